From an optimization exercise on the open Yosys and OpenROAD flow, aimed at small area; shortcuts taken in it are not production practice. RTL that was checked went through simulation tests only; none was proved equivalent to the original. Runs are listed by start time; runs that overlapped did not see each other's results, and the first one shown may already differ from the original design. Some runs may be left out. An edit can pass the tests and still lose a function that they never use. The RTL of runs 4 to 6 and 20 was laid out without a check of its function. No driver is modelled on the clock port, so clocking that relies on it looks cheaper here than on a real chip. Power and IR drop assume default switching activity.

## flow/config.mk

```make
export PLATFORM = sky130hd
export DESIGN_NAME = digi_clock
export DESIGN_NICKNAME = digi_clock
export VERILOG_FILES = /design/flow/design.v
export SDC_FILE = /design/flow/constraint.sdc
export NUM_CORES = 4
export LEC_CHECK = 0
export CAP_MARGIN = 20
export CORE_MARGIN = 2
export CORE_UTILIZATION = 40
export SLEW_MARGIN = 20
```

## flow/constraint.sdc

```tcl
create_clock -name core_clock -period 10.0 [get_ports {clk}]
set_input_delay 2.0000 -clock core_clock [delete_from_list [all_inputs] [get_ports {clk}]]
set_output_delay 2.0000 -clock core_clock [all_outputs]
set_load 0.01 [all_outputs]
```

## flow/design.v

```verilog
`timescale 1ns / 1ps
module clk_gen(
  input  clk,
   input  rst,
   input  ce,
   output o_clk,
   output o_tick
 );
 parameter WIDTH = 3;
 parameter N     = 6;
 reg [WIDTH-1:0] cnt_p;
 reg             clk_p;
 assign o_clk  = clk_p;
 assign o_tick = ce & (cnt_p == (N-1));
 always@(posedge clk) begin
   if (rst)
     cnt_p <= 0;
   else if (ce) begin
     if (cnt_p == (N-1))
       cnt_p <= 0;
     else
       cnt_p <= cnt_p + 1;
   end
 end
 always@(posedge clk) begin
   if (rst) 
     clk_p <= 1;
   else if (ce) begin
     if (cnt_p < (N>>1))
       clk_p <= 1;
     else
       clk_p <= 0;    
   end
 end
 endmodule
module counter60 (
  input            clk,
  input            rst,
  input            ce,
  input            clr,
  input            load,
  input            en,
  input      [3:0] d0,
  input      [2:0] d1,
  output reg [3:0] q0,
  output reg [2:0] q1,
  output           co
);
assign co = q1[2] & q1[0] & q0[3] & q0[0];  
always@(posedge clk) begin
  if (rst) begin
    q0 <= 0;
    q1 <= 0;
  end
  else if (!ce) begin
    q0 <= q0;
    q1 <= q1;
  end
  else if (clr) begin
    q0 <= 0;
    q1 <= 0;
  end
  else if (load) begin
    q0 <= d0;
    q1 <= d1;
  end
  else if (en) begin
    if (q0 == 9) begin
      q0 <= 0;
      if (q1 == 5) 
        q1 <= 0;
      else
        q1 <= q1 + 1;
    end
    else 
      q0 <= q0 + 1;
  end 
  else begin
    q0 <= q0;
    q1 <= q1;
  end
end
endmodule
module counter24 (
  input            clk,
  input            rst,
  input            ce,
  input            clr,
  input            load,
  input            en,
  input      [3:0] d0,
  input      [1:0] d1,
  output reg [3:0] q0,
  output reg [1:0] q1,
  output           co
);
assign co = q0[1] & q0[0] & q1[1];  
always@(posedge clk) begin
  if (rst) begin
    q0 <= 0;
    q1 <= 0;
  end
  else if (!ce) begin
    q0 <= q0;
    q1 <= q1;
  end
  else if (clr) begin
    q0 <= 0;
    q1 <= 0;
  end
  else if (load) begin
    q0 <= d0;
    q1 <= d1;
  end
  else if (en) begin
    if (q0 == 9) begin
      q0 <= 0;
      q1 <= q1 + 1;
    end
    else if (q1 == 2 & q0 == 3) begin  
      q1 <= 0;
      q0 <= 0;
    end 
    else 
      q0 <= q0 + 1;
  end
  else begin
    q0 <= q0;
    q1 <= q1;
  end
end
endmodule
module clock (
  input        clk, 
  input        ce,  
  input        en,  
  input        clr, 
  input        load,
  input  [3:0] sd0, 
  input  [2:0] sd1, 
  input  [3:0] md0, 
  input  [2:0] md1, 
  input  [3:0] hd0, 
  input  [1:0] hd1,   
  output [3:0] sq0,
  output [2:0] sq1,
  output [3:0] mq0, 
  output [2:0] mq1, 
  output [3:0] hq0, 
  output [1:0] hq1, 
  output       co   
);
wire       w_clr;
wire [3:0] w_md0; 
wire [2:0] w_md1;
reg  [3:0] w_hd0;
reg  [1:0] w_hd1;
wire       w_sco;  
wire       w_mco;  
wire       w_hco;  
counter60 sec (
  .clk(clk),
  .rst(clr),
  .ce(ce),
  .load(load),
  .clr(w_clr),
  .en(en),
  .d0(sd0),
  .d1(sd1),
  .q0(sq0),
  .q1(sq1),
  .co(w_sco)
);
counter60 min (
  .clk(clk),
  .rst(clr),
  .ce(ce),
  .load(load),
  .clr(w_clr),
  .en(en & w_sco),
  .d0(w_md0),
  .d1(w_md1),
  .q0(mq0),
  .q1(mq1),
  .co(w_mco)
);
counter24 hour (
  .clk(clk),
  .rst(clr),
  .ce(ce),
  .load(load),
  .clr(w_clr),
  .en(en & w_mco & w_sco),
  .d0(w_hd0),
  .d1(w_hd1),
  .q0(hq0),
  .q1(hq1),
  .co(w_hco)
);
assign w_clr = co;
assign co    = w_hco & w_mco & w_sco;
assign w_md0 = (!load) ? 0 :
               (md0 < 10) ? md0 : 9;
assign w_md1 = (!load) ? 0 : 
               (md1 < 6)  ? md1 : 5;
always@(load or hd0 or hd1) begin
  if (!load) begin
    w_hd0 = 0;
    w_hd1 = 0;
  end
  else begin
    if (hd1 <= 1) begin  
      w_hd1 = hd1;
      if (hd0 < 10)
        w_hd0 = hd0;
      else
        w_hd0 = 9;
    end
    else begin  
      w_hd1 = 2;
      if (hd0 < 4)
        w_hd0 = hd0;
      else
        w_hd0 = 3;
    end
  end
end                        
endmodule
`timescale 1ns / 1ps
module SetTime(
    input clk,
    input ce,
    input en,
	input clr,
    input mp,
    input hp,
    output reg [3:0] mq0,
    output reg [2:0] mq1,
    output reg [3:0] hq0,
    output reg [1:0] hq1
    );
always@( posedge clk ) begin
  if (clr) begin
    mq0 <= 0;
    mq1 <= 0;
	hq0 <= 0;
    hq1 <= 0;
  end
  else if (ce & en) begin
    if ( mp ) begin
	  if (mq0 == 9) begin
        mq0 <= 0;
        if (mq1 == 5)
		  mq1 <= 0;
        else 
		  mq1 <= mq1 + 1;
      end
      else begin
        mq0 <= mq0 + 1;
	  end
	end
	else if ( hp ) begin
	  if (hq0 == 9) begin
        hq0 <= 0;
        hq1 <= hq1 + 1;
      end
      else if (hq1 == 2 & hq0 == 3) begin  
        hq1 <= 0;
        hq0 <= 0;
      end 
      else begin 
        hq0 <= hq0 + 1;
	  end
    end
  end
end
endmodule
`timescale 1ns / 1ps
module AlarmClock(
    input clk,
    input ce,
    input [3:0] sw_en,
    input clr,
    input mp,
    input hp,
	input [1:0] sw_ouput,
	output [3:0] mq0,
    output [2:0] mq1,
    output [3:0] hq0,
    output [1:0] hq1
    );
	wire [3:0] w_acmq0[0:3] ;
    wire [2:0] w_acmq1[0:3] ;
    wire [3:0] w_achq0[0:3] ;
    wire [1:0] w_achq1[0:3] ;
    wire [1:0] sw_ena ;
	assign sw_ena = ( sw_en == 4'b1000 ) ? 2'd3 :
                   	( sw_en == 4'b0100 ) ? 2'd2 :
	                ( sw_en == 4'b0010 ) ? 2'd1 : 2'd0 ;
	assign mq0 = ( sw_en != 4'b0000 ) ? w_acmq0[sw_ena] : w_acmq0[sw_ouput] ;
	assign mq1 = ( sw_en != 4'b0000 ) ? w_acmq1[sw_ena] : w_acmq1[sw_ouput] ;
	assign hq0 = ( sw_en != 4'b0000 ) ? w_achq0[sw_ena] : w_achq0[sw_ouput] ;
	assign hq1 = ( sw_en != 4'b0000 ) ? w_achq1[sw_ena] : w_achq1[sw_ouput] ;
SetTime ac0( 
    .clk( clk ),
    .ce( ce ),
    .en( sw_en[0] ),
	.clr( clr ),
    .mp( mp ),
    .hp( hp ),
    .mq0(w_acmq0[0]),
    .mq1(w_acmq1[0]),
    .hq0(w_achq0[0]),
    .hq1(w_achq1[0])
) ;
SetTime ac1( 
    .clk( clk ),
    .ce( ce ),
    .en( sw_en[1] ),
	.clr( clr ),
    .mp( mp ),
    .hp( hp ),
    .mq0(w_acmq0[1]),
    .mq1(w_acmq1[1]),
    .hq0(w_achq0[1]),
    .hq1(w_achq1[1])
) ;
SetTime ac2( 
    .clk( clk ),
    .ce( ce ),
    .en( sw_en[2] ),
	.clr( clr ),
    .mp( mp ),
    .hp( hp ),
    .mq0(w_acmq0[2]),
    .mq1(w_acmq1[2]),
    .hq0(w_achq0[2]),
    .hq1(w_achq1[2])
) ;
SetTime ac3( 
    .clk( clk ),
    .ce( ce ),
    .en( sw_en[3] ),
	.clr( clr ),
    .mp( mp ),
    .hp( hp ),
    .mq0(w_acmq0[3]),
    .mq1(w_acmq1[3]),
    .hq0(w_achq0[3]),
    .hq1(w_achq1[3])
) ;
endmodule
`timescale 1ns / 1ps
module disp( seg, an, sel, hex );
input	 [3:0]	hex;
input	 [3:0]	sel;	
output reg	[7:0] seg;
output [3:0] an;
assign	an = sel;
always @(*) begin
  case (hex)
       4'b0001 : seg = 8'b11111001;   	 
       4'b0010 : seg = 8'b10100100;   	 
       4'b0011 : seg = 8'b10110000;   	 
       4'b0100 : seg = 8'b10011001;   	 
       4'b0101 : seg = 8'b10010010;   	 
       4'b0110 : seg = 8'b10000010;   	 
       4'b0111 : seg = 8'b11111000;   	 
       4'b1000 : seg = 8'b10000000;   	 
       4'b1001 : seg = 8'b10010000;   	 
       4'b1010 : seg = 8'b10001000;   	 
       4'b1011 : seg = 8'b10000011;   	 
       4'b1100 : seg = 8'b11000110;  	 
       4'b1101 : seg = 8'b10100001;   	 
       4'b1110 : seg = 8'b10000110;   	 
       4'b1111 : seg = 8'b10001110;   	 
       default : seg = 8'b11000000;   	 
   endcase
end   
endmodule
`timescale 1ns / 1ps
module digi_clock ( clk, sw, btn, seg, Led, an );
input clk ;
input [7:0] sw ;
input [3:0] btn ;
output [4:1] Led ;
output [7:0]	seg;
output [3:0]	an;
reg [3:0]	disphex;
reg [3:0]	sel;
wire sw_mshm, sw_setTime, sw_ringmode, sw_ring ;
wire [3:0] sw_en ;
assign sw_setTime = sw[7] ;
assign sw_ringmode = sw[6] ;
assign sw_ring = sw[5] ;
assign sw_en = { sw[4], sw[3], sw[2], sw[1] } ;
assign sw_mshm = sw[0] ;
wire	rst, load, hp, mp ;
assign	rst = btn[3] ;
assign	load = btn[2] ;
assign	hp = btn[1] ;
assign	mp = btn[0] ;
wire [3:0] w_sq0;
wire [2:0] w_sq1;
wire [3:0] w_mq0;
wire [2:0] w_mq1;
wire [3:0] w_hq0;
wire [1:0] w_hq1;
wire	tick_01;
clk_gen	#(2,4) div_5M(
  .clk	(clk),
  .rst	(rst),
  .ce	(1'b1),
  .o_clk	(),
  .o_tick	(tick_01)
 );
wire	tick_10;
clk_gen	#(7,100) div_100(
  .clk	(clk),
  .rst	(rst),
  .ce	(tick_01),
  .o_clk	(),
  .o_tick	(tick_10)
 );
wire	clk_5;
clk_gen	#(1,2) div_2(
  .clk	(clk),
  .rst	(rst),
  .ce	(tick_10),
  .o_clk	(clk_5),
  .o_tick	()
 );
wire	tick_1;
clk_gen	#(10,1000) div_10(
  .clk	(clk),
  .rst	(rst),
  .ce	(tick_01),
  .o_clk	(),
  .o_tick	(tick_1)
 );
wire [3:0] w_setmq0;
wire [2:0] w_setmq1;
wire [3:0] w_sethq0;
wire [1:0] w_sethq1;
SetTime setT( 
    .clk( clk ),
    .ce( tick_10 ),
    .en( sw_setTime ),
	.clr( rst ),
    .mp( mp ),
    .hp( hp ),
    .mq0(w_setmq0),
    .mq1(w_setmq1),
    .hq0(w_sethq0),
    .hq1(w_sethq1)
) ;
clock c1 (
  .clk(clk),
  .ce(tick_1),
  .en(1'b1),      
  .clr(rst),     
  .load( sw_setTime & load ),    
  .sd0(4'd0),       
  .sd1(3'd0),       
  .md0(w_setmq0),    
  .md1(w_setmq1),    
  .hd0(w_sethq0),   
  .hd1(w_sethq1),  
  .sq0(w_sq0),      
  .sq1(w_sq1),      
  .mq0(w_mq0),      
  .mq1(w_mq1),      
  .hq0(w_hq0),      
  .hq1(w_hq1),       
  .co()
);
wire [1:0] w_sw_ouput;
wire [3:0] w_acmq0;
wire [2:0] w_acmq1;
wire [3:0] w_achq0;
wire [1:0] w_achq1;
AlarmClock ac ( 
    .clk( clk ),
    .ce( tick_10 ),
    .sw_en( sw_en ),
	.clr( rst ),
    .mp( mp ),
    .hp( hp ),
	.sw_ouput( w_sw_ouput ),
	.mq0(w_acmq0),
    .mq1(w_acmq1),
    .hq0(w_achq0),
    .hq1(w_achq1)
) ;
wire w_ringing, w_ringmode ;
assign w_ringmode = sw_ringmode ? clk_5 : 1'b1 ;
assign w_ringing = ( sw_en == 4'b0000 ) && ( sw_ring & w_ringmode ) && 
				   ( w_mq0 == w_acmq0 ) && ( w_mq1 == w_acmq1 ) && ( w_hq0 == w_achq0 ) && ( w_hq1 == w_achq1 ) ;
assign Led[1] = ( w_sw_ouput == 2'd0 ) && w_ringing ;
assign Led[2] = ( w_sw_ouput == 2'd1 ) && w_ringing ;
assign Led[3] = ( w_sw_ouput == 2'd2 ) && w_ringing ;
assign Led[4] = ( w_sw_ouput == 2'd3 ) && w_ringing ;
reg	[1:0]	cnt ;
assign w_sw_ouput = cnt ;
always @(posedge clk)
begin
if(rst) begin
	cnt <= 2'd0;
end
else if(tick_01) begin
	cnt <= cnt + 1'b1;
end
end
reg [3:0] tmphex0, tmphex1, tmphex2, tmphex3 ;
always @(*)
begin
    if ( sw_setTime ) begin
		tmphex0 = w_setmq0 ;
		tmphex1 = { 1'b0, w_setmq1 } ;
		tmphex2 = w_sethq0 ;
		tmphex3 = { 2'b00, w_sethq1 } ;
	end
    else if ( sw[4] | sw[3] | sw[2] | sw[1] ) begin
		tmphex0 = w_acmq0 ;
		tmphex1 = { 1'b0, w_acmq1 } ;
		tmphex2 = w_achq0 ;
		tmphex3 = { 2'b00, w_achq1 } ;
	end
	else begin
		tmphex0 = sw_mshm ? w_sq0 : w_mq0 ;
        tmphex1 = { 1'b0, ( sw_mshm ? w_sq1 : w_mq1 ) }  ;
        tmphex2 = sw_mshm ? w_mq0 : w_hq0 ;
        tmphex3 = sw_mshm ? { 1'b0, w_mq1 } : { 2'b00, w_hq1 } ;
	end
	case(cnt)
	2'd0: sel = 4'b1110;
	2'd1: sel = 4'b1101;
	2'd2: sel = 4'b1011;
	2'd3: sel = 4'b0111;
	default: sel = 4'b1110;
	endcase
	case(cnt)
	2'd0: disphex = tmphex0 ;
	2'd1: disphex = tmphex1 ;
	2'd2: disphex = tmphex2 ;
	default: disphex = tmphex3 ;
	endcase
end
disp seg_disp( .seg(seg), .an(an), .sel(sel), .hex(disphex));
endmodule
```

## flow/run.sh

```bash
#!/bin/bash
# synth_recipe.tcl (not shown) runs the flow's synth.tcl, then flattens the netlist and writes it again
# the make line also repeats each setting of config.mk as NAME=value (left out here)
make -C /OpenROAD-flow-scripts/flow DESIGN_CONFIG=/design/flow/config.mk WORK_HOME=/design/flow/orfs CLKGATE_MAP_FILE= SYNTH_SCRIPT=/design/flow/synth_recipe.tcl finish
```

==> results of run 1 <==
worst min-delay path by stage:
stage | from | to | cells after the start
after global routing | div_5M.cnt_p[0] | div_5M.cnt_p[0] | 1
after floorplan | div_5M.cnt_p[0] | div_5M.cnt_p[0] | 1
after detailed placement | div_5M.cnt_p[0] | div_5M.cnt_p[0] | 1
after global placement | div_5M.cnt_p[0] | div_5M.cnt_p[0] | 1
after CTS | div_5M.cnt_p[0] | div_5M.cnt_p[0] | 1
final | div_5M.cnt_p[0] | div_5M.cnt_p[0] | 1
cells in the final DEF, fill, tap and decap left out, drive strengths merged, types with 16 or more instances in the layout:
| cell | synthesis | layout |
|---|---|---|
| ha | 37 | 37 |
| o21ai | 44 | 44 |
| nor2 | 128 | 128 |
| inv | 44 | 49 |
| nor3b | 20 | 20 |
| nor2b | 26 | 26 |
| a21oi | 79 | 79 |
| nand4 | 16 | 16 |
| nor3 | 46 | 46 |
| a222oi | 20 | 20 |
| nand3 | 35 | 35 |
| mux2i | 26 | 26 |
| clkdlybuf4s50 | 0 | 26 |
| nand2 | 83 | 83 |
| xor2 | 20 | 20 |
| or3 | 19 | 19 |
| dfxtp | 108 | 108 |
| xnor2 | 19 | 19 |
| a211oi | 16 | 16 |
area by class of cell:
class / count / area, um^2
Multi-Input combinational cell: 766 / 4810
Tap cell: 229 / 287
Clock inverter: 7 / 83.8
Clock buffer: 9 / 225
Sequential cell: 108 / 2160
Timing Repair Buffer: 36 / 335
Fill cell: 1849 / 9960
Inverter: 44 / 165
state kept, by name (all words and copies together) (netlist names), 4 cells and up:
signal,count
div_10.cnt_p,10
ac.ac3.mq0,4
c1.min.q0,4
c1.hour.q0,4
ac.ac2.mq0,4
setT.hq0,4
div_100.cnt_p,7
ac.ac1.hq0,4
ac.ac3.hq0,4
ac.ac0.hq0,4
ac.ac2.hq0,4
ac.ac0.mq0,4
c1.sec.q0,4
ac.ac1.mq0,4
setT.mq0,4
cells by family after synthesis:
| kind of cell | Yosys count | share of synthesized area |
|---|---|---|
| DFF | 108 | 0.293 |
| other | 1 | 0.000508 |
| muxes | 30 | 0.0414 |
| AOI/OAI and AO/OA | 228 | 0.203 |
| buffers and inverters | 108 | 0.0570 |
| adders and majority gates | 37 | 0.0627 |
| xor gates and xnor gates | 39 | 0.0463 |
| and+or+nand+nor | 431 | 0.296 |
layer usage:
metal  vias to the layer above  track usage  part of all wire
met5                         -            0                 0
met4                         0       0.0605             0.019
met3                        33       0.0365             0.055
met2                       201        0.316              0.43
met1                      3279        0.301              0.49
li1                       3484            -                 -
report_power, final:
part | switching (W) | internal [W]
combinational | 0.0000519 | 0.0000282
clock | 0.000195 | 0.000181
sequential | 0.00000175 | 0.000432
metrics by stage:
stage | hold slack, ns | util | area, um^2 | setup WS [ns]
after global routing | 0.490 | 0.447 | 8070 | 1.45
final | 0.444 | 0.447 | 8070 | 1.69
after CTS | 0.444 | 0.447 | 8070 | 1.70
after floorplan | 0.404 | - | 7380 | 3.18
after detailed placement | 0.432 | 0.430 | 7760 | 1.71
after global placement | 0.420 | 0.430 | 7760 | 1.81
critical path, delay by kind of cell:
kind	cells	cell delay, ns
adder cells (fa/ha/maj)	1	0.23
AO/OA/AOI/OAI	3	0.98
buffers and inverters	4	1.34
multiplexers	1	0.32
AND/OR/NAND/NOR	4	1.42
==> summary.md, run 1 <==
| Metric | Value |
|---|---|
| Critical Path AT | `6.31 ns` |
| Cts bufs inserted | `9` |
| Synth Flop Type | `dfxtp_1` |
| Area fraction of the dominant cell type after synthesis | `0.293` |
| Sequential area share after synthesis | `0.293` |
| CORE AREA | `~18000 um^2` |
| Synth cell count leaders | `nor2_1 (128), dfxtp_1 (108), nand2_1 (83)` |
| Initial antenna violation count | `0` |
| Synth area leaders | `dfxtp_1 (29%), nor2_1 (6.5%), ha_1 (6.3%)` |
| Endpoint type of the worst setup path | `primary output` |
| Total Die Area | `between 15000 and 20000 um^2` |
| Max clock buf depth | `2` |
| Total Routing Usage GR | `0.208` |
| Final nets | `approximately 1000` |
| Worst r2r path cells | `8` |
| Crit-path cells | `clkdlybuf4s50_1 > buf_4 > or4b_4 > o21a_1 > a222oi_1 > a211oi_1 > or4_1 > nand2_1 > inv_1 > ha_1 > nor2b_1 > mux2_2 > clkdlybuf4s50_1` |
| Flop2flop setup slack | `7.12 ns` |
| Skew-Pair Late Insertion Delay | `0.37 ns` |
| IO Port Bufs | `27` |
| Worst-path clk slew | `0.08 ns` |
| Final setup viols | `0` |
| Register bit total from synthesis | `108` |
| Die span in x | `140 um` |
| DRC | `0` |
| EDFF count, synth | `0` |
| Post-CTS Hold Buffers | `0` |
| Slew headroom | `0.282` |
| Tcrit/Tclk final | `0.831` |
| Leak Pwr | `2.79 nW` |
| Synthesized area per cell | `7.51 um^2` |
| CTS Sinks | `108` |
| Hold Vio Cnt, Final | `0` |
| DP HPWL | `14500 um` |
| Yosys warning count | `11` |
| Iter 0 DRT Violations | `741` |
| Crit Path Class | `input port to primary output` |
| Unrepaired setup endpoints after global routing | `no` |
| Slowest cell on crit path | `a222oi_1` |
| Final slew viol count | `0` |
| Reg2reg end | `ac.ac3.hq0[3]` |
| Vias | `6997` |
| GP Congestion | `0.963` |
| ANT nets after route | `0` |
| Async SR Flop Fraction | `0` |
| Site Rows | `just under 50` |
| Final cell count without fillers | `1199` |
| IO Pins | `29` |
| Synthesis-to-finish area growth | `9.31%` |
| Mapped Cells | `between 900 and 1000` |
| # resized after CTS | `0` |
| Synth area leader | `dfxtp_1` |
| Netlist cell types | `64` |
| CP Capture Point | `seg[1]` |
| Cell repeated most along the worst path | `clkdlybuf4s50_1` |
| Worst Tran Pin Value | `1.07 ns` |
| # Post-CTS Setup Buffers | `0` |
| Crit-path max cell delay | `0.63 ns` |
| CTS tree | `done` |
| Crit path from | `sw[2]` |
| WL/cell | `between 15 and 20 um` |
| Pwr Total | `0.000889 W` |
| Type of the worst min-delay path | `flip-flop to flip-flop` |
| First-pass GRT wire length | `around 33000 um` |
| CTS root buf | `clkbuf_16` |
| Die Ht | `~140 um` |
| Total Wirelength | `20200 um` |
| VDD IR max | `0.0783 mV` |
| Final Critical Period | `8.31 ns` |
| Fmax | `120 MHz` |
| Status | `finished clean` |
| Vias in the first global route | `6183` |
| Diode count | `0` |
| RR Startpoint | `div_5M.cnt_p[0]` |
| Detail-routed via count per cell | `about 6` |
| Starting Density | `0.409` |
| Max-cap violations | `0` |
| Mapped Area | `~7400 um^2` |
| WP data required | `around 8 ns` |
| Remaining global-route overflow | `0` |
| Pwr Density | `around 110 nW/um^2` |
| Critical Path Start Type | `input port` |
| Cells after DPL | `1183` |
| Initial DRT Pass Iterations | `6` |
| Layout cell share with drive strength beyond 1 | `0.0474` |
| Count leader, synth | `nor2_1` |
| Setup_tns | `0 ns` |
| Largest net degree at the start of global routing | `96` |
| Post-synth net total | `1032` |
| Crit-path max FO | `35` |
| Clock skew | `about 0.011 ns` |
| H-tree Lvls | `3` |
==> run 2: changes to the inputs <==
==> flow/design.v (replaced) <==
`timescale 1ns / 1ps
module digi_clock ( clk, sw, btn, seg, Led, an );
input clk ;
input [7:0] sw ;
input [3:0] btn ;
output [4:1] Led ;
output [7:0] seg ;
output [3:0] an ;
wire rst  = btn[3] ;
wire load = btn[2] ;
wire hp   = btn[1] ;
wire mp   = btn[0] ;
reg [8:0] t ;
wire tick10 = t[8] & t[7] & t[3] & t[2] & t[1] & t[0] ;    
always @(posedge clk)
  if (rst | tick10) t <= 9'd0 ;
  else              t <= t + 9'd1 ;
wire [1:0] cnt = t[3:2] ;
reg [3:0] d ;
wire d_last = d[3] & d[0] ;             
wire tick1  = tick10 & d[3] & d[0] & ~d[1] ;
always @(posedge clk)
  if (rst)          d <= 4'b1011 ;
  else if (tick10)  d <= d_last ? {3'b000, d[1]} : d + 4'd1 ;
wire blink = d[0] ;
reg [5:0] rm [0:4] ;    
reg [4:0] rh [0:4] ;
wire [4:0] ren = {sw[4:1], sw[7]} ;
integer k ;
always @(posedge clk)
  for (k = 0; k < 5; k = k + 1)
    if (rst) begin
      rm[k] <= 6'd0 ;
      rh[k] <= 5'd0 ;
    end
    else if (tick10 & ren[k]) begin
      if (mp)
        rm[k] <= (rm[k][5] & rm[k][4] & rm[k][3] & rm[k][1] & rm[k][0]) ? 6'd0 : rm[k] + 6'd1 ;
      else if (hp)
        rh[k] <= (rh[k][4] & rh[k][2] & rh[k][1] & rh[k][0]) ? 5'd0 : rh[k] + 5'd1 ;
    end
reg [5:0] cs, cm ;
reg [4:0] ch ;
wire s59 = cs[5] & cs[4] & cs[3] & cs[1] & cs[0] ;
wire m59 = cm[5] & cm[4] & cm[3] & cm[1] & cm[0] ;
wire h23 = ch[4] & ch[2] & ch[1] & ch[0] ;
always @(posedge clk)
  if (rst | (tick1 & s59 & m59 & h23)) begin
    cs <= 6'd0 ; cm <= 6'd0 ; ch <= 5'd0 ;
  end
  else if (tick1) begin
    if (sw[7] & load) begin
      cs <= 6'd0 ; cm <= rm[0] ; ch <= rh[0] ;
    end
    else begin
      cs <= s59 ? 6'd0 : cs + 6'd1 ;
      if (s59) begin
        cm <= m59 ? 6'd0 : cm + 6'd1 ;
        if (m59) ch <= ch + 5'd1 ;
      end
    end
  end
wire any_en = |sw[4:1] ;
wire [1:0] a_sel = any_en ? ( sw[4:1] == 4'b1000 ? 2'd3 :
                              sw[4:1] == 4'b0100 ? 2'd2 :
                              sw[4:1] == 4'b0010 ? 2'd1 : 2'd0 ) : cnt ;
wire [5:0] am = rm[a_sel + 3'd1] ;
wire [4:0] ah = rh[a_sel + 3'd1] ;
wire ring = ~any_en & sw[5] & (blink | ~sw[6]) & (am == cm) & (ah == ch) ;
assign Led[1] = ring & (cnt == 2'd0) ;
assign Led[2] = ring & (cnt == 2'd1) ;
assign Led[3] = ring & (cnt == 2'd2) ;
assign Led[4] = ring & (cnt == 2'd3) ;
wire [5:0] lo = sw[7] ? rm[0] : any_en ? am : sw[0] ? cs : cm ;
wire [5:0] hi = sw[7] ? {1'b0, rh[0]} : any_en ? {1'b0, ah} : sw[0] ? cm : {1'b0, ch} ;
wire [5:0] v  = cnt[1] ? hi : lo ;
reg [3:0] hex ;
always @(*) begin
  if (cnt[0]) hex = v / 6'd10 ;
  else        hex = v % 6'd10 ;
end
assign an = ~(4'b0001 << cnt) ;
reg [6:0] sg ;
always @(*)
  case (hex)
    4'd1: sg = 7'b1111001 ;
    4'd2: sg = 7'b0100100 ;
    4'd3: sg = 7'b0110000 ;
    4'd4: sg = 7'b0011001 ;
    4'd5: sg = 7'b0010010 ;
    4'd6: sg = 7'b0000010 ;
    4'd7: sg = 7'b1111000 ;
    4'd8: sg = 7'b0000000 ;
    4'd9: sg = 7'b0010000 ;
    default: sg = 7'b1000000 ;
  endcase
assign seg = {1'b1, sg} ;
endmodule
--- a/flow/config.mk
+++ b/flow/config.mk
@@ -5,6 +5,7 @@
 export SDC_FILE = /design/flow/constraint.sdc
 export NUM_CORES = 4
 export LEC_CHECK = 0
+export ABC_AREA = 1
 export CAP_MARGIN = 20
 export CORE_MARGIN = 2
 export CORE_UTILIZATION = 40
==> run 2 against run 1 <==
Net effect:
- first-iteration DRC count decreased by 38%
- non-clock buffer count down 8
- via count decreased by 23%
- still clean on timing, DRC and antenna
- register-to-register slack worse by 1.0 ns
- die area decreased by 24%
- worst setup slack improved by 0.35 ns
- critical endpoint is now seg[3]
- final cell count is 15% lower
==> summary.md, run 2 <==
| Metric | Value |
|---|---|
| Final Critical Period | `7.97 ns` |
| Crit-path max cell delay | `0.52 ns` |
| Async SR Flop Fraction | `0` |
| Synth Flop Type | `dfxtp_1` |
| VDD IR max | `0.0907 mV` |
| IO Port Bufs | `27` |
| # Post-CTS Setup Buffers | `0` |
| Layout cell share with drive strength beyond 1 | `0.108` |
| Iter 0 DRT Violations | `458` |
| Final nets | `866` |
| Mapped Area | `about 5500 um^2` |
| Sw power | `0.000200 W` |
| Sequential area share after synthesis | `0.307` |
| Netlist cell types | `56` |
| Starting Density | `0.413` |
| Final slew viol count | `0` |
| Critical Path AT | `5.97 ns` |
| Register bit total from synthesis | `85` |
| Type of the worst min-delay path | `flip-flop to flip-flop` |
| Yosys warning count | `3` |
| Clk network pwr share | `0.466` |
| Area of the multi-input gates | `3280 um^2` |
| Fmax | `approximately 130 MHz` |
| Tcrit/Tclk final | `0.797` |
| CTS Sinks | `between 80 and 90` |
| Post-CTS Hold Buffers | `0` |
| Max-cap violations | `0` |
| Most common cell after layout, fill and taps aside | `nand2_1` |
| Synth area leader | `dfxtp_1` |
| Total Wirelength | `14800 um` |
| Dpl ws | `2.02 ns` |
| Status | `finished clean` |
| DRC | `0` |
| IO Pins | `29` |
| Reg with most FFs | `rm` |
| Setup_tns | `0 ns` |
| Critical Path Start Type | `input port` |
| Initial antenna violation count | `0` |
| Synthesized area per cell | `6.82 um^2` |
| ANT nets after route | `0` |
| CTS root buf | `clkbuf_16` |
| Pwr Density | `132 nW/um^2` |
| Site Rows | `42` |
| Cell repeated most along the worst path | `nand2_1` |
| Area fraction of the dominant cell type after synthesis | `0.307` |
| Skew-Pair Late Insertion Delay | `0.35 ns` |
| Endpoint type of the worst setup path | `primary output` |
| CTS tree | `done` |
| CORE AREA | `13400 um^2` |
| Unrepaired setup endpoints after global routing | `no` |
| Synth cell count leaders | `nand2_1 (139), inv_1 (103), a21oi_1 (86)` |
| Vias in the first global route | `a little over 5000` |
| Detail-routed via count per cell | `5.33` |
| # resized after CTS | `0` |
| Clock skew | `0.00671 ns` |
| Vias | `between 5000 and 6000` |
| Hold Vio Cnt, Final | `0` |
| GP Congestion | `around 0.96` |
| Max clock buf depth | `2` |
| Total Routing Usage GR | `0.212` |
| Combinational fraction of design power | `0.125` |
| Slew headroom | `0.480` |
| Final setup viols | `0` |
| EDFF count, synth | `0` |
| Die span in x | `122 um` |
| Diode count | `0` |
| Slowest cell on crit path | `clkdlybuf4s50_1` |
| Max reg flops | `30` |
| Leak Pwr | `2.44 nW` |
| Worst-path clk slew | `~0.060 ns` |
| Crit-path max FO | `12` |
| Pwr Total | `between 0.0008 and 0.0009 W` |
| Biggest regs | `rm x30, rh x25, t x9` |
| Post-synth net total | `843` |
| Remaining global-route overflow | `0` |
| Sw Share | `0.241` |
| # fillers | `~1400` |
| Largest net degree at the start of global routing | `35` |
| DP HPWL | `11600 um` |
| Final worst slack | `a little over 2 ns` |
| WP data required | `8.00 ns` |
| FF/Latch Area | `about 1700 um^2` |
| Sequential power share | `0.410` |
| First-pass GRT wire length | `24500 um` |
| WL/cell | `14.6 um` |
| Mapped Cells | `between 800 and 900` |
| Internal | `0.000632 W` |
| Synth area leaders | `dfxtp_1 (31%), nand2_1 (9.4%), a21oi_1 (7.8%)` |
| Die Ht | `122 um` |
| Total Die Area | `about 15000 um^2` |
| Count leader, synth | `nand2_1` |
| Worst Tran Pin Value | `~0.77 ns` |
| Most frequent cells in the layout | `nand2_1 (139), inv_1 (103), a21oi_1 (86), dfxtp_1 (85), nor2_1 (65)` |
| H-tree Lvls | `3` |
| Crit Path Class | `input port to primary output` |
| Synthesis-to-finish area growth | `14.1%` |
| Cts bufs inserted | `9` |
| Initial DRT Pass Iterations | `5` |
==> run 2: changes by cell type in the layout (fill, tap and decap cells not counted), sizes merged, moves of 19 or more <==
cell    previous run  this run
a222oi            20         0
inv               49       121
or3               19         0
ha                37        18
dfxtp            108        85
nand2             83       166
nor2b             26         0
o21ai             44        64
nor2             128        76
mux2i             26         0
==> run 2: power by group through the flow <==
stage                     registers (W)  clock network [W]  logic [W]
after global routing           0.000341           0.000413   0.000115
after floorplan                0.000348                  0  0.0000710
after detailed placement       0.000348                  0   0.000102
final                          0.000341           0.000388   0.000104
after global placement         0.000348                  0   0.000101
after CTS                      0.000341           0.000398   0.000103
==> run 2: kinds of logic (layout without fill, tap and decap cells) <==
| logic type | count (synthesis) | count (layout) | share of synthesized area |
|---|---|---|---|
| XOR/XNOR | 14 | 14 | 0.0221 |
| AO/OA/AOI/OAI | 201 | 201 | 0.209 |
| buffers and inverters | 139 | 167 | 0.101 |
| other | 1 | 1 | 0.000677 |
| AND/OR/NAND/NOR | 354 | 354 | 0.319 |
| adder cells (fa/ha/maj) | 18 | 18 | 0.0407 |
| flip-flops | 85 | 85 | 0.307 |
==> run 2: per-layer routing <==
metal  vias to the layer above  share of wire  track usage
met2                       147           0.44        0.342
met5                         -              0            0
met4                         0          0.023       0.0812
li1                       2781              -            -
met3                        28          0.055       0.0360
met1                      2459           0.48        0.283
==> run 2: critical path: cells and delay by family <==
family | cells | cell delay, ns
and+or+nand+nor | 19 | 1.66
AOI/OAI and AO/OA | 2 | 0.25
adders and majority gates | 2 | 0.49
buffers and inverters | 8 | 1.55
==> run 2: path summary, 6_finish.rpt <==
| kind | from | endpoint | slack [ns] | depth (start not counted) |
|---|---|---|---|---|
| max reg2reg | t[3] | ch[2] | 6.11 | 15 |
| max | sw[1] | seg[3] | 2.03 | 31 |
| min | t[0] | t[0] | 0.46 | 1 |
| min reg2reg | t[0] | t[0] | 0.46 | 1 |
==> run 2: final cells by class <==
class	count	area share
multi-input cells	588	0.519
flip-flops and latches	85	0.269
inverters	123	0.0743
repair buffers	28	0.0471
clock buffers	11	0.0384
well taps	176	0.0349
clock inverters	5	0.0170
==> run 2: stage by stage <==
stage	util	hold WS, ns	instance area, um^2	std cells
6_report	0.471	0.456	6320	1016
5_1_grt	0.471	0.493	6320	1016
4_1_cts	0.469	0.458	6290	1015
3_5_place_dp	0.443	0.447	5940	999
3_3_place_gp	0.443	0.427	5940	999
2_1_floorplan	-	0.418	5540	812
==> run 3: changes to the inputs <==
==> flow/design.v (replaced) <==
`timescale 1ns / 1ps
module digi_clock ( clk, sw, btn, seg, Led, an );
input clk ;
input [7:0] sw ;
input [3:0] btn ;
output [4:1] Led ;
output [7:0] seg ;
output [3:0] an ;
wire rst  = btn[3] ;
wire load = btn[2] ;
wire hp   = btn[1] ;
wire mp   = btn[0] ;
function fu ;
  input [3:0] q ;
  fu = (~q[0] & ~q[3]) | (q[1] & ~q[2]) | (q[2] & ~q[3]) ;
endfunction
function u9 ;
  input [3:0] q ;
  u9 = q[3] & ~q[2] & ~q[0] ;
endfunction
function t5 ;
  input [2:0] q ;
  t5 = q[2] & ~q[1] ;
endfunction
reg [1:0] ph ;
always @(posedge clk)
  if (rst) ph <= 2'b00 ;
  else     ph <= {ph[0], ~ph[1]} ;
wire tick01 = ph[1] & ~ph[0] ;
reg [1:0] cnt ;
always @(posedge clk)
  if (rst)         cnt <= 2'd0 ;
  else if (tick01) cnt <= cnt + 2'd1 ;
reg [4:0] q25 ;
wire e25 = tick01 & cnt[1] & cnt[0] ;
wire q25_last = q25[4] & ~q25[3] & ~q25[1] & ~q25[0] ;
always @(posedge clk)
  if (rst)      q25 <= 5'd0 ;
  else if (e25) q25 <= {q25[3:0], (q25[0] & q25[2] & q25[4]) | (~q25[2] & ~q25[4]) | (q25[2] & q25[3] & q25[4])} ;
wire tick10 = e25 & q25_last ;
reg [3:0] d10 ;
always @(posedge clk)
  if (rst)         d10 <= 4'b1110 ;
  else if (tick10) d10 <= {d10[2:0], (~d10[0] & ~d10[1] & d10[3]) | (~d10[0] & ~d10[2] & ~d10[3]) | (~d10[1] & ~d10[2] & ~d10[3])} ;
wire tick1 = tick10 & d10[0] & d10[1] ;
wire blink = (~d10[0] & d10[3]) | (d10[1] & ~d10[2]) ;
reg [3:0] rmu [0:4] ;
reg [2:0] rmt [0:4] ;
reg [3:0] rhu [0:4] ;
reg [1:0] rht [0:4] ;
wire [4:0] ren = {sw[4:1], sw[7]} ;
integer k ;
always @(posedge clk)
  for (k = 0; k < 5; k = k + 1) begin
    if (rst)
      rmu[k] <= 4'd0 ;
    else if (tick10 & ren[k] & mp)
      rmu[k] <= {rmu[k][2:0], fu(rmu[k])} ;
    if (rst)
      rmt[k] <= 3'd0 ;
    else if (tick10 & ren[k] & mp & u9(rmu[k]))
      rmt[k] <= {rmt[k][1:0], ~rmt[k][2]} ;
    if (rst | (tick10 & ren[k] & ~mp & hp & rht[k][1] & rhu[k][2])) begin
      rhu[k] <= 4'd0 ;
      rht[k] <= 2'd0 ;
    end
    else if (tick10 & ren[k] & ~mp & hp) begin
      rhu[k] <= {rhu[k][2:0], fu(rhu[k])} ;
      if (u9(rhu[k])) rht[k] <= {rht[k][0], 1'b1} ;
    end
  end
reg [3:0] su, mu, hu ;
reg [2:0] st, mt ;
reg [1:0] ht ;
wire c1 = u9(su) ;
wire c2 = c1 & t5(st) ;
wire c3 = c2 & u9(mu) ;
wire c4 = c3 & t5(mt) ;
wire c5 = c4 & u9(hu) ;
wire cz = rst | (tick1 & c4 & ht[1] & hu[2]) ;    
always @(posedge clk)
  if (cz) begin
    su <= 4'd0 ; st <= 3'd0 ; mu <= 4'd0 ; mt <= 3'd0 ; hu <= 4'd0 ; ht <= 2'd0 ;
  end
  else if (tick1) begin
    if (sw[7] & load) begin
      su <= 4'd0 ; st <= 3'd0 ;
      mu <= rmu[0] ; mt <= rmt[0] ; hu <= rhu[0] ; ht <= rht[0] ;
    end
    else begin
      su <= {su[2:0], fu(su)} ;
      if (c1) st <= {st[1:0], ~st[2]} ;
      if (c2) mu <= {mu[2:0], fu(mu)} ;
      if (c3) mt <= {mt[1:0], ~mt[2]} ;
      if (c4) hu <= {hu[2:0], fu(hu)} ;
      if (c5) ht <= {ht[0], 1'b1} ;
    end
  end
wire any_en = |sw[4:1] ;
wire [1:0] a_sel = any_en ? ( sw[4:1] == 4'b1000 ? 2'd3 :
                              sw[4:1] == 4'b0100 ? 2'd2 :
                              sw[4:1] == 4'b0010 ? 2'd1 : 2'd0 ) : cnt ;
wire [3:0] amu = rmu[a_sel + 3'd1] ;
wire [2:0] amt = rmt[a_sel + 3'd1] ;
wire [3:0] ahu = rhu[a_sel + 3'd1] ;
wire [1:0] aht = rht[a_sel + 3'd1] ;
wire ring = ~any_en & sw[5] & (blink | ~sw[6]) &
            (amu == mu) & (amt == mt) & (ahu == hu) & (aht == ht) ;
assign Led[1] = ring & (cnt == 2'd0) ;
assign Led[2] = ring & (cnt == 2'd1) ;
assign Led[3] = ring & (cnt == 2'd2) ;
assign Led[4] = ring & (cnt == 2'd3) ;
wire [3:0] lo_u = sw[7] ? rmu[0] : any_en ? amu : sw[0] ? su : mu ;
wire [2:0] lo_t = sw[7] ? rmt[0] : any_en ? amt : sw[0] ? st : mt ;
wire [3:0] hi_u = sw[7] ? rhu[0] : any_en ? ahu : sw[0] ? mu : hu ;
wire [2:0] hi_t = sw[7] ? {1'b0, rht[0]} : any_en ? {1'b0, aht} : sw[0] ? mt : {1'b0, ht} ;
wire [3:0] u = cnt[1] ? hi_u : lo_u ;
wire [2:0] t = cnt[1] ? hi_t : lo_t ;
wire [6:0] su_seg, st_seg ;
assign su_seg[0] = u[0] & ~u[2] ;
assign su_seg[1] = u[0] & u[1] & u[2] ;
assign su_seg[2] = ~u[0] & u[1] & ~u[2] ;
assign su_seg[3] = (~u[0] & u[1] & u[2]) | (u[0] & ~u[2]) ;
assign su_seg[4] = (~u[0] & u[1] & u[2]) | (u[0] & ~u[3]) | (~u[2] & u[3]) ;
assign su_seg[5] = u[0] ^ u[1] ;
assign su_seg[6] = (~u[0] & u[1] & u[2]) | (~u[1] & ~u[2] & ~u[3]) ;
assign st_seg[0] = t[0] ^ t[1] ;
assign st_seg[1] = ~t[1] & t[2] ;
assign st_seg[2] = t[1] & ~t[2] ;
assign st_seg[3] = t[0] ^ t[1] ;
assign st_seg[4] = (t[0] & ~t[1]) | t[2] ;
assign st_seg[5] = t[0] ;
assign st_seg[6] = ~t[1] & ~t[2] ;
assign seg = {1'b1, cnt[0] ? st_seg : su_seg} ;
assign an  = ~(4'b0001 << cnt) ;
endmodule
==> run 3 against run 2 <==
Net effect:
- still clean on timing, DRC and antenna
- maximum frequency is 13% higher
- critical path depth is 18 lower
- core utilization shrank 0.67 points
- non-clock buffer count stayed put
- clock-buffer cell count increased by 1
- first-iteration DRC count down 16%
- global-route usage grew 0.52 points
- final cell count up 0.98%
- critical path type unchanged
==> summary.md, run 3 <==
| Metric | Value |
|---|---|
| Total Wirelength | `15100 um` |
| Most crowded layer after global routing | `met2` |
| CORE AREA | `13300 um^2` |
| Synth Flop Type | `dfxtp_1` |
| Crit path from | `sw[4]` |
| IO Pins | `29` |
| Worst r2r path cells | `10` |
| Async SR Flop Fraction | `0` |
| IO Port Bufs | `27` |
| Leak Pwr | `2.27 nW` |
| Critical Path Start Type | `input port` |
| Initial antenna violation count | `0` |
| Final cell count without fillers | `just over 1000` |
| Largest net degree at the start of global routing | `39` |
| Clk network pwr share | `0.428` |
| FF/Latch Area | `~2000 um^2` |
| Mapped Cells | `830` |
| EDFF count, synth | `0` |
| Final nets | `roughly 870` |
| Worst-path clk slew | `0.07 ns` |
| Pwr Density | `130 nW/um^2` |
| DP HPWL | `11500 um` |
| Synthesized area per cell | `6.65 um^2` |
| Area fraction of the dominant cell type after synthesis | `0.355` |
| RR Startpoint | `cnt[0]` |
| Sw Share | `0.248` |
| Crit-path max FO | `19` |
| Mapped Area | `5520 um^2` |
| Slew headroom | `0.316` |
| Remaining global-route overflow | `0` |
| Status | `finished clean` |
| Register bit total from synthesis | `98` |
| # fillers | `approximately 1400` |
| Flop2flop setup slack | `7.14 ns` |
| Critical Path AT | `5.08 ns` |
| Grt met1 use | `0.275` |
| WP data required | `~8.0 ns` |
| Starting Density | `0.414` |
| Reg2reg end | `ht[1]` |
| Site Rows | `42` |
| Yosys warning count | `5` |
| WL/cell | `14.8 um` |
| Count leader, synth | `nand2_1` |
| Max clock buf depth | `2` |
| Initial DRT Pass Iterations | `7` |
| Crit Path Class | `input port to primary output` |
| Final slew viol count | `0` |
| # Post-CTS Setup Buffers | `0` |
| CTS tree | `done` |
| Most frequent cells in the layout | `nand2_1 (181), a21oi_1 (121), inv_1 (106), dfxtp_1 (98), nor2_1 (67)` |
| Synth cell count leaders | `nand2_1 (181), a21oi_1 (121), inv_1 (106)` |
| DRC | `0` |
| Type of the worst min-delay path | `flip-flop to flip-flop` |
| Die Ht | `121 um` |
| Sequential power share | `0.487` |
| Netlist cell types | `between 40 and 50` |
| Combinational fraction of design power | `0.084` |
| GR Util met3 | `0.0399` |
| Synth area leaders | `dfxtp_1 (36%), nand2_1 (12%), a21oi_1 (11%)` |
| CTS Sinks | `98` |
| Max-cap violations | `0` |
| Hold Vio Cnt, Final | `0` |
| Diode count | `0` |
| GP Congestion | `0.921` |
| M2 GR Usage | `0.367` |
| Area of the multi-input gates | `2990 um^2` |
| Cells after DPL | `1010` |
| Sequential area share after synthesis | `0.355` |
| Final Critical Period | `between 7 and 8 ns` |
| Die span in x | `121 um` |
| Endpoint type of the worst setup path | `primary output` |
| Biggest regs | `rhu x20, rmu x20, rmt x15` |
| Unrepaired setup endpoints after global routing | `no` |
| Setup_tns | `0 ns` |
| Total Die Area | `between 10000 and 15000 um^2` |
| CP Capture Point | `seg[3]` |
| Total Routing Usage GR | `0.217` |
| VDD IR max | `0.0844 mV` |
| Vias in the first global route | `5088` |
| Hold path cells | `1` |
| Final setup viols | `0` |
| Tcrit/Tclk final | `0.708` |
| Worst Tran Pin Value | `1.02 ns` |
| H-tree Lvls | `3` |
| Synthesis-to-finish area growth | `12.3%` |
| Post-synth net total | `850` |
| Fmax | `141 MHz` |
| WHS | `0.438 ns` |
| Post-CTS Hold Buffers | `0` |
| Vias | `around 5400` |
| CTS root buf | `clkbuf_16` |
| Internal | `about 0.0006 W` |
| Synth area leader | `dfxtp_1` |
| Skew-Pair Late Insertion Delay | `0.36 ns` |
| Sw power | `0.000200 W` |
| ANT nets after route | `0` |
| Iter 0 DRT Violations | `383` |
| Clock skew | `0.0127 ns` |
| First-pass GRT wire length | `24900 um` |
| Cts bufs inserted | `9` |
| Most common cell after layout, fill and taps aside | `nand2_1` |
| # resized after CTS | `0` |
| Layout cell share with drive strength beyond 1 | `0.0788` |
| Detail-routed via count per cell | `5.31` |
| Final core occ | `0.465` |
## run 3: critical path: stages
cell	delay (ns)
clkdlybuf4s50_1	0.59
nor2_4	0.09
nand2_2	0.19
clkinv_1	0.44
a21oi_1	0.25
o21ai_1	0.09
nand2_1	0.06
nand2_1	0.05
nand2_1	0.15
ha_1	0.24
or2_2	0.31
nand3_1	0.09
clkdlybuf4s50_1	0.54
## run 3: cell families after synthesis
family | synth area share
and+or+nand+nor | 0.267
AOI/OAI and AO/OA | 0.248
buffers and inverters | 0.103
DFF | 0.355
xor gates and xnor gates | 0.0111
adders and majority gates | 0.0159
other | 0.000679
## run 3: stage by stage
step | cell area [um^2] | setup slack, ns | power, W
after floorplan | 5520 | 4.17 | 0.000445
after global placement | 5910 | 2.98 | 0.000469
after detailed placement | 5910 | 2.92 | 0.000470
after CTS | 6200 | 2.93 | 0.000813
after global routing | 6200 | 2.64 | 0.000836
final | 6200 | 2.92 | 0.000807
## run 3: how the worst min path moves through the flow
| stage | slack (ns) | endpoint | startpoint |
|---|---|---|---|
| after floorplan | 0.41 | rmt[0][0] | rmt[0][2] |
| after global placement | 0.42 | rmt[0][0] | rmt[0][2] |
| after detailed placement | 0.43 | ph[0] | ph[1] |
| after CTS | 0.44 | rmt[0][0] | rmt[0][2] |
| after global routing | 0.48 | rmt[0][0] | rmt[0][2] |
| final | 0.44 | rmt[0][0] | rmt[0][2] |
## run 3: layout make-up
cell class	instances	area share
clock buffers	12	0.0430
clock inverters	4	0.00504
inverters	120	0.0730
multi-input cells	588	0.482
flip-flops and latches	98	0.316
well taps	176	0.0355
repair buffers	28	0.0448
## run 3: routing by layer
layer	wire, um	up-vias
met2	7200	148
met4	354	0
met5	0	-
met3	774	22
li1	-	2768
met1	6810	2511
## run 3: power groups by stage
stage,clock network (W),logic [W],registers [W]
2_1_floorplan,0,0.0000438,0.000401
3_3_place_gp,0,0.0000673,0.000402
3_5_place_dp,0,0.0000675,0.000402
4_1_cts,0.000352,0.0000682,0.000393
5_1_grt,0.000367,0.0000757,0.000393
6_report,0.000345,0.0000679,0.000393
==> run 4: changes to the inputs <==
==> flow/design.v (replaced) <==
`timescale 1ns / 1ps
module digi_clock ( clk, sw, btn, seg, Led, an );
input clk ;
input [7:0] sw ;
input [3:0] btn ;
output [4:1] Led ;
output [7:0] seg ;
output [3:0] an ;
wire rst  = btn[3] ;
wire load = btn[2] ;
wire hp   = btn[1] ;
wire mp   = btn[0] ;
reg [8:0] t ;
wire tick10 = t[8] & t[7] & t[3] & t[2] & t[1] & t[0] ;    
always @(posedge clk)
  if (rst | tick10) t <= 9'd0 ;
  else              t <= t + 9'd1 ;
wire [1:0] cnt = t[3:2] ;
reg [3:0] d ;
wire d_last = d[3] & d[0] ;             
wire tick1  = tick10 & d[3] & d[0] & ~d[1] ;
always @(posedge clk)
  if (rst)          d <= 4'b1011 ;
  else if (tick10)  d <= d_last ? {3'b000, d[1]} : d + 4'd1 ;
wire blink = d[0] ;
wire [4:0] ren = {sw[4:1], sw[7]} ;
wire em = tick10 & mp ;
wire eh = tick10 & ~mp & hp ;
wire [5:0] rm0, rm1, rm2, rm3, rm4 ;
wire [4:0] rh0, rh1, rh2, rh3, rh4 ;
hm_reg r0 (.clk(clk), .rst(rst), .em(em & ren[0]), .eh(eh & ren[0]), .m(rm0), .h(rh0)) ;
hm_reg r1 (.clk(clk), .rst(rst), .em(em & ren[1]), .eh(eh & ren[1]), .m(rm1), .h(rh1)) ;
hm_reg r2 (.clk(clk), .rst(rst), .em(em & ren[2]), .eh(eh & ren[2]), .m(rm2), .h(rh2)) ;
hm_reg r3 (.clk(clk), .rst(rst), .em(em & ren[3]), .eh(eh & ren[3]), .m(rm3), .h(rh3)) ;
hm_reg r4 (.clk(clk), .rst(rst), .em(em & ren[4]), .eh(eh & ren[4]), .m(rm4), .h(rh4)) ;
reg [5:0] cs, cm ;
reg [4:0] ch ;
wire s59 = cs[5] & cs[4] & cs[3] & cs[1] & cs[0] ;
wire m59 = cm[5] & cm[4] & cm[3] & cm[1] & cm[0] ;
wire h23 = ch[4] & ch[2] & ch[1] & ch[0] ;
wire ld  = sw[7] & load ;
wire cz  = rst | (tick1 & s59 & m59 & h23) ;
wire sz  = cz | (tick1 & (ld | s59)) ;
wire mz  = cz | (tick1 & ~ld & s59 & m59) ;
always @(posedge clk) begin
  if (sz)         cs <= 6'd0 ;
  else if (tick1) cs <= cs + 6'd1 ;
  if (mz)         cm <= 6'd0 ;
  else if (tick1 & ld) cm <= rm0 ;
  else if (tick1 & s59) cm <= cm + 6'd1 ;
  if (cz)         ch <= 5'd0 ;
  else if (tick1 & ld) ch <= rh0 ;
  else if (tick1 & s59 & m59) ch <= ch + 5'd1 ;
end
wire any_en = |sw[4:1] ;
wire [1:0] a_sel = any_en ? ( sw[4:1] == 4'b1000 ? 2'd3 :
                              sw[4:1] == 4'b0100 ? 2'd2 :
                              sw[4:1] == 4'b0010 ? 2'd1 : 2'd0 ) : cnt ;
reg [5:0] am ;
reg [4:0] ah ;
always @(*)
  case (a_sel)
    2'd0: begin am = rm1 ; ah = rh1 ; end
    2'd1: begin am = rm2 ; ah = rh2 ; end
    2'd2: begin am = rm3 ; ah = rh3 ; end
    default: begin am = rm4 ; ah = rh4 ; end
  endcase
wire ring = ~any_en & sw[5] & (blink | ~sw[6]) & (am == cm) & (ah == ch) ;
assign Led[1] = ring & (cnt == 2'd0) ;
assign Led[2] = ring & (cnt == 2'd1) ;
assign Led[3] = ring & (cnt == 2'd2) ;
assign Led[4] = ring & (cnt == 2'd3) ;
wire [5:0] lo = sw[7] ? rm0 : any_en ? am : sw[0] ? cs : cm ;
wire [5:0] hi = sw[7] ? {1'b0, rh0} : any_en ? {1'b0, ah} : sw[0] ? cm : {1'b0, ch} ;
wire [5:0] v  = cnt[1] ? hi : lo ;
reg [3:0] hex ;
always @(*) begin
  if (cnt[0]) hex = v / 6'd10 ;
  else        hex = v % 6'd10 ;
end
assign an = ~(4'b0001 << cnt) ;
reg [6:0] sg ;
always @(*)
  case (hex)
    4'd1: sg = 7'b1111001 ;
    4'd2: sg = 7'b0100100 ;
    4'd3: sg = 7'b0110000 ;
    4'd4: sg = 7'b0011001 ;
    4'd5: sg = 7'b0010010 ;
    4'd6: sg = 7'b0000010 ;
    4'd7: sg = 7'b1111000 ;
    4'd8: sg = 7'b0000000 ;
    4'd9: sg = 7'b0010000 ;
    default: sg = 7'b1000000 ;
  endcase
assign seg = {1'b1, sg} ;
endmodule
module hm_reg ( clk, rst, em, eh, m, h ) ;
input clk, rst, em, eh ;
output reg [5:0] m ;
output reg [4:0] h ;
wire mz = rst | (em & m[5] & m[4] & m[3] & m[1] & m[0]) ;    
wire hz = rst | (eh & h[4] & h[2] & h[1] & h[0]) ;           
always @(posedge clk) begin
  if (mz)      m <= 6'd0 ;
  else if (em) m <= m + 6'd1 ;
  if (hz)      h <= 5'd0 ;
  else if (eh) h <= h + 5'd1 ;
end
endmodule
==> flow/flow/run.sh (new file) <==
#!/bin/bash
# Layout flow: the standard ORFS flow (standard.sh), with these changes:
#  - synthesis maps the logic with an area-oriented ABC script
#    (flow/abc_area.script) in place of ORFS's delay-oriented one, and does
#    not map adders to half/full-adder cells (ADDER_MAP_FILE empty). The
#    registers are mapped by dfflibmap before ABC runs, exactly as in the
#    standard synthesis, so they keep their names and cells;
#  - the port buffers are the smallest buffer cell (buf_1).
# Everything else (floorplan, power grid, tap cells, placement, CTS,
# routing) is ORFS's unchanged. make's full output goes to flow_make.log in
# this folder; ORFS writes each tool's own log under orfs/logs/.
set -euo pipefail
here=$(pwd)
rm -rf "$here/scripts_abc"
cp -r "$FLOW_HOME/scripts" "$here/scripts_abc"
cp "$here/flow/abc_area.script" "$here/scripts_abc/abc_area.script"
bash standard.sh SCRIPTS_DIR="$here/scripts_abc" ABC_AREA=1 ADDER_MAP_FILE= \
  BUFFER_PORTS_ARGS="-buffer_cell sky130_fd_sc_hd__buf_1" finish > "$here/flow_make.log" 2>&1
==> flow/flow/abc_area.script (new file) <==
strash
&get -n
&st
&dch -f
&nf -a -R 1000 -F 4 -A 4 -C 32
&put
strash
&get -n
&st
&dch -f
&nf -a -R 1000 -F 4 -A 4 -C 32
&put
topo
==> flow/standard.sh (new file) <==
#!/bin/bash
# synth_recipe.tcl (not shown) runs the flow's synth.tcl, then flattens the netlist and writes it again
# the make line also repeats each setting of config.mk as NAME=value (left out here)
make -C /OpenROAD-flow-scripts/flow DESIGN_CONFIG=/design/flow/config.mk WORK_HOME=/design/flow/orfs CLKGATE_MAP_FILE= SYNTH_SCRIPT=/design/flow/synth_recipe.tcl "${@:-finish}"
--- a/flow/config.mk
+++ b/flow/config.mk
@@ -9,4 +9,5 @@
 export CAP_MARGIN = 20
 export CORE_MARGIN = 2
 export CORE_UTILIZATION = 40
+export CTS_BUF_LIST = sky130_fd_sc_hd__clkbuf_8
 export SLEW_MARGIN = 20
removed: flow/run.sh
==> run 4 against run 3 <==
Net effect:
- still clean on timing, DRC and antenna
- global-route usage shrank 2.1 points
- via count shrank 27%
- die area shrank 24%
- first-iteration DRC count shrank 21%
- clock skew shrank 0.0033 ns
- core utilization shrank 0.46 points
- non-clock buffer count grew 5
- sequential cell count shrank 13
- combinational power shrank 35%
- power shrank 21%
- sequential power shrank 13%
- critical endpoint unchanged
==> summary.md, run 4 <==
| Metric | Value |
|---|---|
| WHS | `0.474 ns` |
| Final core occ | `0.460` |
| Crit Path Class | `input port to primary output` |
| Register bit total from synthesis | `85` |
| Total Wirelength | `10700 um` |
| Most frequent cells in the layout | `dfxtp_1 (85), nor2_1 (75), a21oi_1 (62), nor3_1 (45), and3_1 (29)` |
| Worst hold path startpoint | `t[8]` |
| Diode count | `0` |
| Final Critical Period | `9.27 ns` |
| Post-synth net total | `517` |
| Reg with most FFs | `t` |
| Site Rows | `37` |
| Flop2flop setup slack | `5.57 ns` |
| Synth area leaders | `dfxtp_1 (41%), a21oi_1 (7.6%), nor2_1 (6.7%)` |
| Total Die Area | `11300 um^2` |
| IO Port Bufs | `27` |
| Fmax | `108 MHz` |
| CTS tree | `done` |
| Synth area leader | `dfxtp_1` |
| Hold Vio Cnt, Final | `0` |
| DRC | `0` |
| CTS Sinks | `85` |
| Initial antenna violation count | `0` |
| Synth cell count leaders | `dfxtp_1 (85), nor2_1 (75), a21oi_1 (63)` |
| Vias in the first global route | `3583` |
| Type of the worst min-delay path | `flip-flop to flip-flop` |
| Die Ht | `approximately 110 um` |
| Crit-path max FO | `14` |
| Largest net degree at the start of global routing | `47` |
| DP HPWL | `7850 um` |
| CORE AREA | `roughly 10000 um^2` |
| Final worst slack | `0.729 ns` |
| Skew-Pair Late Insertion Delay | `0.36 ns` |
| EDFF count, synth | `0` |
| Area fraction of the dominant cell type after synthesis | `0.408` |
| Synth Flop Type | `dfxtp_1` |
| Setup_tns | `0 ns` |
| Mapped Cells | `504` |
| Netlist cell types | `42` |
| Final nets | `560` |
| Vias | `3989` |
| Worst-case hold path end point | `t[8]` |
| Die span in x | `106 um` |
| Cts bufs inserted | `9` |
| Mapped Area | `4170 um^2` |
| Synthesized area per cell | `around 8.3 um^2` |
| Max-cap violations | `0` |
| IO Pins | `29` |
| Yosys warning count | `2` |
| # resized after CTS | `0` |
| Count leader, synth | `dfxtp_1` |
| Max clock buf depth | `2` |
| Reg2reg end | `cm[0]` |
| Final setup viols | `0` |
| First-pass GRT wire length | `approximately 18000 um` |
| Post-CTS Hold Buffers | `0` |
| Status | `finished clean` |
| Remaining global-route overflow | `0` |
| Cell repeated most along the worst path | `nor2_1` |
| Initial DRT Pass Iterations | `8` |
| Unrepaired setup endpoints after global routing | `no` |
| Endpoint type of the worst setup path | `primary output` |
| Crit-path max cell delay | `0.53 ns` |
| Worst-path clk slew | `0.09 ns` |
| Critical Path Start Type | `input port` |
| Critical Path AT | `7.27 ns` |
| Max reg flops | `9` |
| VDD IR max | `0.0541 mV` |
| WP data required | `8.00 ns` |
| Synthesis-to-finish area growth | `12.8%` |
| CTS root buf | `clkbuf_8` |
| Async SR Flop Fraction | `0` |
| Starting Density | `0.408` |
| Sequential area share after synthesis | `0.408` |
| Tcrit/Tclk final | `0.927` |
| # fillers | `1008` |
| Slew headroom | `0.290` |
| Most common cell after layout, fill and taps aside | `dfxtp_1` |
| # Post-CTS Setup Buffers | `0` |
| Iter 0 DRT Violations | `304` |
| H-tree Lvls | `3` |
| Layout cell share with drive strength beyond 1 | `0.0562` |
| Slowest cell on crit path | `or4_1` |
| ANT nets after route | `0` |
| Hold path cells | `2` |
| Leak Pwr | `1.76 nW` |
| RR Startpoint | `t[2]` |
| Worst Tran Pin Value | `between 1 and 1.5 ns` |
| Pwr Density | `roughly 140 nW/um^2` |
| Clock skew | `0.00940 ns` |
| Dpl ws | `about 0.6 ns` |
| Final slew viol count | `0` |
| Worst r2r path cells | `10` |
| Detail-routed via count per cell | `roughly 5.8` |
| GP Congestion | `0.981` |
| Total Routing Usage GR | `0.196` |
| WL/cell | `15.5 um` |
[run 4: cell count changes after synthesis, moves of 18 or more]
cell      delta
a222oi_1    +18
a21oi_1     -58
o21ai_0     -47
inv_1      -106
xnor2_1     +18
nand3_1     -19
o21ai_1     -23
and3_1      +29
clkbuf_1    -18
nand2_1    -158
nor3_1      +38
[run 4: layout make-up]
class,count,area [um^2],area share
Inverter,4,15.0,0.00319
Clock buffer,9,124,0.0263
Timing Repair Buffer,33,153,0.0324
Multi-Input combinational cell,414,2460,0.524
Tap cell,136,170,0.0361
Clock inverter,7,80.1,0.0170
Sequential cell,85,1700,0.361
[run 4: worst max-delay path: cells and delay by family]
family / cells / cell delay, ns
compound gates: 11 / 2.01
buf+inv: 4 / 0.63
simple gates: 12 / 2.46
xor+xnor: 1 / 0.16
[run 4: how the worst max path moves through the flow]
stage	start	endpoint	slack [ns]	depth (start not counted)
finish	sw[4]	seg[3]	0.73	28
CTS	sw[4]	seg[3]	0.58	29
detailed placement	sw[4]	seg[3]	0.61	29
global route	sw[2]	seg[3]	0.11	28
global placement	sw[4]	seg[3]	0.84	29
floorplan	sw[3]	seg[3]	0.84	25
[run 4: logic make-up (layout without fill, tap and decap cells)]
family	after synthesis	in the layout	synth area share
XOR/XNOR	22	22	0.0462
AO/OA/AOI/OAI	151	151	0.241
AND/OR/NAND/NOR	231	231	0.274
multiplexers	9	9	0.0246
buffers and inverters	5	53	0.00540
other	1	1	0.000898
flip-flops	85	85	0.408
[run 4: metrics by stage]
| stage | total power [W] | std cells | instance area [um^2] |
|---|---|---|---|
| floorplan | 0.000373 | 504 | 4170 |
| CTS | 0.000642 | 688 | 4700 |
| global placement | 0.000391 | 672 | 4490 |
| global route | 0.000662 | 688 | 4710 |
| detailed placement | 0.000392 | 672 | 4490 |
| finish | 0.000636 | 688 | 4710 |
[run 4: report_power, final]
group	switching [W]	internal (W)	leakage (nW)
Sequential	0.00000168	0.000339	0.685
Combinational	0.0000290	0.0000152	0.976
Clock	0.000132	0.000119	0.102
[run 4: routing by layer]
layer	GRT usage	vias up	wire, um
met3	0.0472	12	699
met4	0.0630	0	145
met1	0.268	1844	4990
li1	-	2000	-
met2	0.305	133	4860
met5	0	-	0
==> run 5: changes to the inputs <==
--- a/flow/config.mk
+++ b/flow/config.mk
@@ -8,6 +8,6 @@
 export ABC_AREA = 1
 export CAP_MARGIN = 20
 export CORE_MARGIN = 2
-export CORE_UTILIZATION = 40
+export CORE_UTILIZATION = 70
 export CTS_BUF_LIST = sky130_fd_sc_hd__clkbuf_8
 export SLEW_MARGIN = 20
==> run 5 against run 4 <==
Net effect:
- maximum frequency shrank 1.1%
- clock-buffer cell count is the same
- first-iteration DRC count grew 91%
- wire length grew 2.0%
- via count grew 4.4%
- worst setup slack lost 0.11 ns
- sequential cell count is the same
- non-clock buffer count shrank 2
==> summary.md, run 5 <==
| Metric | Value |
|---|---|
| Sequential area share after synthesis | `0.408` |
| Worst-path clk slew | `0.09 ns` |
| Unrepaired setup endpoints after global routing | `no` |
| Total Routing Usage GR | `0.338` |
| Final slew viol count | `0` |
| Clock skew | `roughly 0.012 ns` |
| Diode count | `0` |
| VDD IR max | `0.151 mV` |
| DP HPWL | `7850 um` |
| Post-CTS Hold Buffers | `0` |
| Layout cell share with drive strength beyond 1 | `0.0455` |
| Tcrit/Tclk final | `0.938` |
| Async SR Flop Fraction | `0` |
| Final core occ | `0.787` |
| Max-cap violations | `0` |
| Die span in x | `around 80 um` |
| Detail-routed via count per cell | `between 6 and 7` |
| Most common cell after layout, fill and taps aside | `dfxtp_1` |
| CTS Sinks | `85` |
| # Post-CTS Setup Buffers | `0` |
| Final nets | `558` |
| Leak Pwr | `1.75 nW` |
| Critical Path AT | `7.38 ns` |
| Synthesized area per cell | `8.28 um^2` |
| Cell repeated most along the worst path | `nor2_1` |
| IO Port Bufs | `27` |
| Synthesis-to-finish area growth | `10.4%` |
| Skew-Pair Late Insertion Delay | `roughly 0.37 ns` |
| Grt met1 use | `0.446` |
| Critical Path Start Type | `input port` |
| Vias | `~4200` |
| Cts bufs inserted | `9` |
| Max reg flops | `9` |
| IO Pins | `29` |
| GP Congestion | `0.960` |
| Area fraction of the dominant cell type after synthesis | `0.408` |
| Most crowded layer after global routing | `met2` |
| Hold Vio Cnt, Final | `0` |
| EDFF count, synth | `0` |
| Final setup viols | `0` |
| Die Ht | `81.2 um` |
| DRC | `0` |
| Vias in the first global route | `roughly 3600` |
| # resized after CTS | `0` |
| Synth area leaders | `dfxtp_1 (41%), a21oi_1 (7.6%), nor2_1 (6.7%)` |
| Slowest cell on crit path | `or4_4` |
| Reg with most FFs | `t` |
| Max clock buf depth | `2` |
| Status | `finished clean` |
| WL/cell | `17.4 um` |
| CTS tree | `done` |
| Crit Path Class | `input port to primary output` |
| Synth Flop Type | `dfxtp_1` |
| Synth cell count leaders | `dfxtp_1 (85), nor2_1 (75), a21oi_1 (63)` |
| Post-synth net total | `517` |
| Fmax | `approximately 110 MHz` |
| Remaining global-route overflow | `0` |
| Endpoint type of the worst setup path | `primary output` |
| Pwr Density | `138 nW/um^2` |
| Iter 0 DRT Violations | `582` |
| Register bit total from synthesis | `85` |
| Slew headroom | `0.287` |
| Initial DRT Pass Iterations | `6` |
| Synth area leader | `dfxtp_1` |
| Netlist cell types | `42` |
| CTS root buf | `clkbuf_8` |
| Site Rows | `28` |
| Largest net degree at the start of global routing | `47` |
| M2 GR Usage | `0.537` |
| Starting Density | `0.713` |
| Total Die Area | `around 6600 um^2` |
| Crit-path max FO | `14` |
| Yosys warning count | `2` |
| Most frequent cells in the layout | `dfxtp_1 (85), nor2_1 (74), a21oi_1 (63), nor3_1 (45), and3_1 (29)` |
| Type of the worst min-delay path | `flip-flop to flip-flop` |
| Count leader, synth | `dfxtp_1` |
| First-pass GRT wire length | `17100 um` |
| H-tree Lvls | `3` |
| Mapped Area | `4170 um^2` |
| Mapped Cells | `504` |
| Final cell count without fillers | `~630` |
| Final Critical Period | `about 9.4 ns` |
| Setup_tns | `0 ns` |
| Crit-path max cell delay | `0.68 ns` |
| GR Util met3 | `0.0822` |
| Initial antenna violation count | `0` |
| # fillers | `440` |
| CORE AREA | `5850 um^2` |
| WP data required | `8.00 ns` |
| WHS | `around 0.47 ns` |
| Worst Tran Pin Value | `1.04 ns` |
| Cells after DPL | `609` |
| Total Wirelength | `about 11000 um` |
| ANT nets after route | `0` |
==> run 5: cell counts after synthesis <==
Identical to the previous run, type by type.
==> run 5: per-stage QoR <==
stage | total power [W] | setup WS (ns) | cell area, um^2
after floorplan | 0.000373 | 0.838 | 4170
final | 0.000637 | 0.622 | 4610
after global routing | 0.000656 | 0.0642 | 4610
after global placement | 0.000389 | 0.769 | 4390
after detailed placement | 0.000391 | 0.418 | 4390
after CTS | 0.000639 | 0.392 | 4600
==> run 5: worst paths after layout <==
path         slack, ns  depth (start not counted)   from  endpoint
min               0.47                          1   t[0]      t[0]
max reg2reg       5.71                         10   t[2]     cm[1]
min reg2reg       0.47                          1   t[0]      t[0]
max               0.62                         28  sw[4]    seg[3]
==> run 5: worst max-delay path: cells and delay by family <==
family          cells  cell delay [ns]
xor+xnor            2             0.27
buf+inv             3             0.51
compound gates     10             2.15
simple gates       13             2.44
==> run 5: kinds of logic after synthesis <==
| kind of cell | synth area share |
|---|---|
| DFF | 0.408 |
| muxes | 0.0246 |
| and+or+nand+nor | 0.274 |
| xor gates and xnor gates | 0.0462 |
| other | 0.000898 |
| AOI/OAI and AO/OA | 0.241 |
| buffers and inverters | 0.00540 |
==> run 5: metal layers <==
| layer | up-vias | wire [um] |
|---|---|---|
| met4 | 0 | 219 |
| met3 | 23 | 876 |
| met1 | 1958 | 4760 |
| li1 | 1998 | - |
| met2 | 184 | 5050 |
| met5 | - | 0 |
==> run 5: cell type report <==
type / count / area, um^2 / area share
repair buffers: 31 / 133 / 0.0288
clock inverters: 7 / 78.8 / 0.0171
flip-flops and latches: 85 / 1700 / 0.369
multi-input cells: 414 / 2460 / 0.534
inverters: 4 / 15.0 / 0.00326
clock buffers: 9 / 124 / 0.0269
well taps: 75 / 93.8 / 0.0204
==> run 5: power by group <==
| part | switching (W) | total [W] | internal [W] |
|---|---|---|---|
| Combinational | 0.0000294 | 0.0000441 | 0.0000146 |
| Sequential | 0.00000160 | 0.000341 | 0.000339 |
| Clock | 0.000133 | 0.000252 | 0.000119 |
| Total | 0.000164 | 0.000637 | 0.000473 |
==> run 6: changes to the inputs <==
--- a/flow/config.mk
+++ b/flow/config.mk
@@ -8,6 +8,6 @@
 export ABC_AREA = 1
 export CAP_MARGIN = 20
 export CORE_MARGIN = 2
-export CORE_UTILIZATION = 70
-export CTS_BUF_LIST = sky130_fd_sc_hd__clkbuf_8
+export CORE_UTILIZATION = 60
+export CTS_BUF_LIST = sky130_fd_sc_hd__clkbuf_4 sky130_fd_sc_hd__clkbuf_8
 export SLEW_MARGIN = 20
==> run 6 against run 5 <==
Net effect:
- still clean
- combinational power about the same
- global-route usage down 5.5 points
- synthesized area did not move
- worst setup slack worse by 0.043 ns
- register-to-register slack improved by 0.06 ns
- clock skew down 0.0028 ns
- synthesized cell count unchanged
- sequential share of layout area shrank 0.42 points
- critical path type unchanged
- largest cell class unchanged
- largest power group unchanged
==> summary.md, run 6 <==
| Metric | Value |
|---|---|
| Largest net degree at the start of global routing | `47` |
| EDFF count, synth | `0` |
| Slew headroom | `0.285` |
| Mapped Area | `4170 um^2` |
| Max reg flops | `9` |
| Initial DRT Pass Iterations | `6` |
| Final Critical Period | `approximately 9.4 ns` |
| Total Wirelength | `10300 um` |
| Area fraction of the dominant cell type after synthesis | `0.408` |
| VDD IR max | `0.151 mV` |
| Tcrit/Tclk final | `0.942` |
| Synth cell count leaders | `dfxtp_1 (85), nor2_1 (75), a21oi_1 (63)` |
| Mapped Cells | `between 500 and 600` |
| IO Port Bufs | `27` |
| IO Pins | `29` |
| Fmax | `106 MHz` |
| Hold Vio Cnt, Final | `0` |
| Register bit total from synthesis | `85` |
| Critical Path AT | `~7.4 ns` |
| Crit Path Class | `input port to primary output` |
| FF/Latch Area | `1700 um^2` |
| Design area | `around 4700 um^2` |
| Critical Path Start Type | `input port` |
| Worst-path clk slew | `0.09 ns` |
| Type of the worst min-delay path | `flip-flop to flip-flop` |
| Iter 0 DRT Violations | `420` |
| Total Die Area | `7640 um^2` |
| Clock skew | `0.00890 ns` |
| Count leader, synth | `dfxtp_1` |
| Synthesized area per cell | `8.28 um^2` |
| Setup_tns | `0 ns` |
| Endpoint type of the worst setup path | `primary output` |
| CTS root buf | `clkbuf_8` |
| Skew-Pair Late Insertion Delay | `0.36 ns` |
| CTS tree | `done` |
| Diode count | `0` |
| Most frequent cells in the layout | `dfxtp_1 (85), nor2_1 (75), a21oi_1 (63), nor3_1 (45), and3_1 (29)` |
| Worst Tran Pin Value | `1.06 ns` |
| Synth area leader | `dfxtp_1` |
| Site Rows | `30` |
| DP HPWL | `7480 um` |
| Synthesis-to-finish area growth | `11.6%` |
| Layout cell share with drive strength beyond 1 | `0.0506` |
| Max clock buf depth | `2` |
| Die Ht | `87.4 um` |
| Vias in the first global route | `roughly 3500` |
| Area of the multi-input gates | `2460 um^2` |
| Pwr Density | `138 nW/um^2` |
| Unrepaired setup endpoints after global routing | `no` |
| Die span in x | `87.4 um` |
| Synth Flop Type | `dfxtp_1` |
| Final setup viols | `0` |
| Total Routing Usage GR | `0.283` |
| Detail-routed via count per cell | `6.37` |
| WL/cell | `between 15 and 20 um` |
| Synth area leaders | `dfxtp_1 (41%), a21oi_1 (7.6%), nor2_1 (6.7%)` |
| Most common cell after layout, fill and taps aside | `dfxtp_1` |
| First-pass GRT wire length | `16900 um` |
| Final slew viol count | `0` |
| DRC | `0` |
| Post-synth net total | `517` |
| # fillers | `589` |
| ANT nets after route | `0` |
| Starting Density | `0.618` |
| Leak Pwr | `1.77 nW` |
| Reg with most FFs | `t` |
| GP Congestion | `0.943` |
| Status | `finished clean` |
| Sequential area share after synthesis | `0.408` |
| Final core occ | `0.690` |
| WP data required | `8.00 ns` |
| Max-cap violations | `0` |
| DP Area | `4420 um^2` |
| Netlist cell types | `between 40 and 50` |
| CORE AREA | `between 6000 and 7000 um^2` |
| Crit-path max FO | `13` |
| Vias | `between 4000 and 5000` |
| Cts bufs inserted | `9` |
| Yosys warning count | `2` |
| Remaining global-route overflow | `0` |
| Async SR Flop Fraction | `0` |
| Final nets | `561` |
| CTS Sinks | `between 80 and 90` |
| Initial antenna violation count | `0` |
| H-tree Lvls | `3` |
run 6: cell types whose count changed in the layout (fill, tap and decap cells not counted), moves of 2 or more:
cell       delta
clkinv_4      +2
a2111oi_1     -2
buf_4         +2
clkbuf_8      +2
inv_6         -4
run 6: report_power, final:
| group | total, W | switching [W] | internal [W] |
|---|---|---|---|
| registers | 0.000341 | 0.00000157 | 0.000339 |
| logic | 0.0000439 | 0.0000287 | 0.0000152 |
| clock network | 0.000260 | 0.000128 | 0.000132 |
| total | 0.000645 | 0.000159 | 0.000486 |
run 6: final cells by class:
class                   count  area share
multi-input cells         414       0.529
repair buffers             34      0.0341
clock inverters             5      0.0145
inverters                   4     0.00322
well taps                  80      0.0215
clock buffers              11      0.0325
flip-flops and latches     85       0.365
run 6: worst max-delay path, stage by stage:
cell and delay, ns:
buf_1 0.19, or4_1 0.59, buf_4 0.20, nor2_1 0.10, a2111oi_0 0.08, buf_4 0.18, nor2_1 0.49, a222oi_1 0.19
a21oi_1 0.34, o21ai_0 0.13, a31oi_1 0.39, o21bai_1 0.15, xnor2_1 0.15, or2_0 0.21, a21oi_1 0.21, or2_0 0.17
o31ai_1 0.11, nor2_1 0.16, nor2_1 0.07, nor2b_1 0.23, xnor2_1 0.15, nor2_1 0.05, a21oi_1 0.25, a21oi_1 0.14
nor2b_1 0.19, nor2_1 0.10, buf_1 0.16
run 6: metal layers:
metal | wire (um) | GRT usage | vias to the layer above
met4 | 282 | 0.101 | 0
met3 | 640 | 0.0436 | 28
li1 | - | - | 2002
met5 | 0 | 0 | -
met1 | 4860 | 0.401 | 1862
met2 | 4540 | 0.436 | 141
run 6: what timing repair did:
action                     in CTS  in global routing
setup endpoints to repair       0                  6
resized for setup               0                  3
setup buffers                   0                  0
hold buffers                    0                  0
run 6: worst paths after layout:
path	from	end	slack, ns	cells past startpoint
min	t[8]	t[8]	0.47	2
max	sw[4]	seg[3]	0.58	27
min reg2reg	t[8]	t[8]	0.47	2
max reg2reg	t[2]	cm[0]	5.77	10
run 6: cells by family after synthesis:
family                    Yosys count  synth area share
DFF                                85             0.408
and+or+nand+nor                   231             0.274
xor gates and xnor gates           22            0.0462
AOI/OAI and AO/OA                 151             0.241
muxes                               9            0.0246
buffers and inverters               5           0.00540
other                               1          0.000898
run 6: metrics by stage:
stage               hold WS (ns)  setup slack (ns)  total power [W]  cells
floorplan                  0.432             0.838         0.000373    504
global placement           0.445             0.854         0.000390    616
detailed placement         0.454             0.555         0.000391    616
CTS                        0.475             0.543         0.000649    632
global route               0.520            0.0467         0.000668    633
finish                     0.470             0.579         0.000645    633
==> run 7: changes to the inputs <==
--- a/flow/design.v
+++ b/flow/design.v
@@ -53,26 +53,37 @@
   else if (tick1 & s59 & m59) ch <= ch + 5'd1 ;
 end
 wire any_en = |sw[4:1] ;
-wire [1:0] a_sel = any_en ? ( sw[4:1] == 4'b1000 ? 2'd3 :
-                              sw[4:1] == 4'b0100 ? 2'd2 :
-                              sw[4:1] == 4'b0010 ? 2'd1 : 2'd0 ) : cnt ;
-reg [5:0] am ;
-reg [4:0] ah ;
-always @(*)
-  case (a_sel)
-    2'd0: begin am = rm1 ; ah = rh1 ; end
-    2'd1: begin am = rm2 ; ah = rh2 ; end
-    2'd2: begin am = rm3 ; ah = rh3 ; end
-    default: begin am = rm4 ; ah = rh4 ; end
-  endcase
+wire c0 = ~cnt[1] & ~cnt[0] ;
+wire c1 = ~cnt[1] &  cnt[0] ;
+wire c2 =  cnt[1] & ~cnt[0] ;
+wire c3 =  cnt[1] &  cnt[0] ;
+wire e3 =  sw[4] & ~sw[3] & ~sw[2] & ~sw[1] ;
+wire e2 = ~sw[4] &  sw[3] & ~sw[2] & ~sw[1] ;
+wire e1 = ~sw[4] & ~sw[3] &  sw[2] & ~sw[1] ;
+wire k0 = any_en ? ~(e1 | e2 | e3) : c0 ;
+wire k1 = any_en ? e1 : c1 ;
+wire k2 = any_en ? e2 : c2 ;
+wire k3 = any_en ? e3 : c3 ;
+wire [5:0] am = ({6{k0}} & rm1) | ({6{k1}} & rm2) | ({6{k2}} & rm3) | ({6{k3}} & rm4) ;
+wire [4:0] ah = ({5{k0}} & rh1) | ({5{k1}} & rh2) | ({5{k2}} & rh3) | ({5{k3}} & rh4) ;
 wire ring = ~any_en & sw[5] & (blink | ~sw[6]) & (am == cm) & (ah == ch) ;
-assign Led[1] = ring & (cnt == 2'd0) ;
-assign Led[2] = ring & (cnt == 2'd1) ;
-assign Led[3] = ring & (cnt == 2'd2) ;
-assign Led[4] = ring & (cnt == 2'd3) ;
-wire [5:0] lo = sw[7] ? rm0 : any_en ? am : sw[0] ? cs : cm ;
-wire [5:0] hi = sw[7] ? {1'b0, rh0} : any_en ? {1'b0, ah} : sw[0] ? cm : {1'b0, ch} ;
-wire [5:0] v  = cnt[1] ? hi : lo ;
+assign Led[1] = ring & c0 ;
+assign Led[2] = ring & c1 ;
+assign Led[3] = ring & c2 ;
+assign Led[4] = ring & c3 ;
+wire dS = sw[7] ;
+wire dA = ~sw[7] & any_en ;
+wire dC = ~sw[7] & ~any_en ;
+wire dSm = dS & ~cnt[1] ;
+wire dSh = dS &  cnt[1] ;
+wire dAm = dA & ~cnt[1] ;
+wire dAh = dA &  cnt[1] ;
+wire dCs = dC &  sw[0] & ~cnt[1] ;
+wire dCm = dC & (sw[0] ~^ cnt[1]) ;
+wire dCh = dC & ~sw[0] &  cnt[1] ;
+wire [5:0] v = ({6{dSm}} & rm0) | ({6{dSh}} & {1'b0, rh0}) |
+               ({6{dAm}} & am)  | ({6{dAh}} & {1'b0, ah})  |
+               ({6{dCs}} & cs)  | ({6{dCm}} & cm) | ({6{dCh}} & {1'b0, ch}) ;
 reg [3:0] hex ;
 always @(*) begin
   if (cnt[0]) hex = v / 6'd10 ;
--- a/flow/config.mk
+++ b/flow/config.mk
@@ -8,6 +8,8 @@
 export ABC_AREA = 1
 export CAP_MARGIN = 20
 export CORE_MARGIN = 2
-export CORE_UTILIZATION = 60
-export CTS_BUF_LIST = sky130_fd_sc_hd__clkbuf_4 sky130_fd_sc_hd__clkbuf_8
+export CORE_UTILIZATION = 70
+export CTS_BUF_LIST = sky130_fd_sc_hd__clkbuf_16
+export CTS_CLUSTER_DIAMETER = 100
+export CTS_CLUSTER_SIZE = 30
 export SLEW_MARGIN = 20
==> run 7 against run 6 <==
Net effect:
- die area decreased by 16%
- maximum frequency increased by 5.0%
- worst hold slack about the same
- combinational power decreased by 43%
- power increased by 6.8%
- core utilization increased by 13 points
- synthesized cell count decreased by 2.2%
- clock-buffer cell count decreased by 2
- register-to-register slack improved by 0.09 ns
- worst setup slack improved by 0.45 ns
- critical path type unchanged
- critical endpoint is now seg[0]
- largest cell class unchanged
==> summary.md, run 7 <==
| Metric | Value |
|---|---|
| Total Die Area | `around 6500 um^2` |
| Type of the worst min-delay path | `flip-flop to flip-flop` |
| Synth area leaders | `dfxtp_1 (42%), nor2_1 (6.7%), a21oi_1 (5.6%)` |
| Reg with most FFs | `t` |
| Site Rows | `27` |
| Largest net degree at the start of global routing | `41` |
| Combinational fraction of design power | `0.036` |
| Detail-routed via count per cell | `6.90` |
| Critical Path AT | `6.97 ns` |
| Final slew viol count | `0` |
| Crit Path Class | `input port to primary output` |
| Sequential power share | `0.495` |
| Tcrit/Tclk final | `0.897` |
| WL/cell | `around 18 um` |
| Crit-path max FO | `11` |
| Final setup viols | `0` |
| Iter 0 DRT Violations | `~430` |
| Vias in the first global route | `~3700` |
| # fillers | `338` |
| Most common cell after layout, fill and taps aside | `dfxtp_1` |
| Mapped Cells | `between 400 and 500` |
| Hold Vio Cnt, Final | `0` |
| Critical Path Start Type | `input port` |
| Internal | `0.000520 W` |
| Most frequent cells in the layout | `dfxtp_1 (85), nor2_1 (73), a21oi_1 (46), nor3_1 (41), nand2_1 (28)` |
| Register bit total from synthesis | `85` |
| GP Congestion | `0.904` |
| Mapped Area | `4080 um^2` |
| Leak Pwr | `approximately 1.6 nW` |
| Area fraction of the dominant cell type after synthesis | `0.417` |
| Max reg flops | `9` |
| Largest family of logic cells by synthesized area | `simple AND/OR/NAND/NOR gates` |
| Clock skew | `0.00731 ns` |
| XOR/XNOR share of the synthesized area | `0.0494` |
| EDFF count, synth | `0` |
| Sw power | `roughly 0.00017 W` |
| Total Routing Usage GR | `0.349` |
| WHS | `roughly 0.47 ns` |
| Max clock buf depth | `2` |
| WP data required | `roughly 8.0 ns` |
| Max-cap violations | `0` |
| Synthesis-to-finish area growth | `12.6%` |
| Clk network pwr share | `0.469` |
| Endpoint type of the worst setup path | `primary output` |
| Synthesized-area fraction occupied by adder cells | `0` |
| DP HPWL | `7640 um` |
| Initial antenna violation count | `0` |
| CTS root buf | `clkbuf_16` |
| CTS Sinks | `85` |
| Remaining global-route overflow | `0` |
| Yosys warning count | `2` |
| Synth area leader | `dfxtp_1` |
| Post-CTS Hold Buffers | `0` |
| Count leader, synth | `dfxtp_1` |
| Die span in x | `between 80 and 90 um` |
| Final nets | `roughly 550` |
| Netlist cell types | `just over 40` |
| H-tree Lvls | `3` |
| Synthesized area per cell | `between 8 and 9 um^2` |
| Pwr Density | `approximately 150 nW/um^2` |
| CTS tree | `done` |
| Post-synth net total | `506` |
| Setup_tns | `0 ns` |
| # Post-CTS Setup Buffers | `0` |
| Synth cell count leaders | `dfxtp_1 (85), nor2_1 (73), a21oi_1 (46)` |
| Sequential area share after synthesis | `0.417` |
| Skew-Pair Late Insertion Delay | `0.34 ns` |
| ANT nets after route | `0` |
| Layout cell share with drive strength beyond 1 | `0.0408` |
| Starting Density | `0.732` |
| Fmax | `111 MHz` |
| CORE AREA | `5570 um^2` |
| Die Ht | `80.3 um` |
| Vias | `4216` |
| Initial DRT Pass Iterations | `6` |
| Synth Flop Type | `dfxtp_1` |
| Diode count | `0` |
| Async SR Flop Fraction | `0` |
| DRC | `0` |
| VDD IR max | `0.149 mV` |
| Synth Area in Simple Gates | `0.277` |
| Slew headroom | `0.406` |
| Total Wirelength | `around 11000 um` |
| Status | `finished clean` |
| Worst Tran Pin Value | `0.887 ns` |
| Cts bufs inserted | `9` |
| Final Critical Period | `8.97 ns` |
| # resized after CTS | `0` |
| Sw Share | `0.245` |
| Post-synthesis mux area share | `0.00245` |
| Worst-path clk slew | `~0.070 ns` |
| IO Port Bufs | `27` |
| First-pass GRT wire length | `17500 um` |
| Unrepaired setup endpoints after global routing | `no` |
| Compound-cell area share of the yosys netlist | `0.246` |
| IO Pins | `29` |
-- run 7: changes by cell type in the layout (fill, tap and decap cells not counted), moves of 5 or more --
| cell | change |
|---|---|
| mux2i_1 | -7 |
| o21ai_0 | +5 |
| a22oi_1 | +6 |
| nand2_1 | +5 |
| and4_1 | +5 |
| a21oi_1 | -17 |
| clkbuf_8 | -11 |
| a31oi_1 | +8 |
| a21boi_0 | +6 |
| clkbuf_16 | +9 |
| nor2b_1 | -5 |
| o21bai_1 | -6 |
-- run 7: critical path, stage by stage --
cell and delay [ns]:
buf_1 0.20, nor4_1 0.38, buf_4 0.23, a21boi_1 0.25, a222oi_1 0.44, a21boi_0 0.40
o2111ai_1 0.14, nor2_1 0.21, a21oi_1 0.16, xnor2_1 0.18, nor2_1 0.15, clkinv_1 0.10
a21o_1 0.23, xnor2_1 0.23, nand2_1 0.13, a21boi_0 0.37, nor3_1 0.11, o22ai_1 0.15
mux2i_1 0.17, and2_0 0.21, a211o_1 0.25, nor2_1 0.11, buf_1 0.17
-- run 7: through the flow --
stage,std cells,cell area [um^2],setup WS (ns),total power (W),utilization
6_report,611,4590,1.03,0.000689,0.824
4_1_cts,611,4590,0.932,0.000687,0.824
3_5_place_dp,595,4300,0.983,0.000373,0.771
3_3_place_gp,595,4300,1.25,0.000372,0.771
2_1_floorplan,493,4080,1.41,0.000360,-
5_1_grt,611,4590,0.590,0.000703,0.824
-- run 7: path summary, 6_finish.rpt --
| path | from | to | slack (ns) | depth (start not counted) |
|---|---|---|---|---|
| worst max-delay path | sw[1] | seg[0] | 1.03 | 23 |
| worst min-delay path | t[0] | t[0] | 0.47 | 1 |
| worst min register to register | t[0] | t[0] | 0.47 | 1 |
| worst max register to register | t[2] | cm[0] | 5.86 | 11 |
-- run 7: kinds of logic (layout without fill, tap and decap cells) --
kind of cell,after synthesis,count (layout)
AOI/OAI and AO/OA,149,149
xor gates and xnor gates,23,23
buffers and inverters,6,52
DFF,85,85
muxes,1,1
other,1,1
and+or+nand+nor,228,228
-- run 7: layout make-up --
class | count | area, um^2 | area share
clock buffers | 9 | 225 | 0.0490
inverters | 5 | 18.8 | 0.00409
multi-input cells | 402 | 2360 | 0.513
repair buffers | 31 | 133 | 0.0289
well taps | 72 | 90.1 | 0.0196
clock inverters | 7 | 66.3 | 0.0144
flip-flops and latches | 85 | 1700 | 0.371
-- run 7: power groups by stage --
| stage | clock, W | combinational [W] | sequential, W |
|---|---|---|---|
| 2_1_floorplan | 0 | 0.0000117 | 0.000348 |
| 3_3_place_gp | 0 | 0.0000236 | 0.000348 |
| 3_5_place_dp | 0 | 0.0000241 | 0.000348 |
| 4_1_cts | 0.000322 | 0.0000244 | 0.000341 |
| 5_1_grt | 0.000335 | 0.0000271 | 0.000341 |
| 6_report | 0.000323 | 0.0000250 | 0.000341 |
-- run 7: layer usage --
metal	GRT usage	part of all wire
met5	0	0
met4	0.124	0.028
met3	0.0708	0.083
met2	0.606	0.48
met1	0.429	0.41
==> run 8: changes to the inputs <==
--- a/flow/config.mk
+++ b/flow/config.mk
@@ -8,8 +8,7 @@
 export ABC_AREA = 1
 export CAP_MARGIN = 20
 export CORE_MARGIN = 2
-export CORE_UTILIZATION = 70
-export CTS_BUF_LIST = sky130_fd_sc_hd__clkbuf_16
-export CTS_CLUSTER_DIAMETER = 100
-export CTS_CLUSTER_SIZE = 30
+export CORE_UTILIZATION = 80
+export CTS_BUF_LIST = sky130_fd_sc_hd__clkbuf_8
+export CTS_CLUSTER_SIZE = 20
 export SLEW_MARGIN = 20
==> run 8 against run 7 <==
Net effect:
- the run now fails in global placement
- synthesized cell count unchanged
- synthesized area unchanged
==> summary.md, run 8 <==
| Metric | Value |
|---|---|
| EDFF count, synth | `0` |
| Mapped Area | `4080 um^2` |
| Die Ht | `75.4 um` |
| Starting Density | `0.846` |
| Stop stage | `global placement` |
| IO Port Bufs | `27` |
| Netlist cell types | `41` |
| Synth area leader | `dfxtp_1` |
| IO Pins | `29` |
| Yosys warning count | `2` |
| Status | `did not finish` |
| Site Rows | `25` |
| Count leader, synth | `dfxtp_1` |
| Area fraction of the dominant cell type after synthesis | `0.417` |
| Async SR Flop Fraction | `0` |
| Synth area leaders | `dfxtp_1 (42%), nor2_1 (6.7%), a21oi_1 (5.6%)` |
| Sequential area share after synthesis | `0.417` |
| Post-synth net total | `506` |
| Mapped Cells | `approximately 490` |
| Synthesized area per cell | `between 8 and 9 um^2` |
| Synth cell count leaders | `dfxtp_1 (85), nor2_1 (73), a21oi_1 (46)` |
| First Err | `[ERROR GPL-0301] Utilization 101.201 % exceeds 100%.` |
| Synth Flop Type | `dfxtp_1` |
| Die span in x | `75.4 um` |
| Register bit total from synthesis | `85` |
run 8: cells by family after synthesis:
group                  synth area share
buffers and inverters           0.00644
AND/OR/NAND/NOR                   0.277
XOR/XNOR                         0.0494
other                          0.000920
flip-flops                        0.417
AO/OA/AOI/OAI                     0.246
multiplexers                    0.00245
==> run 9: changes to the inputs <==
==> flow/flow/run.sh (replaced) <==
#!/bin/bash
# Layout flow: the standard ORFS flow (standard.sh), with these changes:
#  - synthesis maps the logic with an area-oriented ABC script
#    (flow/abc_area.script) in place of ORFS's delay-oriented one, and does
#    not map adders to half/full-adder cells (ADDER_MAP_FILE empty). The
#    registers are mapped by dfflibmap before ABC runs, exactly as in the
#    standard synthesis, so they keep their names and cells;
#  - the port buffers are the smallest buffer cell (buf_1);
#  - clock tree synthesis uses the arguments in flow/cts_args (no dummy
#    loads; buffers as listed there).
# Everything else (floorplan, power grid, tap cells, placement, routing) is
# ORFS's unchanged. make's full output goes to flow_make.log in this folder;
# ORFS writes each tool's own log under orfs/logs/.
set -euo pipefail
here=$(pwd)
rm -rf "$here/scripts_abc"
cp -r "$FLOW_HOME/scripts" "$here/scripts_abc"
cp "$here/flow/abc_area.script" "$here/scripts_abc/abc_area.script"
cts_args=$(cat "$here/flow/cts_args")
bash standard.sh SCRIPTS_DIR="$here/scripts_abc" ABC_AREA=1 ADDER_MAP_FILE= \
  BUFFER_PORTS_ARGS="-buffer_cell sky130_fd_sc_hd__buf_1" \
  CTS_ARGS="$cts_args" finish > "$here/flow_make.log" 2>&1
==> flow/flow/cts_args (new file) <==
-sink_clustering_enable -repair_clock_nets -buf_list sky130_fd_sc_hd__clkbuf_8 -dont_use_dummy_load -sink_clustering_size 25 -sink_clustering_max_diameter 80
--- a/flow/config.mk
+++ b/flow/config.mk
@@ -8,7 +8,6 @@
 export ABC_AREA = 1
 export CAP_MARGIN = 20
 export CORE_MARGIN = 2
-export CORE_UTILIZATION = 80
-export CTS_BUF_LIST = sky130_fd_sc_hd__clkbuf_8
-export CTS_CLUSTER_SIZE = 20
+export CORE_UTILIZATION = 70
+export GPL_TIMING_DRIVEN = 0
 export SLEW_MARGIN = 20
==> run 9 against run 8 <==
Net effect:
- synthesized area did not move
- now clean on timing, DRC and antenna
- synthesized cell count did not move
==> summary.md, run 9 <==
| Metric | Value |
|---|---|
| Status | `finished clean` |
| CORE AREA | `roughly 5600 um^2` |
| Count leader, synth | `dfxtp_1` |
| Largest net degree at the start of global routing | `41` |
| ANT nets after route | `0` |
| Vias | `4210` |
| Critical Path Start Type | `input port` |
| GP Congestion | `0.951` |
| Sw power | `0.000128 W` |
| Max reg flops | `9` |
| Bufs and invs on worst path | `3` |
| Synthesized area per cell | `8.27 um^2` |
| Total Wirelength | `11100 um` |
| Initial antenna violation count | `0` |
| IO Port Bufs | `27` |
| Crit-path max FO | `11` |
| Slowest cell on crit path | `nor4_4` |
| Combinational fraction of design power | `0.046` |
| Final setup viols | `0` |
| Tcrit/Tclk final | `0.946` |
| Cts bufs inserted | `9` |
| IO Pins | `29` |
| Synth Flop Type | `dfxtp_1` |
| CTS tree | `done` |
| Crit-path cells | `buf_1 > nor4_4 > a21boi_1 > a222oi_1 > a21boi_0 > o21ai_0 > a31oi_1 > a21oi_1 > xnor2_1 > nor2_1 > clkinv_1 > a21o_1 > xnor2_1 > nand2_1 > a21boi_0 > xnor2_1 > o21ai_0 > a21oi_1 > or2_0 > nor2_1 > buf_1` |
| Setup_tns | `0 ns` |
| Post-synth net total | `506` |
| Most crowded layer after global routing | `met2` |
| Netlist cell types | `41` |
| Internal | `0.000426 W` |
| Reg with most FFs | `t` |
| Skew-Pair Late Insertion Delay | `0.36 ns` |
| Remaining global-route overflow | `0` |
| Endpoint type of the worst setup path | `primary output` |
| Critical Path AT | `7.46 ns` |
| Die Ht | `80.3 um` |
| Final core occ | `0.795` |
| H-tree Lvls | `3` |
| Post-CTS Hold Buffers | `0` |
| EDFF count, synth | `0` |
| Cell repeated most along the worst path | `xnor2_1` |
| Type of the worst min-delay path | `flip-flop to flip-flop` |
| CTS Sinks | `85` |
| Total Routing Usage GR | `0.360` |
| Synth cell count leaders | `dfxtp_1 (85), nor2_1 (73), a21oi_1 (46)` |
| Starting Density | `0.732` |
| WHS | `0.470 ns` |
| Initial DRT Pass Iterations | `6` |
| VDD IR max | `0.111 mV` |
| Mapped Cells | `493` |
| Final Critical Period | `9.46 ns` |
| Worst Tran Pin Value | `approximately 0.8 ns` |
| Register bit total from synthesis | `85` |
| DRC | `0` |
| First-pass GRT wire length | `18000 um` |
| Max clock buf depth | `2` |
| Slew headroom | `0.452` |
| Clock skew | `0.0156 ns` |
| Most frequent cells in the layout | `dfxtp_1 (85), nor2_1 (73), a21oi_1 (46), nor3_1 (41), nand2_1 (28)` |
| Mapped Area | `roughly 4000 um^2` |
| M2 GR Usage | `0.598` |
| Fmax | `106 MHz` |
| GR Util met3 | `0.0584` |
| Pwr Density | `125 nW/um^2` |
| Dpl ws | `0.187 ns` |
| Final nets | `546` |
| Hold path cells | `1` |
| Area fraction of the dominant cell type after synthesis | `0.417` |
| Worst r2r path cells | `11` |
| Sequential power share | `0.615` |
| Layout cell share with drive strength beyond 1 | `0.0301` |
| Flop2flop setup slack | `between 5 and 6 ns` |
| Synth area leaders | `dfxtp_1 (42%), nor2_1 (6.7%), a21oi_1 (5.6%)` |
| Crit-path max cell delay | `roughly 0.67 ns` |
| Die span in x | `between 80 and 90 um` |
| Final worst slack | `approximately 0.54 ns` |
| Sw Share | `0.230` |
| Total Die Area | `6450 um^2` |
| Site Rows | `27` |
| RR Startpoint | `t[2]` |
| Synth area leader | `dfxtp_1` |
| Iter 0 DRT Violations | `654` |
| CTS root buf | `clkbuf_8` |
| Worst-case hold path end point | `t[0]` |
| WP data required | `8.00 ns` |
| Grt met1 use | `0.461` |
| Worst-path clk slew | `approximately 0.08 ns` |
| Async SR Flop Fraction | `0` |
| Unrepaired setup endpoints after global routing | `no` |
| Final slew viol count | `0` |
| Sequential area share after synthesis | `0.417` |
| Reg2reg end | `ch[0]` |
| Yosys warning count | `2` |
| Pwr Total | `0.000554 W` |
| Diode count | `0` |
| Clk network pwr share | `0.339` |
| Vias in the first global route | `3851` |
| Worst hold path startpoint | `t[0]` |
| Leak Pwr | `between 1.5 and 2 nW` |
| WL/cell | `18.4 um` |
| Detail-routed via count per cell | `6.98` |
| Hold Vio Cnt, Final | `0` |
| DP HPWL | `just under 8000 um` |
| Max-cap violations | `0` |
| Crit Path Class | `input port to primary output` |
| Most common cell after layout, fill and taps aside | `dfxtp_1` |
| Synthesis-to-finish area growth | `8.68%` |
| Critical path's top delay family | `compound AO/OA/AOI/OAI gates` |
## run 9: cell counts after synthesis
Identical to the previous run, type by type.
## run 9: how the worst max path moves through the flow
stage | startpoint | to | slack, ns | depth (start not counted)
floorplan | sw[2] | seg[6] | 1.41 | 19
global placement | sw[1] | seg[6] | -0.21 | 21
detailed placement | sw[1] | seg[6] | 0.19 | 21
global route | sw[1] | seg[6] | 0.1 | 21
finish | sw[1] | seg[6] | 0.54 | 21
CTS | sw[1] | seg[6] | 0.17 | 21
## run 9: logic make-up (layout without fill, tap and decap cells)
family	count (synthesis)	in the layout	share of synthesized area
compound gates	149	149	0.246
xor+xnor	23	23	0.0494
buf+inv	6	44	0.00644
flops	85	85	0.417
mux	1	1	0.00245
other cells	1	1	0.000920
simple gates	228	228	0.277
## run 9: worst reg2reg max path: cells and delay by family, from the launching register on
family	cells	cell delay [ns]
AND/OR/NAND/NOR	10	3.18
flip-flops	1	0.63
AO/OA/AOI/OAI	1	0.33
## run 9: layer usage
layer	routed length, um	vias to the layer above
met5	0	-
met3	1010	63
met4	407	0
li1	-	1964
met1	4430	1925
met2	5270	258
## run 9: area by class of cell
class,count,area [um^2]
Inverter,5,18.8
Clock buffer,9,124
Buffer,1,7.51
Multi-Input combinational cell,402,2380
Tap cell,72,90.1
Sequential cell,85,1700
Fill cell,409,1140
Timing Repair Buffer,29,113
## run 9: metrics by stage
| step | area [um^2] | cells |
|---|---|---|
| 2_1_floorplan | 4080 | 493 |
| 3_3_place_gp | 4270 | 592 |
| 3_5_place_dp | 4300 | 594 |
| 4_1_cts | 4420 | 603 |
| 5_1_grt | 4430 | 603 |
| 6_report | 4430 | 603 |
## run 9: timing repair
action	CTS	global route
endpoints found under the setup margin	0	5
endpoints found under the hold margin	0	0
setup buffers	0	0
gates resized for setup	0	1
## run 9: power groups by stage
stage / clock [W] / sequential [W] / combinational, W
after floorplan: 0 / 0.000348 / 0.0000117
after global placement: 0 / 0.000348 / 0.0000223
after detailed placement: 0 / 0.000349 / 0.0000241
after CTS: 0.000186 / 0.000341 / 0.0000242
after global routing: 0.000199 / 0.000341 / 0.0000278
final: 0.000188 / 0.000341 / 0.0000255
==> run 10: changes to the inputs <==
==> flow/flow/cts_args (replaced) <==
-sink_clustering_enable -repair_clock_nets -buf_list sky130_fd_sc_hd__clkbuf_8 -dont_use_dummy_load
--- a/flow/config.mk
+++ b/flow/config.mk
@@ -9,5 +9,4 @@
 export CAP_MARGIN = 20
 export CORE_MARGIN = 2
 export CORE_UTILIZATION = 70
-export GPL_TIMING_DRIVEN = 0
 export SLEW_MARGIN = 20
==> run 10 against run 9 <==
Net effect:
- clock-buffer cell count stayed put
- highest routed layer unchanged
- sequential power is essentially flat
- clock skew increased by 0.0043 ns
- still clean
- core utilization fell by 0.13 points
- synthesized cell count did not move
- sequential share of layout area increased by 0.065 points
- critical path type unchanged
==> summary.md, run 10 <==
| Metric | Value |
|---|---|
| Status | `finished clean` |
| Combinational fraction of design power | `0.045` |
| Vias | `4097` |
| Dpl ws | `0.983 ns` |
| Setup_tns | `0 ns` |
| CTS root buf | `clkbuf_8` |
| Unrepaired setup endpoints after global routing | `no` |
| DP HPWL | `roughly 7600 um` |
| Area fraction of the dominant cell type after synthesis | `0.417` |
| Die Ht | `80.3 um` |
| WL/cell | `17.6 um` |
| Most frequent cells in the layout | `dfxtp_1 (85), nor2_1 (73), a21oi_1 (46), nor3_1 (41), nand2_1 (28)` |
| Synth Flop Type | `dfxtp_1` |
| Register bit total from synthesis | `85` |
| Post-CTS Hold Buffers | `0` |
| Final setup viols | `0` |
| DRC | `0` |
| Worst-path clk slew | `0.07 ns` |
| DP Area | `4300 um^2` |
| Hold Vio Cnt, Final | `0` |
| Max clock buf depth | `2` |
| Diode count | `0` |
| Synthesis-to-finish area growth | `8.50%` |
| Sequential power share | `0.617` |
| Sw Share | `0.227` |
| Vias in the first global route | `3654` |
| Final Critical Period | `8.88 ns` |
| Fmax | `113 MHz` |
| First-pass GRT wire length | `16900 um` |
| Tcrit/Tclk final | `0.888` |
| Clk network pwr share | `0.337` |
| Area of the multi-input gates | `2360 um^2` |
| Detail-routed via count per cell | `between 6 and 7` |
| Worst Tran Pin Value | `0.893 ns` |
| Pwr Density | `around 120 nW/um^2` |
| Initial antenna violation count | `0` |
| Most crowded layer after global routing | `met2` |
| # Post-CTS Setup Buffers | `0` |
| Synth area leaders | `dfxtp_1 (42%), nor2_1 (6.7%), a21oi_1 (5.6%)` |
| VDD IR max | `between 0.1 and 0.15 mV` |
| Grt met1 use | `0.408` |
| Reg with most FFs | `t` |
| Die span in x | `80.3 um` |
| Clock skew | `about 0.02 ns` |
| Mapped Area | `4080 um^2` |
| Design area | `4420 um^2` |
| IO Pins | `29` |
| Synth cell count leaders | `dfxtp_1 (85), nor2_1 (73), a21oi_1 (46)` |
| Sw power | `between 0.0001 and 0.00015 W` |
| Count leader, synth | `dfxtp_1` |
| WP data required | `8.00 ns` |
| Final worst slack | `1.12 ns` |
| FF/Latch Area | `around 1700 um^2` |
| Crit Path Class | `input port to primary output` |
| H-tree Lvls | `3` |
| Total Routing Usage GR | `0.339` |
| Synth area leader | `dfxtp_1` |
| GR Util met3 | `0.0989` |
| Netlist cell types | `41` |
| Final slew viol count | `0` |
| Total Die Area | `6450 um^2` |
| Internal | `0.000427 W` |
| Site Rows | `27` |
| GP Congestion | `0.904` |
| Async SR Flop Fraction | `0` |
| M2 GR Usage | `0.577` |
| CTS tree | `done` |
| Leak Pwr | `around 1.6 nW` |
| Yosys warning count | `2` |
| Critical Path Start Type | `input port` |
| Total Wirelength | `10600 um` |
| Crit-path max FO | `11` |
| # fillers | `382` |
| IO Port Bufs | `27` |
| Type of the worst min-delay path | `flip-flop to flip-flop` |
| Synthesized area per cell | `8.27 um^2` |
| CTS Sinks | `85` |
| ANT nets after route | `0` |
| EDFF count, synth | `0` |
| Final nets | `between 500 and 600` |
| Post-synth net total | `506` |
| Skew-Pair Late Insertion Delay | `0.36 ns` |
| Starting Density | `0.732` |
| Most common cell after layout, fill and taps aside | `dfxtp_1` |
| Iter 0 DRT Violations | `between 300 and 400` |
| Slew headroom | `0.405` |
| Sequential area share after synthesis | `0.417` |
| # resized after CTS | `0` |
| Cts bufs inserted | `9` |
| Endpoint type of the worst setup path | `primary output` |
| Max-cap violations | `0` |
| Critical Path AT | `6.88 ns` |
| Remaining global-route overflow | `0` |
| Max reg flops | `9` |
| Initial DRT Pass Iterations | `5` |
| Mapped Cells | `493` |
| Largest net degree at the start of global routing | `41` |
| CORE AREA | `5570 um^2` |
| Layout cell share with drive strength beyond 1 | `0.0282` |
## run 10: cell families after synthesis
| kind of cell | share of synthesized area |
|---|---|
| simple gates | 0.277 |
| mux | 0.00245 |
| flops | 0.417 |
| other cells | 0.000920 |
| buf+inv | 0.00644 |
| compound gates | 0.246 |
| xor+xnor | 0.0494 |
## run 10: final timing paths
check                           startpoint     end  slack (ns)  cells past startpoint
worst max-delay path                 sw[1]  seg[0]        1.12                     23
worst min-delay path                  t[0]    t[0]        0.47                      1
worst max register to register        t[2]   cm[0]        5.90                     11
worst min register to register        t[0]    t[0]        0.47                      1
## run 10: layer usage
metal  vias to the layer above  part of all wire
met5                         -                 0
met1                      1902              0.41
met4                         0             0.023
met2                       209              0.48
li1                       1963                 -
met3                        23             0.089
## run 10: stage by stage
step | total power, W | util | cells | hold WS (ns)
3_5_place_dp | 0.000373 | 0.771 | 595 | 0.454
6_report | 0.000552 | 0.794 | 604 | 0.472
4_1_cts | 0.000555 | 0.794 | 604 | 0.473
3_3_place_gp | 0.000372 | 0.771 | 595 | 0.440
2_1_floorplan | 0.000360 | - | 493 | 0.429
5_1_grt | 0.000570 | 0.794 | 604 | 0.498
## run 10: cell type report
| class | instances | area share |
|---|---|---|
| repair buffers | 31 | 0.0300 |
| flip-flops and latches | 85 | 0.385 |
| inverters | 5 | 0.00424 |
| well taps | 72 | 0.0204 |
| clock buffers | 9 | 0.0280 |
| multi-input cells | 402 | 0.533 |
## run 10: power by group through the flow
stage	registers (W)	logic (W)	clock network [W]
global placement	0.000348	0.0000236	0
detailed placement	0.000348	0.0000241	0
CTS	0.000341	0.0000243	0.000190
finish	0.000341	0.0000250	0.000186
global route	0.000341	0.0000269	0.000203
floorplan	0.000348	0.0000117	0
## run 10: critical path, stage by stage
cell and delay, ns:
buf_1 0.20, nor4_1 0.32, buf_4 0.21, a21boi_1 0.25, a222oi_1 0.43, a21boi_0 0.42
o2111ai_1 0.15, nor2_1 0.21, a21oi_1 0.16, xnor2_1 0.18, nor2_1 0.15, clkinv_1 0.10
a21o_1 0.23, xnor2_1 0.24, nand2_1 0.13, a21boi_0 0.37, nor3_1 0.09, o22ai_1 0.14
mux2i_1 0.17, and2_0 0.21, a211o_1 0.25, nor2_1 0.11, buf_1 0.18
==> run 11: changes to the inputs <==
==> flow/flow/cts_args (replaced) <==
-sink_clustering_enable -repair_clock_nets -buf_list sky130_fd_sc_hd__clkbuf_16 -dont_use_dummy_load -sink_clustering_size 30 -sink_clustering_max_diameter 200
==> run 11 against run 10 <==
Net effect:
- still clean
- wire length up 3.6%
- design area up 2.3%
- via count up 2.9%
- non-clock buffer count unchanged
- final cell count unchanged
- sequential cell count unchanged
- clock-buffer cell count unchanged
- synthesized area unchanged
- synthesized cell count unchanged
- clock power up 49%
- die area unchanged
==> summary.md, run 11 <==
| Metric | Value |
|---|---|
| Most common cell after layout, fill and taps aside | `dfxtp_1` |
| Type of the worst min-delay path | `flip-flop to flip-flop` |
| Total Routing Usage GR | `0.347` |
| Endpoint type of the worst setup path | `primary output` |
| Max-cap violations | `0` |
| Critical path's top delay family | `compound AO/OA/AOI/OAI gates` |
| Most frequent cells in the layout | `dfxtp_1 (85), nor2_1 (73), a21oi_1 (46), nor3_1 (41), nand2_1 (28)` |
| Clock skew | `~0.017 ns` |
| Setup_tns | `0 ns` |
| Cts bufs inserted | `9` |
| DP HPWL | `7640 um` |
| Synthesized area per cell | `8.27 um^2` |
| Fmax | `112 MHz` |
| Yosys warning count | `2` |
| Tcrit/Tclk final | `0.894` |
| Vias in the first global route | `3707` |
| Skew-Pair Late Insertion Delay | `0.35 ns` |
| Initial DRT Pass Iterations | `9` |
| Netlist cell types | `41` |
| Synth cell count leaders | `dfxtp_1 (85), nor2_1 (73), a21oi_1 (46)` |
| Synth area leader | `dfxtp_1` |
| Slew headroom | `0.412` |
| CTS tree | `done` |
| GP Congestion | `about 0.90` |
| Vias | `around 4200` |
| Critical Path AT | `6.94 ns` |
| Crit-path cells | `buf_1 > nor4_1 > buf_4 > a21boi_1 > a222oi_1 > a21boi_0 > o2111ai_1 > nor2_1 > a21oi_1 > xnor2_1 > nor2_1 > clkinv_1 > a21o_1 > xnor2_1 > nand2_1 > a21boi_0 > nor3_1 > o22ai_1 > mux2i_1 > and2_0 > a211o_1 > nor2_1 > buf_1` |
| Hold Vio Cnt, Final | `0` |
| Diode count | `0` |
| WP data required | `8.00 ns` |
| Status | `finished clean` |
| Worst-path clk slew | `0.06 ns` |
| CTS Sinks | `85` |
| Mapped Cells | `493` |
| # fillers | `354` |
| ANT nets after route | `0` |
| Die span in x | `80.3 um` |
| Final cell count without fillers | `604` |
| Async SR Flop Fraction | `0` |
| Bufs and invs on worst path | `4` |
| Final Critical Period | `between 8 and 9 ns` |
| Starting Density | `0.732` |
| IO Port Bufs | `27` |
| WL/cell | `18.2 um` |
| Site Rows | `27` |
| Unrepaired setup endpoints after global routing | `no` |
| Worst Tran Pin Value | `0.882 ns` |
| DRC | `0` |
| Area fraction of the dominant cell type after synthesis | `0.417` |
| Slowest cell on crit path | `a222oi_1` |
| Synth area leaders | `dfxtp_1 (42%), nor2_1 (6.7%), a21oi_1 (5.6%)` |
| Pwr Density | `142 nW/um^2` |
| Cell repeated most along the worst path | `nor2_1` |
| Remaining global-route overflow | `0` |
| Leak Pwr | `1.62 nW` |
| # resized after CTS | `0` |
| Die Ht | `80.3 um` |
| Synthesis-to-finish area growth | `11.0%` |
| H-tree Lvls | `3` |
| Synth Flop Type | `dfxtp_1` |
| Total Wirelength | `~11000 um` |
| Detail-routed via count per cell | `6.98` |
| VDD IR max | `roughly 0.12 mV` |
| Final nets | `547` |
| EDFF count, synth | `0` |
| Layout cell share with drive strength beyond 1 | `0.0282` |
| Reg with most FFs | `t` |
| IO Pins | `29` |
| Crit-path max FO | `11` |
| Post-CTS Hold Buffers | `0` |
| CTS root buf | `clkbuf_16` |
| CORE AREA | `5570 um^2` |
| Dpl ws | `0.983 ns` |
| WHS | `0.474 ns` |
| Max reg flops | `9` |
| Crit Path Class | `input port to primary output` |
| Critical Path Start Type | `input port` |
| Final setup viols | `0` |
| Final worst slack | `1.06 ns` |
| Total Die Area | `6450 um^2` |
| Max clock buf depth | `2` |
| # Post-CTS Setup Buffers | `0` |
| Sequential area share after synthesis | `0.417` |
| Post-synth net total | `506` |
| Initial antenna violation count | `0` |
| Count leader, synth | `dfxtp_1` |
| First-pass GRT wire length | `17400 um` |
| Iter 0 DRT Violations | `411` |
| Mapped Area | `4080 um^2` |
| Cells after DPL | `595` |
| Register bit total from synthesis | `85` |
| Crit-path max cell delay | `0.44 ns` |
| Final slew viol count | `0` |
| Largest net degree at the start of global routing | `41` |
## run 11: cell counts after synthesis
Identical to the previous run, type by type.
## run 11: routing by layer
layer	part of all wire	GRT usage	wire length (um)	up-vias
met2	0.48	0.604	5250	242
met1	0.41	0.425	4500	1966
met3	0.086	0.0663	941	39
met5	0	0	0	-
met4	0.027	0.127	297	0
li1	-	-	-	1969
## run 11: through the flow
stage | total power [W] | util | instance area, um^2
after floorplan | 0.000360 | - | 4080
after CTS | 0.000642 | 0.812 | 4530
final | 0.000644 | 0.812 | 4530
after global routing | 0.000656 | 0.812 | 4530
after detailed placement | 0.000373 | 0.771 | 4300
after global placement | 0.000372 | 0.771 | 4300
## run 11: path summary, 6_finish.rpt
path	start	cells past startpoint	slack, ns	endpoint
setup / recovery	sw[1]	23	1.06	seg[0]
hold / removal	t[0]	1	0.47	t[0]
setup reg to reg	t[2]	10	5.86	ch[4]
hold reg to reg	t[0]	1	0.47	t[0]
## run 11: power breakdown
part	switching, W	internal (W)	leakage, nW
Combinational	0.0000183	0.00000693	0.825
Clock	0.000120	0.000158	0.111
Sequential	0.00000162	0.000340	0.685
Total	0.000140	0.000505	1.62
## run 11: cell families after synthesis
kind of cell | after synthesis | synth area share
other | 1 | 0.000920
AOI/OAI and AO/OA | 149 | 0.246
DFF | 85 | 0.417
buffers and inverters | 6 | 0.00644
xor gates and xnor gates | 23 | 0.0494
and+or+nand+nor | 228 | 0.277
muxes | 1 | 0.00245
## run 11: final cells by class
class,instances,area [um^2],share of cell area
Timing Repair Buffer,31,133,0.0293
Sequential cell,85,1700,0.376
Inverter,5,18.8,0.00415
Multi-Input combinational cell,402,2360,0.521
Clock buffer,9,225,0.0498
Tap cell,72,90.1,0.0199
## run 11: worst register-to-register path, cell delays in order (launching register included)
cell and delay, ns:
dfxtp_1 0.61, and3_1 0.29, and2_0 0.26, and3_1 0.59, and3_1 0.30, nor2b_1 0.42
and3_1 0.34, nand4_1 0.22, nor4_1 0.67, a22oi_1 0.13, a21oi_1 0.21
==> run 12: changes to the inputs <==
==> flow/flow/cts_args (replaced) <==
-sink_clustering_enable -repair_clock_nets -buf_list sky130_fd_sc_hd__clkbuf_8 -root_buf sky130_fd_sc_hd__clkbuf_16 -dont_use_dummy_load -sink_clustering_size 24 -sink_clustering_max_diameter 150
==> run 12 against run 11 <==
Net effect:
- non-clock buffer count unchanged
- design area unchanged
- final cell count unchanged
- wire length unchanged
- clock-buffer cell count unchanged
- critical endpoint unchanged
==> summary.md, run 12 <==
| Metric | Value |
|---|---|
| Status | `finished clean` |
| Diode count | `0` |
| Yosys warning count | `2` |
| Detail-routed via count per cell | `6.98` |
| First-pass GRT wire length | `17400 um` |
| IO Pins | `29` |
| Cts bufs inserted | `9` |
| Die Ht | `80.3 um` |
| Final setup viols | `0` |
| Register bit total from synthesis | `85` |
| WHS | `0.474 ns` |
| ANT nets after route | `0` |
| Post-synthesis mux area share | `0.00245` |
| Final Critical Period | `8.94 ns` |
| Most frequent cells in the layout | `dfxtp_1 (85), nor2_1 (73), a21oi_1 (46), nor3_1 (41), nand2_1 (28)` |
| Initial DRT Pass Iterations | `9` |
| Die span in x | `80.3 um` |
| CTS tree | `done` |
| Total Routing Usage GR | `0.347` |
| EDFF count, synth | `0` |
| Max reg flops | `9` |
| DRC | `0` |
| H-tree Lvls | `3` |
| # Post-CTS Setup Buffers | `0` |
| Worst Tran Pin Value | `0.882 ns` |
| Total Die Area | `6450 um^2` |
| VDD IR max | `~0.12 mV` |
| Final worst slack | `1.06 ns` |
| Unrepaired setup endpoints after global routing | `no` |
| Synth area leaders | `dfxtp_1 (42%), nor2_1 (6.7%), a21oi_1 (5.6%)` |
| Crit-path max cell delay | `0.44 ns` |
| Endpoint type of the worst setup path | `primary output` |
| Largest net degree at the start of global routing | `41` |
| Crit path from | `sw[1]` |
| Fmax | `112 MHz` |
| Critical Path AT | `6.94 ns` |
| Sequential area share after synthesis | `0.417` |
| Slowest cell on crit path | `a222oi_1` |
| Pwr Density | `142 nW/um^2` |
| Max-cap violations | `0` |
| Synth Area in Simple Gates | `0.277` |
| Post-CTS Hold Buffers | `0` |
| Crit Path Class | `input port to primary output` |
| Leak Pwr | `1.62 nW` |
| WP data required | `about 8.0 ns` |
| Crit-path max FO | `11` |
| Type of the worst min-delay path | `flip-flop to flip-flop` |
| Crit-path cells | `buf_1 > nor4_1 > buf_4 > a21boi_1 > a222oi_1 > a21boi_0 > o2111ai_1 > nor2_1 > a21oi_1 > xnor2_1 > nor2_1 > clkinv_1 > a21o_1 > xnor2_1 > nand2_1 > a21boi_0 > nor3_1 > o22ai_1 > mux2i_1 > and2_0 > a211o_1 > nor2_1 > buf_1` |
| Skew-Pair Late Insertion Delay | `0.35 ns` |
| GP Congestion | `0.904` |
| Worst-path clk slew | `0.06 ns` |
| Area fraction of the dominant cell type after synthesis | `0.417` |
| Most common cell after layout, fill and taps aside | `dfxtp_1` |
| Remaining global-route overflow | `0` |
| Critical Path Start Type | `input port` |
| Hold Vio Cnt, Final | `0` |
| Dpl ws | `0.983 ns` |
| Compound-cell area share of the yosys netlist | `0.246` |
| CP Capture Point | `seg[0]` |
| Tcrit/Tclk final | `0.894` |
| CORE AREA | `5570 um^2` |
| Vias in the first global route | `3707` |
| Mapped Area | `4080 um^2` |
| # resized after CTS | `0` |
| RR Startpoint | `t[2]` |
| Synth Flop Type | `dfxtp_1` |
| Synthesis-to-finish area growth | `11.0%` |
| Vias | `4216` |
| Site Rows | `27` |
| Total Wirelength | `~11000 um` |
| CTS Sinks | `85` |
| Largest family of logic cells by synthesized area | `simple AND/OR/NAND/NOR gates` |
| Flop2flop setup slack | `5.86 ns` |
| Synthesized-area fraction occupied by adder cells | `0` |
| IO Port Bufs | `27` |
| Worst r2r path cells | `10` |
| Count leader, synth | `dfxtp_1` |
| Cell repeated most along the worst path | `nor2_1` |
| Clock skew | `0.0168 ns` |
| CTS root buf | `clkbuf_16` |
| Post-synth net total | `around 510` |
| Mapped Cells | `493` |
| XOR/XNOR share of the synthesized area | `0.0494` |
| Initial antenna violation count | `0` |
| Synth area leader | `dfxtp_1` |
| Max clock buf depth | `2` |
| Reg2reg end | `ch[4]` |
| Iter 0 DRT Violations | `411` |
| Final slew viol count | `0` |
| WL/cell | `18.2 um` |
| Starting Density | `0.732` |
| Synth cell count leaders | `dfxtp_1 (85), nor2_1 (73), a21oi_1 (46)` |
| Async SR Flop Fraction | `0` |
| Reg with most FFs | `t` |
| Netlist cell types | `slightly above 40` |
| Layout cell share with drive strength beyond 1 | `0.0282` |
| DP HPWL | `roughly 7600 um` |
| Setup_tns | `0 ns` |
| Final nets | `approximately 550` |
| Synthesized area per cell | `8.27 um^2` |
| Slew headroom | `0.412` |
-- run 12: cell families after synthesis --
logic type | count (synthesis)
buf+inv | 6
other cells | 1
flops | 85
mux | 1
simple gates | 228
xor+xnor | 23
compound gates | 149
-- run 12: worst max-delay path, delay by kind of cell --
family / cells / cell delay, ns
AND/OR/NAND/NOR: 7 / 1.24
multiplexers: 1 / 0.17
AO/OA/AOI/OAI: 9 / 2.39
XOR/XNOR: 2 / 0.41
buffers and inverters: 4 / 0.70
-- run 12: metrics by stage --
step                total power [W]  area (um^2)  instances   util
finish                     0.000644         4530        604  0.812
global route               0.000656         4530        604  0.812
CTS                        0.000642         4530        604  0.812
detailed placement         0.000373         4300        595  0.771
global placement           0.000372         4300        595  0.771
floorplan                  0.000360         4080        493      -
-- run 12: layout make-up --
type | count | area, um^2
tap | 72 | 90.1
sequential | 85 | 1700
inverter | 5 | 18.8
fill | 354 | 1050
timing repair buffer | 31 | 133
clock buffer | 9 | 225
multi-input combinational | 402 | 2360
-- run 12: worst min path at each step --
stage | startpoint | to | depth (start not counted)
3_3_place_gp | t[0] | t[0] | 1
3_5_place_dp | t[0] | t[0] | 1
6_report | t[0] | t[0] | 1
5_1_grt | t[0] | t[0] | 1
4_1_cts | t[0] | t[0] | 1
2_1_floorplan | t[8] | t[8] | 2
-- run 12: layer usage --
| metal | GRT usage | share of wire | up-vias | routed length (um) |
|---|---|---|---|---|
| met1 | 0.425 | 0.41 | 1966 | 4500 |
| met2 | 0.604 | 0.48 | 242 | 5250 |
| met3 | 0.0663 | 0.086 | 39 | 941 |
| met4 | 0.127 | 0.027 | 0 | 297 |
| met5 | 0 | 0 | - | 0 |
| li1 | - | - | 1969 | - |
-- run 12: where the power goes --
part	switching (W)	leakage (nW)	internal [W]
Clock	0.000120	0.111	0.000158
Combinational	0.0000183	0.825	0.00000693
Sequential	0.00000162	0.685	0.000340
Total	0.000140	1.62	0.000505
==> run 13: changes to the inputs <==
==> flow/flow/cts_args (replaced) <==
-sink_clustering_enable -repair_clock_nets -buf_list sky130_fd_sc_hd__clkbuf_4 -root_buf sky130_fd_sc_hd__clkbuf_8 -dont_use_dummy_load -sink_buffer_max_cap_derate 0.5
==> run 13 against run 12 <==
Net effect:
- still clean
- wire length shrank 3.5%
- non-clock buffer count is the same
- synthesized cell count is the same
- sequential power is essentially flat
- final cell count is the same
- core utilization shrank 1.8 points
- design area shrank 2.2%
- clock skew grew 0.0031 ns
- clock power shrank 33%
==> summary.md, run 13 <==
| Metric | Value |
|---|---|
| Status | `finished clean` |
| Crit Path Class | `input port to primary output` |
| Max reg flops | `9` |
| Clock skew | `0.0199 ns` |
| Sequential area share after synthesis | `0.417` |
| Unrepaired setup endpoints after global routing | `no` |
| Design area | `4420 um^2` |
| Total Routing Usage GR | `0.339` |
| Cts bufs inserted | `9` |
| Synth area leader | `dfxtp_1` |
| Die span in x | `80.3 um` |
| Initial antenna violation count | `0` |
| Critical Path AT | `6.88 ns` |
| WL/cell | `17.6 um` |
| Iter 0 DRT Violations | `372` |
| Leak Pwr | `around 1.6 nW` |
| Final setup viols | `0` |
| # Post-CTS Setup Buffers | `0` |
| Slew headroom | `0.405` |
| Total Wirelength | `10600 um` |
| Fmax | `113 MHz` |
| Synth area leaders | `dfxtp_1 (42%), nor2_1 (6.7%), a21oi_1 (5.6%)` |
| IO Pins | `29` |
| Synth Flop Type | `dfxtp_1` |
| Vias in the first global route | `3654` |
| Endpoint type of the worst setup path | `primary output` |
| Largest net degree at the start of global routing | `41` |
| Met2 wire len | `5100 um` |
| Most frequent cells in the layout | `dfxtp_1 (85), nor2_1 (73), a21oi_1 (46), nor3_1 (41), nand2_1 (28)` |
| WP data required | `8.00 ns` |
| Reg with most FFs | `t` |
| Critical Path Start Type | `input port` |
| Hold Vio Cnt, Final | `0` |
| Post-CTS Hold Buffers | `0` |
| VDD IR max | `between 0.1 and 0.15 mV` |
| Worst Tran Pin Value | `~0.89 ns` |
| Total Die Area | `6450 um^2` |
| Worst-path clk slew | `~0.070 ns` |
| Final nets | `between 500 and 600` |
| Post-synth net total | `between 500 and 600` |
| Final Critical Period | `8.88 ns` |
| ANT nets after route | `0` |
| Site Rows | `27` |
| Remaining global-route overflow | `0` |
| Final cell count without fillers | `604` |
| Layout cell share with drive strength beyond 1 | `0.0282` |
| Synthesis-to-finish area growth | `8.50%` |
| Type of the worst min-delay path | `flip-flop to flip-flop` |
| Netlist cell types | `41` |
| Yosys warning count | `2` |
| Mapped Cells | `493` |
| CTS Sinks | `85` |
| H-tree Lvls | `3` |
| CTS root buf | `clkbuf_8` |
| GP Congestion | `0.904` |
| Synthesized area per cell | `8.27 um^2` |
| WL met3 | `941 um` |
| Cells after DPL | `595` |
| Count leader, synth | `dfxtp_1` |
| Skew-Pair Late Insertion Delay | `approximately 0.36 ns` |
| Async SR Flop Fraction | `0` |
| First-pass GRT wire length | `approximately 17000 um` |
| Tcrit/Tclk final | `0.888` |
| EDFF count, synth | `0` |
| Synth cell count leaders | `dfxtp_1 (85), nor2_1 (73), a21oi_1 (46)` |
| Max-cap violations | `0` |
| DP Area | `4300 um^2` |
| Mapped Area | `4080 um^2` |
| Initial DRT Pass Iterations | `5` |
| Max clock buf depth | `2` |
| IO Port Bufs | `27` |
| Pwr Density | `around 120 nW/um^2` |
| Diode count | `0` |
| Vias | `4097` |
| DP HPWL | `7640 um` |
| Final slew viol count | `0` |
| Starting Density | `0.732` |
| # resized after CTS | `0` |
| Register bit total from synthesis | `85` |
| Area fraction of the dominant cell type after synthesis | `0.417` |
| CTS tree | `done` |
| # fillers | `around 380` |
| Setup_tns | `0 ns` |
| DRC | `0` |
| Top routing layer used | `met4` |
| Die Ht | `80.3 um` |
| Crit-path max FO | `11` |
| Most common cell after layout, fill and taps aside | `dfxtp_1` |
| DRT met1 WL | `4330 um` |
| CORE AREA | `5570 um^2` |
| Detail-routed via count per cell | `6.78` |
## run 13: changes by cell type in the layout (fill, tap and decap cells not counted)
cell       change
clkbuf_16      -9
clkbuf_8       +9
## run 13: stage by stage
step	power, W	hold slack, ns	worst slack, ns	util
2_1_floorplan	0.000360	0.429	1.41	-
3_3_place_gp	0.000372	0.440	1.25	0.771
3_5_place_dp	0.000373	0.454	0.983	0.771
4_1_cts	0.000555	0.473	0.952	0.794
5_1_grt	0.000570	0.498	0.651	0.794
6_report	0.000552	0.472	1.12	0.794
## run 13: report_power, final
group / total [W] / switching, W / leakage (nW) / internal, W
clock network: 0.000186 / 0.000106 / 0.0647 / 0.0000805
registers: 0.000341 / 0.00000152 / 0.685 / 0.000339
logic: 0.0000250 / 0.0000180 / 0.825 / 0.00000693
total: 0.000552 / 0.000125 / 1.57 / 0.000427
## run 13: kinds of logic (layout without fill, tap and decap cells)
| kind of cell | after synthesis | in the layout | synth area share |
|---|---|---|---|
| buf+inv | 6 | 45 | 0.00644 |
| compound gates | 149 | 149 | 0.246 |
| xor+xnor | 23 | 23 | 0.0494 |
| simple gates | 228 | 228 | 0.277 |
| mux | 1 | 1 | 0.00245 |
| other cells | 1 | 1 | 0.000920 |
| flops | 85 | 85 | 0.417 |
## run 13: worst paths after layout
path	end	depth (start not counted)	from	slack [ns]
hold / removal	t[0]	1	t[0]	0.47
setup reg to reg	cm[0]	11	t[2]	5.90
hold reg to reg	t[0]	1	t[0]	0.47
setup / recovery	seg[0]	23	sw[1]	1.12
## run 13: critical path, stage by stage
cell	delay [ns]
buf_1	0.20
nor4_1	0.32
buf_4	0.21
a21boi_1	0.25
a222oi_1	0.43
a21boi_0	0.42
o2111ai_1	0.15
nor2_1	0.21
a21oi_1	0.16
xnor2_1	0.18
nor2_1	0.15
clkinv_1	0.10
a21o_1	0.23
xnor2_1	0.24
nand2_1	0.13
a21boi_0	0.37
nor3_1	0.09
o22ai_1	0.14
mux2i_1	0.17
and2_0	0.21
a211o_1	0.25
nor2_1	0.11
buf_1	0.18
## run 13: area by class of cell
| type | instances | area [um^2] | area share |
|---|---|---|---|
| clock buffer | 9 | 124 | 0.0280 |
| inverter | 5 | 18.8 | 0.00424 |
| multi-input combinational | 402 | 2360 | 0.533 |
| sequential | 85 | 1700 | 0.385 |
| tap | 72 | 90.1 | 0.0204 |
| timing repair buffer | 31 | 133 | 0.0300 |
## run 13: per-layer routing
| layer | GRT usage | vias to the layer above |
|---|---|---|
| met5 | 0 | - |
| met4 | 0.120 | 0 |
| met3 | 0.0989 | 23 |
| met2 | 0.577 | 209 |
| met1 | 0.408 | 1902 |
| li1 | - | 1963 |
==> run 14: changes to the inputs <==
==> flow/flow/run.sh (replaced) <==
#!/bin/bash
# Layout flow: the standard ORFS flow (standard.sh), with these changes:
#  - synthesis maps the logic with area-oriented ABC scripts in place of
#    ORFS's delay-oriented one: it synthesizes once with each of
#    flow/abc*.script and keeps the script whose netlist has the smallest
#    cell area (ties: the first). Adders are not mapped to half/full-adder
#    cells (ADDER_MAP_FILE empty). The registers are mapped by dfflibmap
#    before ABC runs, exactly as in the standard synthesis, so they keep
#    their names and cells;
#  - the port buffers are the smallest buffer cell (buf_1);
#  - clock tree synthesis uses the arguments in flow/cts_args (no dummy
#    loads; buffers as listed there).
# Everything else (floorplan, power grid, tap cells, placement, routing) is
# ORFS's unchanged. make's full output goes to flow_make*.log in this
# folder; ORFS writes each tool's own log under orfs/logs/.
set -euo pipefail
here=$(pwd)
cts_args=$(cat "$here/flow/cts_args")
stat_file="$here/orfs/reports/sky130hd/digi_clock/base/synth_stat.txt"
best=""; best_area=""
for s in "$here"/flow/abc*.script; do
  n=$(basename "$s" .script)
  rm -rf "$here/scripts_abc" "$here/orfs"
  cp -r "$FLOW_HOME/scripts" "$here/scripts_abc"
  cp "$s" "$here/scripts_abc/abc_area.script"
  bash standard.sh SCRIPTS_DIR="$here/scripts_abc" ABC_AREA=1 ADDER_MAP_FILE= \
    synth > "$here/flow_make_synth_$n.log" 2>&1 || continue
  a=$(awk '/Chip area for module/{print $NF}' "$stat_file" | tail -1)
  echo "$n $a" >> "$here/synth_areas.txt"
  if [[ -z "$best" ]] || awk -v a="$a" -v b="$best_area" 'BEGIN{exit !(a < b)}'; then
    best="$s"; best_area="$a"
  fi
done
echo "chosen: $(basename "$best") $best_area" >> "$here/synth_areas.txt"
rm -rf "$here/scripts_abc" "$here/orfs"
cp -r "$FLOW_HOME/scripts" "$here/scripts_abc"
cp "$best" "$here/scripts_abc/abc_area.script"
bash standard.sh SCRIPTS_DIR="$here/scripts_abc" ABC_AREA=1 ADDER_MAP_FILE= \
  BUFFER_PORTS_ARGS="-buffer_cell sky130_fd_sc_hd__buf_1" \
  CTS_ARGS="$cts_args" finish > "$here/flow_make.log" 2>&1
==> flow/flow/abc1.script (new file) <==
strash
&get -n
&st
&dch -f
&nf -a -R 1000 -F 4 -A 4 -C 32
&put
strash
&get -n
&st
&dch -f
&nf -a -R 1000 -F 4 -A 4 -C 32
&put
topo
==> flow/flow/abc2.script (new file) <==
strash
&get -n
&st
&dch -f
&nf -a -R 1000 -F 6 -A 6 -C 24
&put
strash
&get -n
&st
&dch -f
&nf -a -R 1000 -F 6 -A 6 -C 24
&put
topo
==> flow/flow/abc3.script (new file) <==
strash
&get -n
&st
&dch -f
&nf -a -R 1000 -F 4 -A 4 -C 32
&put
strash
&get -n
&st
&dch -f
&nf -a -R 1000 -F 4 -A 4 -C 32
&put
strash
&get -n
&st
&dch -f
&nf -a -R 1000 -F 4 -A 4 -C 32
&put
topo
==> flow/flow/abc4.script (new file) <==
strash
&get -n
&st
&dc2
&dch -f
&nf -a -R 1000 -F 4 -A 4 -C 32
&put
strash
&get -n
&st
&dch -f
&nf -a -R 1000 -F 4 -A 4 -C 32
&put
topo
==> flow/flow/abc5.script (new file) <==
strash
&get -n
&st
&dch -f
&nf -a -R 1000 -F 4 -A 4 -C 32
&put
topo
==> flow/flow/abc6.script (new file) <==
strash
&get -n
&st
&dch -f
&nf -p -a -R 1000 -F 4 -A 4 -C 32
&put
topo
==> flow/flow/cts_args (replaced) <==
-sink_clustering_enable -repair_clock_nets -buf_list sky130_fd_sc_hd__clkbuf_8 -dont_use_dummy_load
removed: flow/flow/abc_area.script
==> run 14 against run 13 <==
Net effect:
- sequential power about the same
- clock power about the same
- largest cell class unchanged
- largest power group unchanged
- register-to-register slack worse by 0.03 ns
==> summary.md, run 14 <==
| Metric | Value |
|---|---|
| Crit path from | `sw[1]` |
| Clk network pwr share | `0.338` |
| Hold Vio Cnt, Final | `0` |
| Clock skew | `0.0212 ns` |
| Sequential power share | `0.612` |
| Worst-path clk slew | `0.08 ns` |
| Initial DRT Pass Iterations | `7` |
| Tcrit/Tclk final | `0.948` |
| IO Port Bufs | `27` |
| Sw Share | `0.232` |
| Site Rows | `27` |
| Most frequent cells in the layout | `dfxtp_1 (85), nor2_1 (78), a21oi_1 (54), nor3_1 (38), and3_1 (33)` |
| Detail-routed via count per cell | `~6.9` |
| Post-synthesis mux area share | `0.00493` |
| Skew-Pair Late Insertion Delay | `0.36 ns` |
| Total Routing Usage GR | `0.346` |
| Total Wirelength | `about 11000 um` |
| Most common cell after layout, fill and taps aside | `dfxtp_1` |
| CORE AREA | `5540 um^2` |
| XOR/XNOR share of the synthesized area | `0.0410` |
| Synthesized area per cell | `roughly 8 um^2` |
| Type of the worst min-delay path | `flip-flop to flip-flop` |
| Final slew viol count | `0` |
| # resized after CTS | `0` |
| Yosys warning count | `2` |
| Die Ht | `80.2 um` |
| RR Startpoint | `t[2]` |
| Count leader, synth | `dfxtp_1` |
| CTS tree | `done` |
| Async SR Flop Fraction | `0` |
| Netlist cell types | `41` |
| VDD IR max | `about 0.11 mV` |
| IO Pins | `29` |
| Die span in x | `roughly 80 um` |
| Reg with most FFs | `t` |
| Largest net degree at the start of global routing | `36` |
| Worst hold path startpoint | `t[0]` |
| First-pass GRT wire length | `17400 um` |
| EDFF count, synth | `0` |
| Largest family of logic cells by synthesized area | `simple AND/OR/NAND/NOR gates` |
| Setup_tns | `0 ns` |
| Synth area leaders | `dfxtp_1 (42%), nor2_1 (7.2%), a21oi_1 (6.7%)` |
| Final cell count without fillers | `611` |
| Post-CTS Hold Buffers | `0` |
| Initial antenna violation count | `0` |
| Synth area leader | `dfxtp_1` |
| Leak Pwr | `about 1.7 nW` |
| Mapped Cells | `499` |
| Synth Area in Simple Gates | `0.274` |
| Register bit total from synthesis | `85` |
| Endpoint type of the worst setup path | `primary output` |
| Synth Flop Type | `dfxtp_1` |
| Compound-cell area share of the yosys netlist | `0.254` |
| CTS root buf | `clkbuf_8` |
| Synthesized-area fraction occupied by adder cells | `0` |
| Crit Path Class | `input port to primary output` |
| Synthesis-to-finish area growth | `8.56%` |
| # fillers | `383` |
| Area of the multi-input gates | `2340 um^2` |
| Max-cap violations | `0` |
| Cts bufs inserted | `9` |
| ANT nets after route | `0` |
| Final nets | `554` |
| Slew headroom | `0.325` |
| Synth cell count leaders | `dfxtp_1 (85), nor2_1 (78), a21oi_1 (54)` |
| Flop2flop setup slack | `5.87 ns` |
| DRC | `0` |
| FF/Latch Area | `roughly 1700 um^2` |
| Crit-path max FO | `11` |
| Sw power | `0.000129 W` |
| Area fraction of the dominant cell type after synthesis | `0.419` |
| Internal | `0.000427 W` |
| Final setup viols | `0` |
| Remaining global-route overflow | `0` |
| Starting Density | `0.733` |
| # Post-CTS Setup Buffers | `0` |
| Combinational fraction of design power | `0.049` |
| Final core occ | `0.796` |
| Unrepaired setup endpoints after global routing | `no` |
| Status | `finished clean` |
| Mapped Area | `slightly above 4000 um^2` |
| Pwr Density | `126 nW/um^2` |
| Vias in the first global route | `3731` |
| WL/cell | `17.5 um` |
| CTS Sinks | `85` |
| Diode count | `0` |
| Cells after DPL | `602` |
| Total Die Area | `6430 um^2` |
| GP Congestion | `0.958` |
| Max clock buf depth | `2` |
| Layout cell share with drive strength beyond 1 | `0.0260` |
| Critical Path Start Type | `input port` |
| Post-synth net total | `512` |
| Final Critical Period | `9.48 ns` |
| Sequential area share after synthesis | `0.419` |
| Critical Path AT | `7.48 ns` |
| DP HPWL | `between 7000 and 8000 um` |
| Iter 0 DRT Violations | `570` |
| Vias | `4189` |
| WP data required | `8.00 ns` |
| H-tree Lvls | `3` |
| Fmax | `106 MHz` |
| Worst Tran Pin Value | `1.00 ns` |
| Max reg flops | `9` |
run 14: changes by cell type after synthesis, sizes merged, moves of 4 or more:
cell / before / now
and4: 8 / 1
o21ai: 21 / 26
and3: 27 / 33
nor2: 73 / 78
o21a: 1 / 9
xnor2: 19 / 12
a31oi: 10 / 4
a22oi: 11 / 7
a222oi: 14 / 18
a221oi: 8 / 4
a21oi: 46 / 54
run 14: logic make-up after synthesis:
family	count (synthesis)
other	1
muxes	2
AOI/OAI and AO/OA	155
and+or+nand+nor	231
buffers and inverters	6
DFF	85
xor gates and xnor gates	19
run 14: final timing paths:
check	endpoint	cells after the start
worst max register to register	cm[0]	9
worst min register to register	t[0]	1
worst min-delay path	t[0]	1
worst max-delay path	seg[6]	27
run 14: layer usage:
metal	up-vias	global-route usage	wire, um
met5	-	0	0
li1	1963	-	-
met2	268	0.562	4870
met3	45	0.0618	993
met4	0	0.136	345
met1	1913	0.457	4500
run 14: layout make-up:
cell class	count	share of cell area
multi-input combinational	408	0.530
sequential	85	0.386
timing repair buffer	32	0.0315
clock buffer	9	0.0281
tap	72	0.0204
inverter	5	0.00426
run 14: critical path, cell delays in order:
cell	delay, ns
buf_1	0.19
nor4_1	0.30
buf_4	0.20
a2111oi_1	0.10
buf_4	0.20
a222oi_1	0.34
a21boi_0	0.40
o21ai_0	0.16
a221o_1	0.29
a311oi_1	0.40
nand2_1	0.10
nand2_1	0.13
xor2_1	0.25
nor2_1	0.10
o21ai_0	0.20
nor2b_1	0.24
xor2_1	0.25
and2_0	0.18
nor2_1	0.07
nor3_1	0.22
o21ai_0	0.14
o21ai_0	0.40
clkinv_1	0.17
nand2_1	0.11
nand2_1	0.07
a21oi_1	0.11
buf_1	0.16
run 14: power groups by stage:
stage	clock [W]	combinational (W)	sequential (W)
after global placement	0	0.0000256	0.000348
after detailed placement	0	0.0000267	0.000348
after floorplan	0	0.0000140	0.000348
after global routing	0.000199	0.0000299	0.000341
after CTS	0.000187	0.0000268	0.000341
final	0.000188	0.0000275	0.000341
run 14: per-stage QoR:
step	total power, W	hold slack, ns	area, um^2	setup slack (ns)
after floorplan	0.000362	0.429	4060	1.14
after global placement	0.000374	0.444	4290	1.16
after detailed placement	0.000375	0.457	4290	0.769
after CTS	0.000554	0.473	4410	0.755
after global routing	0.000570	0.493	4410	0.110
final	0.000556	0.469	4410	0.522
==> run 15: changes to the inputs <==
--- a/flow/flow/run.sh
+++ b/flow/flow/run.sh
@@ -8,11 +8,6 @@
 #    before ABC runs, exactly as in the standard synthesis, so they keep
 #    their names and cells;
 #  - the port buffers are the smallest buffer cell (buf_1);
-#  - clock tree synthesis uses the arguments in flow/cts_args (no dummy
-#    loads; buffers as listed there).
-# Everything else (floorplan, power grid, tap cells, placement, routing) is
-# ORFS's unchanged. make's full output goes to flow_make*.log in this
-# folder; ORFS writes each tool's own log under orfs/logs/.
 set -euo pipefail
 here=$(pwd)
 cts_args=$(cat "$here/flow/cts_args")
@@ -37,4 +32,4 @@
 cp "$best" "$here/scripts_abc/abc_area.script"
 bash standard.sh SCRIPTS_DIR="$here/scripts_abc" ABC_AREA=1 ADDER_MAP_FILE= \
   BUFFER_PORTS_ARGS="-buffer_cell sky130_fd_sc_hd__buf_1" \
-  CTS_ARGS="$cts_args" finish > "$here/flow_make.log" 2>&1
+  CTS_ARGS="$cts_args" POST_CTS_TCL="$here/flow/post_cts.tcl" finish > "$here/flow_make.log" 2>&1
==> flow/flow/post_cts.tcl (new file) <==
proc clk_slew_max {} {
  set mx 0
  foreach p [get_pins -hierarchical */CLK] {
    set s [get_property $p slew_max]
    if {$s > $mx} { set mx $s }
  }
  return $mx
}
set limit 0.112
set sizes {sky130_fd_sc_hd__clkbuf_1 sky130_fd_sc_hd__clkbuf_2 sky130_fd_sc_hd__clkbuf_4}
estimate_parasitics -placement
puts "post_cts: clock slew before [clk_slew_max]"
foreach i [get_cells *] {
  set m [get_property $i ref_name]
  if {$m ne "sky130_fd_sc_hd__clkbuf_8" && $m ne "sky130_fd_sc_hd__clkbuf_16"} { continue }
  set n [get_full_name $i]
  if {![string match clkbuf_* $n]} { continue }
  foreach c $sizes {
    replace_cell $i $c
    estimate_parasitics -placement
    if {[clk_slew_max] <= $limit} {
      puts "post_cts: $n $m -> $c"
      set m ""
      break
    }
  }
  if {$m ne ""} { replace_cell $i $m ; estimate_parasitics -placement }
}
puts "post_cts: clock slew after [clk_slew_max]"
==> run 15 against run 14 <==
Net effect:
- via count rose by 0.36%
- core utilization fell by 0.63 points
- synthesized area did not move
- power fell by 5.3%
- final cell count did not move
- maximum frequency rose by 0.46%
- critical path type unchanged
- sequential share of layout area rose by 0.31 points
- critical path depth did not move
- worst setup slack improved by 0.044 ns
- worst hold slack got worse by 0.0025 ns
- non-clock buffer count did not move
- global-route usage barely moved
==> summary.md, run 15 <==
| Metric | Value |
|---|---|
| Register bit total from synthesis | `85` |
| Status | `finished clean` |
| DRC | `0` |
| Mapped Cells | `between 400 and 500` |
| Clock skew | `0.0381 ns` |
| Synthesis-to-finish area growth | `7.70%` |
| Total Wirelength | `10700 um` |
| Tcrit/Tclk final | `0.943` |
| Final setup viols | `0` |
| Reg with most FFs | `t` |
| Largest net degree at the start of global routing | `36` |
| ANT nets after route | `0` |
| Yosys warning count | `2` |
| Synth area leaders | `dfxtp_1 (42%), nor2_1 (7.2%), a21oi_1 (6.7%)` |
| Most frequent cells in the layout | `dfxtp_1 (85), nor2_1 (78), a21oi_1 (54), nor3_1 (38), and3_1 (33)` |
| Die span in x | `roughly 80 um` |
| Sequential area share after synthesis | `0.419` |
| DP HPWL | `7660 um` |
| Dpl ws | `between 0.7 and 0.8 ns` |
| Crit-path max FO | `11` |
| Post-synth net total | `between 500 and 600` |
| Grt met1 use | `0.459` |
| Type of the worst min-delay path | `flip-flop to flip-flop` |
| Starting Density | `0.733` |
| EDFF count, synth | `0` |
| Total Die Area | `6430 um^2` |
| Leak Pwr | `1.64 nW` |
| Skew-Pair Late Insertion Delay | `about 0.82 ns` |
| Area of the multi-input gates | `around 2300 um^2` |
| Most crowded layer after global routing | `met2` |
| Slew headroom | `0.289` |
| Final slew viol count | `0` |
| Final worst slack | `0.566 ns` |
| Total Routing Usage GR | `0.346` |
| Critical Path Start Type | `input port` |
| Pwr Density | `120 nW/um^2` |
| Area fraction of the dominant cell type after synthesis | `0.419` |
| Layout cell share with drive strength beyond 1 | `0.0241` |
| Max reg flops | `9` |
| Crit Path Class | `input port to primary output` |
| Synth area leader | `dfxtp_1` |
| Synth Flop Type | `dfxtp_1` |
| Most common cell after layout, fill and taps aside | `dfxtp_1` |
| Synthesized area per cell | `8.14 um^2` |
| Netlist cell types | `41` |
| Vias | `4204` |
| Count leader, synth | `dfxtp_1` |
| Fmax | `106 MHz` |
| Final nets | `554` |
| WP data required | `8.00 ns` |
| Endpoint type of the worst setup path | `primary output` |
| WL/cell | `between 15 and 20 um` |
| FF/Latch Area | `1700 um^2` |
| Initial DRT Pass Iterations | `9` |
| First-pass GRT wire length | `17400 um` |
| IO Port Bufs | `27` |
| Worst Tran Pin Value | `roughly 1.1 ns` |
| Max-cap violations | `0` |
| Vias in the first global route | `3722` |
| Die Ht | `80.2 um` |
| Remaining global-route overflow | `0` |
| Worst-path clk slew | `0.11 ns` |
| Critical Path AT | `between 7 and 8 ns` |
| GP Congestion | `approximately 0.96` |
| Synth cell count leaders | `dfxtp_1 (85), nor2_1 (78), a21oi_1 (54)` |
| VDD IR max | `about 0.11 mV` |
| Async SR Flop Fraction | `0` |
| M2 GR Usage | `0.563` |
| Site Rows | `27` |
| # fillers | `390` |
| CTS Sinks | `85` |
| CORE AREA | `5540 um^2` |
| Setup_tns | `0 ns` |
| Initial antenna violation count | `0` |
| IO Pins | `29` |
| Diode count | `0` |
| Iter 0 DRT Violations | `579` |
| Mapped Area | `4060 um^2` |
| Hold Vio Cnt, Final | `0` |
| GR Util met3 | `0.0584` |
| Detail-routed via count per cell | `6.88` |
| CTS tree | `done` |
| Unrepaired setup endpoints after global routing | `no` |
| Final Critical Period | `roughly 9.4 ns` |
[run 15: cell counts after synthesis]
Identical to the previous run, type by type.
[run 15: cells by family (layout without fill, tap and decap cells)]
| family | count (synthesis) | count (layout) | synth area share |
|---|---|---|---|
| other | 1 | 1 | 0.000923 |
| multiplexers | 2 | 2 | 0.00493 |
| AND/OR/NAND/NOR | 231 | 231 | 0.274 |
| AO/OA/AOI/OAI | 155 | 155 | 0.254 |
| flip-flops | 85 | 85 | 0.419 |
| buffers and inverters | 6 | 46 | 0.00647 |
| XOR/XNOR | 19 | 19 | 0.0410 |
[run 15: worst max-delay path, cell delays in order]
cell and delay (ns):
buf_1 0.19, nor4_1 0.30, buf_4 0.20, a2111oi_1 0.09, buf_4 0.20, a222oi_1 0.33, a21boi_0 0.39, o21ai_0 0.15
a221o_1 0.27, a311oi_1 0.39, nand2_1 0.10, nand2_1 0.13, xor2_1 0.24, nor2_1 0.10, o21ai_0 0.20, nor2b_1 0.24
xor2_1 0.25, and2_0 0.18, nor2_1 0.07, nor3_1 0.22, o21ai_0 0.14, o21ai_0 0.40, clkinv_1 0.17, nand2_1 0.11
nand2_1 0.07, a21oi_1 0.11, buf_1 0.16
[run 15: layer usage]
layer	part of all wire	routed length [um]
met5	0	0
met4	0.031	336
met3	0.11	1160
met2	0.46	4920
met1	0.40	4270
[run 15: layout make-up]
cell class,count,area share
multi-input combinational,408,0.534
sequential,85,0.389
timing repair buffer,32,0.0318
tap,72,0.0206
clock buffer,9,0.0203
inverter,5,0.00429
[run 15: where the power goes]
part / switching (W) / internal [W] / total (W)
combinational: 0.0000199 / 0.00000768 / 0.0000276
clock: 0.000104 / 0.0000550 / 0.000159
sequential: 0.00000154 / 0.000339 / 0.000341
total: 0.000125 / 0.000402 / 0.000527
[run 15: worst paths after layout]
kind	depth (start not counted)	start	to	slack (ns)
worst max-delay path	27	sw[1]	seg[6]	0.57
worst min register to register	2	r0.h[0]	ch[0]	0.47
worst min-delay path	2	r0.h[0]	ch[0]	0.47
worst max register to register	9	t[2]	cm[0]	5.89
[run 15: per-stage QoR]
step / std cells / cell area (um^2) / hold slack [ns] / utilization / power (W)
after floorplan: 499 / 4060 / 0.429 / - / 0.000362
final: 611 / 4370 / 0.466 / 0.790 / 0.000527
after global routing: 611 / 4370 / 0.479 / 0.790 / 0.000542
after detailed placement: 602 / 4290 / 0.457 / 0.773 / 0.000375
after global placement: 602 / 4290 / 0.444 / 0.773 / 0.000374
==> run 16: changes to the inputs <==
--- a/flow/config.mk
+++ b/flow/config.mk
@@ -8,5 +8,6 @@
 export ABC_AREA = 1
 export CAP_MARGIN = 20
 export CORE_MARGIN = 2
-export CORE_UTILIZATION = 70
+export CORE_UTILIZATION = 78
+export PLACE_DENSITY = 0.88
 export SLEW_MARGIN = 20
==> run 16 against run 15 <==
Net effect:
- still clean on timing, DRC and antenna
- combinational power hardly changed
- design area hardly changed
- clock skew is 0.0012 ns higher
- worst setup slack better by 0.055 ns
- power is 0.19% higher
- sequential share of layout area hardly changed
- critical path type unchanged
- largest power group unchanged
==> summary.md, run 16 <==
| Metric | Value |
|---|---|
| Synth area leader | `dfxtp_1` |
| Crit-path max cell delay | `0.41 ns` |
| ANT nets after route | `0` |
| Combinational fraction of design power | `0.053` |
| Synthesized area per cell | `8.14 um^2` |
| Vias in the first global route | `3961` |
| Crit-path max FO | `11` |
| Bufs and invs on worst path | `5` |
| Vias | `4308` |
| Die span in x | `76.2 um` |
| Fmax | `107 MHz` |
| WP data required | `around 8.0 ns` |
| Async SR Flop Fraction | `0` |
| Final Critical Period | `about 9.4 ns` |
| Die Ht | `76.2 um` |
| DRC | `0` |
| # fillers | `310` |
| Clock skew | `0.0393 ns` |
| Crit Path Class | `input port to primary output` |
| Setup_tns | `0 ns` |
| CTS tree | `done` |
| Slowest cell on crit path | `a21boi_0` |
| Final worst slack | `0.621 ns` |
| Status | `finished clean` |
| Site Rows | `26` |
| Detail-routed via count per cell | `7.07` |
| Reg with most FFs | `t` |
| Most common cell after layout, fill and taps aside | `dfxtp_1` |
| Sequential area share after synthesis | `0.419` |
| Critical Path AT | `7.38 ns` |
| Total Wirelength | `10900 um` |
| Skew-Pair Late Insertion Delay | `0.81 ns` |
| Cell repeated most along the worst path | `nor2_1` |
| EDFF count, synth | `0` |
| Synth area leaders | `dfxtp_1 (42%), nor2_1 (7.2%), a21oi_1 (6.7%)` |
| VDD IR max | `0.111 mV` |
| Tcrit/Tclk final | `0.938` |
| Worst Tran Pin Value | `0.992 ns` |
| Mapped Area | `4060 um^2` |
| Slew headroom | `0.331` |
| CTS Sinks | `85` |
| Total Routing Usage GR | `0.391` |
| Initial DRT Pass Iterations | `10` |
| Iter 0 DRT Violations | `656` |
| Critical path's top delay family | `compound AO/OA/AOI/OAI gates` |
| Leak Pwr | `1.64 nW` |
| Final nets | `554` |
| Pwr Density | `121 nW/um^2` |
| Endpoint type of the worst setup path | `primary output` |
| IO Pins | `29` |
| Register bit total from synthesis | `85` |
| Synthesis-to-finish area growth | `7.64%` |
| Unrepaired setup endpoints after global routing | `no` |
| Clk network pwr share | `0.301` |
| DP HPWL | `7650 um` |
| Max reg flops | `9` |
| Sw Share | `0.239` |
| Remaining global-route overflow | `0` |
| Starting Density | `0.800` |
| Final setup viols | `0` |
| First-pass GRT wire length | `~18000 um` |
| Pwr Total | `0.000528 W` |
| Layout cell share with drive strength beyond 1 | `0.0241` |
| Internal | `0.000402 W` |
| Yosys warning count | `2` |
| Critical Path Start Type | `input port` |
| Most frequent cells in the layout | `dfxtp_1 (85), nor2_1 (78), a21oi_1 (54), nor3_1 (38), and3_1 (33)` |
| Mapped Cells | `between 400 and 500` |
| CORE AREA | `5070 um^2` |
| Count leader, synth | `dfxtp_1` |
| Dpl ws | `around 0.76 ns` |
| IO Port Bufs | `27` |
| Synth Flop Type | `dfxtp_1` |
| Largest net degree at the start of global routing | `36` |
| Total Die Area | `5800 um^2` |
| Type of the worst min-delay path | `flip-flop to flip-flop` |
| Initial antenna violation count | `0` |
| Netlist cell types | `41` |
| Worst-path clk slew | `0.10 ns` |
| Max-cap violations | `0` |
| Hold Vio Cnt, Final | `0` |
| Final slew viol count | `0` |
| Post-synth net total | `about 510` |
| Area fraction of the dominant cell type after synthesis | `0.419` |
| Diode count | `0` |
| GP Congestion | `1.02` |
| Synth cell count leaders | `dfxtp_1 (85), nor2_1 (78), a21oi_1 (54)` |
| Sw power | `approximately 0.00013 W` |
| WL/cell | `approximately 18 um` |
| Sequential power share | `0.646` |
==> run 16: cell counts in the layout (fill, tap and decap cells not counted) <==
No cell type changed its count.
==> run 16: worst reg2reg max path: cells and delay by family, from the launching register on <==
kind	cells	cell delay [ns]
AND/OR/NAND/NOR	9	3.37
flip-flops	1	0.63
==> run 16: per-stage QoR <==
stage | hold slack (ns) | cells | area, um^2 | utilization
global route | 0.498 | 609 | 4370 | 0.861
detailed placement | 0.451 | 600 | 4280 | 0.844
global placement | 0.445 | 600 | 4280 | 0.844
floorplan | 0.429 | 499 | 4060 | -
finish | 0.482 | 609 | 4370 | 0.861
==> run 16: path summary, 6_finish.rpt <==
path / start / end / slack (ns) / cells past startpoint
setup / recovery: sw[1] / seg[3] / 0.62 / 28
hold reg to reg: r0.h[0] / ch[0] / 0.48 / 2
setup reg to reg: t[2] / cm[3] / 5.88 / 9
hold / removal: r0.h[0] / ch[0] / 0.48 / 2
==> run 16: area by class of cell <==
cell class                 instances  area, um^2  area share
sequential                        85        1700       0.389
inverter                           5        18.8     0.00429
tap                               70        87.6      0.0200
multi-input combinational        408        2340       0.534
clock buffer                       9        88.8      0.0203
timing repair buffer              32         139      0.0318
==> run 16: power groups by stage <==
stage	registers (W)	logic [W]	clock network, W
after detailed placement	0.000348	0.0000263	0
after floorplan	0.000348	0.0000140	0
final	0.000341	0.0000279	0.000159
after global routing	0.000341	0.0000303	0.000170
after global placement	0.000348	0.0000254	0
==> run 16: kinds of logic after synthesis <==
kind of cell    Yosys count  share of synthesized area
flops                    85                      0.419
simple gates            231                      0.274
other cells               1                   0.000923
compound gates          155                      0.254
mux                       2                    0.00493
xor+xnor                 19                     0.0410
buf+inv                   6                    0.00647
==> run 16: routing by layer <==
| layer | global-route usage | routed length (um) | vias up |
|---|---|---|---|
| met2 | 0.646 | 5080 | 331 |
| met1 | 0.495 | 4220 | 1946 |
| met3 | 0.0711 | 1190 | 62 |
| met4 | 0.195 | 455 | 0 |
| met5 | 0 | 0 | - |
| li1 | - | - | 1969 |
==> run 17: changes to the inputs <==
--- a/flow/config.mk
+++ b/flow/config.mk
@@ -6,8 +6,7 @@
 export NUM_CORES = 4
 export LEC_CHECK = 0
 export ABC_AREA = 1
-export CAP_MARGIN = 20
+export CAP_MARGIN = 0
 export CORE_MARGIN = 2
-export CORE_UTILIZATION = 78
-export PLACE_DENSITY = 0.88
-export SLEW_MARGIN = 20
+export CORE_UTILIZATION = 70
+export SLEW_MARGIN = 0
==> run 17 against run 16 <==
Net effect:
- still clean on timing, DRC and antenna
- clock skew is 0.00074 ns higher
- critical path depth is 1 lower
- sequential share of layout area hardly changed
- combinational power is 2% lower
- synthesized area stayed put
- clock power hardly changed
- synthesized cell count stayed put
- global-route usage is 4.5 points lower
- first-iteration DRC count is 12% lower
- worst hold slack worse by 0.017 ns
- critical endpoint is now seg[6]
==> summary.md, run 17 <==
| Metric | Value |
|---|---|
| Status | `finished clean` |
| Synthesized area per cell | `between 8 and 9 um^2` |
| Sequential area share after synthesis | `0.419` |
| Critical Path AT | `7.44 ns` |
| Crit Path Class | `input port to primary output` |
| Initial antenna violation count | `0` |
| Worst Tran Pin Value | `1.10 ns` |
| Crit-path max FO | `11` |
| Vias in the first global route | `3722` |
| CTS Sinks | `85` |
| Diode count | `0` |
| Mapped Cells | `499` |
| Synth Flop Type | `dfxtp_1` |
| Max-cap violations | `0` |
| Remaining global-route overflow | `0` |
| Leak Pwr | `approximately 1.6 nW` |
| Skew-Pair Late Insertion Delay | `0.82 ns` |
| Slowest cell on crit path | `o21ai_0` |
| Hold Vio Cnt, Final | `0` |
| Vias | `4205` |
| Endpoint type of the worst setup path | `primary output` |
| Setup_tns | `0 ns` |
| WL/cell | `17.5 um` |
| Slew headroom | `0.259` |
| Crit path from | `sw[1]` |
| Synthesis-to-finish area growth | `7.70%` |
| WP data required | `~8.0 ns` |
| Total Routing Usage GR | `0.346` |
| Max reg flops | `9` |
| IO Port Bufs | `27` |
| First-pass GRT wire length | `17400 um` |
| Post-synth net total | `512` |
| Internal | `0.000402 W` |
| Synth Area in Simple Gates | `0.274` |
| Starting Density | `0.733` |
| Critical Path Start Type | `input port` |
| Final Critical Period | `9.44 ns` |
| Sequential power share | `0.646` |
| Compound-cell area share of the yosys netlist | `0.254` |
| Type of the worst min-delay path | `flip-flop to flip-flop` |
| Die span in x | `80.2 um` |
| Total Die Area | `roughly 6400 um^2` |
| Bufs and invs on worst path | `5` |
| VDD IR max | `0.113 mV` |
| Iter 0 DRT Violations | `just under 600` |
| Reg with most FFs | `t` |
| Layout cell share with drive strength beyond 1 | `0.0241` |
| CTS tree | `done` |
| EDFF count, synth | `0` |
| Synthesized-area fraction occupied by adder cells | `0` |
| Fmax | `106 MHz` |
| Register bit total from synthesis | `85` |
| Most common cell after layout, fill and taps aside | `dfxtp_1` |
| Total Wirelength | `10700 um` |
| Worst hold path startpoint | `r0.h[0]` |
| Critical path's top delay family | `compound AO/OA/AOI/OAI gates` |
| DP HPWL | `7660 um` |
| Sw Share | `0.238` |
| GP Congestion | `0.958` |
| IO Pins | `29` |
| Final slew viol count | `0` |
| Cells after DPL | `602` |
| RR Startpoint | `t[2]` |
| Mapped Area | `approximately 4000 um^2` |
| Count leader, synth | `dfxtp_1` |
| Most frequent cells in the layout | `dfxtp_1 (85), nor2_1 (78), a21oi_1 (54), nor3_1 (38), and3_1 (33)` |
| Worst-path clk slew | `around 0.11 ns` |
| Final cell count without fillers | `just over 600` |
| Yosys warning count | `2` |
| Site Rows | `27` |
| Pwr Density | `approximately 120 nW/um^2` |
| Final setup viols | `0` |
| Clock skew | `0.0401 ns` |
| Largest family of logic cells by synthesized area | `simple AND/OR/NAND/NOR gates` |
| Synth area leaders | `dfxtp_1 (42%), nor2_1 (7.2%), a21oi_1 (6.7%)` |
| Tcrit/Tclk final | `0.944` |
| Combinational fraction of design power | `0.052` |
| Die Ht | `80.2 um` |
| Async SR Flop Fraction | `0` |
| Detail-routed via count per cell | `slightly below 7` |
| CORE AREA | `5540 um^2` |
| Netlist cell types | `41` |
| Unrepaired setup endpoints after global routing | `no` |
| Synth area leader | `dfxtp_1` |
| Sw power | `around 0.00013 W` |
| Final nets | `554` |
| Post-synthesis mux area share | `0.00493` |
| Area fraction of the dominant cell type after synthesis | `0.419` |
| Crit-path max cell delay | `0.40 ns` |
| XOR/XNOR share of the synthesized area | `0.0410` |
| Largest net degree at the start of global routing | `36` |
| DRC | `0` |
| Clk network pwr share | `0.302` |
| Synth cell count leaders | `dfxtp_1 (85), nor2_1 (78), a21oi_1 (54)` |
| ANT nets after route | `0` |
| Initial DRT Pass Iterations | `9` |
[run 17: final cells by class]
class	count	area [um^2]
clock buffer	9	88.8
fill	390	1170
inverter	5	18.8
multi-input combinational	408	2340
sequential	85	1700
tap	72	90.1
timing repair buffer	32	139
[run 17: routing by layer]
layer  GRT usage  up-vias  part of all wire
met5           0        -                 0
met4       0.132        0             0.024
met3      0.0584       36              0.10
met2       0.563      266              0.47
met1       0.459     1932              0.41
li1            -     1971                 -
[run 17: power groups by stage]
stage	combinational, W	sequential (W)	clock, W
floorplan	0.0000140	0.000348	0
global placement	0.0000256	0.000348	0
global route	0.0000299	0.000341	0.000171
detailed placement	0.0000267	0.000348	0
finish	0.0000273	0.000341	0.000159
[run 17: worst reg2reg max path, stage by stage, from the launching register on]
cell,delay (ns)
dfxtp_1,0.62
and3_1,0.27
and2_0,0.27
and3_1,0.34
and3_1,0.26
nor2b_1,0.50
nand4_1,0.30
nor4_1,0.89
or2_0,0.40
a221oi_1,0.10
[run 17: worst paths after layout]
check | endpoint | slack (ns) | depth (start not counted)
max | seg[6] | 0.56 | 27
min | ch[0] | 0.47 | 2
min reg2reg | ch[0] | 0.47 | 2
max reg2reg | cm[0] | 5.96 | 9
[run 17: cell families (layout without fill, tap and decap cells)]
group	Yosys count	in the layout
simple gates	231	231
compound gates	155	155
flops	85	85
xor+xnor	19	19
buf+inv	6	46
mux	2	2
other cells	1	1
[run 17: metrics by stage]
step / instance area (um^2) / total power, W / utilization / setup WS [ns] / hold WS (ns)
floorplan: 4060 / 0.000362 / - / 1.14 / 0.429
global placement: 4290 / 0.000374 / 0.773 / 1.16 / 0.444
detailed placement: 4290 / 0.000375 / 0.773 / 0.769 / 0.457
global route: 4370 / 0.000542 / 0.790 / 0.107 / 0.479
finish: 4370 / 0.000527 / 0.790 / 0.556 / 0.465
==> run 18: changes to the inputs <==
--- a/flow/config.mk
+++ b/flow/config.mk
@@ -9,4 +9,5 @@
 export CAP_MARGIN = 0
 export CORE_MARGIN = 2
 export CORE_UTILIZATION = 70
+export GPL_TIMING_DRIVEN = 0
 export SLEW_MARGIN = 0
==> run 18 against run 17 <==
Net effect:
- still clean on timing, DRC and antenna
- non-clock buffer count fell by 3
- worst hold slack improved by 0.0051 ns
- sequential power barely moved
- clock skew fell by 0.0066 ns
- critical path type unchanged
==> summary.md, run 18 <==
| Metric | Value |
|---|---|
| Die span in x | `80.2 um` |
| Unrepaired setup endpoints after global routing | `no` |
| Synth area leader | `dfxtp_1` |
| DRC | `0` |
| Final Critical Period | `9.37 ns` |
| Crit Path Class | `input port to primary output` |
| Post-synthesis mux area share | `0.00493` |
| WP data required | `around 8 ns` |
| XOR/XNOR share of the synthesized area | `0.0410` |
| Final setup viols | `0` |
| CTS tree | `done` |
| Worst-path clk slew | `0.08 ns` |
| Remaining global-route overflow | `0` |
| CORE AREA | `5540 um^2` |
| Total Routing Usage GR | `0.336` |
| WL/cell | `17.0 um` |
| Async SR Flop Fraction | `0` |
| First-pass GRT wire length | `16900 um` |
| Synthesized-area fraction occupied by adder cells | `0` |
| Critical Path AT | `7.37 ns` |
| Largest net degree at the start of global routing | `36` |
| Synth cell count leaders | `dfxtp_1 (85), nor2_1 (78), a21oi_1 (54)` |
| Register bit total from synthesis | `85` |
| EDFF count, synth | `0` |
| Fmax | `107 MHz` |
| Area fraction of the dominant cell type after synthesis | `0.419` |
| Sequential area share after synthesis | `0.419` |
| Pwr Density | `122 nW/um^2` |
| Max-cap violations | `0` |
| Clock skew | `0.0335 ns` |
| Worst Tran Pin Value | `~1.1 ns` |
| Cells after DPL | `598` |
| Iter 0 DRT Violations | `419` |
| Synth Area in Simple Gates | `0.274` |
| Final core occ | `0.792` |
| Layout cell share with drive strength beyond 1 | `0.0261` |
| Reg with most FFs | `t` |
| IO Pins | `29` |
| VDD IR max | `0.112 mV` |
| Final slew viol count | `0` |
| Endpoint type of the worst setup path | `primary output` |
| Max reg flops | `9` |
| Hold Vio Cnt, Final | `0` |
| Synth area leaders | `dfxtp_1 (42%), nor2_1 (7.2%), a21oi_1 (6.7%)` |
| Diode count | `0` |
| WHS | `about 0.47 ns` |
| Mapped Cells | `499` |
| Compound-cell area share of the yosys netlist | `0.254` |
| Total Die Area | `6430 um^2` |
| Mapped Area | `4060 um^2` |
| Most frequent cells in the layout | `dfxtp_1 (85), nor2_1 (78), a21oi_1 (54), nor3_1 (38), and3_1 (33)` |
| Count leader, synth | `dfxtp_1` |
| Post-synth net total | `512` |
| Crit-path max FO | `11` |
| Synth Flop Type | `dfxtp_1` |
| # fillers | `419` |
| Type of the worst min-delay path | `flip-flop to flip-flop` |
| IO Port Bufs | `27` |
| Site Rows | `27` |
| Yosys warning count | `2` |
| Slew headroom | `0.255` |
| Critical Path Start Type | `input port` |
| Synthesized area per cell | `8.14 um^2` |
| GP Congestion | `between 0.9 and 1` |
| Final nets | `551` |
| DP HPWL | `around 7400 um` |
| Starting Density | `0.733` |
| Status | `finished clean` |
| Final cell count without fillers | `608` |
| Die Ht | `80.2 um` |
| Netlist cell types | `slightly above 40` |
| ANT nets after route | `0` |
| Detail-routed via count per cell | `approximately 6.7` |
| Synthesis-to-finish area growth | `8.10%` |
| Tcrit/Tclk final | `0.937` |
| Initial DRT Pass Iterations | `6` |
| Leak Pwr | `1.63 nW` |
| Vias in the first global route | `3685` |
| Vias | `4073` |
| Initial antenna violation count | `0` |
| Largest family of logic cells by synthesized area | `simple AND/OR/NAND/NOR gates` |
| Most common cell after layout, fill and taps aside | `dfxtp_1` |
| Total Wirelength | `10300 um` |
| Skew-Pair Late Insertion Delay | `0.77 ns` |
| CTS Sinks | `between 80 and 90` |
## run 18: cell counts after synthesis
No cell type changed its count.
## run 18: final timing paths
check	start	cells after the start	endpoint	slack [ns]
worst max-delay path	sw[1]	25	seg[6]	0.63
worst min-delay path	t[0]	1	t[0]	0.47
worst max register to register	t[2]	9	cm[0]	5.86
worst min register to register	t[0]	1	t[0]	0.47
## run 18: per-layer routing
| layer | vias up | part of all wire | track usage |
|---|---|---|---|
| met4 | 0 | 0.021 | 0.112 |
| met2 | 202 | 0.47 | 0.569 |
| met3 | 30 | 0.071 | 0.0573 |
| met5 | - | 0 | 0 |
| li1 | 1958 | - | - |
| met1 | 1883 | 0.44 | 0.434 |
## run 18: layout make-up
class,instances,area (um^2),area share
inverters,5,18.8,0.00427
flip-flops and latches,85,1700,0.388
plain buffers,1,7.51,0.00171
clock buffers,9,101,0.0231
repair buffers,28,110,0.0251
multi-input cells,408,2360,0.538
well taps,72,90.1,0.0205
## run 18: worst max-delay path, stage by stage
cell       delay, ns
buf_1           0.44
nor4_4          0.11
a2111oi_2       1.03
a222oi_1        0.30
a21boi_0        0.24
o21ai_0         0.29
a221o_1         0.16
a311oi_1        0.08
nand2_1         0.12
nand2_1         0.09
xor2_1          0.23
nor2_1          0.09
o21ai_0         0.22
nor2b_1         0.23
xor2_1          0.27
and2_0          0.20
nor2_1          0.06
nor3_1          0.21
o21ai_0         0.11
o21ai_1         0.28
clkinv_1        0.14
nand2_1         0.10
nand2_1         0.07
a21oi_1         0.11
buf_1           0.17
## run 18: where the power goes
group / total, W / internal, W / leakage, nW / switching, W
clock network: 0.000167 / 0.0000635 / 0.0535 / 0.000104
logic: 0.0000277 / 0.00000743 / 0.895 / 0.0000203
registers: 0.000341 / 0.000339 / 0.685 / 0.00000160
total: 0.000536 / 0.000410 / 1.63 / 0.000126
## run 18: kinds of logic after synthesis
group,after synthesis
flops,85
simple gates,231
other cells,1
xor+xnor,19
buf+inv,6
mux,2
compound gates,155
## run 18: through the flow
stage               total power, W  setup TNS [ns]  setup WS [ns]  area (um^2)
global placement          0.000373           -2.39         -0.430         4250
floorplan                 0.000362               0           1.14         4060
finish                    0.000536               0          0.632         4390
global route              0.000553               0          0.115         4390
detailed placement        0.000375          -0.288         -0.105         4270
==> run 19: changes to the inputs <==
==> flow/flow/abc7.script (new file) <==
strash
&get -n
&st
&dch -f
&nf -a -R 1000 -F 6 -A 6 -C 24
&put
strash
&get -n
&st
&dch -f
&nf -a -R 1000 -F 6 -A 6 -C 24
&put
strash
&get -n
&st
&dch -f
&nf -a -R 1000 -F 6 -A 6 -C 24
&put
topo
==> flow/flow/abc8.script (new file) <==
strash
&get -n
&st
&dch -f
&nf -a -R 1000 -F 6 -A 6 -C 24 -E 0.5
&put
strash
&get -n
&st
&dch -f
&nf -a -R 1000 -F 6 -A 6 -C 24 -E 0.5
&put
topo
==> flow/flow/abc9.script (new file) <==
strash
&get -n
&st
&b
&dch -f
&nf -a -R 1000 -F 6 -A 6 -C 24
&put
strash
&get -n
&st
&dch -f
&nf -a -R 1000 -F 6 -A 6 -C 24
&put
topo
--- a/flow/config.mk
+++ b/flow/config.mk
@@ -6,8 +6,7 @@
 export NUM_CORES = 4
 export LEC_CHECK = 0
 export ABC_AREA = 1
-export CAP_MARGIN = 0
+export CAP_MARGIN = 20
 export CORE_MARGIN = 2
 export CORE_UTILIZATION = 70
-export GPL_TIMING_DRIVEN = 0
-export SLEW_MARGIN = 0
+export SLEW_MARGIN = 20
==> run 19 against run 18 <==
Net effect:
- sequential share of layout area up 0.37 points
- clock-buffer cell count did not move
- non-clock buffer count up 3
- register-to-register slack better by 0.28 ns
- combinational power is 3% higher
- power fell by 1.4%
- critical endpoint is now seg[0]
- highest routed layer unchanged
==> summary.md, run 19 <==
| Metric | Value |
|---|---|
| DRC | `0` |
| Max-cap violations | `0` |
| Critical Path Start Type | `input port` |
| Sw power | `0.000126 W` |
| DP Area | `between 4000 and 5000 um^2` |
| Layout cell share with drive strength beyond 1 | `0.0264` |
| IO Port Bufs | `27` |
| Critical Path AT | `6.65 ns` |
| Hold Vio Cnt, Final | `0` |
| Slew headroom | `0.334` |
| RR Startpoint | `t[2]` |
| Sequential power share | `0.645` |
| Crit-path cells | `buf_1 > nor4_1 > clkbuf_2 > a2111oi_1 > buf_4 > a222oi_1 > a21boi_0 > o21ai_0 > or2_0 > and2_0 > o21a_1 > xnor2_1 > nand2_1 > and2_0 > nor2_1 > nor3_1 > nor2_1 > a311oi_1 > a21oi_1 > o21ai_0 > a21oi_1 > buf_1` |
| Dpl ws | `1.14 ns` |
| Iter 0 DRT Violations | `433` |
| Worst hold path startpoint | `t[4]` |
| Crit-path max cell delay | `between 0.5 and 0.6 ns` |
| Slowest cell on crit path | `nor4_1` |
| Vias | `4131` |
| Largest family of logic cells by synthesized area | `compound AO/OA/AOI/OAI gates` |
| Vias in the first global route | `3596` |
| Synthesis-to-finish area growth | `7.75%` |
| Area fraction of the dominant cell type after synthesis | `0.422` |
| Count leader, synth | `dfxtp_1` |
| Initial DRT Pass Iterations | `9` |
| Tcrit/Tclk final | `0.865` |
| Final nets | `546` |
| Skew-Pair Late Insertion Delay | `approximately 0.79 ns` |
| Reg2reg end | `cm[2]` |
| XOR/XNOR share of the synthesized area | `0.0347` |
| Async SR Flop Fraction | `0` |
| Mapped Area | `4040 um^2` |
| Area of the multi-input gates | `2310 um^2` |
| WHS | `0.474 ns` |
| Post-synth net total | `504` |
| WP data required | `8.00 ns` |
| VDD IR max | `0.145 mV` |
| Status | `finished clean` |
| Synth area leaders | `dfxtp_1 (42%), a21oi_1 (8.2%), nor2_1 (5.2%)` |
| Worst-path clk slew | `0.08 ns` |
| # fillers | `396` |
| First-pass GRT wire length | `16800 um` |
| Endpoint type of the worst setup path | `primary output` |
| Final Critical Period | `8.65 ns` |
| Most frequent cells in the layout | `dfxtp_1 (85), a21oi_1 (66), nor2_1 (56), nor3_1 (38), and3_1 (32)` |
| Final slew viol count | `0` |
| Mapped Cells | `491` |
| Max reg flops | `9` |
| FF/Latch Area | `1700 um^2` |
| Design area | `~4300 um^2` |
| Total Die Area | `between 6000 and 7000 um^2` |
| Synth area leader | `dfxtp_1` |
| Remaining global-route overflow | `0` |
| Largest net degree at the start of global routing | `44` |
| Synthesized-area fraction occupied by adder cells | `0` |
| Compound-cell area share of the yosys netlist | `0.280` |
| Fmax | `116 MHz` |
| Netlist cell types | `37` |
| Detail-routed via count per cell | `6.85` |
| Die span in x | `around 80 um` |
| Clk network pwr share | `0.301` |
| Hold path cells | `1` |
| Sequential area share after synthesis | `0.422` |
| Total Wirelength | `10600 um` |
| Pwr Total | `0.000528 W` |
| Die Ht | `79.9 um` |
| Most common cell after layout, fill and taps aside | `dfxtp_1` |
| Internal | `0.000402 W` |
| CTS tree | `done` |
| GP Congestion | `0.889` |
| Initial antenna violation count | `0` |
| Crit Path Class | `input port to primary output` |
| DP HPWL | `7640 um` |
| WL/cell | `approximately 18 um` |
| Site Rows | `27` |
| Unrepaired setup endpoints after global routing | `no` |
| Post-synthesis mux area share | `0` |
| Starting Density | `0.729` |
| Diode count | `0` |
| IO Pins | `29` |
| EDFF count, synth | `0` |
| Register bit total from synthesis | `85` |
| Worst r2r path cells | `10` |
| Synthesized area per cell | `8.22 um^2` |
| Leak Pwr | `1.57 nW` |
| Worst Tran Pin Value | `0.989 ns` |
| Synth Flop Type | `dfxtp_1` |
| Final setup viols | `0` |
| Clock skew | `0.0452 ns` |
| Synth Area in Simple Gates | `0.256` |
| Total Routing Usage GR | `0.340` |
| Synth cell count leaders | `dfxtp_1 (85), a21oi_1 (66), nor2_1 (56)` |
| Setup_tns | `0 ns` |
| Yosys warning count | `2` |
| Worst-case hold path end point | `t[4]` |
| Reg with most FFs | `t` |
| Crit-path max FO | `11` |
| Type of the worst min-delay path | `flip-flop to flip-flop` |
| CORE AREA | `5540 um^2` |
| Flop2flop setup slack | `6.14 ns` |
| Pwr Density | `around 120 nW/um^2` |
| ANT nets after route | `0` |
| Combinational fraction of design power | `0.054` |
| CTS Sinks | `85` |
| Sw Share | `0.238` |
| Final worst slack | `1.35 ns` |
[run 19: cell type report]
type | instances | share of cell area
inverter | 5 | 0.00432
tap | 72 | 0.0207
sequential | 85 | 0.391
timing repair buffer | 32 | 0.0316
clock buffer | 9 | 0.0204
multi-input combinational | 400 | 0.532
[run 19: routing by layer]
| metal | vias to the layer above | part of all wire | wire (um) | GRT usage |
|---|---|---|---|---|
| met2 | 216 | 0.47 | 4980 | 0.561 |
| met4 | 0 | 0.025 | 264 | 0.137 |
| li1 | 1969 | - | - | - |
| met1 | 1915 | 0.43 | 4500 | 0.443 |
| met5 | - | 0 | 0 | 0 |
| met3 | 31 | 0.079 | 840 | 0.0543 |
[run 19: worst max-delay path by stage]
stage          startpoint      to  cells past startpoint
2_1_floorplan       sw[2]  seg[3]                     19
3_3_place_gp        sw[1]  seg[0]                     21
3_5_place_dp        sw[1]  seg[0]                     21
5_1_grt             sw[1]  seg[0]                     22
6_report            sw[1]  seg[0]                     22
[run 19: through the flow]
| step | utilization | cells |
|---|---|---|
| 2_1_floorplan | - | 491 |
| 3_3_place_gp | 0.768 | 593 |
| 3_5_place_dp | 0.768 | 593 |
| 5_1_grt | 0.785 | 603 |
| 6_report | 0.785 | 603 |
[run 19: cells by family (layout without fill, tap and decap cells)]
logic type | Yosys count | after routing
DFF | 85 | 85
buffers and inverters | 6 | 46
other | 1 | 1
and+or+nand+nor | 209 | 209
xor gates and xnor gates | 16 | 16
AOI/OAI and AO/OA | 174 | 174
[run 19: worst max-delay path: cells and delay by family]
kind	cells	cell delay, ns
AOI/OAI and AO/OA	9	1.90
and+or+nand+nor	8	1.69
buffers and inverters	4	0.82
xor gates and xnor gates	1	0.23
[run 19: power by group through the flow]
stage	registers [W]	clock network (W)	logic, W
floorplan	0.000348	0	0.0000146
global placement	0.000348	0	0.0000268
detailed placement	0.000349	0	0.0000275
global route	0.000341	0.000173	0.0000310
finish	0.000341	0.000159	0.0000285
==> run 20: changes to the inputs <==
--- a/flow/design.v
+++ b/flow/design.v
@@ -40,17 +40,19 @@
 wire h23 = ch[4] & ch[2] & ch[1] & ch[0] ;
 wire ld  = sw[7] & load ;
 wire cz  = rst | (tick1 & s59 & m59 & h23) ;
-wire sz  = cz | (tick1 & (ld | s59)) ;
+wire lz  = tick1 & ld ;
+wire sz  = cz | lz | (tick1 & s59) ;
 wire mz  = cz | (tick1 & ~ld & s59 & m59) ;
+wire ces = tick1 ;
+wire cem = tick1 & s59 ;
+wire ceh = tick1 & s59 & m59 ;
+wire [5:0] ts = {ces & (&cs[4:0]), ces & (&cs[3:0]), ces & (&cs[2:0]), ces & (&cs[1:0]), ces & cs[0], ces} ;
+wire [5:0] tm = {cem & (&cm[4:0]), cem & (&cm[3:0]), cem & (&cm[2:0]), cem & (&cm[1:0]), cem & cm[0], cem} ;
+wire [4:0] th = {ceh & (&ch[3:0]), ceh & (&ch[2:0]), ceh & (&ch[1:0]), ceh & ch[0], ceh} ;
 always @(posedge clk) begin
-  if (sz)         cs <= 6'd0 ;
-  else if (tick1) cs <= cs + 6'd1 ;
-  if (mz)         cm <= 6'd0 ;
-  else if (tick1 & ld) cm <= rm0 ;
-  else if (tick1 & s59) cm <= cm + 6'd1 ;
-  if (cz)         ch <= 5'd0 ;
-  else if (tick1 & ld) ch <= rh0 ;
-  else if (tick1 & s59 & m59) ch <= ch + 5'd1 ;
+  cs <= sz ? 6'd0 : cs ^ ts ;
+  cm <= mz ? 6'd0 : lz ? rm0 : cm ^ tm ;
+  ch <= cz ? 5'd0 : lz ? rh0 : ch ^ th ;
 end
 wire any_en = |sw[4:1] ;
 wire c0 = ~cnt[1] & ~cnt[0] ;
@@ -84,11 +86,9 @@
 wire [5:0] v = ({6{dSm}} & rm0) | ({6{dSh}} & {1'b0, rh0}) |
                ({6{dAm}} & am)  | ({6{dAh}} & {1'b0, ah})  |
                ({6{dCs}} & cs)  | ({6{dCm}} & cm) | ({6{dCh}} & {1'b0, ch}) ;
-reg [3:0] hex ;
-always @(*) begin
-  if (cnt[0]) hex = v / 6'd10 ;
-  else        hex = v % 6'd10 ;
-end
+wire [2:0] tens  = v / 6'd10 ;
+wire [5:0] units = v - {tens, 3'b000} - {2'b00, tens, 1'b0} ;
+wire [3:0] hex = cnt[0] ? {1'b0, tens} : units[3:0] ;
 assign an = ~(4'b0001 << cnt) ;
 reg [6:0] sg ;
 always @(*)
==> run 20 against run 19 <==
Net effect:
- global-route usage fell by 1.4 points
- maximum frequency fell by 6.6%
- power fell by 0.39%
- synthesized area fell by 0.87%
- worst setup slack got worse by 0.61 ns
- register-to-register slack got worse by 0.54 ns
- clock-buffer cell count did not move
- design area fell by 0.75%
- core utilization fell by 0.11 points
- sequential cell count did not move
- via count fell by 4.9%
- clock skew fell by 0.0085 ns
- critical path type unchanged
- largest cell class unchanged
==> summary.md, run 20 <==
| Metric | Value |
|---|---|
| Status | `finished clean` |
| Internal | `0.000403 W` |
| Synthesized area per cell | `slightly above 8 um^2` |
| Crit path from | `sw[1]` |
| ANT nets after route | `0` |
| Endpoint type of the worst setup path | `primary output` |
| Iter 0 DRT Violations | `417` |
| Initial antenna violation count | `0` |
| Critical Path Start Type | `input port` |
| Async SR Flop Fraction | `0` |
| CTS tree | `done` |
| Synthesis-to-finish area growth | `7.88%` |
| Synth Flop Type | `dfxtp_1` |
| Setup_tns | `0 ns` |
| Fmax | `108 MHz` |
| Skew-Pair Late Insertion Delay | `0.78 ns` |
| Tcrit/Tclk final | `0.926` |
| Total Wirelength | `approximately 9700 um` |
| IO Port Bufs | `27` |
| Initial DRT Pass Iterations | `10` |
| Area fraction of the dominant cell type after synthesis | `0.425` |
| Synth area leaders | `dfxtp_1 (43%), a21oi_1 (9.0%), nor2_1 (6.2%)` |
| Type of the worst min-delay path | `flip-flop to flip-flop` |
| Yosys warning count | `2` |
| Sw power | `0.000123 W` |
| Most crowded layer after global routing | `met2` |
| Clock skew | `around 0.037 ns` |
| Sequential power share | `0.648` |
| Final worst slack | `~0.74 ns` |
| Total Die Area | `6340 um^2` |
| Dpl ws | `approximately 0.91 ns` |
| Clk network pwr share | `0.297` |
| Remaining global-route overflow | `0` |
| Worst-path clk slew | `0.09 ns` |
| WL/cell | `16.1 um` |
| Sw Share | `0.234` |
| Netlist cell types | `39` |
| Synth area leader | `dfxtp_1` |
| Detail-routed via count per cell | `6.57` |
| GR Util met3 | `0.0543` |
| Site Rows | `27` |
| Layout cell share with drive strength beyond 1 | `0.0266` |
| Final Critical Period | `roughly 9 ns` |
| First-pass GRT wire length | `16100 um` |
| Synth cell count leaders | `dfxtp_1 (85), a21oi_1 (72), nor2_1 (66)` |
| Crit-path max FO | `11` |
| VDD IR max | `0.112 mV` |
| EDFF count, synth | `0` |
| Pwr Density | `122 nW/um^2` |
| Sequential area share after synthesis | `0.425` |
| Critical Path AT | `7.26 ns` |
| CTS Sinks | `85` |
| Combinational fraction of design power | `0.055` |
| Final nets | `541` |
| IO Pins | `29` |
| Most frequent cells in the layout | `dfxtp_1 (85), a21oi_1 (72), nor2_1 (66), nor3_1 (35), and3_1 (35)` |
| Reg with most FFs | `t` |
| Slew headroom | `0.317` |
| Vias | `between 3000 and 4000` |
| Worst hold path startpoint | `t[8]` |
| Post-synth net total | `499` |
| M2 GR Usage | `0.560` |
| DP HPWL | `7070 um` |
| Mapped Area | `4000 um^2` |
| WP data required | `8.00 ns` |
| GP Congestion | `0.954` |
| Diode count | `0` |
| Vias in the first global route | `around 3600` |
| DRC | `0` |
| Final setup viols | `0` |
| Mapped Cells | `just under 500` |
| Most common cell after layout, fill and taps aside | `dfxtp_1` |
| Final slew viol count | `0` |
| Starting Density | `0.727` |
| Hold Vio Cnt, Final | `0` |
| Total Routing Usage GR | `0.326` |
| Max reg flops | `9` |
| Crit Path Class | `input port to primary output` |
| CORE AREA | `5510 um^2` |
| RR Startpoint | `t[2]` |
| Largest net degree at the start of global routing | `48` |
| Die Ht | `roughly 80 um` |
| Max-cap violations | `0` |
| Unrepaired setup endpoints after global routing | `no` |
| Worst Tran Pin Value | `between 1 and 1.5 ns` |
| Die span in x | `79.6 um` |
| Grt met1 use | `0.412` |
| Count leader, synth | `dfxtp_1` |
| Register bit total from synthesis | `85` |
| Leak Pwr | `around 1.6 nW` |
run 20: changes by cell type after synthesis, moves of 4 or more:
| cell | delta |
|---|---|
| a222oi_1 | -5 |
| nand3_1 | -8 |
| a21oi_1 | +6 |
| a22oi_1 | -4 |
| nand4_1 | -4 |
| nor2_1 | +10 |
| a211oi_1 | -4 |
| nand2_1 | -4 |
run 20: logic make-up (layout without fill, tap and decap cells):
kind of cell,Yosys count,in the layout,synth area share
buf+inv,4,44,0.00469
simple gates,200,200,0.246
flops,85,85,0.425
xor+xnor,20,20,0.0438
compound gates,176,176,0.280
other cells,1,1,0.000937
run 20: per-stage QoR:
step	hold slack [ns]	std cells	power (W)	area, um^2	util
after global routing	0.508	598	0.000544	4320	0.784
final	0.474	598	0.000526	4320	0.784
after global placement	0.439	589	0.000376	4230	0.768
after detailed placement	0.448	589	0.000377	4230	0.768
after floorplan	0.430	486	0.000363	4000	-
run 20: final timing paths:
check        endpoint  cells past startpoint  slack [ns]
max            seg[6]                     25        0.74
min              t[8]                      1        0.47
max reg2reg     cs[1]                     13        5.60
min reg2reg      t[8]                      1        0.47
run 20: worst max-delay path, stage by stage:
cell,delay [ns]
buf_1,0.21
nor4_1,0.31
buf_4,0.20
a2111oi_1,0.08
buf_4,0.20
a222oi_1,0.36
a21boi_0,0.40
nor2_1,0.09
a2111oi_0,0.85
nand2_1,0.16
nand2_1,0.14
xor2_1,0.10
o21a_1,0.24
nor2_1,0.22
nor2_1,0.08
xnor2_1,0.22
nor2_1,0.08
nor2_1,0.17
nor2_1,0.09
xor2_1,0.15
o21ai_0,0.42
a21o_1,0.15
nand2_1,0.06
a21oi_1,0.11
buf_1,0.16
run 20: power by group through the flow:
stage          clock network (W)  registers [W]  logic (W)
6_report                0.000156       0.000341  0.0000291
5_1_grt                 0.000171       0.000341  0.0000320
3_3_place_gp                   0       0.000348  0.0000273
2_1_floorplan                  0       0.000348  0.0000152
3_5_place_dp                   0       0.000349  0.0000283
run 20: metal layers:
| metal | vias to the layer above | part of all wire |
|---|---|---|
| li1 | 1926 | - |
| met1 | 1796 | 0.43 |
| met2 | 172 | 0.47 |
| met3 | 34 | 0.076 |
| met4 | 0 | 0.023 |
| met5 | - | 0 |
run 20: area by class of cell:
type | count | area (um^2)
fill | 416 | 1190
tap | 72 | 90.1
timing repair buffer | 32 | 140
inverter | 3 | 11.3
clock buffer | 9 | 88.8
sequential | 85 | 1700
multi-input combinational | 397 | 2280
==> run 21: changes to the inputs <==
--- a/flow/design.v
+++ b/flow/design.v
@@ -86,9 +86,11 @@
 wire [5:0] v = ({6{dSm}} & rm0) | ({6{dSh}} & {1'b0, rh0}) |
                ({6{dAm}} & am)  | ({6{dAh}} & {1'b0, ah})  |
                ({6{dCs}} & cs)  | ({6{dCm}} & cm) | ({6{dCh}} & {1'b0, ch}) ;
-wire [2:0] tens  = v / 6'd10 ;
-wire [5:0] units = v - {tens, 3'b000} - {2'b00, tens, 1'b0} ;
-wire [3:0] hex = cnt[0] ? {1'b0, tens} : units[3:0] ;
+reg [3:0] hex ;
+always @(*) begin
+  if (cnt[0]) hex = v / 6'd10 ;
+  else        hex = v % 6'd10 ;
+end
 assign an = ~(4'b0001 << cnt) ;
 reg [6:0] sg ;
 always @(*)
==> run 21 against run 20 <==
Net effect:
- worst hold slack improved by 0.00056 ns
- sequential share of layout area is 0.13 points higher
- clock power down 4%
- final cell count is 0.84% lower
- first-iteration DRC count grew 5.3%
- global-route usage grew 0.073 points
- power is 1.4% lower
- sequential power about the same
- synthesized area grew 0.28%
- critical path depth fell by 3
- die area increased by 0.26%
- critical path type unchanged
==> summary.md, run 21 <==
| Metric | Value |
|---|---|
| Starting Density | `0.729` |
| First-pass GRT wire length | `16200 um` |
| Fmax | `approximately 110 MHz` |
| Reg with most FFs | `t` |
| Total Die Area | `6350 um^2` |
| Setup_tns | `0 ns` |
| CORE AREA | `5510 um^2` |
| CTS tree | `done` |
| Initial DRT Pass Iterations | `5` |
| Critical Path Start Type | `input port` |
| Most common cell after layout, fill and taps aside | `dfxtp_1` |
| IO Pins | `29` |
| Synthesized area per cell | `8.31 um^2` |
| Leak Pwr | `roughly 1.6 nW` |
| RR Startpoint | `t[3]` |
| Worst Tran Pin Value | `approximately 1 ns` |
| Final nets | `about 540` |
| Final Critical Period | `8.75 ns` |
| Register bit total from synthesis | `85` |
| Max-cap violations | `0` |
| Grt met1 use | `0.425` |
| # fillers | `~420` |
| Yosys warning count | `2` |
| Iter 0 DRT Violations | `around 440` |
| Flop2flop setup slack | `5.64 ns` |
| Total Wirelength | `~10000 um` |
| Unrepaired setup endpoints after global routing | `no` |
| EDFF count, synth | `0` |
| Async SR Flop Fraction | `0` |
| Initial antenna violation count | `0` |
| Final cell count without fillers | `593` |
| Synthesis-to-finish area growth | `7.23%` |
| Netlist cell types | `40` |
| Total Routing Usage GR | `0.326` |
| Crit-path cells | `buf_1 > nor4_1 > nand2b_1 > nor3b_1 > a222oi_1 > o21ai_0 > nand2_1 > xor2_1 > nor2_1 > o21ai_0 > xnor2_1 > nand2_1 > and2_0 > nor2_1 > nor2b_1 > o21ai_0 > o21ai_0 > clkinv_1 > nand2_1 > nand2_1 > a21oi_1 > buf_1` |
| Slew headroom | `0.333` |
| CTS Sinks | `85` |
| Crit Path Class | `input port to primary output` |
| Bufs and invs on worst path | `3` |
| Worst-path clk slew | `0.09 ns` |
| Area fraction of the dominant cell type after synthesis | `0.424` |
| IO Port Bufs | `27` |
| Worst r2r path cells | `13` |
| VDD IR max | `roughly 0.17 mV` |
| Most crowded layer after global routing | `met2` |
| Crit-path max cell delay | `0.75 ns` |
| Hold path cells | `1` |
| WP data required | `8.00 ns` |
| Detail-routed via count per cell | `6.71` |
| DP HPWL | `7220 um` |
| GR Util met3 | `0.0814` |
| Cells after DPL | `584` |
| Crit-path max FO | `9` |
| Clock skew | `0.0364 ns` |
| CP Capture Point | `seg[6]` |
| Synth Flop Type | `dfxtp_1` |
| Slowest cell on crit path | `nor4_1` |
| Critical Path AT | `just under 7 ns` |
| Largest net degree at the start of global routing | `48` |
| Layout cell share with drive strength beyond 1 | `0.0230` |
| Die Ht | `79.7 um` |
| Crit path from | `sw[2]` |
| Final slew viol count | `0` |
| Mapped Area | `4010 um^2` |
| Synth area leaders | `dfxtp_1 (42%), a21oi_1 (7.2%), nor2_1 (5.9%)` |
| Hold Vio Cnt, Final | `0` |
| Count leader, synth | `dfxtp_1` |
| ANT nets after route | `0` |
| Synth cell count leaders | `dfxtp_1 (85), nor2_1 (63), a21oi_1 (58)` |
| Diode count | `0` |
| Remaining global-route overflow | `0` |
| Pwr Density | `121 nW/um^2` |
| Synth area leader | `dfxtp_1` |
| Die span in x | `roughly 80 um` |
| Site Rows | `27` |
| M2 GR Usage | `0.522` |
| Max reg flops | `9` |
| Most frequent cells in the layout | `dfxtp_1 (85), nor2_1 (63), a21oi_1 (58), nor3_1 (37), and3_1 (30)` |
| WP depth | `22` |
| Endpoint type of the worst setup path | `primary output` |
| Skew-Pair Late Insertion Delay | `0.81 ns` |
| Status | `finished clean` |
| Critical path's top delay family | `simple AND/OR/NAND/NOR gates` |
| Type of the worst min-delay path | `flip-flop to flip-flop` |
| Sequential area share after synthesis | `0.424` |
| WL/cell | `16.9 um` |
| DRC | `0` |
| Reg2reg end | `cm[0]` |
| Post-synth net total | `496` |
| GP Congestion | `between 0.9 and 1` |
| Vias | `3980` |
| Tcrit/Tclk final | `0.875` |
| Mapped Cells | `483` |
| Final setup viols | `0` |
| Vias in the first global route | `3537` |
-- run 21: final cells by class --
cell class / instances / area [um^2] / area share
Tap cell: 72 / 90.1 / 0.0209
Multi-Input combinational cell: 392 / 2280 / 0.531
Inverter: 5 / 18.8 / 0.00436
Clock buffer: 9 / 82.6 / 0.0192
Timing Repair Buffer: 30 / 125 / 0.0291
Sequential cell: 85 / 1700 / 0.395
-- run 21: where the power goes --
group | total, W | switching, W | internal, W
logic | 0.0000280 | 0.0000200 | 0.00000794
clock network | 0.000150 | 0.0000991 | 0.0000508
registers | 0.000341 | 0.00000159 | 0.000339
-- run 21: metrics by stage --
stage | hold slack (ns) | power [W] | worst slack [ns] | area, um^2 | util
floorplan | 0.432 | 0.000363 | 2.22 | 4010 | -
global placement | 0.447 | 0.000375 | 1.58 | 4220 | 0.766
detailed placement | 0.458 | 0.000376 | 1.30 | 4220 | 0.766
global route | 0.499 | 0.000535 | 0.587 | 4300 | 0.781
finish | 0.475 | 0.000519 | 1.25 | 4300 | 0.781
-- run 21: layer usage --
layer	vias to the layer above	part of all wire	wire length [um]
li1	1925	-	-
met1	1834	0.44	4370
met2	195	0.45	4540
met3	26	0.082	826
met4	0	0.028	284
met5	-	0	0
-- run 21: worst min path at each step --
stage,slack (ns),end,startpoint
after global routing,0.50,t[4],t[4]
after detailed placement,0.46,t[6],t[6]
final,0.47,t[6],t[6]
after global placement,0.45,t[8],t[8]
after floorplan,0.43,t[8],t[8]
-- run 21: logic make-up after synthesis --
group / count (synthesis) / share of synthesized area
and+or+nand+nor: 202 / 0.246
AOI/OAI and AO/OA: 166 / 0.272
DFF: 85 / 0.424
xor gates and xnor gates: 21 / 0.0458
buffers and inverters: 6 / 0.00655
muxes: 2 / 0.00499
other: 1 / 0.000935

separate check: timing with driven ports:
The flow's constraints put no driver on any port. The routed layouts listed below were extracted and timed again, unchanged, in two steps.
Step 1 assumes that a clkbuf_16 drives the clock port and a buf_2 every other input.
Step 2, shift: input delay + t, output delay - t, t = (earliest + latest rising clock arrival at the registers) / 2. This alone moves slack from input paths to output paths.
Three values: no drivers, after step 1, after step 2; two values: the first two.
run	t (ns)	setup slack, ns	latest minus earliest clock arrival (ns)	slew at the worst register clock pin (ns)	cell pins on the clock port's net
run 1	0.408	1.687 / 1.665 / 1.665	0.012 / 0.012	0.09 / 0.09	1
run 2	0.382	2.034 / 2.012 / 2.012	0.007 / 0.007	0.06 / 0.06	1
run 3	0.392	2.923 / 2.900 / 2.900	0.013 / 0.013	0.07 / 0.07	1
run 4	0.388	0.729 / 0.708 / 0.708	0.013 / 0.013	0.10 / 0.10	1
run 5	0.394	0.622 / 0.601 / 0.601	0.012 / 0.012	0.09 / 0.09	1
run 6	0.388	0.579 / 0.556 / 0.556	0.010 / 0.011	0.09 / 0.09	1
run 7	0.372	1.029 / 1.006 / 1.006	0.009 / 0.008	0.07 / 0.07	1
run 9	0.381	0.537 / 0.517 / 0.517	0.017 / 0.017	0.08 / 0.08	1
run 10	0.384	1.115 / 1.091 / 1.091	0.032 / 0.031	0.09 / 0.09	1
run 11	0.373	1.056 / 1.034 / 1.034	0.020 / 0.021	0.07 / 0.07	1
run 12	0.373	1.056 / 1.034 / 1.034	0.020 / 0.021	0.07 / 0.07	1
run 13	0.384	1.115 / 1.091 / 1.091	0.032 / 0.031	0.09 / 0.09	1
run 14	0.384	0.522 / 0.502 / 0.502	0.022 / 0.021	0.09 / 0.09	1
run 15	0.832	0.566 / 0.545 / 0.545	0.038 / 0.038	0.11 / 0.11	1
run 16	0.819	0.621 / 0.601 / 0.601	0.039 / 0.039	0.11 / 0.11	1
run 17	0.837	0.556 / 0.536 / 0.536	0.040 / 0.040	0.11 / 0.11	1
run 18	0.789	0.632 / 0.609 / 0.609	0.034 / 0.034	0.10 / 0.10	1
run 19	0.795	1.354 / 1.333 / 1.333	0.045 / 0.046	0.12 / 0.12	1
run 20	0.797	0.740 / 0.719 / 0.719	0.037 / 0.037	0.11 / 0.11	1
run 21	0.815	1.247 / 1.225 / 1.225	0.037 / 0.037	0.11 / 0.11	1
After both steps every run listed still meets setup and hold.
